From an optimization exercise on the open Yosys and OpenROAD flow, aimed at small area; shortcuts taken in it are not production practice. RTL that was checked went through simulation tests only; none was proved equivalent to the original. Runs are listed by start time; runs that overlapped did not see each other's results, and the first one shown may already differ from the original design. Not every run is shown, and edits may drop behaviour that the tests do not exercise. For runs 1, 5 and 7 to 9, only the layout was checked, not whether the RTL still works. Power is estimated from default activity; no workload was simulated.

[config.mk]
export PLATFORM = sky130hd
export DESIGN_NAME = traffic
export DESIGN_NICKNAME = traffic
export VERILOG_FILES = /design/flow/design.v
export SDC_FILE = /design/flow/constraint.sdc
export NUM_CORES = 4
export LEC_CHECK = 0
export CAP_MARGIN = 20
export CORE_MARGIN = 2
export CORE_UTILIZATION = 40
export SLEW_MARGIN = 20
[constraint.sdc]
create_clock -name core_clock -period 10.0 [get_ports {clk}]
set_input_delay 2.0000 -clock core_clock [delete_from_list [all_inputs] [get_ports {clk}]]
set_output_delay 2.0000 -clock core_clock [all_outputs]
set_load 0.01 [all_outputs]
[design.v]
module oneshot(clk, rst, bt, bt_trig);
parameter WIDTH = 1;
input clk, rst;
input [WIDTH-1:0] bt;
reg [WIDTH-1:0] bt_reg;
output reg [WIDTH-1:0] bt_trig;
always @(negedge rst or posedge clk) begin
    if(!rst) begin
        bt_reg <= {WIDTH{1'b0}};
        bt_trig <= {WIDTH{1'b0}};
      end
      else begin
        bt_reg <= bt;
        bt_trig <= bt & ~ bt_reg;
      end
   end
   endmodule
module clockHz(clk, rst, dip, clk1, tick);   
	input	clk, rst;
	input[1:0] dip;
	output	clk1;
	output	tick;       
	reg [24:0] cnt_clk1;
	reg	clk1;
	reg [24:0] hz;
always @(posedge clk or negedge rst) begin
if(!rst) begin
    hz <= 25'd1000;      
    end
    else if(cnt_clk1 == 0) begin
    case(dip)
    2'b00 : hz <= 25'd1000;
    2'b01 : hz <= 25'd100;
    2'b10 : hz <= 25'd10;
    2'b11 : hz <= 25'd5;
    endcase
	end
	end
	always @ (posedge clk or negedge rst) begin
		if(!rst) begin
			cnt_clk1 <= 0;
			clk1		<= 0;
		end
		else if (cnt_clk1 == hz)	begin   
			cnt_clk1 <= 0;
			clk1		<= ~clk1;
		end
		else
			cnt_clk1 <= cnt_clk1 + 1'b1;
	end
	assign tick = (cnt_clk1 == hz) & ~clk1;
endmodule
module second(clk, en, rst, w_m, sec_10, sec1);
	input 	clk, en, rst;
	output 	[3:0] sec_10, sec1;
	output	w_m;        
	reg		[3:0] sec_10, sec1;
	always @(posedge clk or negedge rst)
		if(!rst) begin
			sec1 		<= 4'b0;
			sec_10	<= 4'd0;
		end
		else if(en) begin
		if(sec_10 == 4'd5 && sec1 == 4'd9) begin  
			sec1		<= 4'd0;
			sec_10	<= 4'd0;
		end
		else if(sec1 == 4'd9) begin
			sec1 		<= 4'd0;
			sec_10	    <= sec_10 + 4'd1;
		end
		else begin
			sec1 		<= sec1 + 4'd1;
			sec_10	<= sec_10;
		end
		end
	assign w_m = en && sec_10 == 4'd5 && sec1 == 4'd9;
endmodule
module minute	(
					  clk,
					  w_m,
					  rst,
					  w_h,
					  min_10,
					  min1 );
	input			clk;
	input			rst;
	input			w_m;        
	output		w_h;            
	output		[3:0] min_10, min1;
	reg			[3:0] min_10, min1;
	always @ ( posedge clk or negedge rst ) begin
		if(!rst) begin
			min1 	<= 4'd0;
			min_10	<= 4'd0;
		end
		else if (w_m) begin
		if (min_10 == 4'd5 && min1 == 4'd9) begin  
			min1	<= 4'd0;
			min_10	<= 4'd0;
		end
		else if (min1 == 4'd9) begin
			min1 	<= 4'd0;
			min_10	<= min_10 + 4'd1;
		end
		else begin
			min1 	<= min1 + 4'd1;
			min_10	<= min_10;
		end
		end
	end
	assign w_h = w_m && min_10 == 4'd5 && min1 == 4'd9;
endmodule
module	hour	(
						clk,
						w_h,
						rst,
						hplus,
						hour_10,
						hour1 );
	input				clk;
	input				rst;
	input				w_h;        
	input                  hplus;   
	output			[3:0] hour_10, hour1;
	reg				[3:0] hour_10,hour1;
	always @ (posedge clk or negedge rst) begin
		if(!rst) begin
			hour1 <= 4'd0;
			hour_10	<= 4'd0;
		end
		else if (w_h || hplus) begin
		if ( hour1 == 9 ) begin
			hour1 <= 4'd0;
			hour_10   <= hour_10 + 4'd1;
		end
		else if ( hour_10 == 2 && hour1 == 3 ) begin   
			hour1 	<= 4'd0;
			hour_10	<= 4'd0;
		end
				else if (hplus) begin
			hour1 <= hour1 + 4'd1;
			hour_10 <= hour_10;
		end
			else  begin
			hour1 <= hour1 + 2'd1;
			hour_10 <= hour_10;
		end
		end
	end
endmodule
module hourbt( clk, rst, bt, hplus);    
input clk, rst;
input bt;
output hplus;
wire bt_trig;
oneshot #(.WIDTH(1))  O1(clk, rst, bt, bt_trig);   
assign hplus = bt_trig;
     endmodule
module daynight(clk, rst, hour_10, hour1, daynight);  
input clk;
input rst;
input	[3:0] hour_10, hour1;
output daynight;             
reg daynight;        
always @(posedge clk or negedge rst)
    if(!rst)
    daynight <= 1'b1;
    else begin
    if( hour_10 == 0 && hour1 >= 8)
    daynight <= 1'b0;    
    else if ( hour_10 == 2 && hour1 >= 3)
    daynight <= 1'b1;   
    end
    endmodule
module	clock (                                   
					clk,rst,
					dip,                        
					bt,                         
					hour_10, hour1,
					min_10, min1,
					sec_10, sec1,
					daynight);                  
	input				clk, rst;
	input           [1:0] dip;
	input            bt;
	output			[3:0] hour_10, hour1, min_10, min1, sec_10, sec1;
	output daynight;
	wire				w_m, w_h;   
	wire				clk1;
	wire				tick;       
	wire[3:0]               hour_10, hour1;
	wire hplus;
	clockHz		U0 (
							  .clk		(clk),
							  .rst		(rst),
							  .dip       (dip),
							  .clk1		(clk1),
							  .tick		(tick) );
	second			U1 (
							  .clk		(clk),
							  .en		(tick),
							  .rst		(rst),
							  .w_m		(w_m),
							  .sec_10	(sec_10),
							  .sec1		(sec1) );
	minute			U2 (
							  .clk		(clk),
							  .w_m		(w_m),
							  .rst		(rst),
							  .w_h		(w_h),
							  .min_10	(min_10),
							  .min1		(min1) );
	hour				U3 (
							  .clk		(clk),
							  .w_h		(w_h),
							  .rst		(rst),
							 .hplus  (hplus),
							  .hour_10	(hour_10),
							  .hour1		(hour1) );
    hourbt             U4 ( .clk       (clk),
	                        .rst       (rst),
	                        .bt        (bt),
	                        .hplus     (hplus)   );
	daynight  U5 (
	                      .clk (clk),
	                      .rst (rst),
	                      .hour_10  (hour_10),
	                      .hour1    (hour1),
	                      .daynight (daynight) );
endmodule
module statework( rst, clk, 
                    daynight, st, bt_manual,
                led_red, led_yellow, led_green, led_left,
                led_walk_red, led_walk_green);
input clk;
input rst;
input daynight;              
input [7:0] bt_manual;       
wire [7:0] bt_trig;
oneshot #(.WIDTH(8)) O2(clk, rst, bt_manual, bt_trig);  
parameter stateA1 = 4'b0000;
parameter stateB = 4'b0001;
parameter stateC = 4'b0010;
parameter stateD = 4'b0011;
parameter stateE1 = 4'b0100;
parameter stateF = 4'b0101;
parameter stateG = 4'b0110;
parameter stateH = 4'b0111;
parameter stateA2 = 4'b1000;         
parameter stateE2 = 4'b1100;         
output [3:0] st;             
output [3:0] led_red;
output [3:0] led_yellow;
output [3:0] led_green;
output [3:0] led_left;
output [3:0] led_walk_red;
output [3:0] led_walk_green;               
reg [3:0] led_red;
reg [3:0] led_yellow;
reg [3:0] led_green;
reg [3:0] led_left;
reg [3:0] led_walk_red;
reg [3:0] led_walk_green;                
reg [31:0] cnt_1h;               
reg [31:0] cnt_circle;           
reg [31:0] daynight_circle;      
reg [3:0] st;            
reg [3:0] st2;
reg [7:0] bt_trig_t;     
wire clk_1h;
wire clk_flicker;
 always @ (negedge rst or posedge clk)
 begin
    if(!rst) begin
        cnt_1h <= 0;
        cnt_circle <= 0 ;
        daynight_circle <= 80;           
        bt_trig_t <= 1'b0;  
        end
           else if( bt_trig_t >= 8'b00000001 && cnt_circle == 4) begin       
    case(bt_trig_t)                                              
    8'b00000001 : begin
                    cnt_circle <= 0;
                    bt_trig_t <= 8'b00000000;
                    end
    8'b00000010 : begin
                  cnt_circle <= 0;
                  bt_trig_t <= 8'b00000000;
                  end
    8'b00000100 : begin
                  cnt_circle <= 0;
                  bt_trig_t <= 8'b00000000;
                  end
    8'b00001000 : begin
                  cnt_circle <= 0;
                  bt_trig_t <= 8'b00000000;
                  end
    8'b00010000 : begin
                  cnt_circle <= 0;
                  bt_trig_t <= 8'b00000000;
                  end
    8'b00100000 : begin 
                  cnt_circle <= 0;
                  bt_trig_t <= 8'b00000000;
                  end
    8'b01000000 : begin 
                  cnt_circle <= 0;
                  bt_trig_t <= 8'b00000000;
                  end
    8'b10000000 : begin 
                  cnt_circle <= 0;
                  bt_trig_t <= 8'b00000000;
    end
    endcase
end
    else 
        if(cnt_1h >= 250) begin   
           cnt_1h <= 0;
          cnt_circle <= cnt_circle + 1;     
           end
           else  if(bt_trig >= 8'b00000001)  begin
                   daynight_circle <= 120;           
                      cnt_1h <= 0;
                  cnt_circle <= 0;                   
                     bt_trig_t <= bt_trig;           
                   end
      else
        if(cnt_circle >= daynight_circle + 1) begin
            cnt_circle <= 0;
             if( daynight == 0)              
                    daynight_circle <= 40;
             else if (daynight == 1)         
                    daynight_circle <= 80;
            end
     else 
          cnt_1h <= cnt_1h + 1;      
    end
    assign clk_1h = (cnt_1h >= 250) ? 1 : 0;    
 assign clk_flicker = (cnt_1h <= 125) ? 0 : 1;  
always @(posedge clk or negedge rst) begin
    if(!rst)  begin 
  st <= stateB;          
  st2 <= stateB;
    end
         else if( bt_trig_t >= 8'b00000001 && cnt_circle == 4) begin     
    case(bt_trig_t)
    8'b00000001 : begin
                    st <= stateA1;
                    end
    8'b00000010 : begin
                    st <= stateB;
                  end
    8'b00000100 : begin
                    st <= stateC;
                  end
    8'b00001000 : begin
                    st <= stateD;
                  end
    8'b00010000 : begin
                    st <= stateE1;
                  end
    8'b00100000 : begin 
                     st <= stateF;
                  end
    8'b01000000 : begin 
                    st <= stateG;
                  end
    8'b10000000 : begin 
                    st <= stateH;
    end
    endcase
end
     else  if(bt_trig >= 8'b00000001)  begin
    st2 <= st;         
    end
     else if((clk_1h == 1'b1) && ( cnt_circle == daynight_circle)) begin     
    case(daynight)
    0 :   
        case(st2)                   
        stateA1  :st2 <= stateD;        
        stateD  : st2 <= stateF;
        stateF  : st2 <= stateE1;
        stateE1 : st2 <= stateG;
        stateG  : st2 <= stateE2;
        stateE2 : st2 <= stateA1;
        default : st2 <= stateA1;
    endcase
    1:  
        case(st2)
        stateB  : st2 <= stateA1;
        stateA1 : st2 <= stateC;
        stateC  : st2 <= stateA2;
        stateA2 : st2 <= stateE1;
        stateE1  : st2 <= stateH;       
       default : st2 <= stateB;
        endcase
    endcase 
  st <= st2;
end
end
 always @(negedge rst or posedge clk)
 begin
    if(!rst)
        begin
            led_red <= 4'b0000;
            led_green <= 4'b0000;
            led_yellow <= 4'b0000;
            led_walk_red <= 4'b0000;
            led_walk_green <= 4'b0000;
            led_left <= 4'b0000;
         end
        else
            case(st)         
                stateA1 : 
                    begin
                    if(cnt_circle <= ((daynight_circle)/2) )     
                        begin   
                        led_red <= 4'b0101;
                        led_green <= 4'b1010;
                        led_yellow <= 4'b0000;
                        led_left <= 4'b0000;
                        end
                    else
                        begin                                
                        led_red <= 4'b0101;
                        led_green <= 4'b0000;
                        led_yellow <= 4'b1010;
                        led_left <= 4'b0000;
                        end
                    if(cnt_circle <= ((daynight_circle)/2))  
                        begin
                        led_walk_red <= 4'b1010;
                        led_walk_green <= 4'b0101;
                        end
                    else if(cnt_circle <= (daynight_circle))         
                        begin
                        led_walk_red <= 4'b1010;
                        led_walk_green <= {1'b0, ~clk_flicker, 1'b0,~clk_flicker};
                        end
                     else
                        begin  
                        led_walk_red <= 4'b1111;
                        led_walk_green <= 4'b0000;
                        end
                  end
                   stateA2 : 
                    begin
                    if(cnt_circle <= ((daynight_circle)/2))
                        begin   
                        led_red <= 4'b0101;
                        led_green <= 4'b1010;
                        led_yellow <= 4'b0000;
                        led_left <= 4'b0000;
                        end
                    else
                        begin   
                        led_red <= 4'b0101;
                        led_green <= 4'b0000;
                        led_yellow <= 4'b1010;
                        led_left <= 4'b0000;
                        end
                    if(cnt_circle <= ((daynight_circle)/2))
                        begin
                        led_walk_red <= 4'b1010;
                        led_walk_green <= 4'b0101;
                        end
                    else if(cnt_circle <= daynight_circle)
                        begin
                        led_walk_red <= 4'b1010;
                        led_walk_green <= {1'b0, ~clk_flicker, 1'b0,~clk_flicker};
                        end
                     else
                        begin  
                        led_walk_red <= 4'b1111;
                        led_walk_green <= 4'b0000;
                        end
                  end
                   stateB : 
                    begin
                    if(cnt_circle <= ((daynight_circle)/2))
                        begin   
                        led_red <= 4'b0111;
                        led_green <= 4'b1000;
                        led_yellow <= 4'b0000;
                        led_left <= 4'b1000;
                        end
                    else
                        begin   
                        led_red <= 4'b0111;
                        led_green <= 4'b0000;
                        led_yellow <= 4'b1000;
                        led_left <= 4'b0000;
                        end
                    if(cnt_circle <= ((daynight_circle)/2))
                        begin
                        led_walk_red <= 4'b1110;
                        led_walk_green <= 4'b0001;
                        end
                    else if(cnt_circle <= daynight_circle)
                        begin
                        led_walk_red <= 4'b1110;
                        led_walk_green <= {3'b000, ~clk_flicker};
                        end
                     else
                        begin
                        led_walk_red <= 4'b1111;
                        led_walk_green <= 4'b0000;
                        end
                   end
                      stateC : 
                    begin
                    if(cnt_circle <= ((daynight_circle)/2))
                        begin   
                        led_red <= 4'b1101;
                        led_green <= 4'b0010;
                        led_yellow <= 4'b0000;
                        led_left <= 4'b0010;
                        end
                    else
                        begin   
                        led_red <= 4'b1101;
                        led_green <= 4'b0000;
                        led_yellow <= 4'b0010;
                        led_left <= 4'b0000;
                        end
                    if(cnt_circle <= ((daynight_circle)/2))
                        begin
                        led_walk_red <= 4'b1011;
                        led_walk_green <= 4'b0100;
                        end
                    else if(cnt_circle <= daynight_circle)
                        begin
                        led_walk_red <= 4'b1011;
                        led_walk_green <= {1'b0, ~clk_flicker, 2'b00};
                        end
                     else
                        begin
                        led_walk_red <= 4'b1111;
                        led_walk_green <= 4'b0000;
                        end
                  end
                     stateD : 
                    begin
                    if(cnt_circle <= ((daynight_circle)/2))
                        begin   
                        led_red <= 4'b0101;
                        led_green <= 4'b0000;
                        led_yellow <= 4'b0000;
                        led_left <= 4'b1010;
                        end
                    else
                        begin   
                        led_red <= 4'b0101;
                        led_green <= 4'b0000;
                        led_yellow <= 4'b1010;
                        led_left <= 4'b0000;
                        end
                    if(cnt_circle <= ((daynight_circle)/2))
                        begin
                        led_walk_red <= 4'b1111;
                        led_walk_green <= 4'b0000;
                        end
                    else if(cnt_circle <= daynight_circle)
                        begin
                        led_walk_red <= 4'b1111;
                        led_walk_green <= 4'b0000;
                        end
                     else
                        begin
                        led_walk_red <= 4'b1111;
                        led_walk_green <= 4'b0000;
                        end
               end
                     stateE1 : 
                    begin
                    if(cnt_circle <= ((daynight_circle)/2))
                        begin   
                        led_red <= 4'b1010;
                        led_green <= 4'b0101;
                        led_yellow <= 4'b0000;
                        led_left <= 4'b0000;
                        end
                    else
                        begin   
                        led_red <= 4'b1010;
                        led_green <= 4'b0000;
                        led_yellow <= 4'b0101;
                        led_left <= 4'b0000;
                        end
                    if(cnt_circle <= ((daynight_circle)/2))
                        begin
                        led_walk_red <= 4'b0101;
                        led_walk_green <= 4'b1010;
                        end
                    else if(cnt_circle <= daynight_circle)
                        begin
                        led_walk_red <= 4'b0101;
                        led_walk_green <= {~clk_flicker,1'b0,~clk_flicker, 1'b0};
                        end
                     else
                        begin
                        led_walk_red <= 4'b1111;
                        led_walk_green <= 4'b0000;
                        end
               end
                     stateE2 : 
                    begin
                    if(cnt_circle <= ((daynight_circle)/2))
                        begin   
                        led_red <= 4'b1010;
                        led_green <= 4'b0101;
                        led_yellow <= 4'b0000;
                        led_left <= 4'b0000;
                        end
                    else
                        begin   
                        led_red <= 4'b1010;
                        led_green <= 4'b0000;
                        led_yellow <= 4'b0101;
                        led_left <= 4'b0000;
                        end
                    if(cnt_circle <= ((daynight_circle)/2))
                        begin
                        led_walk_red <= 4'b0101;
                        led_walk_green <= 4'b1010;
                        end
                    else if(cnt_circle <= daynight_circle)
                        begin
                        led_walk_red <= 4'b0101;
                        led_walk_green <= {~clk_flicker,1'b0,~clk_flicker, 1'b0};
                        end
                     else
                        begin
                        led_walk_red <= 4'b1111;
                        led_walk_green <= 4'b0000;
                        end
               end
                     stateF : 
                    begin
                    if(cnt_circle <= ((daynight_circle)/2))
                        begin   
                        led_red <= 4'b1011;
                        led_green <= 4'b0100;
                        led_yellow <= 4'b0000;
                        led_left <= 4'b0100;
                        end
                    else
                        begin   
                        led_red <= 4'b1011;
                        led_green <= 4'b0000;
                        led_yellow <= 4'b0100;
                        led_left <= 4'b0100;
                        end
                    if(cnt_circle <= ((daynight_circle)/2))
                        begin
                        led_walk_red <= 4'b0111;
                        led_walk_green <= 4'b1000;
                        end
                    else if(cnt_circle <= daynight_circle)
                        begin
                        led_walk_red <= 4'b0111;
                        led_walk_green <= {~clk_flicker,3'b000};
                        end
                     else
                        begin
                        led_walk_red <= 4'b1111;
                        led_walk_green <= 4'b0000;
                        end
               end
                     stateG : 
                    begin
                    if(cnt_circle <= ((daynight_circle)/2))
                        begin   
                        led_red <= 4'b1110;
                        led_green <= 4'b0001;
                        led_yellow <= 4'b0000;
                        led_left <= 4'b0001;
                        end
                    else
                        begin   
                        led_red <= 4'b1110;
                        led_green <= 4'b0000;
                        led_yellow <= 4'b0001;
                        led_left <= 4'b0000;
                        end
                    if(cnt_circle <= ((daynight_circle)/2))
                        begin
                        led_walk_red <= 4'b1101;
                        led_walk_green <= 4'b0010;
                        end
                    else if(cnt_circle <= daynight_circle)
                        begin
                        led_walk_red <= 4'b1101;
                        led_walk_green <= {2'b00, ~clk_flicker, 1'b0};
                        end
                     else
                        begin
                        led_walk_red <= 4'b1111;
                        led_walk_green <= 4'b0000;
                        end
               end  
                     stateH : 
                    begin
                    if(cnt_circle <= ((daynight_circle)/2))
                        begin   
                        led_red <= 4'b1010;
                        led_green <= 4'b0000;
                        led_yellow <= 4'b0000;
                        led_left <= 4'b0101;
                        end
                    else
                        begin   
                        led_red <= 4'b1010;
                        led_green <= 4'b0000;
                        led_yellow <= 4'b0101;
                        led_left <= 4'b0000;
                        end
                    if(cnt_circle <= ((daynight_circle)/2))
                        begin
                        led_walk_red <= 4'b1111;
                        led_walk_green <= 4'b0000;
                        end
                    else if(cnt_circle <= daynight_circle)
                        begin
                        led_walk_red <= 4'b1111;
                        led_walk_green <= 4'b0000;
                        end
                     else
                        begin
                        led_walk_red <= 4'b1111;
                        led_walk_green <= 4'b0000;
                        end
               end
               default :
                    begin
                    led_red <= 4'b0000;
                    led_green <= 4'b0000;
                    led_yellow <= 4'b0000;
                    led_walk_red <= 4'b0000;
                    led_walk_green <= 4'b0000;                 
                    end
               endcase
 end
 endmodule
module lcdstate(clk, rst, st, state2);   
input clk, rst;
input [3:0] st;
output [3:0] state2;
parameter stateA1 = 4'b0000;
parameter stateB = 4'b0001;
parameter stateC = 4'b0010;
parameter stateD = 4'b0011;
parameter stateE1 = 4'b0100;
parameter stateF = 4'b0101;
parameter stateG = 4'b0110;
parameter stateH = 4'b0111;
parameter stateA2 = 4'b1000;
parameter stateE2 = 4'b1100;
reg [3:0] state2;
always @(posedge clk or negedge rst) begin
    if(!rst)
        state2 <= 4'b0010;
     else begin
        case(st)
            stateA1 : state2 <= 4'b0001;
            stateA2 : state2 <= 4'b0001;
            stateB  : state2 <= 4'b0010;
            stateC  : state2 <= 4'b0011;
            stateD  : state2 <= 4'b0100;
            stateE1 : state2 <= 4'b0101;
            stateE2 : state2 <= 4'b0101;
            stateF  : state2 <= 4'b0110;
            stateG  : state2 <= 4'b0111;
            stateH  : state2 <= 4'b1000;
        endcase
        end
   end 
 endmodule           
module LCD(clk, rst,
            hour_10, hour1, min_10, min1, sec_10, sec1,
            daynight, state2,
                LCD_RS, LCD_RW, LCD_DATA, LED_out);
input rst, clk;
input [3:0] hour_10, hour1, min_10, min1, sec_10, sec1;
input daynight;
input [3:0] state2;
output LCD_RS, LCD_RW;
output reg[7:0] LCD_DATA;
output reg[7:0] LED_out;
reg LCD_RS, LCD_RW;
reg [2:0] state;
parameter DELAY = 3'b000;
parameter FUNCTION_SET = 3'b001;
parameter ENTRY_MODE   = 3'b010;
parameter DISP_ONOFF   = 3'b011;
parameter LINE1        = 3'b100;
parameter LINE2        = 3'b101; 
parameter DELAY_T      = 3'b110; 
parameter CLEAR_DISP   = 3'b111;
reg[31:0] cnt;
parameter state2A = 4'b0001;
parameter state2B = 4'b0010;
parameter state2C = 4'b0011;
parameter state2D = 4'b0100;
parameter state2E = 4'b0101;
parameter state2F = 4'b0110;
parameter state2G = 4'b0111;
parameter state2H = 4'b1000;
always @(posedge clk or negedge rst)
begin
    if(!rst)
        begin
        {state, cnt} <= {DELAY, 32'd0};
        LED_out <= 8'b1000_0000;
        end
    else begin
        case(state)
            DELAY : begin
                LED_out <= 8'b1000_0000;
                if(cnt == 70) {state, cnt} <= {FUNCTION_SET, 32'd0};
                else cnt <= cnt + 1;
            end
            FUNCTION_SET : begin
                LED_out <= 8'b0100_0000;
                if(cnt == 30) {state, cnt} <= {DISP_ONOFF, 32'd0};
                else cnt <= cnt + 1;
            end
            DISP_ONOFF : begin
                LED_out <= 8'b0010_0000;
                if(cnt == 30) {state, cnt} <= {ENTRY_MODE, 32'd0};
                else cnt <= cnt + 1;
            end
            ENTRY_MODE : begin
                LED_out <= 8'b0001_0000;
                if(cnt == 30) {state, cnt} <= {LINE1, 32'd0};
                else cnt <= cnt + 1;
            end
            LINE1 : begin
                LED_out <= 8'b0000_1000;
                if(cnt == 20) {state, cnt} <= {LINE2, 32'd0};
                else cnt <= cnt + 1;
            end
            LINE2 : begin
                LED_out <= 8'b0000_0100;
                if(cnt == 20) {state, cnt} <= {DELAY_T, 32'd0};
                else cnt <= cnt + 1;
            end
            DELAY_T : begin
                LED_out <= 8'b0000_0010;
                if(cnt == 80) {state, cnt} <= {CLEAR_DISP, 32'd0};
                else cnt <= cnt + 1;
            end
            CLEAR_DISP : begin
                LED_out <= 8'b0000_0001;
                if(cnt == 5) {state, cnt} <= {LINE1, 32'd0};
                else cnt <= cnt + 1;
            end
            default : state <= DELAY;
         endcase
     end
  end
always @(posedge clk or negedge rst)
begin
    if(!rst)
        {LCD_RS, LCD_RW, LCD_DATA} <= 10'b1_1_00000000;
    else begin
        case(state)
            FUNCTION_SET : 
                {LCD_RS, LCD_RW, LCD_DATA} <= 10'b0_0_0011_1000;
            DISP_ONOFF :
                {LCD_RS, LCD_RW, LCD_DATA} <= 10'b0_0_0000_1100;
            ENTRY_MODE :
                {LCD_RS, LCD_RW, LCD_DATA} <= 10'b0_0_0000_0110;
            LINE1 :
                begin
                    case(cnt)
            00 : {LCD_RS, LCD_RW, LCD_DATA} <= 10'b0_0_1000_0000;           
            01 : {LCD_RS, LCD_RW, LCD_DATA} <= 10'b1_0_0101_0100;            
            02 : {LCD_RS, LCD_RW, LCD_DATA} <= 10'b1_0_0110_1001;            
            03 : {LCD_RS, LCD_RW, LCD_DATA} <= 10'b1_0_0110_1101;           
            04 : {LCD_RS, LCD_RW, LCD_DATA} <= 10'b1_0_0110_0101;           
            05 : {LCD_RS, LCD_RW, LCD_DATA} <= 10'b1_0_0010_0000;         
            06 : {LCD_RS, LCD_RW, LCD_DATA} <= 10'b1_0_0011_1010;           
            07 : {LCD_RS, LCD_RW, LCD_DATA} <= 10'b1_0_0010_0000;           
            08 : case(hour_10)                                       
            4'd0 :{LCD_RS, LCD_RW, LCD_DATA} <= 10'b1_0_0011_0000;
            4'd1 :{LCD_RS, LCD_RW, LCD_DATA} <= 10'b1_0_0011_0001;
            4'd2 :{LCD_RS, LCD_RW, LCD_DATA} <= 10'b1_0_0011_0010;
            4'd3 :{LCD_RS, LCD_RW, LCD_DATA} <= 10'b1_0_0011_0011;
            4'd4 :{LCD_RS, LCD_RW, LCD_DATA} <= 10'b1_0_0011_0100;
            4'd5 :{LCD_RS, LCD_RW, LCD_DATA} <= 10'b1_0_0011_0101;
            4'd6 :{LCD_RS, LCD_RW, LCD_DATA} <= 10'b1_0_0011_0110;
            4'd7 :{LCD_RS, LCD_RW, LCD_DATA} <= 10'b1_0_0011_0111;
            4'd8 :{LCD_RS, LCD_RW, LCD_DATA} <= 10'b1_0_0011_1000;
            4'd9 :{LCD_RS, LCD_RW, LCD_DATA} <= 10'b1_0_0011_1001;
            endcase
            09 :case(hour1) 
            4'd0 :{LCD_RS, LCD_RW, LCD_DATA} <= 10'b1_0_0011_0000;
            4'd1 :{LCD_RS, LCD_RW, LCD_DATA} <= 10'b1_0_0011_0001;
            4'd2 :{LCD_RS, LCD_RW, LCD_DATA} <= 10'b1_0_0011_0010;
            4'd3 :{LCD_RS, LCD_RW, LCD_DATA} <= 10'b1_0_0011_0011;
            4'd4 :{LCD_RS, LCD_RW, LCD_DATA} <= 10'b1_0_0011_0100;
            4'd5 :{LCD_RS, LCD_RW, LCD_DATA} <= 10'b1_0_0011_0101;
            4'd6 :{LCD_RS, LCD_RW, LCD_DATA} <= 10'b1_0_0011_0110;
            4'd7 :{LCD_RS, LCD_RW, LCD_DATA} <= 10'b1_0_0011_0111;
            4'd8 :{LCD_RS, LCD_RW, LCD_DATA} <= 10'b1_0_0011_1000;
            4'd9 :{LCD_RS, LCD_RW, LCD_DATA} <= 10'b1_0_0011_1001;
            endcase        
            10 : {LCD_RS, LCD_RW, LCD_DATA} <= 10'b1_0_0011_1010;          
            11 : {LCD_RS, LCD_RW, LCD_DATA} <= {6'b1_0_0011,min_10};       
            12 : {LCD_RS, LCD_RW, LCD_DATA} <= {6'b1_0_0011,min1};         
            13 : {LCD_RS, LCD_RW, LCD_DATA} <= 10'b1_0_0011_1010;          
            14 : {LCD_RS, LCD_RW, LCD_DATA} <= {6'b1_0_0011, sec_10};      
            15 : {LCD_RS, LCD_RW, LCD_DATA} <= {6'b1_0_0011, sec1};        
            16 : {LCD_RS, LCD_RW, LCD_DATA} <= 10'b1_0_0010_0000;
            default : {LCD_RS, LCD_RW, LCD_DATA} <= 10'b1_0_0010_0000;
         endcase
     end
            LINE2 :
            begin
            case(daynight)
            0:
                    case(cnt)
            00 : {LCD_RS, LCD_RW, LCD_DATA} <= 10'b0_0_1100_0000;
            01 : {LCD_RS, LCD_RW, LCD_DATA} <= 10'b1_0_0101_0011;  
            02 : {LCD_RS, LCD_RW, LCD_DATA} <= 10'b1_0_0111_0100;  
            03 : {LCD_RS, LCD_RW, LCD_DATA} <= 10'b1_0_0110_0001;  
            04 : {LCD_RS, LCD_RW, LCD_DATA} <= 10'b1_0_0101_0100;  
            05 : {LCD_RS, LCD_RW, LCD_DATA} <= 10'b1_0_0110_0101;  
            06 : {LCD_RS, LCD_RW, LCD_DATA} <= 10'b1_0_0010_0000; 
            07 : {LCD_RS, LCD_RW, LCD_DATA} <= 10'b1_0_0011_1010;  
            08 : {LCD_RS, LCD_RW, LCD_DATA} <= 10'b1_0_0010_0000; 
            09 : {LCD_RS, LCD_RW, LCD_DATA} <= {6'b1_0_0100, state2} ;  
            10 : {LCD_RS, LCD_RW, LCD_DATA} <= 10'b1_0_0010_0000;
            11 : {LCD_RS, LCD_RW, LCD_DATA} <= 10'b1_0_0010_1000; 
            12 : {LCD_RS, LCD_RW, LCD_DATA} <= 10'b1_0_0100_0100; 
            13 : {LCD_RS, LCD_RW, LCD_DATA} <= 10'b1_0_0110_0001; 
            14 : {LCD_RS, LCD_RW, LCD_DATA} <= 10'b1_0_0111_1001; 
            15 : {LCD_RS, LCD_RW, LCD_DATA} <= 10'b1_0_0010_1001; 
            16 : {LCD_RS, LCD_RW, LCD_DATA} <= 10'b1_0_0010_0000;
            default : {LCD_RS, LCD_RW, LCD_DATA} <= 10'b1_0_0010_0000;
         endcase
          1:
                    case(cnt)
            00 : {LCD_RS, LCD_RW, LCD_DATA} <= 10'b0_0_1100_0000;
            01 : {LCD_RS, LCD_RW, LCD_DATA} <= 10'b1_0_0101_0011;   
            02 : {LCD_RS, LCD_RW, LCD_DATA} <= 10'b1_0_0111_0100;   
            03 : {LCD_RS, LCD_RW, LCD_DATA} <= 10'b1_0_0110_0001;   
            04 : {LCD_RS, LCD_RW, LCD_DATA} <= 10'b1_0_0101_0100;   
            05 : {LCD_RS, LCD_RW, LCD_DATA} <= 10'b1_0_0110_0101;   
            06 : {LCD_RS, LCD_RW, LCD_DATA} <= 10'b1_0_0010_0000; 
            07 : {LCD_RS, LCD_RW, LCD_DATA} <= 10'b1_0_0011_1010;   
            08 : {LCD_RS, LCD_RW, LCD_DATA} <= 10'b1_0_0010_0000; 
            09 : {LCD_RS, LCD_RW, LCD_DATA} <= {6'b1_0_0100, state2} ;  
            10 : {LCD_RS, LCD_RW, LCD_DATA} <= 10'b1_0_0010_1000;   
            11 : {LCD_RS, LCD_RW, LCD_DATA} <= 10'b1_0_0100_1110;   
            12 : {LCD_RS, LCD_RW, LCD_DATA} <= 10'b1_0_0110_1001;   
            13 : {LCD_RS, LCD_RW, LCD_DATA} <= 10'b1_0_0110_0111;   
            14 : {LCD_RS, LCD_RW, LCD_DATA} <= 10'b1_0_0110_1000;   
            15 : {LCD_RS, LCD_RW, LCD_DATA} <= 10'b1_0_0111_0100;   
            16 : {LCD_RS, LCD_RW, LCD_DATA} <= 10'b1_0_0010_1001;   
            default : {LCD_RS, LCD_RW, LCD_DATA} <= 10'b1_0_0010_0000;
         endcase
         endcase
     end
            DELAY_T : 
                {LCD_RS, LCD_RW, LCD_DATA} <= 10'b0_0_0000_0010;
            CLEAR_DISP :
                {LCD_RS, LCD_RW, LCD_DATA} <= 10'b0_0_0000_0001;
            default :
                {LCD_RS, LCD_RW, LCD_DATA} <= 10'b1_1_0000_0000;
         endcase
      end
   end
  endmodule    
module traffic( rst, clk,
                    dip, bt,
                    bt_manual,
                led_red, led_yellow, led_green, led_left,
                led_walk_red, led_walk_green,
                LCD_RS, LCD_RW,
                LCD_DATA, LED_out);
input rst;
input clk;
input [1:0] dip;
input bt;
input [7:0] bt_manual;
output [3:0] led_red;
output [3:0] led_yellow;
output [3:0] led_green;
output [3:0] led_left;
output [3:0] led_walk_red;
output [3:0] led_walk_green;          
output LCD_RS, LCD_RW;
output [7:0] LCD_DATA;
output [7:0] LED_out;
wire rstn;
assign rstn = ~rst;
wire [3:0] hour_10, hour1, min_10, min1, sec_10, sec1;   
wire daynight;           
wire [3:0] st;           
wire [3:0] state2;       
	clock			TIME(
						.clk		(clk),
						.rst		(rstn),
						.dip        (dip),
						.bt         (bt),
						.sec_10	    (sec_10),
						.sec1		(sec1),
						.min_10	    (min_10),
						.min1		(min1),
						.hour_10	(hour_10),
						.hour1	    (hour1),
						.daynight   (daynight) );
   statework      SWK(
            .clk                    (clk),
            .rst                    (rstn),
            .daynight               (daynight),
            .st                     (st),
            .bt_manual              (bt_manual),
            .led_red                (led_red),
            .led_yellow             (led_yellow),
            .led_green              (led_green),
            .led_left               (led_left),
            .led_walk_red           (led_walk_red),
            .led_walk_green         (led_walk_green) );
  lcdstate       lcdstate(
                    .clk        (clk),
                    .rst        (rstn),
                    .st         (st),
                    .state2     (state2)    );          
    LCD             LCD(
                      .clk          (clk),
                      .rst          (rstn),
                      .hour_10      (hour_10),
                      .hour1        (hour1),
                      .min_10       (min_10),
                      .min1         (min1),
                      .sec_10       (sec_10),
                      .sec1         (sec1),
                      .daynight     (daynight),
                      .state2           (state2),
                                            .LCD_RS       (LCD_RS),
                      .LCD_RW       (LCD_RW),
                      .LCD_DATA     (LCD_DATA),
                      .LED_out      (LED_out)   );
 endmodule
[run.sh]
#!/bin/bash
# synth_recipe.tcl (not shown) runs the flow's synth.tcl, then flattens the netlist and writes it again
# the make line also repeats each setting of config.mk as NAME=value (left out here)
make -C /OpenROAD-flow-scripts/flow DESIGN_CONFIG=/design/flow/config.mk WORK_HOME=/design/flow/orfs CLKGATE_MAP_FILE= SYNTH_SCRIPT=/design/flow/synth_recipe.tcl finish
==> impl_metrics.py, run 1 <==
metrics = {
    "pwr": {
        "p_sw_uw": 629,
        "leakagePower_nw": 5.98,
        "ir_drop_mv": 0.120,
        "p_per_area_nw_per_um2": 168,
        "p_int_mw": 1.78,
        "power_frac_seq_pct": 46.1,
        "switching_share_pct": 26.2,
        "power_frac_comb_pct": 10.4,
        "clkPwrFrac_pct": 43.6,
    },
    "floorplanning": {
        "fp.dieW_um": 181,
        "die_area_sq_um": 32800,
        "die_y_um": 181,
        "start_util_pct": 40.8,
        "fp-row-count": 64,
        "boundaryPins": 55,
        "core_area_sq_um": 30700,
    },
    "sta": {
        "maxSlewHeadroom_pct": 32.5,
        "fmax_mhz": 241,
        "worst_slew_pin_slew_ns": 0.987,
        "finClkSkew_ns": 0.0105,
        "hold_slack_ns": 0.392,
        "rsz0062_at_grt": "no",
        "report.final.setup_viol": 0,
        "post-route-period-util_pct": 41.5,
        "period_minus_slack_ns": 4.15,
        "setup_tns_ns": 0,
        "drv_slew": 0,
        "hold_violations": 0,
    },
    "yosys": {
        "ys_top_cells_by_area": "dfrtp_1, nor2_1, xnor2_1",
        "synth_cell_types": 88,
        "synth_flop_cell": "dfrtp_1",
        "synth-seq-cells": 238,
        "yosysTopAreaCellShare_pct": 45.3,
        "synth-async-reset-ratio_pct": 100,
        "syn_avg_cell_area_sq_um": 9.36,
        "yosys.area.top_type": "dfrtp_1",
        "synth_warnings": 10,
        "synthCells": 1339,
        "synthesis.nets": 1386,
        "syn_area_sq_um": 12500,
        "synth_edf_count": 0,
        "yosysSeqAreaShare_pct": 47.6,
    },
    "critical_path": {
        "max_stage_delay_ns": 0.76,
        "critical-path-slowest-cell": "buf_4",
        "crit_fanout": 112,
        "cp.required_ns": 10.56,
        "cp_common_cell": "buf_4",
        "cp-end-kind": "asynchronous set/reset pin",
        "start_kind": "input pin",
        "critPathArrivalTime_ns": 4.71,
        "path_cells": "clkdlybuf4s50_1 -> inv_8 -> buf_4 -> buf_4",
        "critical_path_class": "in -> async",
    },
    "global_route": {
        "grt_remaining_overflow": 0,
        "grt_pass1_wl_um": 48400,
        "antenna_found_initial": 0,
        "grt_pass1_vias": 9582,
        "grtUsageTotal_pct": 17.5,
        "grt_max_degree": 113,
    },
    "cts": {
        "clock_sinks": 238,
        "cts_resized": 0,
        "cts_buffers": 28,
        "post_cts_buffers": 0,
        "cts_tree": "done",
        "clk_pin_slew_ns": 0.06,
        "holdBufCountCts": 0,
        "cts_root_buf": "clkbuf_16",
        "htreeDepth": 1,
        "insertion_delay_ns": 0.55,
        "clock_path_buffers": 3,
    },
    "layout": {
        "area_delta_synth_final_pct": 14.3,
        "postLayoutCoreUtil_pct": 46.6,
        "layout-drive-gt1-share_pct": 7.12,
        "top_regs": "LCD.cnt: 32 flops, SWK.cnt_1h: 32 flops, SWK.cnt_circle: 32 flops",
        "nets": 1415,
        "n_antenna_cell": 0,
    },
    "run": {
        "maxCapViolCount": 0,
    },
    "routing": {
        "via_per_inst": 5.50,
        "drcViolationCount": 0,
        "dr_total_vias": 9820,
        "drt_iter0_drc": 802,
        "drt.antenna.violating_nets": 0,
        "first_pass_iters": 5,
        "wl_per_cell_um": 16.0,
        "finalWirelength_um": 28500,
    },
    "hold_path": {
        "min_path_type": "reg -> reg",
    },
    "placed_design": {
        "dp_hpwl_um": 19600,
        "place_congestion": 0.884,
        "io_buffers": 54,
    },
    "run_status": {
        "status": "complete, no violations",
    },
}
[logic make-up (layout without fill, tap and decap cells)]
| family | Yosys count | after routing | synth area share, % |
|---|---|---|---|
| simple gates | 578 | 578 | 23.4 |
| compound gates | 259 | 259 | 13.6 |
| flops | 238 | 238 | 47.6 |
| buf+inv | 116 | 167 | 3.82 |
| xor+xnor | 100 | 100 | 6.99 |
| fa+ha+maj | 34 | 34 | 3.39 |
| mux | 14 | 14 | 1.18 |
[layout by cell type (no fill, tap or decap), types with 10 or more instances in the layout]
cell type        Yosys  routed
xor2_1              47      47
inv_1               53      52
nand3_1             52      52
dfstp_2             11      11
nand4_1             46      46
xnor2_1             53      53
nor2_1             161     161
o21ai_0             73      73
clkbuf_16            0      28
or3_1               11      11
o22ai_1             10      10
and3_1              24      24
nor2b_1             41      41
a31oi_1             18      18
nor3_1              21      21
nand2b_1            12      12
ha_1                34      34
o211ai_1            10      10
nor4_1              33      33
clkdlybuf4s50_1      0      54
dfrtp_1            227     227
a21oi_1             57      57
nand2_1            123     123
and2_1              13      13
[area by class of cell]
class	instances	area, sq um
Fill cell	2928	16400
Tap cell	396	495
Clock buffer	42	823
Inverter	54	210
Timing Repair Buffer	61	593
Sequential cell	238	5970
Clock inverter	10	139
Multi-Input combinational cell	985	6090
[layer usage]
metal / GRT usage [%] / part of all wire, % / vias to the layer above
met3: 2.62 / 4.5 / 47
met2: 27.5 / 44 / 213
met5: 0 / 0 / -
met4: 4.20 / 1.7 / 0
li1: - / - / 4801
met1: 25.6 / 49 / 4759
[worst max-delay path: cells and delay by family]
family / cells / cell delay [ns]
buffers and inverters: 4 / 2.56
[metrics by stage]
step                cells  cell area (sq um)  worst slack (ns)  total power [mW]
global route         1786              14300              5.41              2.52
detailed placement   1734              13400              5.15              1.38
CTS                  1786              14300              5.71              2.43
global placement     1734              13400              5.17              1.37
finish               1786              14300              5.85              2.40
floorplan            1339              12500              1.49              1.31
[cells in the mapped netlist, types with 5 or more instances]
library cell	n
dfrtp_1	227
nor2_1	161
nand2_1	123
o21ai_0	73
a21oi_1	57
inv_1	53
xnor2_1	53
nand3_1	52
xor2_1	47
nand4_1	46
clkbuf_1	44
nor2b_1	41
ha_1	34
nor4_1	33
and3_1	24
nor3_1	21
a31oi_1	18
and2_1	13
nand2b_1	12
dfstp_2	11
or3_1	11
o211ai_1	10
o22ai_1	10
a211oi_1	8
and4_1	8
mux2i_1	8
o31ai_1	8
buf_1	7
o21a_1	7
a221oi_1	6
a41oi_1	5
buf_2	5
o41ai_1	5
or2_2	5
or4_1	5
[final timing paths]
check                                                       to  slack (ns)  cells past startpoint                     startpoint
worst max-delay path                     LCD.cnt[10]$_DFF_PP0_        5.85                      4                            rst
worst min-delay path               SWK.O2.bt_trig[4]$_DFF_PP0_        0.39                      1     SWK.O2.bt_reg[4]$_DFF_PP0_
worst max register to register  SWK.cnt_circle[27]$_DFFE_PP0P_        6.49                      7  SWK.cnt_circle[8]$_DFFE_PP0P_
worst min register to register     SWK.O2.bt_trig[4]$_DFF_PP0_        0.39                      1     SWK.O2.bt_reg[4]$_DFF_PP0_
max in group core_clock                                 LCD_RS        6.40                      1         LCD.LCD_RS$_DFFE_PP1P_
min in group asynchronous           SWK.led_green[2]$_DFF_PP0_        2.03                      2                            rst
[power by group through the flow]
stage / clock network (mW) / logic (mW) / registers, mW
after global placement: 0 / 0.245 / 1.12
after detailed placement: 0 / 0.251 / 1.12
after global routing: 1.12 / 0.286 / 1.12
after floorplan: 0 / 0.233 / 1.08
after CTS: 1.07 / 0.253 / 1.11
final: 1.05 / 0.250 / 1.11
==> inputs of run 2 (changes only) <==
==> design.v (replaced) <==
module traffic( rst, clk,
                dip, bt,
                bt_manual,
                led_red, led_yellow, led_green, led_left,
                led_walk_red, led_walk_green,
                LCD_RS, LCD_RW,
                LCD_DATA, LED_out);
input rst;
input clk;
input [1:0] dip;
input bt;
input [7:0] bt_manual;
output reg [3:0] led_red;
output reg [3:0] led_yellow;
output reg [3:0] led_green;
output reg [3:0] led_left;
output reg [3:0] led_walk_red;
output reg [3:0] led_walk_green;
output reg LCD_RS, LCD_RW;
output reg [7:0] LCD_DATA;
output reg [7:0] LED_out;
reg [9:0] r;
reg clk1;
wire r_first = (r == 10'd0);
wire r_last  = (r == 10'd1);
wire tick = r_last & ~clk1;
always @(posedge clk or posedge rst)
    if (rst) begin
        r <= 10'd0;
        clk1 <= 1'b0;
    end else if (r_first) begin
        case (dip)
            2'b00: r <= 10'd1000;
            2'b01: r <= 10'd100;
            2'b10: r <= 10'd10;
            2'b11: r <= 10'd5;
        endcase
    end else begin
        r <= r - 10'd1;
        if (r_last) clk1 <= ~clk1;
    end
reg [3:0] s1, m1, h1;
reg [2:0] s10, m10;
reg [1:0] h10;
reg bt_d, hplus;
wire s1_9  = s1[3] & s1[0];
wire m1_9  = m1[3] & m1[0];
wire h1_9  = h1[3] & h1[0];
wire s59   = s1_9 & s10[2] & s10[0];
wire m59   = m1_9 & m10[2] & m10[0];
wire w_m   = tick & s59;
wire w_h   = w_m & m59;
wire h_inc = w_h | hplus;
always @(posedge clk or posedge rst)
    if (rst) begin
        bt_d <= 1'b0;
        hplus <= 1'b0;
    end else begin
        bt_d <= bt;
        hplus <= bt & ~bt_d;
    end
always @(posedge clk or posedge rst)
    if (rst) begin
        s1 <= 4'd0; s10 <= 3'd0;
    end else if (tick) begin
        if (s59) begin
            s1 <= 4'd0; s10 <= 3'd0;
        end else if (s1_9) begin
            s1 <= 4'd0; s10 <= s10 + 3'd1;
        end else
            s1 <= s1 + 4'd1;
    end
always @(posedge clk or posedge rst)
    if (rst) begin
        m1 <= 4'd0; m10 <= 3'd0;
    end else if (w_m) begin
        if (m59) begin
            m1 <= 4'd0; m10 <= 3'd0;
        end else if (m1_9) begin
            m1 <= 4'd0; m10 <= m10 + 3'd1;
        end else
            m1 <= m1 + 4'd1;
    end
always @(posedge clk or posedge rst)
    if (rst) begin
        h1 <= 4'd0; h10 <= 2'd0;
    end else if (h_inc) begin
        if (h1_9) begin
            h1 <= 4'd0; h10 <= h10 + 2'd1;
        end else if (h10[1] & h1[1] & h1[0]) begin    
            h1 <= 4'd0; h10 <= 2'd0;
        end else
            h1 <= h1 + 4'd1;
    end
reg daynight;
always @(posedge clk or posedge rst)
    if (rst)
        daynight <= 1'b1;
    else if (h10 == 2'd0 && h1[3])
        daynight <= 1'b0;
    else if (h10[1] & h1[1] & h1[0])
        daynight <= 1'b1;
reg [7:0] bm_d;
reg [3:0] trig;
wire [7:0] bm_e = bt_manual & ~bm_d;
wire [2:0] bm_idx = {bm_e[7] | bm_e[6] | bm_e[5] | bm_e[4],
                     bm_e[7] | bm_e[6] | bm_e[3] | bm_e[2],
                     bm_e[7] | bm_e[5] | bm_e[3] | bm_e[1]};
wire bm_lo_any = |bm_e[3:0];
wire bm_hi_any = |bm_e[7:4];
wire bm_lo_mul = (bm_e[0] & (bm_e[1] | bm_e[2] | bm_e[3])) |
                 (bm_e[1] & (bm_e[2] | bm_e[3])) | (bm_e[2] & bm_e[3]);
wire bm_hi_mul = (bm_e[4] & (bm_e[5] | bm_e[6] | bm_e[7])) |
                 (bm_e[5] & (bm_e[6] | bm_e[7])) | (bm_e[6] & bm_e[7]);
wire bm_mul = bm_lo_mul | bm_hi_mul | (bm_lo_any & bm_hi_any);
wire bm_any = bm_lo_any | bm_hi_any;
always @(posedge clk or posedge rst)
    if (rst) begin
        bm_d <= 8'd0;
        trig <= 4'd0;
    end else begin
        bm_d <= bt_manual;
        trig <= {bm_any & ~bm_mul, bm_idx};
    end
wire trig_any = |trig;
localparam [3:0] SA1 = 4'b0000, SB = 4'b0001, SC = 4'b0010, SD = 4'b0011,
                 SE1 = 4'b0100, SF = 4'b0101, SG = 4'b0110, SH = 4'b0111,
                 SA2 = 4'b1000, SE2 = 4'b1100, SMUL = 4'b1111;
localparam [1:0] M_NIGHT = 2'b00, M_DAY = 2'b01, M_MAN = 2'b10, M_PEND = 2'b11;
reg [7:0] c1;      
reg [6:0] cc;      
reg [1:0] md;
reg [3:0] st, st2;
wire step_end = c1[7] & c1[6] & c1[5] & c1[4] & c1[3] & c1[1];    
wire flick    = c1[7] | (&c1[6:1]);                                
wire pend     = md[1] & md[0];
wire jump     = pend & cc[2];                                      
wire at_lim   = md[1] ? (cc[6] & cc[5] & cc[4] & cc[3]) :
                md[0] ? (cc[5] & cc[3]) : (cc[6] & cc[4]);
wire beyond   = at_lim & cc[0];
wire half     = md[1] ? (cc <= 7'd60) : md[0] ? (cc <= 7'd20) : (cc <= 7'd40);
wire jmul     = (st2 == SMUL);
always @(posedge clk or posedge rst)
    if (rst) begin
        c1 <= 8'd0;
        cc <= 7'd0;
        md <= M_NIGHT;
    end else if (jump) begin
        if (!jmul) begin
            cc <= 7'd0;
            md <= M_MAN;
        end
    end else if (step_end) begin
        c1 <= 8'd0;
        cc <= cc + 7'd1;
    end else if (trig_any) begin
        md <= M_PEND;
        c1 <= 8'd0;
        cc <= 7'd0;
    end else if (beyond) begin
        cc <= 7'd0;
        md <= daynight ? M_NIGHT : M_DAY;
    end else
        c1 <= c1 + 8'd1;
reg [3:0] nxt;
always @(*)
    if (!daynight)
        case (st2)
            SA1: nxt = SD;
            SD:  nxt = SF;
            SF:  nxt = SE1;
            SE1: nxt = SG;
            SG:  nxt = SE2;
            default: nxt = SA1;
        endcase
    else
        case (st2)
            SB:  nxt = SA1;
            SA1: nxt = SC;
            SC:  nxt = SA2;
            SA2: nxt = SE1;
            SE1: nxt = SH;
            default: nxt = SB;
        endcase
always @(posedge clk or posedge rst)
    if (rst) begin
        st <= SB;
        st2 <= SB;
    end else if (jump) begin
        if (!jmul) begin
            st <= st2;
            st2 <= st;
        end
    end else if (trig_any) begin
        if (!step_end)
            st2 <= trig[3] ? {1'b0, trig[2:0]} : SMUL;
        else if (!pend)
            st2 <= st;
    end else if (step_end & at_lim) begin
        st2 <= nxt;
        st <= st2;
    end
reg [2:0] lcls;
reg lh, lle, lwg;
always @(posedge clk or posedge rst)
    if (rst) begin
        lcls <= 3'b001;
        lh <= 1'b1;
        lle <= 1'b0;
        lwg <= 1'b0;
    end else begin
        lcls <= st[2:0];
        lh <= half;
        lle <= ~beyond;
        lwg <= half | (~beyond & ~flick);
    end
wire lv = ~lh | lle;
reg [3:0] p_red, p_grn, p_yel, p_left, p_wr, p_wg;
always @(*) begin
    case (lcls)
        3'd0: begin p_red = 4'b0101; p_grn = 4'b1010; p_yel = 4'b1010; p_left = 4'b0000; p_wr = 4'b1010; p_wg = 4'b0101; end
        3'd1: begin p_red = 4'b0111; p_grn = 4'b1000; p_yel = 4'b1000; p_left = 4'b1000; p_wr = 4'b1110; p_wg = 4'b0001; end
        3'd2: begin p_red = 4'b1101; p_grn = 4'b0010; p_yel = 4'b0010; p_left = 4'b0010; p_wr = 4'b1011; p_wg = 4'b0100; end
        3'd3: begin p_red = 4'b0101; p_grn = 4'b0000; p_yel = 4'b1010; p_left = 4'b1010; p_wr = 4'b1111; p_wg = 4'b0000; end
        3'd4: begin p_red = 4'b1010; p_grn = 4'b0101; p_yel = 4'b0101; p_left = 4'b0000; p_wr = 4'b0101; p_wg = 4'b1010; end
        3'd5: begin p_red = 4'b1011; p_grn = 4'b0100; p_yel = 4'b0100; p_left = 4'b0100; p_wr = 4'b0111; p_wg = 4'b1000; end
        3'd6: begin p_red = 4'b1110; p_grn = 4'b0001; p_yel = 4'b0001; p_left = 4'b0001; p_wr = 4'b1101; p_wg = 4'b0010; end
        default: begin p_red = 4'b1010; p_grn = 4'b0000; p_yel = 4'b0101; p_left = 4'b0101; p_wr = 4'b1111; p_wg = 4'b0000; end
    endcase
    led_red        = lv ? p_red : 4'b0000;
    led_green      = (lv & lh) ? p_grn : 4'b0000;
    led_yellow     = (lv & ~lh) ? p_yel : 4'b0000;
    led_left       = (lv & (lh | (lcls == 3'd5))) ? p_left : 4'b0000;
    led_walk_red   = lv ? (lle ? p_wr : 4'b1111) : 4'b0000;
    led_walk_green = lwg ? p_wg : 4'b0000;
end
localparam [2:0] DELAY = 3'b000, FUNCTION_SET = 3'b001, ENTRY_MODE = 3'b010,
                 DISP_ONOFF = 3'b011, LINE1 = 3'b100, LINE2 = 3'b101,
                 DELAY_T = 3'b110, CLEAR_DISP = 3'b111;
reg [2:0] ls;
reg [6:0] lc;
reg [3:0] ld;      
reg lc_end;
always @(*)
    case (ls)
        DELAY:        lc_end = lc[6] & lc[2] & lc[1] & lc[0];             
        FUNCTION_SET, DISP_ONOFF, ENTRY_MODE:
                      lc_end = lc[4] & lc[3] & lc[2] & lc[1];             
        LINE1, LINE2: lc_end = lc[4] & lc[2];                             
        DELAY_T:      lc_end = lc[6] & lc[4];                             
        default:      lc_end = lc[2] & lc[0];                             
    endcase
reg [2:0] ls_nx;
always @(*)
    case (ls)
        DELAY:        ls_nx = FUNCTION_SET;
        FUNCTION_SET: ls_nx = DISP_ONOFF;
        DISP_ONOFF:   ls_nx = ENTRY_MODE;
        ENTRY_MODE:   ls_nx = LINE1;
        LINE1:        ls_nx = LINE2;
        LINE2:        ls_nx = DELAY_T;
        DELAY_T:      ls_nx = CLEAR_DISP;
        default:      ls_nx = LINE1;
    endcase
always @(posedge clk or posedge rst)
    if (rst) begin
        ls <= DELAY;
        lc <= 7'd0;
    end else if (lc_end) begin
        ls <= ls_nx;
        lc <= 7'd0;
    end else
        lc <= lc + 7'd1;
always @(posedge clk or posedge rst)
    if (rst)
        ld <= 4'd0;
    else if (!ls[0])
        case (lc[3:0])
            4'd7:  ld <= {2'b00, h10};
            4'd8:  ld <= h1;
            4'd10: ld <= {1'b0, m10};
            4'd11: ld <= m1;
            4'd13: ld <= {1'b0, s10};
            4'd14: ld <= s1;
            default: ;
        endcase
    else if (lc == 7'd8)
        ld <= {1'b0, lcls} + 4'd1;
    else
        ld <= {3'b000, daynight};
always @(*) begin
    case (ls)
        DELAY:        LED_out = 8'b1000_0000;
        FUNCTION_SET: LED_out = 8'b0100_0000;
        DISP_ONOFF:   LED_out = 8'b0010_0000;
        ENTRY_MODE:   LED_out = 8'b0001_0000;
        LINE1:        LED_out = 8'b0000_1000;
        LINE2:        LED_out = 8'b0000_0100;
        DELAY_T:      LED_out = 8'b0000_0010;
        default:      LED_out = 8'b0000_0001;
    endcase
    case (ls)
        FUNCTION_SET: {LCD_RS, LCD_RW, LCD_DATA} = 10'b0_0_0011_1000;
        DISP_ONOFF:   {LCD_RS, LCD_RW, LCD_DATA} = 10'b0_0_0000_1100;
        ENTRY_MODE:   {LCD_RS, LCD_RW, LCD_DATA} = 10'b0_0_0000_0110;
        LINE1:
            case (lc)
                7'd0:  {LCD_RS, LCD_RW, LCD_DATA} = 10'b0_0_1000_0000;
                7'd1:  {LCD_RS, LCD_RW, LCD_DATA} = 10'b1_0_0101_0100;
                7'd2:  {LCD_RS, LCD_RW, LCD_DATA} = 10'b1_0_0110_1001;
                7'd3:  {LCD_RS, LCD_RW, LCD_DATA} = 10'b1_0_0110_1101;
                7'd4:  {LCD_RS, LCD_RW, LCD_DATA} = 10'b1_0_0110_0101;
                7'd6:  {LCD_RS, LCD_RW, LCD_DATA} = 10'b1_0_0011_1010;
                7'd8, 7'd9, 7'd11, 7'd12, 7'd14, 7'd15:
                       {LCD_RS, LCD_RW, LCD_DATA} = {6'b1_0_0011, ld};
                7'd10, 7'd13:
                       {LCD_RS, LCD_RW, LCD_DATA} = 10'b1_0_0011_1010;
                default: {LCD_RS, LCD_RW, LCD_DATA} = 10'b1_0_0010_0000;
            endcase
        LINE2:
            case (lc)
                7'd0:  {LCD_RS, LCD_RW, LCD_DATA} = 10'b0_0_1100_0000;
                7'd1:  {LCD_RS, LCD_RW, LCD_DATA} = 10'b1_0_0101_0011;
                7'd2:  {LCD_RS, LCD_RW, LCD_DATA} = 10'b1_0_0111_0100;
                7'd3:  {LCD_RS, LCD_RW, LCD_DATA} = 10'b1_0_0110_0001;
                7'd4:  {LCD_RS, LCD_RW, LCD_DATA} = 10'b1_0_0101_0100;
                7'd5:  {LCD_RS, LCD_RW, LCD_DATA} = 10'b1_0_0110_0101;
                7'd7:  {LCD_RS, LCD_RW, LCD_DATA} = 10'b1_0_0011_1010;
                7'd9:  {LCD_RS, LCD_RW, LCD_DATA} = {6'b1_0_0100, ld};
                7'd10: {LCD_RS, LCD_RW, LCD_DATA} = ld[0] ? 10'b1_0_0010_1000 : 10'b1_0_0010_0000;
                7'd11: {LCD_RS, LCD_RW, LCD_DATA} = ld[0] ? 10'b1_0_0100_1110 : 10'b1_0_0010_1000;
                7'd12: {LCD_RS, LCD_RW, LCD_DATA} = ld[0] ? 10'b1_0_0110_1001 : 10'b1_0_0100_0100;
                7'd13: {LCD_RS, LCD_RW, LCD_DATA} = ld[0] ? 10'b1_0_0110_0111 : 10'b1_0_0110_0001;
                7'd14: {LCD_RS, LCD_RW, LCD_DATA} = ld[0] ? 10'b1_0_0110_1000 : 10'b1_0_0111_1001;
                7'd15: {LCD_RS, LCD_RW, LCD_DATA} = ld[0] ? 10'b1_0_0111_0100 : 10'b1_0_0010_1001;
                7'd16: {LCD_RS, LCD_RW, LCD_DATA} = ld[0] ? 10'b1_0_0010_1001 : 10'b1_0_0010_0000;
                default: {LCD_RS, LCD_RW, LCD_DATA} = 10'b1_0_0010_0000;
            endcase
        DELAY_T:      {LCD_RS, LCD_RW, LCD_DATA} = 10'b0_0_0000_0010;
        CLEAR_DISP:   {LCD_RS, LCD_RW, LCD_DATA} = 10'b0_0_0000_0001;
        default:      {LCD_RS, LCD_RW, LCD_DATA} = 10'b1_1_0000_0000;
    endcase
end
endmodule
==> impl_metrics.py, run 2 <==
metrics = {
    "cts": {
        "clock_sinks": 91,
        "cts_root_buf": "clkbuf_16",
        "insertion_delay_ns": 0.35,
        "cts_buffers": 9,
        "cts_resized": 0,
        "clk_pin_slew_ns": 0.07,
        "post_cts_buffers": 0,
        "cts_tree": "done",
        "clock_path_buffers": 2,
        "htreeDepth": 3,
        "holdBufCountCts": 0,
    },
    "critical_path": {
        "critical_path_class": "reg -> out",
        "cp-end-kind": "output pin",
        "cp.required_ns": 8.00,
        "critPathArrivalTime_ns": 3.18,
        "crit_fanout": 16,
        "start_kind": "flip-flop",
        "ff2ff_setup_slack_ns": 7.39,
        "worst-path-buf-inv": 3,
        "crit_family": "buffers and inverters",
        "max_stage_delay_ns": 0.56,
        "path_cells": "inv_1 -> ha_1 -> inv_1 -> o21ai_1 -> nand3_1 -> a311o_1 -> o211ai_1 -> clkdlybuf4s50_1",
        "critical-path-slowest-cell": "ha_1",
        "cp_common_cell": "inv_1",
    },
    "routing": {
        "via_per_inst": 5.85,
        "drt.antenna.violating_nets": 0,
        "drcViolationCount": 0,
        "finalWirelength_um": 14400,
        "first_pass_iters": 5,
        "dr_total_vias": 5326,
        "wl_per_cell_um": 15.8,
        "drt_iter0_drc": 497,
    },
    "yosys": {
        "synth_cell_types": 79,
        "synth_top_family_by_area": "simple AND/OR/NAND/NOR gates",
        "synth_warnings": 1,
        "synth-async-reset-ratio_pct": 100,
        "synth_xor_area_share_pct": 2.69,
        "synth_most_common_cell": "dfrtp_1",
        "muxShareOfSynthArea_pct": 3.40,
        "yosysTopAreaCellShare_pct": 36.8,
        "synth_flop_cell": "dfrtp_1",
        "yosysSeqAreaShare_pct": 39.0,
        "synth_compound_area_share_pct": 22.5,
        "yosys.area.top_type": "dfrtp_1",
        "yosys-top-cells-count": "dfrtp_1, nor2_1, o21ai_0",
        "synth-seq-cells": 91,
        "synth_edf_count": 0,
        "ys_top_cells_by_area": "dfrtp_1, o21ai_0, nor2_1",
        "synth_fa_ha_area_share_pct": 4.62,
        "synthesis.nets": 722,
        "synthCells": 689,
        "syn_area_sq_um": 5850,
        "synth-simple-area-share_pct": 22.7,
        "syn_avg_cell_area_sq_um": 8.49,
    },
    "global_route": {
        "grt_pass1_vias": 5193,
        "grtUsageTotal_pct": 18.7,
        "antenna_found_initial": 0,
        "grt_remaining_overflow": 0,
        "grt_pass1_wl_um": 24600,
        "grt_max_degree": 57,
    },
    "layout": {
        "area_delta_synth_final_pct": 16.4,
        "mostFrequentLayoutCells": "dfrtp_1, nor2_1, o21ai_0",
        "top_regs": "r: 10 flops, bm_d: 8 flops, c1: 8 flops",
        "postLayoutCellArea_sq_um": 6810,
        "top_register": "r",
        "final_common_cell": "dfrtp_1",
        "instances_no_fill": 910,
        "largest_reg_flops": 10,
        "nets": 754,
        "layout-drive-gt1-share_pct": 7.16,
        "n_antenna_cell": 0,
    },
    "pwr": {
        "power.total_uw": 935,
        "clkPwrFrac_pct": 40.6,
        "p_per_area_nw_per_um2": 137,
        "switching_share_pct": 26.8,
        "power_frac_seq_pct": 47.8,
        "p_int_uw": 684,
        "leakagePower_nw": 2.78,
        "p_sw_uw": 251,
        "ir_drop_mv": 0.0795,
        "power_frac_comb_pct": 11.6,
    },
    "sta": {
        "maxSlewHeadroom_pct": 27.7,
        "hold_violations": 0,
        "report.final.setup_viol": 0,
        "worst_slew_pin_slew_ns": 1.08,
        "setup_tns_ns": 0,
        "fmax_mhz": 193,
        "rsz0062_at_grt": "no",
        "drv_slew": 0,
        "period_minus_slack_ns": 5.18,
        "finClkSkew_ns": 0.0100,
        "post-route-period-util_pct": 51.8,
    },
    "floorplanning": {
        "fp-row-count": 44,
        "die_y_um": 125,
        "fp.dieW_um": 125,
        "start_util_pct": 40.6,
        "die_area_sq_um": 15600,
        "core_area_sq_um": 14400,
        "boundaryPins": 55,
    },
    "placed_design": {
        "place_congestion": 0.908,
        "postPlaceCellArea_sq_um": 6480,
        "placedCellCount": 894,
        "dp_hpwl_um": 10400,
        "io_buffers": 54,
    },
    "run": {
        "maxCapViolCount": 0,
    },
    "run_status": {
        "status": "complete, no violations",
    },
    "hold_path": {
        "min_path_type": "reg -> reg",
    },
}
==> run 2: cell count changes after synthesis, moves of 38 or more <==
cell / change
dfrtp_1: -141
nand2_1: -62
nand4_1: -38
nor2_1: -94
xnor2_1: -42
xor2_1: -40
==> run 2: kinds of logic (layout without fill, tap and decap cells) <==
logic type                 after synthesis  after routing
and+or+nand+nor                        266            266
AOI/OAI and AO/OA                      204            204
DFF                                     91             91
buffers and inverters                   71            108
adders and majority gates               22             22
xor gates and xnor gates                18             18
muxes                                   17             17
==> run 2: power by group through the flow <==
stage	Sequential, mW	Clock [mW]	Combinational [mW]
after detailed placement	0.453	0	0.110
after global routing	0.453	0.403	0.127
final	0.447	0.379	0.109
after global placement	0.451	0	0.105
after floorplan	0.436	0	0.0920
after CTS	0.446	0.390	0.110
==> run 2: metrics by stage <==
step	hold slack, ns	setup slack, ns	utilization, %
2_1_floorplan	0.357	5.64	-
3_3_place_gp	0.373	5.28	44.9
3_5_place_dp	0.372	5.22	44.9
4_1_cts	0.388	4.81	47.2
5_1_grt	0.399	4.57	47.2
6_report	0.384	4.82	47.2
==> run 2: cell type report <==
| class | count | area, sq um |
|---|---|---|
| tap | 184 | 230 |
| timing repair buffer | 56 | 556 |
| clock inverter | 6 | 95.1 |
| sequential | 91 | 2280 |
| clock buffer | 10 | 239 |
| multi-input combinational | 527 | 3270 |
| fill | 1447 | 7610 |
| inverter | 36 | 136 |
==> run 2: final timing paths <==
kind                                   start           endpoint  cells after the start
max                          lc[1]$_DFF_PP0_        LCD_DATA[3]                      8
min                        st[0]$_DFFE_PP1P_  lcls[0]$_DFF_PP1_                      0
max reg2reg                   r[1]$_DFF_PP0_  h1[3]$_DFFE_PP0P_                      7
min reg2reg                st[0]$_DFFE_PP1P_  lcls[0]$_DFF_PP1_                      0
max in group asynchronous                rst  ls[2]$_DFFE_PP0N_                      3
min in group asynchronous                rst  bm_d[6]$_DFF_PP0_                      2
==> run 2: layer usage <==
metal	up-vias	GRT usage, %	part of all wire [%]	wire [um]
met5	-	0	0	0
met4	0	6.54	1.9	272
met3	22	2.52	4.1	585
met2	128	33.4	51	7310
met1	2597	23.4	43	6200
li1	2579	-	-	-
==> inputs of run 3 (changes only) <==
--- a/config.mk
+++ b/config.mk
@@ -6,6 +6,8 @@
 export NUM_CORES = 4
 export LEC_CHECK = 0
+export ABC_AREA = 1
 export CAP_MARGIN = 20
 export CORE_MARGIN = 2
-export CORE_UTILIZATION = 40
+export CORE_UTILIZATION = 70
+export PLACE_DENSITY = 0.8
 export SLEW_MARGIN = 20
==> impl_metrics.py, run 3 <==
metrics = {
    "sta": {
        "report.final.setup_viol": 0,
        "setup_tns_ns": 0,
        "fmax_mhz": 211,
        "hold_violations": 0,
        "worst_slew_pin_slew_ns": 0.801,
        "rsz0062_at_grt": "no",
        "period_minus_slack_ns": 4.74,
        "post-route-period-util_pct": 47.4,
        "drv_slew": 0,
        "finClkSkew_ns": 0.0156,
        "maxSlewHeadroom_pct": 46.6,
    },
    "layout": {
        "final_common_cell": "nand2_1",
        "largest_reg_flops": 10,
        "layout-drive-gt1-share_pct": 8.90,
        "postLayoutCellArea_sq_um": 7030,
        "nets": 961,
        "n_antenna_cell": 0,
        "top_regs": "r: 10 flops, bm_d: 8 flops, c1: 8 flops",
        "instances_no_fill": 1041,
        "area_delta_synth_final_pct": 12.2,
        "regArea_sq_um": 2280,
        "multiInputGateArea_sq_um": 3350,
        "fillers": 587,
        "mostFrequentLayoutCells": "nand2_1, inv_1, nor2_1",
        "top_register": "r",
    },
    "critical_path": {
        "path_cells": "inv_1 -> nand3_1 -> nor2_1 -> nor2_2 -> nand2_1 -> nor2_1 -> nand2_1 -> nand2_1 -> nand2_1 -> nand2_1 -> clkdlybuf4s50_1",
        "critical_path_class": "reg -> out",
        "start_kind": "flip-flop",
        "critical-path-slowest-cell": "dfrtp_1",
        "critPathArrivalTime_ns": 2.74,
        "crit_fanout": 14,
        "cp-end-kind": "output pin",
        "cp_common_cell": "nand2_1",
        "worst-path-buf-inv": 2,
        "max_stage_delay_ns": 0.78,
        "crit_family": "simple AND/OR/NAND/NOR gates",
        "cp.required_ns": 8.00,
    },
    "cts": {
        "cts_buffers": 9,
        "holdBufCountCts": 0,
        "htreeDepth": 3,
        "cts_tree": "done",
        "cts_root_buf": "clkbuf_8",
        "insertion_delay_ns": 0.36,
        "cts_resized": 0,
        "clock_path_buffers": 2,
        "clk_pin_slew_ns": 0.10,
        "clock_sinks": 91,
        "post_cts_buffers": 0,
    },
    "yosys": {
        "synth_cell_types": 49,
        "synth_fa_ha_area_share_pct": 3.99,
        "synth_warnings": 1,
        "synth-seq-cells": 91,
        "ys_top_cells_by_area": "dfrtp_1, nand2_1, inv_1",
        "synth_compound_area_share_pct": 8.86,
        "syn_area_sq_um": 6270,
        "yosys-top-cells-count": "nand2_1, inv_1, nor2_1",
        "syn_avg_cell_area_sq_um": 7.17,
        "muxShareOfSynthArea_pct": 0.160,
        "yosysTopAreaCellShare_pct": 34.3,
        "synthesis.nets": 907,
        "yosysSeqAreaShare_pct": 36.4,
        "synthCells": 874,
        "yosys.area.top_type": "dfrtp_1",
        "synth-simple-area-share_pct": 36.5,
        "synth-async-reset-ratio_pct": 100,
        "synth_top_family_by_area": "simple AND/OR/NAND/NOR gates",
        "synth_edf_count": 0,
        "synth_most_common_cell": "nand2_1",
        "synth_flop_cell": "dfrtp_1",
        "synth_xor_area_share_pct": 3.91,
    },
    "floorplanning": {
        "die_area_sq_um": 9730,
        "fp-row-count": 34,
        "die_y_um": 98.6,
        "boundaryPins": 55,
        "fp.dieW_um": 98.6,
        "start_util_pct": 71.9,
        "core_area_sq_um": 8720,
    },
    "routing": {
        "via_per_inst": 5.76,
        "dr_total_vias": 5993,
        "drt_iter0_drc": 550,
        "first_pass_iters": 6,
        "drt.antenna.violating_nets": 0,
        "finalWirelength_um": 15100,
        "wl_per_cell_um": 14.5,
        "drcViolationCount": 0,
    },
    "pwr": {
        "p_per_area_nw_per_um2": 105,
        "leakagePower_nw": 3.46,
        "ir_drop_mv": 0.131,
    },
    "placed_design": {
        "placedCellCount": 1025,
        "place_congestion": 0.941,
        "io_buffers": 54,
        "dp_hpwl_um": 11400,
        "postPlaceCellArea_sq_um": 6830,
    },
    "run_status": {
        "status": "complete, no violations",
    },
    "run": {
        "maxCapViolCount": 0,
    },
    "global_route": {
        "grt_pass1_wl_um": 26200,
        "antenna_found_initial": 0,
        "grt_remaining_overflow": 0,
        "grtUsageTotal_pct": 32.3,
        "grt_max_degree": 92,
        "grt_pass1_vias": 5742,
    },
    "hold_path": {
        "min_path_type": "reg -> reg",
    },
}
## run 3: cell types whose count changed in the layout (fill, tap and decap cells not counted), sizes merged, moves of 27 or more
cell | before | now
nand3 | 37 | 90
nor2 | 67 | 118
inv | 36 | 137
o21ai | 68 | 41
nand2 | 61 | 234
## run 3: per-layer routing
metal,vias up,global-route usage (%),wire [um]
met1,2783,43.5,6450
met3,37,5.39,996
met2,265,54.2,7350
met4,0,9.38,276
li1,2908,-,-
met5,-,0,0
## run 3: cell families after synthesis
family / after synthesis
mux: 1
buf+inv: 149
simple gates: 487
fa+ha+maj: 20
xor+xnor: 28
compound gates: 98
flops: 91
## run 3: per-stage QoR
stage               setup slack [ns]  utilization [%]  hold WS [ns]  power (mW)
floorplan                       5.64                -         0.361       0.471
global route                    5.02             80.6         0.400       0.771
finish                          5.26             80.6         0.390       0.739
CTS                             5.26             80.5         0.390       0.739
detailed placement              5.67             78.4         0.374       0.501
global placement                5.69             78.4         0.369       0.494
## run 3: final timing paths
kind,cells after the start,startpoint,slack (ns),to
min in group asynchronous,3,rst,2.21,bm_d[0]$_DFF_PP0_
worst max register to register,8,c1[6]$_DFFE_PP0P_,7.94,st[2]$_DFFE_PP0P_
worst max-delay path,11,lc[3]$_DFF_PP0_,5.26,LCD_DATA[5]
worst min register to register,0,st[0]$_DFFE_PP1P_,0.39,lcls[0]$_DFF_PP1_
max in group asynchronous,3,rst,7.26,r[4]$_DFF_PP0_
worst min-delay path,0,st[0]$_DFFE_PP1P_,0.39,lcls[0]$_DFF_PP1_
## run 3: report_power, final
group          leakage [nW]  switching (mW)  internal, mW
logic                  2.24          0.0562        0.0336
registers              1.13          0.0203         0.388
clock network        0.0872           0.145        0.0959
total                  3.46           0.222         0.518
## run 3: layout make-up
type | instances | area share (%)
Timing Repair Buffer | 55 | 7.85
Multi-Input combinational cell | 634 | 47.7
Tap cell | 108 | 1.92
Inverter | 137 | 7.37
Clock inverter | 7 | 0.961
Clock buffer | 9 | 1.76
Sequential cell | 91 | 32.5
==> inputs of run 4 (changes only) <==
--- a/config.mk
+++ b/config.mk
@@ -6,8 +6,7 @@
 export NUM_CORES = 4
 export LEC_CHECK = 0
-export ABC_AREA = 1
 export CAP_MARGIN = 20
 export CORE_MARGIN = 2
-export CORE_UTILIZATION = 70
-export PLACE_DENSITY = 0.8
+export CORE_UTILIZATION = 40
+export CTS_BUF_LIST = sky130_fd_sc_hd__clkbuf_8
 export SLEW_MARGIN = 20
==> impl_metrics.py, run 4 <==
metrics = {
    "run_status": {
        "status": "complete, no violations",
    },
    "critical_path": {
        "ff2ff_setup_slack_ns": 7.39,
        "r2r_cells": 7,
        "cp.required_ns": 8.00,
        "critical_path_class": "reg -> out",
        "critPathArrivalTime_ns": 3.21,
        "crit_fanout": 16,
        "start_kind": "flip-flop",
        "cp-end-kind": "output pin",
        "worst_r2r_endpoint": "h1[3]$_DFFE_PP0P_",
        "r2r-start": "r[1]$_DFF_PP0_",
    },
    "layout": {
        "mostFrequentLayoutCells": "dfrtp_1, nor2_1, o21ai_0",
        "area_delta_synth_final_pct": 14.6,
        "top_regs": "r: 10 flops, bm_d: 8 flops, c1: 8 flops",
        "postLayoutCellArea_sq_um": 6710,
        "final_common_cell": "dfrtp_1",
        "postLayoutCoreUtil_pct": 46.5,
        "largest_reg_flops": 10,
        "top_register": "r",
        "n_antenna_cell": 0,
        "nets": 754,
        "instances_no_fill": 910,
        "layout-drive-gt1-share_pct": 7.16,
    },
    "yosys": {
        "synthCells": 689,
        "synth_cell_types": 79,
        "ys_top_cells_by_area": "dfrtp_1, o21ai_0, nor2_1",
        "synth_warnings": 1,
        "synth_most_common_cell": "dfrtp_1",
        "synth-seq-cells": 91,
        "synth_flop_cell": "dfrtp_1",
        "yosysSeqAreaShare_pct": 39.0,
        "syn_area_sq_um": 5850,
        "yosysTopAreaCellShare_pct": 36.8,
        "syn_avg_cell_area_sq_um": 8.49,
        "synthesis.nets": 722,
        "yosys.area.top_type": "dfrtp_1",
        "synth_edf_count": 0,
        "synth-async-reset-ratio_pct": 100,
        "yosys-top-cells-count": "dfrtp_1, nor2_1, o21ai_0",
    },
    "sta": {
        "finClkSkew_ns": 0.0128,
        "rsz0062_at_grt": "no",
        "hold_slack_ns": 0.393,
        "period_minus_slack_ns": 5.21,
        "post-route-period-util_pct": 52.1,
        "fmax_mhz": 192,
        "report.final.setup_viol": 0,
        "layout_setup_ws_ns": 4.79,
        "setup_tns_ns": 0,
        "worst_slew_pin_slew_ns": 1.02,
        "hold_violations": 0,
        "maxSlewHeadroom_pct": 31.3,
        "drv_slew": 0,
    },
    "cts": {
        "cts_root_buf": "clkbuf_8",
        "clock_path_buffers": 2,
        "insertion_delay_ns": 0.37,
        "cts_resized": 0,
        "cts_tree": "done",
        "clock_sinks": 91,
        "post_cts_buffers": 0,
        "cts_buffers": 9,
        "clk_pin_slew_ns": 0.09,
        "holdBufCountCts": 0,
        "htreeDepth": 3,
    },
    "hold_path": {
        "min_path_type": "reg -> reg",
        "hp-start": "st[0]$_DFFE_PP1P_",
        "holdPathEnd": "lcls[0]$_DFF_PP1_",
        "whs_path_depth": 0,
    },
    "floorplanning": {
        "die_y_um": 125,
        "fp.dieW_um": 125,
        "fp-row-count": 44,
        "core_area_sq_um": 14400,
        "die_area_sq_um": 15600,
        "boundaryPins": 55,
        "start_util_pct": 40.6,
    },
    "placed_design": {
        "dp_slack_ns": 5.22,
        "io_buffers": 54,
        "postPlaceCellArea_sq_um": 6480,
        "dp_hpwl_um": 10400,
        "place_congestion": 0.908,
        "placedCellCount": 894,
    },
    "pwr": {
        "leakagePower_nw": 2.73,
        "p_per_area_nw_per_um2": 126,
        "power.total_uw": 844,
        "ir_drop_mv": 0.0709,
    },
    "routing": {
        "drt.antenna.violating_nets": 0,
        "via_per_inst": 5.84,
        "drcViolationCount": 0,
        "dr_total_vias": 5317,
        "wl_per_cell_um": 15.7,
        "first_pass_iters": 5,
        "drt_iter0_drc": 417,
        "finalWirelength_um": 14300,
    },
    "global_route": {
        "top_usage_layer": "met2",
        "grt_use_met2_pct": 33.2,
        "grt_max_degree": 57,
        "grt_remaining_overflow": 0,
        "use_met1_pct": 23.2,
        "met3_usage_pct": 2.57,
        "grtUsageTotal_pct": 18.5,
        "antenna_found_initial": 0,
        "grt_pass1_wl_um": 24400,
        "grt_pass1_vias": 5174,
    },
    "run": {
        "maxCapViolCount": 0,
    },
}
==> run 4: changes by cell type after synthesis, moves of 11 or more <==
cell	before	now
nor2b_1	0	13
nand3_1	79	36
nor2_1	94	67
inv_1	126	33
clkbuf_1	0	24
nor2_2	14	0
nand2b_1	0	11
o21ai_0	35	65
nand2_1	228	61
xor2_1	21	7
==> run 4: logic make-up (layout without fill, tap and decap cells) <==
kind of cell	after synthesis	count (layout)	synth area share [%]
fa+ha+maj	22	22	4.62
compound gates	204	204	22.5
buf+inv	71	108	5.09
xor+xnor	18	18	2.69
mux	17	17	3.40
flops	91	91	39.0
simple gates	266	266	22.7
==> run 4: how the worst max path moves through the flow <==
stage                          startpoint                 to  slack, ns  cells after the start
after floorplan                       rst  bm_d[0]$_DFF_PP0_       5.64                      1
after global placement    lc[1]$_DFF_PP0_        LCD_DATA[3]       5.28                      8
after detailed placement  lc[1]$_DFF_PP0_        LCD_DATA[3]       5.22                      8
after CTS                 lc[1]$_DFF_PP0_        LCD_DATA[3]       4.77                      8
after global routing      lc[1]$_DFF_PP0_        LCD_DATA[3]       4.54                      8
final                     lc[1]$_DFF_PP0_        LCD_DATA[3]       4.79                      8
==> run 4: cell type report <==
| class | count | area, sq um |
|---|---|---|
| clock buffer | 10 | 138 |
| clock inverter | 6 | 95.1 |
| sequential | 91 | 2280 |
| multi-input combinational | 527 | 3270 |
| tap | 184 | 230 |
| timing repair buffer | 56 | 556 |
| fill | 1460 | 7710 |
| inverter | 36 | 136 |
==> run 4: power breakdown <==
| part | internal [mW] | total [mW] | switching [mW] |
|---|---|---|---|
| combinational | 0.0522 | 0.108 | 0.0562 |
| clock | 0.151 | 0.289 | 0.138 |
| sequential | 0.403 | 0.447 | 0.0439 |
| total | 0.605 | 0.844 | 0.238 |
==> run 4: critical path, stage by stage, from the launching register on <==
cell	delay, ns
dfrtp_1	0.43
inv_1	0.14
ha_1	0.55
inv_1	0.23
o21ai_1	0.33
nand3_1	0.12
a311o_1	0.39
o211ai_1	0.09
clkdlybuf4s50_1	0.56
==> run 4: routing by layer <==
metal	part of all wire, %	vias to the layer above
met5	0	-
met4	1.4	0
met3	3.3	15
met2	51	113
met1	44	2612
li1	-	2577
==> inputs of run 5 (changes only) <==
--- a/design.v
+++ b/design.v
@@ -21,27 +21,27 @@
 output reg [7:0] LED_out;
 reg [9:0] r;
-reg clk1;
+reg ph;
 wire r_first = (r == 10'd0);
-wire r_last  = (r == 10'd1);
-wire tick = r_last & ~clk1;
+wire tick_d = r_first & ~ph;
 always @(posedge clk or posedge rst)
     if (rst) begin
         r <= 10'd0;
-        clk1 <= 1'b0;
-    end else if (r_first) begin
-        case (dip)
-            2'b00: r <= 10'd1000;
-            2'b01: r <= 10'd100;
-            2'b10: r <= 10'd10;
-            2'b11: r <= 10'd5;
-        endcase
+        ph <= 1'b1;
     end else begin
-        r <= r - 10'd1;
-        if (r_last) clk1 <= ~clk1;
+        ph <= ph ^ r_first;
+        if (r_first)
+            case (dip)
+                2'b00: r <= 10'b1000000100;
+                2'b01: r <= 10'b1001110110;
+                2'b10: r <= 10'b0111000111;
+                2'b11: r <= 10'b0011100000;
+            endcase
+        else
+            r <= {r[8:0], ~(r[9] ^ r[6])};
     end
 reg [3:0] s1, m1, h1;
 reg [2:0] s10, m10;
 reg [1:0] h10;
-reg bt_d, hplus;
+reg bt_d, bt_d2, hplus_d;
 wire s1_9  = s1[3] & s1[0];
 wire m1_9  = m1[3] & m1[0];
@@ -49,19 +49,21 @@
 wire s59   = s1_9 & s10[2] & s10[0];
 wire m59   = m1_9 & m10[2] & m10[0];
-wire w_m   = tick & s59;
+wire w_m   = tick_d & s59;
 wire w_h   = w_m & m59;
-wire h_inc = w_h | hplus;
+wire h_inc = w_h | hplus_d;
 always @(posedge clk or posedge rst)
     if (rst) begin
         bt_d <= 1'b0;
-        hplus <= 1'b0;
+        bt_d2 <= 1'b0;
+        hplus_d <= 1'b0;
     end else begin
         bt_d <= bt;
-        hplus <= bt & ~bt_d;
+        bt_d2 <= bt_d;
+        hplus_d <= bt_d & ~bt_d2;
     end
 always @(posedge clk or posedge rst)
     if (rst) begin
         s1 <= 4'd0; s10 <= 3'd0;
-    end else if (tick) begin
+    end else if (tick_d) begin
         if (s59) begin
             s1 <= 4'd0; s10 <= 3'd0;
@@ -93,12 +95,5 @@
             h1 <= h1 + 4'd1;
     end
-reg daynight;
-always @(posedge clk or posedge rst)
-    if (rst)
-        daynight <= 1'b1;
-    else if (h10 == 2'd0 && h1[3])
-        daynight <= 1'b0;
-    else if (h10[1] & h1[1] & h1[0])
-        daynight <= 1'b1;
+wire daynight = ~((h10 == 2'd0 & h1[3]) | (h10 == 2'd1) | (h10[1] & ~(h1[1] & h1[0])));
 reg [7:0] bm_d;
 reg [3:0] trig;
@@ -275,15 +270,5 @@
     if (rst)
         ld <= 4'd0;
-    else if (!ls[0])
-        case (lc[3:0])
-            4'd7:  ld <= {2'b00, h10};
-            4'd8:  ld <= h1;
-            4'd10: ld <= {1'b0, m10};
-            4'd11: ld <= m1;
-            4'd13: ld <= {1'b0, s10};
-            4'd14: ld <= s1;
-            default: ;
-        endcase
-    else if (lc == 7'd8)
+    else if (lc[3:0] == 4'd8)
         ld <= {1'b0, lcls} + 4'd1;
     else
@@ -312,6 +297,10 @@
                 7'd4:  {LCD_RS, LCD_RW, LCD_DATA} = 10'b1_0_0110_0101;
                 7'd6:  {LCD_RS, LCD_RW, LCD_DATA} = 10'b1_0_0011_1010;
-                7'd8, 7'd9, 7'd11, 7'd12, 7'd14, 7'd15:
-                       {LCD_RS, LCD_RW, LCD_DATA} = {6'b1_0_0011, ld};
+                7'd8:  {LCD_RS, LCD_RW, LCD_DATA} = {8'b1_0_0011_00, h10};
+                7'd9:  {LCD_RS, LCD_RW, LCD_DATA} = {6'b1_0_0011, h1};
+                7'd11: {LCD_RS, LCD_RW, LCD_DATA} = {7'b1_0_0011_0, m10};
+                7'd12: {LCD_RS, LCD_RW, LCD_DATA} = {6'b1_0_0011, m1};
+                7'd14: {LCD_RS, LCD_RW, LCD_DATA} = {7'b1_0_0011_0, s10};
+                7'd15: {LCD_RS, LCD_RW, LCD_DATA} = {6'b1_0_0011, s1};
                 7'd10, 7'd13:
                        {LCD_RS, LCD_RW, LCD_DATA} = 10'b1_0_0011_1010;
==> flow/run.sh (new file) <==
#!/bin/bash
# Own layout flow: the standard flow (standard.sh), with
#  - the standard synthesis, except that ABC maps the logic with an area-oriented
#    script (flow/abc.script) instead of ORFS's speed script;
#  - port buffers of the smallest buffer cell;
#  - clock tree buffers from CTS_BUF_LIST without dummy loads.
# Each tool's output is in orfs/logs/; make's own output in own_flow_make.log.
set -euo pipefail
W=$(pwd)
F=$W/flow
sed -e "s|^  log_cmd abc {\*}\$abc_args|  set abc_args [lreplace \$abc_args 1 1 $F/abc.script]\n  log_cmd abc {*}\$abc_args|" \
    "$FLOW_HOME/scripts/synth.tcl" > "$W/own_synth_body.tcl"
grep -q "$F/abc.script" "$W/own_synth_body.tcl"
sed -e "s|source \$::env(SCRIPTS_DIR)/synth.tcl|source $W/own_synth_body.tcl|" "$W/synth_recipe.tcl" > "$W/own_synth.tcl"
grep -q own_synth_body "$W/own_synth.tcl"
CTS="-sink_clustering_enable -repair_clock_nets -dont_use_dummy_load -buf_list sky130_fd_sc_hd__clkbuf_8"
bash "$W/standard.sh" "SYNTH_SCRIPT=$W/own_synth.tcl" \
    "BUFFER_PORTS_ARGS=-buffer_cell sky130_fd_sc_hd__buf_1" \
    "CTS_ARGS=$CTS" finish > "$W/own_flow_make.log" 2>&1
==> flow/abc.script (new file) <==
strash
&get -n
&deepsyn -T 20
&put
dch -f
amap
topo
stime -c
==> standard.sh (new file) <==
#!/bin/bash
# synth_recipe.tcl (not shown) runs the flow's synth.tcl, then flattens the netlist and writes it again
# the make line also repeats each setting of config.mk as NAME=value (left out here)
make -C /OpenROAD-flow-scripts/flow DESIGN_CONFIG=/design/flow/config.mk WORK_HOME=/design/flow/orfs CLKGATE_MAP_FILE= SYNTH_SCRIPT=/design/flow/synth_recipe.tcl "${@:-finish}"
--- a/config.mk
+++ b/config.mk
@@ -9,4 +9,3 @@
 export CORE_MARGIN = 2
 export CORE_UTILIZATION = 40
-export CTS_BUF_LIST = sky130_fd_sc_hd__clkbuf_8
 export SLEW_MARGIN = 20
removed: run.sh
==> impl_metrics.py, run 5 <==
metrics = {
    "run_status": {
        "status": "complete, no violations",
    },
    "floorplanning": {
        "die_area_sq_um": 13400,
        "die_y_um": 116,
        "fp.dieW_um": 116,
        "fp-row-count": 40,
        "start_util_pct": 41.2,
        "core_area_sq_um": 12100,
        "boundaryPins": 55,
    },
    "sta": {
        "post-route-period-util_pct": 50.0,
        "maxSlewHeadroom_pct": 42.2,
        "hold_violations": 0,
        "setup_tns_ns": 0,
        "worst_slew_pin_slew_ns": 0.861,
        "fmax_mhz": 200,
        "finClkSkew_ns": 0.0380,
        "period_minus_slack_ns": 5.00,
        "rsz0062_at_grt": "no",
        "report.final.setup_viol": 0,
        "drv_slew": 0,
    },
    "cts": {
        "clock_sinks": 91,
        "holdBufCountCts": 0,
        "htreeDepth": 3,
        "cts_resized": 0,
        "cts_tree": "done",
        "insertion_delay_ns": 0.38,
        "post_cts_buffers": 0,
        "clk_pin_slew_ns": 0.08,
        "cts_buffers": 9,
        "cts_root_buf": "clkbuf_8",
        "clock_path_buffers": 2,
    },
    "yosys": {
        "synth_edf_count": 0,
        "synthCells": 614,
        "synth_warnings": 1,
        "synth_most_common_cell": "nor2_1",
        "synthesis.nets": 652,
        "synth-async-reset-ratio_pct": 100,
        "syn_area_sq_um": 4990,
        "synth_cell_types": 40,
        "synth-seq-cells": 91,
        "synth_flop_cell": "dfrtp_1",
        "yosysSeqAreaShare_pct": 45.8,
        "yosys.area.top_type": "dfrtp_1",
        "ys_top_cells_by_area": "dfrtp_1, nor2_1, clkinv_1",
        "yosysTopAreaCellShare_pct": 43.2,
        "yosys-top-cells-count": "nor2_1, clkinv_1, dfrtp_1",
        "syn_avg_cell_area_sq_um": 8.12,
    },
    "pwr": {
        "leakagePower_nw": 2.25,
        "ir_drop_mv": 0.0767,
        "p_per_area_nw_per_um2": 164,
    },
    "critical_path": {
        "cp.required_ns": 8.00,
        "start_kind": "flip-flop",
        "path_cells": "clkinv_1 -> nand2_1 -> nor2_1 -> or3_1 -> a2111o_1 -> a2111oi_0 -> a211oi_1 -> buf_1",
        "critPathArrivalTime_ns": 3.00,
        "critical-path-slowest-cell": "dfrtp_1",
        "cp-end-kind": "output pin",
        "critical_path_class": "reg -> out",
        "crit_fanout": 12,
        "worst-path-buf-inv": 2,
        "crit_family": "compound AO/OA/AOI/OAI gates",
        "max_stage_delay_ns": 0.50,
    },
    "placed_design": {
        "dp_hpwl_um": 8830,
        "io_buffers": 54,
        "place_congestion": 1.03,
    },
    "routing": {
        "finalWirelength_um": 11600,
        "drt.antenna.violating_nets": 0,
        "drcViolationCount": 0,
        "dr_total_vias": 4411,
        "drt_iter0_drc": 262,
        "wl_per_cell_um": 13.7,
        "via_per_inst": 5.23,
        "first_pass_iters": 7,
    },
    "global_route": {
        "grt_pass1_vias": 4118,
        "top_usage_layer": "met2",
        "antenna_found_initial": 0,
        "use_met1_pct": 23.5,
        "met3_usage_pct": 3.19,
        "grt_use_met2_pct": 29.6,
        "grt_max_degree": 53,
        "grt_pass1_wl_um": 19400,
        "grtUsageTotal_pct": 18.2,
        "grt_remaining_overflow": 0,
    },
    "layout": {
        "largest_reg_flops": 10,
        "n_antenna_cell": 0,
        "nets": 716,
        "top_register": "r",
        "top_regs": "r: 10 flops, bm_d: 8 flops, c1: 8 flops",
        "final_common_cell": "nor2_1",
        "mostFrequentLayoutCells": "nor2_1, clkinv_1, dfrtp_1",
        "layout-drive-gt1-share_pct": 2.37,
        "postLayoutCoreUtil_pct": 45.6,
        "area_delta_synth_final_pct": 10.8,
    },
    "run": {
        "maxCapViolCount": 0,
    },
    "hold_path": {
        "min_path_type": "reg -> reg",
    },
}
run 5: per-layer routing:
layer / vias up / wire length (um)
met5: - / 0
met4: 0 / 280
met3: 25 / 526
met2: 117 / 5550
met1: 2035 / 5220
li1: 2234 / -
run 5: worst paths after layout:
| check | cells past startpoint | endpoint | slack [ns] | from |
|---|---|---|---|---|
| hold / removal | 0 | bt_d2$_DFF_PP0_ | 0.38 | bt_d$_DFF_PP0_ |
| setup reg to reg | 15 | h10[0]$_DFFE_PP0P_ | 5.48 | r[1]$_DFF_PP0_ |
| hold reg to reg | 0 | bt_d2$_DFF_PP0_ | 0.38 | bt_d$_DFF_PP0_ |
| min in group asynchronous | 2 | bm_d[2]$_DFF_PP0_ | 1.69 | rst |
| setup / recovery | 8 | LCD_DATA[0] | 5.00 | lc[2]$_DFF_PP0_ |
| max in group asynchronous | 3 | lc[2]$_DFF_PP0_ | 7.20 | rst |
run 5: logic make-up (layout without fill, tap and decap cells):
kind of cell	count (synthesis)	in the layout	share of synthesized area, %
and+or+nand+nor	246	246	21.2
AOI/OAI and AO/OA	155	155	19.4
buffers and inverters	97	159	7.30
DFF	91	91	45.8
adders and majority gates	25	25	6.27
run 5: area by class of cell:
type	count	area (sq um)
clock buffer	9	124
fill	1231	6590
inverter	95	358
multi-input combinational	426	2340
sequential	91	2280
tap	168	210
timing repair buffer	55	210
run 5: where the power goes:
group	total [mW]	switching [mW]	internal, mW
Clock	0.195	0.114	0.0806
Combinational	0.240	0.150	0.0893
Sequential	0.470	0.0479	0.422
run 5: stage by stage:
| step | cells | hold slack, ns | setup WS (ns) | power, mW | cell area, sq um |
|---|---|---|---|---|---|
| 2_1_floorplan | 614 | 0.347 | 5.91 | 0.638 | 4990 |
| 3_3_place_gp | 835 | 0.355 | 5.53 | 0.717 | 5400 |
| 3_5_place_dp | 835 | 0.363 | 5.49 | 0.718 | 5400 |
| 4_1_cts | 844 | 0.384 | 5.09 | 0.919 | 5520 |
| 5_1_grt | 844 | 0.395 | 4.81 | 0.973 | 5520 |
| 6_report | 844 | 0.382 | 5.00 | 0.905 | 5520 |
run 5: worst reg2reg max path: stages (launching register included):
cell	delay [ns]
dfrtp_1	0.39
nor4_1	0.30
nand3_1	0.15
nor2_1	0.31
ha_1	0.34
clkinv_1	0.14
nor3_1	0.73
nand2_1	0.16
nor2_1	0.44
nand3_1	0.27
nor3_1	0.31
nor2_1	0.12
nor2_1	0.22
o21ai_0	0.16
nor2_1	0.25
o22ai_1	0.12
==> inputs of run 6 (changes only) <==
--- a/design.v
+++ b/design.v
@@ -20,11 +20,12 @@
 output reg [7:0] LCD_DATA;
 output reg [7:0] LED_out;
+localparam [9:0] R_FIRST = 10'b0000110011;
 reg [9:0] r;
 reg ph;
-wire r_first = (r == 10'd0);
+wire r_first = (r == R_FIRST);
 wire tick_d = r_first & ~ph;
 always @(posedge clk or posedge rst)
     if (rst) begin
-        r <= 10'd0;
+        r <= R_FIRST;
         ph <= 1'b1;
     end else begin
@@ -32,11 +33,11 @@
         if (r_first)
             case (dip)
-                2'b00: r <= 10'b1000000100;
-                2'b01: r <= 10'b1001110110;
-                2'b10: r <= 10'b0111000111;
-                2'b11: r <= 10'b0011100000;
+                2'b00: r <= 10'b1101001111;
+                2'b01: r <= 10'b0101100111;
+                2'b10: r <= 10'b1101101011;
+                2'b11: r <= 10'b0101100001;
             endcase
         else
-            r <= {r[8:0], ~(r[9] ^ r[6])};
+            r <= {r[8:0], r[9] ^ r[6]};
     end
 reg [3:0] s1, m1, h1;
@@ -123,10 +124,12 @@
                  SA2 = 4'b1000, SE2 = 4'b1100, SMUL = 4'b1111;
 localparam [1:0] M_NIGHT = 2'b00, M_DAY = 2'b01, M_MAN = 2'b10, M_PEND = 2'b11;
-reg [7:0] c1;      
+localparam [6:0] C1_START = 7'b0000001, C1_E0 = 7'b1100000, C1_E1 = 7'b1111000;
+reg c1p;
+reg [6:0] c1q;
 reg [6:0] cc;      
 reg [1:0] md;
 reg [3:0] st, st2;
-wire step_end = c1[7] & c1[6] & c1[5] & c1[4] & c1[3] & c1[1];    
-wire flick    = c1[7] | (&c1[6:1]);                                
+wire step_end = c1p & (c1q == C1_E1);                               
+wire flick    = c1p;                                               
 wire pend     = md[1] & md[0];
 wire jump     = pend & cc[2];                                      
@@ -136,7 +139,18 @@
 wire half     = md[1] ? (cc <= 7'd60) : md[0] ? (cc <= 7'd20) : (cc <= 7'd40);
 wire jmul     = (st2 == SMUL);
+wire c1_run = ~jump & ~step_end & ~trig_any & ~beyond;
+always @(posedge clk or posedge rst)
+    if (rst) begin
+        c1p <= 1'b0;
+        c1q <= C1_START;
+    end else if (c1_run) begin
+        c1p <= c1p | (c1q == C1_E0);
+        c1q <= {c1q[5:0], c1q[6] ^ c1q[5]};
+    end else begin
+        c1p <= 1'b0;
+        c1q <= C1_START;
+    end
 always @(posedge clk or posedge rst)
     if (rst) begin
-        c1 <= 8'd0;
         cc <= 7'd0;
         md <= M_NIGHT;
@@ -147,15 +161,12 @@
         end
     end else if (step_end) begin
-        c1 <= 8'd0;
         cc <= cc + 7'd1;
     end else if (trig_any) begin
         md <= M_PEND;
-        c1 <= 8'd0;
         cc <= 7'd0;
     end else if (beyond) begin
         cc <= 7'd0;
         md <= daynight ? M_NIGHT : M_DAY;
-    end else
-        c1 <= c1 + 8'd1;
+    end
 reg [3:0] nxt;
 always @(*)
==> impl_metrics.py, run 6 <==
metrics = {
    "critical_path": {
        "critPathArrivalTime_ns": 2.93,
        "path_cells": "clkinv_1 -> nand2_1 -> nor2_1 -> clkinv_1 -> nor2_1 -> clkinv_1 -> o21ai_0 -> o211ai_1 -> o21ai_0 -> o2111ai_1 -> a21o_1 -> buf_1",
        "crit_fanout": 7,
        "max_stage_delay_ns": 0.40,
        "critical-path-slowest-cell": "dfrtp_1",
        "critical_path_class": "reg -> out",
        "cp_common_cell": "clkinv_1",
        "worst-path-buf-inv": 4,
        "start_kind": "flip-flop",
        "cp.required_ns": 8.00,
        "crit_family": "simple AND/OR/NAND/NOR gates",
        "cp-end-kind": "output pin",
    },
    "placed_design": {
        "io_buffers": 54,
        "dp_slack_ns": 5.53,
        "dp_hpwl_um": 8790,
        "place_congestion": 0.922,
    },
    "yosys": {
        "yosysSeqAreaShare_pct": 47.4,
        "muxShareOfSynthArea_pct": 0,
        "synth-seq-cells": 91,
        "synth_compound_area_share_pct": 19.2,
        "yosysTopAreaCellShare_pct": 42.0,
        "syn_area_sq_um": 4830,
        "ys_top_cells_by_area": "dfrtp_1, nor2_1, clkinv_1",
        "synth-async-reset-ratio_pct": 100,
        "synth_flop_cell": "dfrtp_1",
        "synth_xor_area_share_pct": 0.181,
        "yosys-top-cells-count": "nor2_1, clkinv_1, dfrtp_1",
        "synth_most_common_cell": "nor2_1",
        "synthesis.nets": 605,
        "synth_edf_count": 0,
        "synth_fa_ha_area_share_pct": 4.92,
        "synth-simple-area-share_pct": 20.7,
        "synth_cell_types": 48,
        "synth_warnings": 1,
        "synthCells": 573,
        "synth_top_family_by_area": "simple AND/OR/NAND/NOR gates",
        "syn_avg_cell_area_sq_um": 8.43,
        "yosys.area.top_type": "dfrtp_1",
    },
    "sta": {
        "layout_setup_ws_ns": 5.07,
        "report.final.setup_viol": 0,
        "hold_violations": 0,
        "finClkSkew_ns": 0.0286,
        "worst_slew_pin_slew_ns": 0.677,
        "drv_slew": 0,
        "setup_tns_ns": 0,
        "period_minus_slack_ns": 4.93,
        "rsz0062_at_grt": "no",
        "maxSlewHeadroom_pct": 54.9,
        "fmax_mhz": 203,
        "post-route-period-util_pct": 49.3,
    },
    "layout": {
        "nets": 667,
        "multiInputGateArea_sq_um": 2170,
        "area_delta_synth_final_pct": 10.4,
        "layout-drive-gt1-share_pct": 3.32,
        "fillers": 1187,
        "mostFrequentLayoutCells": "nor2_1, clkinv_1, dfrtp_1",
        "top_regs": "r: 10 flops, bm_d: 8 flops",
        "postLayoutCoreUtil_pct": 44.8,
        "largest_reg_flops": 10,
        "final_common_cell": "nor2_1",
        "regArea_sq_um": 2290,
        "top_register": "r",
        "n_antenna_cell": 0,
    },
    "routing": {
        "dr_total_vias": 4238,
        "via_per_inst": 5.43,
        "drt.antenna.violating_nets": 0,
        "first_pass_iters": 4,
        "wl_per_cell_um": 14.3,
        "drcViolationCount": 0,
        "drt_iter0_drc": 181,
        "finalWirelength_um": 11100,
    },
    "floorplanning": {
        "boundaryPins": 55,
        "start_util_pct": 40.5,
        "fp-row-count": 40,
        "core_area_sq_um": 11900,
        "die_y_um": 114,
        "die_area_sq_um": 13000,
        "fp.dieW_um": 114,
    },
    "global_route": {
        "antenna_found_initial": 0,
        "grt_max_degree": 57,
        "grt_remaining_overflow": 0,
        "grt_pass1_wl_um": 19100,
        "grt_pass1_vias": 4026,
        "grtUsageTotal_pct": 18.2,
    },
    "cts": {
        "clock_sinks": 91,
        "cts_buffers": 9,
        "clk_pin_slew_ns": 0.08,
        "cts_tree": "done",
        "cts_resized": 0,
        "insertion_delay_ns": 0.36,
        "clock_path_buffers": 2,
        "post_cts_buffers": 0,
        "cts_root_buf": "clkbuf_8",
        "holdBufCountCts": 0,
        "htreeDepth": 3,
    },
    "pwr": {
        "p_per_area_nw_per_um2": 165,
        "leakagePower_nw": 2.14,
        "ir_drop_mv": 0.114,
    },
    "hold_path": {
        "min_path_type": "reg -> reg",
    },
    "run": {
        "maxCapViolCount": 0,
    },
    "run_status": {
        "status": "complete, no violations",
    },
}
-- run 6: cell types whose count changed after synthesis, moves of 6 or more --
cell and change:
nor2_1 -14, o21ai_0 -12, ha_1 -6, a21oi_1 -13
nor3_1 -8, nor2b_1 +8
-- run 6: cells by family (layout without fill, tap and decap cells) --
logic type,after synthesis,after routing
compound gates,138,138
xor+xnor,1,1
fa+ha+maj,19,19
buf+inv,97,157
flops,91,91
simple gates,227,227
-- run 6: report_power, final --
| part | leakage, nW | total, mW | internal [mW] | switching (mW) |
|---|---|---|---|---|
| combinational | 0.972 | 0.230 | 0.0822 | 0.148 |
| clock | 0.0647 | 0.190 | 0.0807 | 0.109 |
| sequential | 1.11 | 0.462 | 0.421 | 0.0412 |
-- run 6: metal layers --
layer	routed length, um	global-route usage (%)	vias up
li1	-	-	2119
met3	504	4.46	16
met2	5570	31.9	107
met1	4870	22.4	1996
met4	195	5.20	0
met5	0	0	-
-- run 6: layout make-up --
cell class | count | area share (%)
Inverter | 93 | 6.57
Sequential cell | 91 | 42.9
Clock buffer | 9 | 2.32
Timing Repair Buffer | 55 | 3.94
Multi-Input combinational cell | 385 | 40.8
Tap cell | 147 | 3.45
-- run 6: path summary, 6_finish.rpt --
path                            startpoint                 end  slack, ns  cells past startpoint
setup / recovery           lc[6]$_DFF_PP0_         LCD_DATA[5]       5.07                     12
hold / removal              bt_d$_DFF_PP0_     bt_d2$_DFF_PP0_       0.38                      0
setup reg to reg            r[0]$_DFF_PP1_  h10[1]$_DFFE_PP0P_       5.68                     18
hold reg to reg             bt_d$_DFF_PP0_     bt_d2$_DFF_PP0_       0.38                      0
max in group asynchronous              rst     lc[6]$_DFF_PP0_       7.24                      3
min in group asynchronous              rst      r[2]$_DFF_PP0_       1.64                      2
-- run 6: per-stage QoR --
stage | hold WS, ns | std cells | area, sq um | power, mW
3_3_place_gp | 0.358 | 771 | 5210 | 0.695
5_1_grt | 0.399 | 780 | 5330 | 0.947
2_1_floorplan | 0.347 | 573 | 4830 | 0.623
6_report | 0.380 | 780 | 5330 | 0.882
4_1_cts | 0.385 | 780 | 5330 | 0.894
3_5_place_dp | 0.362 | 771 | 5210 | 0.700
==> inputs of run 7 (changes only) <==
--- a/design.v
+++ b/design.v
@@ -127,5 +127,6 @@
 reg c1p;
 reg [6:0] c1q;
-reg [6:0] cc;      
+reg hf;
+reg [5:0] d;
 reg [1:0] md;
 reg [3:0] st, st2;
@@ -133,9 +134,10 @@
 wire flick    = c1p;                                               
 wire pend     = md[1] & md[0];
-wire jump     = pend & cc[2];                                      
-wire at_lim   = md[1] ? (cc[6] & cc[5] & cc[4] & cc[3]) :
-                md[0] ? (cc[5] & cc[3]) : (cc[6] & cc[4]);
-wire beyond   = at_lim & cc[0];
-wire half     = md[1] ? (cc <= 7'd60) : md[0] ? (cc <= 7'd20) : (cc <= 7'd40);
+wire jump     = pend & ~d[2] & ~d[1] & ~d[0];                      
+wire d_zero   = (d == 6'd0);
+wire at_lim   = ~hf & (d == 6'd1);                                 
+wire beyond   = ~hf & d_zero;                                      
+wire half     = hf;
+wire [5:0] d_half = md[1] ? 6'd60 : md[0] ? 6'd20 : 6'd40;
 wire jmul     = (st2 == SMUL);
 wire c1_run = ~jump & ~step_end & ~trig_any & ~beyond;
@@ -153,18 +155,26 @@
 always @(posedge clk or posedge rst)
     if (rst) begin
-        cc <= 7'd0;
+        hf <= 1'b1;
+        d <= 6'd40;
         md <= M_NIGHT;
     end else if (jump) begin
         if (!jmul) begin
-            cc <= 7'd0;
+            hf <= 1'b1;
+            d <= 6'd60;
             md <= M_MAN;
         end
     end else if (step_end) begin
-        cc <= cc + 7'd1;
+        if (hf & d_zero) begin
+            hf <= 1'b0;
+            d <= d_half;
+        end else
+            d <= d - 6'd1;
     end else if (trig_any) begin
         md <= M_PEND;
-        cc <= 7'd0;
+        hf <= 1'b1;
+        d <= 6'd60;
     end else if (beyond) begin
-        cc <= 7'd0;
+        hf <= 1'b1;
+        d <= daynight ? 6'd40 : 6'd20;
         md <= daynight ? M_NIGHT : M_DAY;
     end
@@ -222,22 +232,18 @@
     end
 wire lv = ~lh | lle;
-reg [3:0] p_red, p_grn, p_yel, p_left, p_wr, p_wg;
+wire [2:0] c = lcls;
+wire [3:0] y  = {~c[2] & ~(c[1] & ~c[0]), c[2] & ~(c[1] & ~c[0]),
+                 ~c[2] & ~(~c[1] & c[0]), c[2] & ~(~c[1] & c[0])};
+wire [3:0] wg = {c[2] & ~c[1], ~c[2] & ~c[0], c[2] & ~c[0], ~c[2] & ~c[1]};
+wire no_grn   = c[1] & c[0];
+wire has_left = c[1] | c[0];
+wire left_2nd = c[2] & ~c[1] & c[0];
 always @(*) begin
-    case (lcls)
-        3'd0: begin p_red = 4'b0101; p_grn = 4'b1010; p_yel = 4'b1010; p_left = 4'b0000; p_wr = 4'b1010; p_wg = 4'b0101; end
-        3'd1: begin p_red = 4'b0111; p_grn = 4'b1000; p_yel = 4'b1000; p_left = 4'b1000; p_wr = 4'b1110; p_wg = 4'b0001; end
-        3'd2: begin p_red = 4'b1101; p_grn = 4'b0010; p_yel = 4'b0010; p_left = 4'b0010; p_wr = 4'b1011; p_wg = 4'b0100; end
-        3'd3: begin p_red = 4'b0101; p_grn = 4'b0000; p_yel = 4'b1010; p_left = 4'b1010; p_wr = 4'b1111; p_wg = 4'b0000; end
-        3'd4: begin p_red = 4'b1010; p_grn = 4'b0101; p_yel = 4'b0101; p_left = 4'b0000; p_wr = 4'b0101; p_wg = 4'b1010; end
-        3'd5: begin p_red = 4'b1011; p_grn = 4'b0100; p_yel = 4'b0100; p_left = 4'b0100; p_wr = 4'b0111; p_wg = 4'b1000; end
-        3'd6: begin p_red = 4'b1110; p_grn = 4'b0001; p_yel = 4'b0001; p_left = 4'b0001; p_wr = 4'b1101; p_wg = 4'b0010; end
-        default: begin p_red = 4'b1010; p_grn = 4'b0000; p_yel = 4'b0101; p_left = 4'b0101; p_wr = 4'b1111; p_wg = 4'b0000; end
-    endcase
-    led_red        = lv ? p_red : 4'b0000;
-    led_green      = (lv & lh) ? p_grn : 4'b0000;
-    led_yellow     = (lv & ~lh) ? p_yel : 4'b0000;
-    led_left       = (lv & (lh | (lcls == 3'd5))) ? p_left : 4'b0000;
-    led_walk_red   = lv ? (lle ? p_wr : 4'b1111) : 4'b0000;
-    led_walk_green = lwg ? p_wg : 4'b0000;
+    led_red        = {4{lv}} & ~y;
+    led_yellow     = {4{lv & ~lh}} & y;
+    led_green      = {4{lv & lh & ~no_grn}} & y;
+    led_left       = {4{lv & has_left}} & y & {lh, lh | left_2nd, lh, lh};
+    led_walk_red   = {4{lv}} & ({4{~lle}} | ~wg);
+    led_walk_green = {4{lwg}} & wg;
 end
 localparam [2:0] DELAY = 3'b000, FUNCTION_SET = 3'b001, ENTRY_MODE = 3'b010,
@@ -246,5 +252,5 @@
 reg [2:0] ls;
 reg [6:0] lc;
-reg [3:0] ld;      
+reg [2:0] ld;      
 reg lc_end;
 always @(*)
@@ -280,9 +286,9 @@
 always @(posedge clk or posedge rst)
     if (rst)
-        ld <= 4'd0;
+        ld <= 3'd0;
     else if (lc[3:0] == 4'd8)
-        ld <= {1'b0, lcls} + 4'd1;
+        ld <= lcls;
     else
-        ld <= {3'b000, daynight};
+        ld <= {2'b00, daynight};
 always @(*) begin
     case (ls)
@@ -301,38 +307,39 @@
         ENTRY_MODE:   {LCD_RS, LCD_RW, LCD_DATA} = 10'b0_0_0000_0110;
         LINE1:
-            case (lc)
-                7'd0:  {LCD_RS, LCD_RW, LCD_DATA} = 10'b0_0_1000_0000;
-                7'd1:  {LCD_RS, LCD_RW, LCD_DATA} = 10'b1_0_0101_0100;
-                7'd2:  {LCD_RS, LCD_RW, LCD_DATA} = 10'b1_0_0110_1001;
-                7'd3:  {LCD_RS, LCD_RW, LCD_DATA} = 10'b1_0_0110_1101;
-                7'd4:  {LCD_RS, LCD_RW, LCD_DATA} = 10'b1_0_0110_0101;
-                7'd6:  {LCD_RS, LCD_RW, LCD_DATA} = 10'b1_0_0011_1010;
-                7'd8:  {LCD_RS, LCD_RW, LCD_DATA} = {8'b1_0_0011_00, h10};
-                7'd9:  {LCD_RS, LCD_RW, LCD_DATA} = {6'b1_0_0011, h1};
-                7'd11: {LCD_RS, LCD_RW, LCD_DATA} = {7'b1_0_0011_0, m10};
-                7'd12: {LCD_RS, LCD_RW, LCD_DATA} = {6'b1_0_0011, m1};
-                7'd14: {LCD_RS, LCD_RW, LCD_DATA} = {7'b1_0_0011_0, s10};
-                7'd15: {LCD_RS, LCD_RW, LCD_DATA} = {6'b1_0_0011, s1};
-                7'd10, 7'd13:
+            if (lc[4]) {LCD_RS, LCD_RW, LCD_DATA} = 10'b1_0_0010_0000; else
+            case (lc[3:0])
+                4'd0:  {LCD_RS, LCD_RW, LCD_DATA} = 10'b0_0_1000_0000;
+                4'd1:  {LCD_RS, LCD_RW, LCD_DATA} = 10'b1_0_0101_0100;
+                4'd2:  {LCD_RS, LCD_RW, LCD_DATA} = 10'b1_0_0110_1001;
+                4'd3:  {LCD_RS, LCD_RW, LCD_DATA} = 10'b1_0_0110_1101;
+                4'd4:  {LCD_RS, LCD_RW, LCD_DATA} = 10'b1_0_0110_0101;
+                4'd6:  {LCD_RS, LCD_RW, LCD_DATA} = 10'b1_0_0011_1010;
+                4'd8:  {LCD_RS, LCD_RW, LCD_DATA} = {8'b1_0_0011_00, h10};
+                4'd9:  {LCD_RS, LCD_RW, LCD_DATA} = {6'b1_0_0011, h1};
+                4'd11: {LCD_RS, LCD_RW, LCD_DATA} = {7'b1_0_0011_0, m10};
+                4'd12: {LCD_RS, LCD_RW, LCD_DATA} = {6'b1_0_0011, m1};
+                4'd14: {LCD_RS, LCD_RW, LCD_DATA} = {7'b1_0_0011_0, s10};
+                4'd15: {LCD_RS, LCD_RW, LCD_DATA} = {6'b1_0_0011, s1};
+                4'd10, 4'd13:
                        {LCD_RS, LCD_RW, LCD_DATA} = 10'b1_0_0011_1010;
                 default: {LCD_RS, LCD_RW, LCD_DATA} = 10'b1_0_0010_0000;
             endcase
         LINE2:
-            case (lc)
-                7'd0:  {LCD_RS, LCD_RW, LCD_DATA} = 10'b0_0_1100_0000;
-                7'd1:  {LCD_RS, LCD_RW, LCD_DATA} = 10'b1_0_0101_0011;
-                7'd2:  {LCD_RS, LCD_RW, LCD_DATA} = 10'b1_0_0111_0100;
-                7'd3:  {LCD_RS, LCD_RW, LCD_DATA} = 10'b1_0_0110_0001;
-                7'd4:  {LCD_RS, LCD_RW, LCD_DATA} = 10'b1_0_0101_0100;
-                7'd5:  {LCD_RS, LCD_RW, LCD_DATA} = 10'b1_0_0110_0101;
-                7'd7:  {LCD_RS, LCD_RW, LCD_DATA} = 10'b1_0_0011_1010;
-                7'd9:  {LCD_RS, LCD_RW, LCD_DATA} = {6'b1_0_0100, ld};
-                7'd10: {LCD_RS, LCD_RW, LCD_DATA} = ld[0] ? 10'b1_0_0010_1000 : 10'b1_0_0010_0000;
-                7'd11: {LCD_RS, LCD_RW, LCD_DATA} = ld[0] ? 10'b1_0_0100_1110 : 10'b1_0_0010_1000;
-                7'd12: {LCD_RS, LCD_RW, LCD_DATA} = ld[0] ? 10'b1_0_0110_1001 : 10'b1_0_0100_0100;
-                7'd13: {LCD_RS, LCD_RW, LCD_DATA} = ld[0] ? 10'b1_0_0110_0111 : 10'b1_0_0110_0001;
-                7'd14: {LCD_RS, LCD_RW, LCD_DATA} = ld[0] ? 10'b1_0_0110_1000 : 10'b1_0_0111_1001;
-                7'd15: {LCD_RS, LCD_RW, LCD_DATA} = ld[0] ? 10'b1_0_0111_0100 : 10'b1_0_0010_1001;
-                7'd16: {LCD_RS, LCD_RW, LCD_DATA} = ld[0] ? 10'b1_0_0010_1001 : 10'b1_0_0010_0000;
+            if (lc[4]) {LCD_RS, LCD_RW, LCD_DATA} = (ld[0] & ~lc[3] & ~lc[2] & ~lc[1] & ~lc[0]) ? 10'b1_0_0010_1001 : 10'b1_0_0010_0000; else
+            case (lc[3:0])
+                4'd0:  {LCD_RS, LCD_RW, LCD_DATA} = 10'b0_0_1100_0000;
+                4'd1:  {LCD_RS, LCD_RW, LCD_DATA} = 10'b1_0_0101_0011;
+                4'd2:  {LCD_RS, LCD_RW, LCD_DATA} = 10'b1_0_0111_0100;
+                4'd3:  {LCD_RS, LCD_RW, LCD_DATA} = 10'b1_0_0110_0001;
+                4'd4:  {LCD_RS, LCD_RW, LCD_DATA} = 10'b1_0_0101_0100;
+                4'd5:  {LCD_RS, LCD_RW, LCD_DATA} = 10'b1_0_0110_0101;
+                4'd7:  {LCD_RS, LCD_RW, LCD_DATA} = 10'b1_0_0011_1010;
+                4'd9:  {LCD_RS, LCD_RW, LCD_DATA} = {6'b1_0_0100, {1'b0, ld} + 4'd1};
+                4'd10: {LCD_RS, LCD_RW, LCD_DATA} = ld[0] ? 10'b1_0_0010_1000 : 10'b1_0_0010_0000;
+                4'd11: {LCD_RS, LCD_RW, LCD_DATA} = ld[0] ? 10'b1_0_0100_1110 : 10'b1_0_0010_1000;
+                4'd12: {LCD_RS, LCD_RW, LCD_DATA} = ld[0] ? 10'b1_0_0110_1001 : 10'b1_0_0100_0100;
+                4'd13: {LCD_RS, LCD_RW, LCD_DATA} = ld[0] ? 10'b1_0_0110_0111 : 10'b1_0_0110_0001;
+                4'd14: {LCD_RS, LCD_RW, LCD_DATA} = ld[0] ? 10'b1_0_0110_1000 : 10'b1_0_0111_1001;
+                4'd15: {LCD_RS, LCD_RW, LCD_DATA} = ld[0] ? 10'b1_0_0111_0100 : 10'b1_0_0010_1001;
                 default: {LCD_RS, LCD_RW, LCD_DATA} = 10'b1_0_0010_0000;
             endcase
==> flow/abc.script (replaced) <==
strash
&get -n
&deepsyn -T 60
&put
dch -f
amap
topo
stime -c
==> impl_metrics.py, run 7 <==
metrics = {
    "run_status": {
        "status": "complete, no violations",
    },
    "critical_path": {
        "r2r_cells": 17,
        "cp-end-kind": "output pin",
        "cp.required_ns": 8.00,
        "crit_fanout": 13,
        "max_stage_delay_ns": 0.60,
        "start_kind": "flip-flop",
        "critical_path_class": "reg -> out",
        "critPathArrivalTime_ns": 2.92,
        "ff2ff_setup_slack_ns": 5.15,
        "worst_r2r_endpoint": "h10[0]$_DFFE_PP0P_",
        "path_cells": "clkinv_1 -> nor2_1 -> clkinv_1 -> nor2_1 -> nand2_1 -> a2111o_1 -> o32a_1 -> buf_1",
        "crit_start": "lc[3]$_DFF_PP0_",
        "r2r-start": "r[1]$_DFF_PP1_",
        "critical-path-slowest-cell": "dfrtp_1",
    },
    "floorplanning": {
        "boundaryPins": 55,
        "fp.dieW_um": 112,
        "start_util_pct": 40.9,
        "core_area_sq_um": 11400,
        "fp-row-count": 39,
        "die_y_um": 112,
        "die_area_sq_um": 12500,
    },
    "global_route": {
        "grt_pass1_wl_um": 18200,
        "antenna_found_initial": 0,
        "grt_remaining_overflow": 0,
        "grt_max_degree": 91,
        "grt_pass1_vias": 3944,
        "grtUsageTotal_pct": 17.9,
    },
    "routing": {
        "finalWirelength_um": 10500,
        "drt_iter0_drc": 313,
        "via_per_inst": 5.45,
        "wl_per_cell_um": 14.0,
        "drt.antenna.violating_nets": 0,
        "dr_total_vias": 4092,
        "drcViolationCount": 0,
        "first_pass_iters": 5,
    },
    "cts": {
        "cts_resized": 0,
        "cts_buffers": 9,
        "holdBufCountCts": 0,
        "cts_root_buf": "clkbuf_8",
        "post_cts_buffers": 0,
        "clk_pin_slew_ns": 0.08,
        "htreeDepth": 3,
        "clock_path_buffers": 2,
        "insertion_delay_ns": 0.36,
        "clock_sinks": 90,
        "cts_tree": "done",
    },
    "sta": {
        "post-route-period-util_pct": 49.2,
        "drv_slew": 0,
        "rsz0062_at_grt": "no",
        "setup_tns_ns": 0,
        "period_minus_slack_ns": 4.92,
        "hold_violations": 0,
        "fmax_mhz": 203,
        "finClkSkew_ns": 0.0250,
        "maxSlewHeadroom_pct": 45.3,
        "report.final.setup_viol": 0,
        "hold_slack_ns": 0.371,
        "worst_slew_pin_slew_ns": 0.815,
    },
    "pwr": {
        "p_sw_uw": 176,
        "leakagePower_nw": 2.02,
        "switching_share_pct": 26.4,
        "ir_drop_mv": 0.0986,
        "p_per_area_nw_per_um2": 129,
        "power_frac_seq_pct": 60.1,
        "p_int_uw": 490,
        "power_frac_comb_pct": 11.6,
        "clkPwrFrac_pct": 28.3,
    },
    "layout": {
        "area_delta_synth_final_pct": 10.8,
        "postLayoutCellArea_sq_um": 5160,
        "layout-drive-gt1-share_pct": 3.95,
        "final_common_cell": "nor2_1",
        "regArea_sq_um": 2270,
        "multiInputGateArea_sq_um": 2080,
        "nets": 638,
        "top_register": "r",
        "largest_reg_flops": 10,
        "mostFrequentLayoutCells": "nor2_1, clkinv_1, dfrtp_1",
        "n_antenna_cell": 0,
        "top_regs": "r: 10 flops, bm_d: 8 flops",
        "fillers": 1134,
    },
    "yosys": {
        "synth-async-reset-ratio_pct": 100,
        "synthCells": 548,
        "synth_most_common_cell": "nor2_1",
        "yosysTopAreaCellShare_pct": 41.4,
        "yosys-top-cells-count": "nor2_1, clkinv_1, dfrtp_1",
        "synthesis.nets": 576,
        "syn_area_sq_um": 4650,
        "synth-seq-cells": 90,
        "synth_edf_count": 0,
        "yosysSeqAreaShare_pct": 48.7,
        "synth_warnings": 1,
        "ys_top_cells_by_area": "dfrtp_1, nor2_1, dfstp_2",
        "synth_cell_types": 44,
        "synth_flop_cell": "dfrtp_1",
        "yosys.area.top_type": "dfrtp_1",
        "syn_avg_cell_area_sq_um": 8.49,
    },
    "hold_path": {
        "min_path_type": "reg -> reg",
        "holdPathEnd": "lcls[0]$_DFF_PP1_",
        "whs_path_depth": 0,
        "hp-start": "st[0]$_DFFE_PP1P_",
    },
    "placed_design": {
        "place_congestion": 0.929,
        "postPlaceCellArea_sq_um": 5030,
        "dp_hpwl_um": 7950,
        "io_buffers": 54,
    },
    "run": {
        "maxCapViolCount": 0,
    },
}
run 7: changes by cell type in the layout (fill, tap and decap cells not counted), moves of 3 or more:
cell / previous run / this run
clkinv_1: 92 / 77
nor2_1: 125 / 116
o21a_1: 4 / 10
o21ai_0: 19 / 25
nand2_1: 30 / 35
a211oi_1: 10 / 6
dfrtp_1: 81 / 77
ha_1: 19 / 15
dfstp_2: 10 / 13
o221ai_1: 4 / 1
run 7: power groups by stage:
stage	clock (mW)	combinational [mW]	sequential [mW]
4_1_cts	0.200	0.0780	0.401
6_report	0.189	0.0772	0.401
3_3_place_gp	0	0.0768	0.407
2_1_floorplan	0	0.0582	0.402
5_1_grt	0.216	0.0903	0.403
3_5_place_dp	0	0.0775	0.408
run 7: worst max path at each step:
stage / slack (ns) / endpoint / depth (start not counted)
6_report: 5.08 / LCD_DATA[5] / 8
3_3_place_gp: 5.47 / h10[0]$_DFFE_PP0P_ / 17
4_1_cts: 5.09 / LCD_DATA[5] / 8
5_1_grt: 4.51 / h10[0]$_DFFE_PP0P_ / 17
2_1_floorplan: 5.92 / LCD_DATA[5] / 7
3_5_place_dp: 5.19 / h10[1]$_DFFE_PP0P_ / 17
run 7: final cells by class:
type	count	area share [%]
inverter	78	5.70
sequential	90	44.0
tap	143	3.47
timing repair buffer	55	4.15
multi-input combinational	376	40.3
clock buffer	9	2.40
run 7: through the flow:
| step | util, % | power, mW | setup slack [ns] | instances |
|---|---|---|---|---|
| floorplan | - | 0.460 | 5.92 | 548 |
| global placement | 44.2 | 0.484 | 5.47 | 742 |
| detailed placement | 44.2 | 0.485 | 5.19 | 742 |
| CTS | 45.3 | 0.680 | 5.09 | 751 |
| global route | 45.4 | 0.710 | 4.51 | 751 |
| finish | 45.4 | 0.667 | 5.08 | 751 |
run 7: worst max-delay path: cells and delay by family, from the launching register on:
family	cells	cell delay, ns
AO/OA/AOI/OAI	2	0.76
buffers and inverters	3	0.63
flip-flops	1	0.60
AND/OR/NAND/NOR	3	0.58
run 7: cell families after synthesis:
logic type,synth area share (%)
compound gates,19.0
xor+xnor,0.188
fa+ha+maj,4.03
buf+inv,6.61
flops,48.7
simple gates,21.4
run 7: routing by layer:
layer	GRT usage, %	share of wire (%)
met5	0	0
met4	7.33	2.4
met3	4.74	5.5
met2	29.2	48
met1	22.7	44
==> inputs of run 8 (changes only) <==
--- a/design.v
+++ b/design.v
@@ -127,6 +127,5 @@
 reg c1p;
 reg [6:0] c1q;
-reg hf;
-reg [5:0] d;
+reg [6:0] cc;      
 reg [1:0] md;
 reg [3:0] st, st2;
@@ -134,10 +133,9 @@
 wire flick    = c1p;                                               
 wire pend     = md[1] & md[0];
-wire jump     = pend & ~d[2] & ~d[1] & ~d[0];                      
-wire d_zero   = (d == 6'd0);
-wire at_lim   = ~hf & (d == 6'd1);                                 
-wire beyond   = ~hf & d_zero;                                      
-wire half     = hf;
-wire [5:0] d_half = md[1] ? 6'd60 : md[0] ? 6'd20 : 6'd40;
+wire jump     = pend & cc[2];                                      
+wire at_lim   = md[1] ? (cc[6] & cc[5] & cc[4] & cc[3]) :
+                md[0] ? (cc[5] & cc[3]) : (cc[6] & cc[4]);
+wire beyond   = at_lim & cc[0];
+wire half     = md[1] ? (cc <= 7'd60) : md[0] ? (cc <= 7'd20) : (cc <= 7'd40);
 wire jmul     = (st2 == SMUL);
 wire c1_run = ~jump & ~step_end & ~trig_any & ~beyond;
@@ -155,26 +153,18 @@
 always @(posedge clk or posedge rst)
     if (rst) begin
-        hf <= 1'b1;
-        d <= 6'd40;
+        cc <= 7'd0;
         md <= M_NIGHT;
     end else if (jump) begin
         if (!jmul) begin
-            hf <= 1'b1;
-            d <= 6'd60;
+            cc <= 7'd0;
             md <= M_MAN;
         end
     end else if (step_end) begin
-        if (hf & d_zero) begin
-            hf <= 1'b0;
-            d <= d_half;
-        end else
-            d <= d - 6'd1;
+        cc <= cc + 7'd1;
     end else if (trig_any) begin
         md <= M_PEND;
-        hf <= 1'b1;
-        d <= 6'd60;
+        cc <= 7'd0;
     end else if (beyond) begin
-        hf <= 1'b1;
-        d <= daynight ? 6'd40 : 6'd20;
+        cc <= 7'd0;
         md <= daynight ? M_NIGHT : M_DAY;
     end
==> impl_metrics.py, run 8 <==
metrics = {
    "cts": {
        "clock_sinks": 90,
        "cts_buffers": 9,
        "clk_pin_slew_ns": 0.09,
        "holdBufCountCts": 0,
        "cts_tree": "done",
        "post_cts_buffers": 0,
        "cts_root_buf": "clkbuf_8",
        "insertion_delay_ns": 0.37,
        "clock_path_buffers": 2,
        "htreeDepth": 3,
        "cts_resized": 0,
    },
    "layout": {
        "nets": 637,
        "area_delta_synth_final_pct": 10.8,
        "mostFrequentLayoutCells": "nor2_1, clkinv_1, dfrtp_1",
        "layout-drive-gt1-share_pct": 3.46,
        "n_antenna_cell": 0,
        "top_register": "r",
        "fillers": 1140,
        "postLayoutCellArea_sq_um": 5140,
        "top_regs": "r: 10 flops, bm_d: 8 flops",
        "final_common_cell": "nor2_1",
        "largest_reg_flops": 10,
    },
    "critical_path": {
        "crit_fanout": 7,
        "critical_path_class": "reg -> out",
        "max_stage_delay_ns": 0.45,
        "cp-end-kind": "output pin",
        "path_cells": "clkinv_1 -> ha_1 -> nor2_1 -> clkinv_1 -> a22oi_1 -> o21ai_0 -> a21oi_1 -> nor2_1 -> o32a_1 -> buf_1",
        "ff2ff_setup_slack_ns": 5.80,
        "critical-path-slowest-cell": "dfrtp_1",
        "r2r-start": "r[6]$_DFF_PP0_",
        "cp.required_ns": 8.00,
        "start_kind": "flip-flop",
        "critPathArrivalTime_ns": 2.82,
        "crit_start": "lc[0]$_DFF_PP0_",
    },
    "hold_path": {
        "min_path_type": "reg -> reg",
        "hp-start": "bt_d$_DFF_PP0_",
    },
    "yosys": {
        "yosys-top-cells-count": "nor2_1, clkinv_1, dfrtp_1",
        "synth_warnings": 1,
        "synth_edf_count": 0,
        "yosysSeqAreaShare_pct": 48.8,
        "synth_most_common_cell": "nor2_1",
        "synthCells": 547,
        "syn_area_sq_um": 4640,
        "synthesis.nets": 575,
        "yosysTopAreaCellShare_pct": 43.1,
        "synth-async-reset-ratio_pct": 100,
        "synth_cell_types": 39,
        "synth_flop_cell": "dfrtp_1",
        "ys_top_cells_by_area": "dfrtp_1, nor2_1, clkinv_1",
        "syn_avg_cell_area_sq_um": 8.49,
        "synth-seq-cells": 90,
        "yosys.area.top_type": "dfrtp_1",
    },
    "sta": {
        "fmax_mhz": 207,
        "post-route-period-util_pct": 48.2,
        "rsz0062_at_grt": "no",
        "finClkSkew_ns": 0.0316,
        "period_minus_slack_ns": 4.82,
        "report.final.setup_viol": 0,
        "setup_tns_ns": 0,
        "hold_violations": 0,
        "drv_slew": 0,
        "worst_slew_pin_slew_ns": 0.835,
        "maxSlewHeadroom_pct": 43.8,
    },
    "floorplanning": {
        "boundaryPins": 55,
        "die_area_sq_um": 12500,
        "die_y_um": 112,
        "start_util_pct": 40.8,
        "fp.dieW_um": 112,
        "core_area_sq_um": 11400,
        "fp-row-count": 39,
    },
    "pwr": {
        "power_frac_comb_pct": 14.5,
        "power_frac_seq_pct": 58.6,
        "p_int_uw": 512,
        "ir_drop_mv": 0.0873,
        "p_per_area_nw_per_um2": 138,
        "clkPwrFrac_pct": 26.9,
        "switching_share_pct": 27.9,
        "power.total_uw": 710,
        "leakagePower_nw": 2.05,
        "p_sw_uw": 198,
    },
    "placed_design": {
        "postPlaceCellArea_sq_um": 5020,
        "io_buffers": 54,
        "dp_hpwl_um": 8150,
        "place_congestion": 0.937,
    },
    "routing": {
        "via_per_inst": 5.44,
        "drt_iter0_drc": 277,
        "dr_total_vias": 4077,
        "wl_per_cell_um": 14.2,
        "drt.antenna.violating_nets": 0,
        "first_pass_iters": 7,
        "drcViolationCount": 0,
        "finalWirelength_um": 10600,
    },
    "global_route": {
        "grt_pass1_wl_um": 18100,
        "grt_remaining_overflow": 0,
        "grt_pass1_vias": 3894,
        "grt_max_degree": 70,
        "antenna_found_initial": 0,
        "grtUsageTotal_pct": 17.7,
    },
    "run_status": {
        "status": "complete, no violations",
    },
    "run": {
        "maxCapViolCount": 0,
    },
}
run 8: layer usage:
layer	up-vias	GRT usage (%)	routed length (um)
met4	0	9.55	338
li1	2032	-	-
met2	107	28.5	5090
met1	1912	22.6	4760
met5	-	0	0
met3	26	3.65	436
run 8: logic make-up after synthesis:
kind of cell             synth area share, %
flip-flops                              48.8
adder cells (fa/ha/maj)                 4.04
AO/OA/AOI/OAI                           19.2
buffers and inverters                   7.28
AND/OR/NAND/NOR                         20.7
run 8: critical path: cells and delay by family (launching register included):
| family | cells | cell delay [ns] |
|---|---|---|
| compound gates | 4 | 0.83 |
| simple gates | 2 | 0.46 |
| flops | 1 | 0.45 |
| buf+inv | 3 | 0.40 |
| fa+ha+maj | 1 | 0.31 |
run 8: power by group through the flow:
stage / clock network (mW) / registers (mW) / logic [mW]
finish: 0.191 / 0.416 / 0.103
CTS: 0.201 / 0.416 / 0.104
floorplan: 0 / 0.417 / 0.0787
global placement: 0 / 0.422 / 0.101
detailed placement: 0 / 0.423 / 0.104
global route: 0.218 / 0.420 / 0.119
run 8: stage by stage:
stage | worst slack [ns] | utilization [%] | hold WS [ns] | std cells
detailed placement | 5.64 | 44.1 | 0.354 | 741
global route | 4.92 | 45.2 | 0.392 | 750
global placement | 5.70 | 44.1 | 0.351 | 741
CTS | 5.24 | 45.2 | 0.376 | 750
finish | 5.18 | 45.2 | 0.375 | 750
floorplan | 6.03 | - | 0.347 | 547
run 8: path summary, 6_finish.rpt:
path	to	depth (start not counted)
setup / recovery	LCD_DATA[5]	10
hold / removal	bt_d2$_DFF_PP0_	0
setup reg to reg	h10[0]$_DFFE_PP0P_	13
hold reg to reg	bt_d2$_DFF_PP0_	0
max in group asynchronous	ls[2]$_DFFE_PP0N_	3
min in group asynchronous	bt_d$_DFF_PP0_	2
run 8: final cells by class:
type | instances | area, sq um | area share [%]
Tap cell | 143 | 179 | 3.48
Multi-Input combinational cell | 367 | 2040 | 39.7
Clock buffer | 9 | 124 | 2.41
Inverter | 86 | 324 | 6.30
Sequential cell | 90 | 2260 | 44.0
Timing Repair Buffer | 55 | 210 | 4.09
==> inputs of run 9 (changes only) <==
--- a/design.v
+++ b/design.v
@@ -63,36 +63,35 @@
         hplus_d <= bt_d & ~bt_d2;
     end
+wire e_s1  = tick_d;
+wire e_s10 = tick_d & s1_9;
+wire e_m1  = w_m;
+wire e_m10 = w_m & m1_9;
+wire wrap23 = h10[1] & h1[1] & h1[0];
 always @(posedge clk or posedge rst)
     if (rst) begin
         s1 <= 4'd0; s10 <= 3'd0;
-    end else if (tick_d) begin
-        if (s59) begin
-            s1 <= 4'd0; s10 <= 3'd0;
-        end else if (s1_9) begin
-            s1 <= 4'd0; s10 <= s10 + 3'd1;
-        end else
-            s1 <= s1 + 4'd1;
-    end
-always @(posedge clk or posedge rst)
-    if (rst) begin
         m1 <= 4'd0; m10 <= 3'd0;
-    end else if (w_m) begin
-        if (m59) begin
-            m1 <= 4'd0; m10 <= 3'd0;
-        end else if (m1_9) begin
-            m1 <= 4'd0; m10 <= m10 + 3'd1;
-        end else
-            m1 <= m1 + 4'd1;
-    end
-always @(posedge clk or posedge rst)
-    if (rst) begin
         h1 <= 4'd0; h10 <= 2'd0;
-    end else if (h_inc) begin
-        if (h1_9) begin
-            h1 <= 4'd0; h10 <= h10 + 2'd1;
-        end else if (h10[1] & h1[1] & h1[0]) begin    
-            h1 <= 4'd0; h10 <= 2'd0;
-        end else
-            h1 <= h1 + 4'd1;
+    end else begin
+        s1  <= s1 ^ {e_s1 & s1[0] & (s1[3] | (s1[1] & s1[2])),
+                     e_s1 & s1[0] & s1[1],
+                     e_s1 & s1[0] & ~s1[3],
+                     e_s1};
+        s10 <= s10 ^ {e_s10 & s10[0] & (s10[1] | s10[2]),
+                      e_s10 & s10[0] & ~s10[2],
+                      e_s10};
+        m1  <= m1 ^ {e_m1 & m1[0] & (m1[3] | (m1[1] & m1[2])),
+                     e_m1 & m1[0] & m1[1],
+                     e_m1 & m1[0] & ~m1[3],
+                     e_m1};
+        m10 <= m10 ^ {e_m10 & m10[0] & (m10[1] | m10[2]),
+                      e_m10 & m10[0] & ~m10[2],
+                      e_m10};
+        h1  <= h1 ^ {h_inc & h1[0] & (h1[3] | (h1[1] & h1[2])),
+                     h_inc & h1[0] & h1[1] & ~h10[1],
+                     h_inc & h1[0] & ~h1[3],
+                     h_inc};
+        h10 <= h10 ^ {h_inc & ((h1_9 & h10[0]) | wrap23),
+                      h_inc & h1_9};
     end
 wire daynight = ~((h10 == 2'd0 & h1[3]) | (h10 == 2'd1) | (h10[1] & ~(h1[1] & h1[0])));
@@ -127,5 +126,6 @@
 reg c1p;
 reg [6:0] c1q;
-reg [6:0] cc;      
+reg hf;
+reg [5:0] d;
 reg [1:0] md;
 reg [3:0] st, st2;
@@ -133,9 +133,10 @@
 wire flick    = c1p;                                               
 wire pend     = md[1] & md[0];
-wire jump     = pend & cc[2];                                      
-wire at_lim   = md[1] ? (cc[6] & cc[5] & cc[4] & cc[3]) :
-                md[0] ? (cc[5] & cc[3]) : (cc[6] & cc[4]);
-wire beyond   = at_lim & cc[0];
-wire half     = md[1] ? (cc <= 7'd60) : md[0] ? (cc <= 7'd20) : (cc <= 7'd40);
+wire jump     = pend & ~d[2] & ~d[1] & ~d[0];                      
+wire d_zero   = (d == 6'd0);
+wire at_lim   = ~hf & (d == 6'd1);                                 
+wire beyond   = ~hf & d_zero;                                      
+wire half     = hf;
+wire [5:0] d_half = md[1] ? 6'd60 : md[0] ? 6'd20 : 6'd40;
 wire jmul     = (st2 == SMUL);
 wire c1_run = ~jump & ~step_end & ~trig_any & ~beyond;
@@ -153,18 +154,26 @@
 always @(posedge clk or posedge rst)
     if (rst) begin
-        cc <= 7'd0;
+        hf <= 1'b1;
+        d <= 6'd40;
         md <= M_NIGHT;
     end else if (jump) begin
         if (!jmul) begin
-            cc <= 7'd0;
+            hf <= 1'b1;
+            d <= 6'd60;
             md <= M_MAN;
         end
     end else if (step_end) begin
-        cc <= cc + 7'd1;
+        if (hf & d_zero) begin
+            hf <= 1'b0;
+            d <= d_half;
+        end else
+            d <= d - 6'd1;
     end else if (trig_any) begin
         md <= M_PEND;
-        cc <= 7'd0;
+        hf <= 1'b1;
+        d <= 6'd60;
     end else if (beyond) begin
-        cc <= 7'd0;
+        hf <= 1'b1;
+        d <= daynight ? 6'd40 : 6'd20;
         md <= daynight ? M_NIGHT : M_DAY;
     end
==> impl_metrics.py, run 9 <==
metrics = {
    "layout": {
        "largest_reg_flops": 10,
        "layout-drive-gt1-share_pct": 4.43,
        "n_antenna_cell": 0,
        "nets": 615,
        "area_delta_synth_final_pct": 11.7,
        "top_regs": "r: 10 flops, bm_d: 8 flops",
        "top_register": "r",
        "fillers": 1080,
        "mostFrequentLayoutCells": "nor2_1, dfrtp_1, clkinv_1",
        "final_common_cell": "nor2_1",
        "postLayoutCellArea_sq_um": 5050,
    },
    "floorplanning": {
        "fp.dieW_um": 110,
        "boundaryPins": 55,
        "die_y_um": 110,
        "fp-row-count": 38,
        "core_area_sq_um": 10900,
        "start_util_pct": 41.3,
        "die_area_sq_um": 12200,
    },
    "cts": {
        "insertion_delay_ns": 0.36,
        "cts_buffers": 9,
        "cts_tree": "done",
        "cts_root_buf": "clkbuf_8",
        "clk_pin_slew_ns": 0.09,
        "htreeDepth": 3,
        "clock_path_buffers": 2,
        "cts_resized": 0,
        "holdBufCountCts": 0,
        "clock_sinks": 90,
        "post_cts_buffers": 0,
    },
    "sta": {
        "maxSlewHeadroom_pct": 45.8,
        "report.final.setup_viol": 0,
        "post-route-period-util_pct": 49.3,
        "finClkSkew_ns": 0.0335,
        "drv_slew": 0,
        "rsz0062_at_grt": "no",
        "period_minus_slack_ns": 4.93,
        "setup_tns_ns": 0,
        "worst_slew_pin_slew_ns": 0.810,
        "fmax_mhz": 203,
        "hold_violations": 0,
    },
    "yosys": {
        "synthesis.nets": 551,
        "yosys.area.top_type": "dfrtp_1",
        "syn_area_sq_um": 4520,
        "ys_top_cells_by_area": "dfrtp_1, nor2_1, dfstp_2",
        "synth-seq-cells": 90,
        "synth_top_family_by_area": "simple AND/OR/NAND/NOR gates",
        "synth_cell_types": 40,
        "muxShareOfSynthArea_pct": 0,
        "synth-simple-area-share_pct": 21.2,
        "synth_edf_count": 0,
        "synth_fa_ha_area_share_pct": 3.60,
        "syn_avg_cell_area_sq_um": 8.61,
        "synthCells": 525,
        "yosysSeqAreaShare_pct": 50.2,
        "synth_compound_area_share_pct": 18.6,
        "synth_xor_area_share_pct": 0,
        "yosys-top-cells-count": "nor2_1, dfrtp_1, clkinv_1",
        "synth_warnings": 1,
        "yosysTopAreaCellShare_pct": 42.6,
        "synth_flop_cell": "dfrtp_1",
        "synth-async-reset-ratio_pct": 100,
        "synth_most_common_cell": "nor2_1",
    },
    "critical_path": {
        "cp-end-kind": "output pin",
        "cp.required_ns": 8.00,
        "start_kind": "flip-flop",
        "critPathArrivalTime_ns": 2.93,
        "critical_path_class": "reg -> out",
        "crit_fanout": 6,
    },
    "routing": {
        "wl_per_cell_um": 14.5,
        "dr_total_vias": 3888,
        "drcViolationCount": 0,
        "via_per_inst": 5.35,
        "first_pass_iters": 5,
        "drt.antenna.violating_nets": 0,
        "drt_iter0_drc": 248,
        "finalWirelength_um": 10500,
    },
    "global_route": {
        "grt_pass1_wl_um": 17600,
        "grtUsageTotal_pct": 18.6,
        "grt_max_degree": 49,
        "antenna_found_initial": 0,
        "grt_pass1_vias": 3735,
        "grt_remaining_overflow": 0,
    },
    "run_status": {
        "status": "complete, no violations",
    },
    "pwr": {
        "p_per_area_nw_per_um2": 166,
        "power_frac_seq_pct": 54.2,
        "ir_drop_mv": 0.0916,
        "power_frac_comb_pct": 23.1,
        "p_int_uw": 567,
        "power.total_uw": 839,
        "leakagePower_nw": 1.99,
        "clkPwrFrac_pct": 22.7,
        "switching_share_pct": 32.5,
        "p_sw_uw": 272,
    },
    "hold_path": {
        "min_path_type": "reg -> reg",
    },
    "placed_design": {
        "dp_hpwl_um": 8170,
        "io_buffers": 54,
        "postPlaceCellArea_sq_um": 4930,
        "place_congestion": 0.918,
    },
    "run": {
        "maxCapViolCount": 0,
    },
}
run 9: cell count changes after synthesis, moves of 5 or more:
cell and delta:
a22oi_1 -6, clkinv_1 -13, nand2_1 +7, nor2_1 -11
nor3_1 -17, o21a_1 +5, o21ai_0 +9
run 9: critical path, stage by stage, from the launching register on:
cell and delay, ns:
dfrtp_1 0.41, clkinv_1 0.16, ha_1 0.23, clkinv_1 0.12, nor2_1 0.11, o21ai_0 0.44
o221ai_1 0.25, nor4_1 0.28, a211oi_1 0.08, o21a_1 0.19, o21ai_0 0.16, buf_1 0.17
run 9: power groups by stage:
| stage | Sequential (mW) | Combinational [mW] | Clock [mW] |
|---|---|---|---|
| final | 0.454 | 0.194 | 0.191 |
| after global routing | 0.463 | 0.220 | 0.214 |
| after CTS | 0.455 | 0.196 | 0.199 |
| after detailed placement | 0.462 | 0.196 | 0 |
| after global placement | 0.462 | 0.194 | 0 |
| after floorplan | 0.449 | 0.139 | 0 |
run 9: worst paths after layout:
check,startpoint,to,slack (ns),cells past startpoint
min in group asynchronous,rst,bm_d[4]$_DFF_PP0_,1.75,3
worst max register to register,d[3]$_DFFE_PP1P_,d[4]$_DFFE_PP0P_,7.10,12
max in group asynchronous,rst,d[3]$_DFFE_PP1P_,7.54,4
worst max-delay path,lc[0]$_DFF_PP0_,LCD_DATA[5],5.07,11
worst min register to register,bt_d$_DFF_PP0_,bt_d2$_DFF_PP0_,0.38,0
worst min-delay path,bt_d$_DFF_PP0_,bt_d2$_DFF_PP0_,0.38,0
run 9: final cells by class:
cell class                 count  area (sq um)  area share, %
multi-input combinational    358          1960           38.9
sequential                    90          2270           44.9
inverter                      73           275           5.45
timing repair buffer          57           245           4.86
clock buffer                   9           124           2.45
tap                          140           175           3.47
run 9: metrics by stage:
| stage | utilization [%] | setup WS, ns | cells | hold slack [ns] |
|---|---|---|---|---|
| floorplan | - | 5.90 | 525 | 0.347 |
| finish | 46.2 | 5.07 | 727 | 0.379 |
| CTS | 46.2 | 5.10 | 727 | 0.382 |
| detailed placement | 45.0 | 5.51 | 718 | 0.365 |
| global placement | 44.8 | 5.48 | 717 | 0.355 |
| global route | 46.2 | 4.81 | 727 | 0.389 |
run 9: logic make-up (layout without fill, tap and decap cells):
kind of cell / after synthesis / in the layout
and+or+nand+nor: 214 / 214
buffers and inverters: 77 / 139
AOI/OAI and AO/OA: 131 / 131
DFF: 90 / 90
adders and majority gates: 13 / 13
run 9: metal layers:
layer / track usage, % / wire (um) / vias to the layer above
li1: - / - / 1940
met1: 23.9 / 4700 / 1834
met2: 31.3 / 5080 / 94
met3: 3.35 / 483 / 20
met4: 7.41 / 253 / 0
met5: 0 / 0 / -
==> inputs of run 10 (changes only) <==
--- a/design.v
+++ b/design.v
@@ -99,15 +99,13 @@
 reg [3:0] trig;
 wire [7:0] bm_e = bt_manual & ~bm_d;
-wire [2:0] bm_idx = {bm_e[7] | bm_e[6] | bm_e[5] | bm_e[4],
-                     bm_e[7] | bm_e[6] | bm_e[3] | bm_e[2],
-                     bm_e[7] | bm_e[5] | bm_e[3] | bm_e[1]};
-wire bm_lo_any = |bm_e[3:0];
-wire bm_hi_any = |bm_e[7:4];
-wire bm_lo_mul = (bm_e[0] & (bm_e[1] | bm_e[2] | bm_e[3])) |
-                 (bm_e[1] & (bm_e[2] | bm_e[3])) | (bm_e[2] & bm_e[3]);
-wire bm_hi_mul = (bm_e[4] & (bm_e[5] | bm_e[6] | bm_e[7])) |
-                 (bm_e[5] & (bm_e[6] | bm_e[7])) | (bm_e[6] & bm_e[7]);
-wire bm_mul = bm_lo_mul | bm_hi_mul | (bm_lo_any & bm_hi_any);
+wire a01 = bm_e[0] | bm_e[1], m01 = bm_e[0] & bm_e[1];
+wire a23 = bm_e[2] | bm_e[3], m23 = bm_e[2] & bm_e[3];
+wire a45 = bm_e[4] | bm_e[5], m45 = bm_e[4] & bm_e[5];
+wire a67 = bm_e[6] | bm_e[7], m67 = bm_e[6] & bm_e[7];
+wire bm_lo_any = a01 | a23, bm_lo_mul = m01 | m23 | (a01 & a23);
+wire bm_hi_any = a45 | a67, bm_hi_mul = m45 | m67 | (a45 & a67);
 wire bm_any = bm_lo_any | bm_hi_any;
+wire bm_mul = bm_lo_mul | bm_hi_mul | (bm_lo_any & bm_hi_any);
+wire [2:0] bm_idx = {bm_hi_any, a23 | a67, bm_e[1] | bm_e[3] | bm_e[5] | bm_e[7]};
 always @(posedge clk or posedge rst)
     if (rst) begin
==> impl_metrics.py, run 10 <==
metrics = {
    "yosys": {
        "synth_cell_types": 41,
        "yosys.area.top_type": "dfrtp_1",
        "syn_avg_cell_area_sq_um": 8.56,
        "synthesis.nets": 555,
        "synth-async-reset-ratio_pct": 100,
        "yosysTopAreaCellShare_pct": 42.5,
        "syn_area_sq_um": 4530,
        "synth_most_common_cell": "nor2_1",
        "synth_warnings": 1,
        "yosys-top-cells-count": "nor2_1, clkinv_1, dfrtp_1",
        "synth-seq-cells": 90,
        "ys_top_cells_by_area": "dfrtp_1, nor2_1, dfstp_2",
        "synth_edf_count": 0,
        "yosysSeqAreaShare_pct": 50.1,
        "synthCells": 529,
        "synth_flop_cell": "dfrtp_1",
    },
    "cts": {
        "insertion_delay_ns": 0.35,
        "cts_root_buf": "clkbuf_8",
        "htreeDepth": 3,
        "holdBufCountCts": 0,
        "clk_pin_slew_ns": 0.09,
        "cts_resized": 0,
        "clock_path_buffers": 2,
        "cts_buffers": 9,
        "cts_tree": "done",
        "post_cts_buffers": 0,
        "clock_sinks": 90,
    },
    "pwr": {
        "ir_drop_mv": 0.109,
        "leakagePower_nw": 1.99,
        "p_int_uw": 513,
        "switching_share_pct": 26.9,
        "p_sw_uw": 189,
        "power.total_uw": 702,
        "power_frac_seq_pct": 61.9,
        "clkPwrFrac_pct": 27.2,
        "p_per_area_nw_per_um2": 139,
        "power_frac_comb_pct": 10.9,
    },
    "sta": {
        "rsz0062_at_grt": "no",
        "drv_slew": 0,
        "period_minus_slack_ns": 4.82,
        "maxSlewHeadroom_pct": 47.0,
        "setup_tns_ns": 0,
        "post-route-period-util_pct": 48.2,
        "worst_slew_pin_slew_ns": 0.796,
        "finClkSkew_ns": 0.0340,
        "report.final.setup_viol": 0,
        "fmax_mhz": 208,
        "hold_violations": 0,
    },
    "routing": {
        "dr_total_vias": 3992,
        "drt_iter0_drc": 223,
        "wl_per_cell_um": 14.9,
        "finalWirelength_um": 10900,
        "via_per_inst": 5.48,
        "drcViolationCount": 0,
        "drt.antenna.violating_nets": 0,
        "first_pass_iters": 4,
    },
    "layout": {
        "top_regs": "r: 10 flops, bm_d: 8 flops",
        "mostFrequentLayoutCells": "nor2_1, clkinv_1, dfrtp_1",
        "final_common_cell": "nor2_1",
        "multiInputGateArea_sq_um": 1930,
        "layout-drive-gt1-share_pct": 4.07,
        "nets": 617,
        "largest_reg_flops": 10,
        "n_antenna_cell": 0,
        "area_delta_synth_final_pct": 11.0,
        "fillers": 1108,
        "regArea_sq_um": 2270,
        "top_register": "r",
    },
    "floorplanning": {
        "die_area_sq_um": 12200,
        "boundaryPins": 55,
        "core_area_sq_um": 10900,
        "die_y_um": 110,
        "fp-row-count": 38,
        "start_util_pct": 41.4,
        "fp.dieW_um": 110,
    },
    "critical_path": {
        "cp-end-kind": "output pin",
        "cp.required_ns": 8.00,
        "max_stage_delay_ns": 0.52,
        "path_cells": "clkinv_1 -> nor2_1 -> clkinv_1 -> nor2_1 -> nor3_1 -> o32ai_1 -> o21ai_0 -> nor2_1 -> o22ai_1 -> buf_1",
        "start_kind": "flip-flop",
        "critical-path-slowest-cell": "dfrtp_1",
        "critical_path_class": "reg -> out",
        "cp_common_cell": "nor2_1",
        "critPathArrivalTime_ns": 2.82,
        "crit_fanout": 11,
    },
    "placed_design": {
        "place_congestion": 0.966,
        "dp_hpwl_um": 8330,
        "io_buffers": 54,
    },
    "run": {
        "maxCapViolCount": 0,
    },
    "run_status": {
        "status": "complete, no violations",
    },
    "global_route": {
        "grt_pass1_wl_um": 18500,
        "grtUsageTotal_pct": 18.5,
        "antenna_found_initial": 0,
        "grt_pass1_vias": 3822,
        "grt_max_degree": 91,
        "grt_remaining_overflow": 0,
    },
    "hold_path": {
        "min_path_type": "reg -> reg",
    },
}
-- run 10: cell type report --
class,count,area share [%]
Sequential cell,90,45.1
Multi-Input combinational cell,351,38.4
Clock buffer,9,2.46
Tap cell,140,3.48
Inverter,84,6.29
Timing Repair Buffer,55,4.25
-- run 10: cell families (layout without fill, tap and decap cells) --
logic type	Yosys count	count (layout)	synth area share, %
buffers and inverters	88	148	7.29
adder cells (fa/ha/maj)	13	13	3.59
AO/OA/AOI/OAI	129	129	19.0
AND/OR/NAND/NOR	209	209	20.0
flip-flops	90	90	50.1
-- run 10: stage by stage --
stage / hold slack, ns / utilization [%] / cells / setup WS (ns) / cell area, sq um
2_1_floorplan: 0.347 / - / 529 / 6.13 / 4530
3_3_place_gp: 0.361 / 44.8 / 720 / 5.71 / 4900
3_5_place_dp: 0.364 / 44.8 / 720 / 5.60 / 4900
4_1_cts: 0.378 / 46.0 / 729 / 5.21 / 5030
5_1_grt: 0.392 / 46.0 / 729 / 4.85 / 5030
6_report: 0.374 / 46.0 / 729 / 5.18 / 5030
-- run 10: final timing paths --
| path | slack (ns) | endpoint | start | cells after the start |
|---|---|---|---|---|
| max | 5.18 | LCD_DATA[4] | lc[2]$_DFF_PP0_ | 10 |
| min | 0.37 | r[4]$_DFF_PP1_ | r[3]$_DFF_PP0_ | 0 |
| max reg2reg | 6.77 | h1[2]$_DFF_PP0_ | r[0]$_DFF_PP1_ | 13 |
| min reg2reg | 0.37 | r[4]$_DFF_PP1_ | r[3]$_DFF_PP0_ | 0 |
| max in group asynchronous | 7.60 | ld[0]$_DFF_PP0_ | rst | 3 |
| min in group asynchronous | 1.83 | bm_d[7]$_DFF_PP0_ | rst | 3 |
-- run 10: per-layer routing --
layer | up-vias | part of all wire, % | GRT usage [%]
met3 | 26 | 4.2 | 4.72
met2 | 127 | 49 | 31.4
li1 | 1951 | - | -
met4 | 0 | 3.3 | 7.92
met1 | 1888 | 43 | 22.4
met5 | - | 0 | 0
-- run 10: worst max-delay path, delay by kind of cell, from the launching register on --
family          cells  cell delay [ns]
compound gates      3             0.50
flops               1             0.52
buf+inv             3             0.73
simple gates        4             0.75
-- run 10: power by group through the flow --
stage	logic, mW	registers, mW	clock network (mW)
final	0.0767	0.434	0.191
after global routing	0.0922	0.440	0.216
after CTS	0.0785	0.434	0.201
after detailed placement	0.0787	0.441	0
after global placement	0.0772	0.440	0
after floorplan	0.0604	0.431	0
==> inputs of run 11 (changes only) <==
--- a/design.v
+++ b/design.v
@@ -176,24 +176,10 @@
         md <= daynight ? M_NIGHT : M_DAY;
     end
-reg [3:0] nxt;
-always @(*)
-    if (!daynight)
-        case (st2)
-            SA1: nxt = SD;
-            SD:  nxt = SF;
-            SF:  nxt = SE1;
-            SE1: nxt = SG;
-            SG:  nxt = SE2;
-            default: nxt = SA1;
-        endcase
-    else
-        case (st2)
-            SB:  nxt = SA1;
-            SA1: nxt = SC;
-            SC:  nxt = SA2;
-            SA2: nxt = SE1;
-            SE1: nxt = SH;
-            default: nxt = SB;
-        endcase
+wire s0 = st2[0], s1x = st2[1], s2 = st2[2], s3 = st2[3], dn = daynight;
+wire [3:0] nxt = {(~s0 & s1x & ~s2 & dn) | (~s0 & s1x & s2 & ~dn),
+                  (s0 & s1x & ~s2 & ~dn) | (~s0 & ~s1x & s2 & ~s3) | (~s2 & s3 & dn) |
+                  (~s0 & s2 & ~s3 & ~dn) | (s0 & ~s1x & s2 & ~dn),
+                  ~s0 & ~s1x & ~s3,
+                  (~s0 & ~s1x & ~s2 & ~s3 & ~dn) | (s0 & s1x & ~s2) | (s2 & dn)};
 always @(posedge clk or posedge rst)
     if (rst) begin
--- a/flow/run.sh
+++ b/flow/run.sh
@@ -14,5 +14,5 @@
 sed -e "s|source \$::env(SCRIPTS_DIR)/synth.tcl|source $W/own_synth_body.tcl|" "$W/synth_recipe.tcl" > "$W/own_synth.tcl"
 grep -q own_synth_body "$W/own_synth.tcl"
-CTS="-sink_clustering_enable -repair_clock_nets -dont_use_dummy_load -buf_list sky130_fd_sc_hd__clkbuf_8"
+CTS="-sink_clustering_enable -repair_clock_nets -dont_use_dummy_load -buf_list {sky130_fd_sc_hd__clkbuf_2 sky130_fd_sc_hd__clkbuf_4 sky130_fd_sc_hd__clkbuf_8}"
 bash "$W/standard.sh" "SYNTH_SCRIPT=$W/own_synth.tcl" \
     "BUFFER_PORTS_ARGS=-buffer_cell sky130_fd_sc_hd__buf_1" \
==> impl_metrics.py, run 11 <==
metrics = {
    "hold_path": {
        "min_path_type": "reg -> reg",
        "whs_path_depth": 0,
        "hp-start": "bt_d$_DFF_PP0_",
        "holdPathEnd": "bt_d2$_DFF_PP0_",
    },
    "critical_path": {
        "ff2ff_setup_slack_ns": 7.08,
        "cp.required_ns": 8.00,
        "cp-end-kind": "output pin",
        "critical-path-slowest-cell": "dfrtp_1",
        "r2r-start": "c1q[0]$_DFF_PP1_",
        "max_stage_delay_ns": 0.51,
        "worst_r2r_endpoint": "st2[2]$_DFFE_PP0P_",
        "path_cells": "clkinv_1 -> nor2_1 -> clkinv_1 -> a2111oi_0 -> o22a_1 -> nor2_1 -> nor2_1 -> o21ai_0 -> buf_1",
        "crit_fanout": 9,
        "start_kind": "flip-flop",
        "r2r_cells": 10,
        "critPathArrivalTime_ns": 2.85,
        "cp_common_cell": "nor2_1",
        "critical_path_class": "reg -> out",
    },
    "yosys": {
        "ys_top_cells_by_area": "dfrtp_1, nor2_1, dfstp_2",
        "synth-async-reset-ratio_pct": 100,
        "synthesis.nets": 562,
        "synthCells": 536,
        "yosysSeqAreaShare_pct": 49.8,
        "synth_most_common_cell": "nor2_1",
        "syn_area_sq_um": 4560,
        "synth_cell_types": 44,
        "synth_edf_count": 0,
        "synth_warnings": 1,
        "yosys.area.top_type": "dfrtp_1",
        "synth-seq-cells": 90,
        "syn_avg_cell_area_sq_um": 8.50,
        "yosys-top-cells-count": "nor2_1, clkinv_1, dfrtp_1",
        "yosysTopAreaCellShare_pct": 42.3,
        "synth_flop_cell": "dfrtp_1",
    },
    "layout": {
        "instances_no_fill": 737,
        "top_register": "r",
        "mostFrequentLayoutCells": "nor2_1, clkinv_1, dfrtp_1",
        "layout-drive-gt1-share_pct": 4.19,
        "area_delta_synth_final_pct": 11.1,
        "n_antenna_cell": 0,
        "final_common_cell": "nor2_1",
        "largest_reg_flops": 10,
        "postLayoutCoreUtil_pct": 46.1,
        "nets": 625,
        "top_regs": "r: 10 flops, bm_d: 8 flops",
        "fillers": 1121,
    },
    "floorplanning": {
        "boundaryPins": 55,
        "die_y_um": 111,
        "start_util_pct": 41.5,
        "fp-row-count": 38,
        "core_area_sq_um": 11000,
        "fp.dieW_um": 111,
        "die_area_sq_um": 12300,
    },
    "routing": {
        "wl_per_cell_um": 14.5,
        "drt_iter0_drc": 219,
        "first_pass_iters": 5,
        "dr_total_vias": 3941,
        "drt.antenna.violating_nets": 0,
        "via_per_inst": 5.35,
        "finalWirelength_um": 10700,
        "drcViolationCount": 0,
    },
    "pwr": {
        "power.total_uw": 822,
        "leakagePower_nw": 2.02,
        "p_per_area_nw_per_um2": 162,
        "ir_drop_mv": 0.111,
    },
    "run_status": {
        "status": "complete, no violations",
    },
    "sta": {
        "worst_slew_pin_slew_ns": 0.699,
        "report.final.setup_viol": 0,
        "setup_tns_ns": 0,
        "layout_setup_ws_ns": 5.15,
        "rsz0062_at_grt": "no",
        "hold_violations": 0,
        "post-route-period-util_pct": 48.5,
        "drv_slew": 0,
        "fmax_mhz": 206,
        "period_minus_slack_ns": 4.85,
        "finClkSkew_ns": 0.0278,
        "maxSlewHeadroom_pct": 53.4,
    },
    "cts": {
        "cts_resized": 0,
        "cts_root_buf": "clkbuf_8",
        "holdBufCountCts": 0,
        "htreeDepth": 3,
        "cts_tree": "done",
        "post_cts_buffers": 0,
        "clock_sinks": 90,
        "insertion_delay_ns": 0.36,
        "clk_pin_slew_ns": 0.09,
        "clock_path_buffers": 2,
        "cts_buffers": 9,
    },
    "global_route": {
        "grt_pass1_vias": 3736,
        "antenna_found_initial": 0,
        "grt_remaining_overflow": 0,
        "grt_max_degree": 82,
        "grt_pass1_wl_um": 18100,
        "grtUsageTotal_pct": 18.1,
    },
    "placed_design": {
        "dp_slack_ns": 5.56,
        "place_congestion": 0.939,
        "io_buffers": 54,
        "placedCellCount": 728,
        "dp_hpwl_um": 8200,
    },
    "run": {
        "maxCapViolCount": 0,
    },
}
run 11: area by class of cell:
type	count	area [sq um]	area share, %
repair buffers	56	221	4.37
clock buffers	9	124	2.45
inverters	86	324	6.40
multi-input cells	356	1950	38.5
well taps	140	175	3.46
flip-flops and latches	90	2270	44.8
run 11: metal layers:
layer  global-route usage, %  part of all wire (%)
met1                    26.1                    49
met2                    26.8                    44
met3                    3.55                   5.2
met4                    7.08                   1.8
met5                       0                     0
run 11: how the worst max path moves through the flow:
stage | startpoint | depth (start not counted) | slack, ns | to
2_1_floorplan | lc[2]$_DFF_PP0_ | 8 | 6.12 | LCD_DATA[3]
3_3_place_gp | lc[3]$_DFF_PP0_ | 9 | 5.65 | LCD_DATA[3]
3_5_place_dp | lc[3]$_DFF_PP0_ | 9 | 5.56 | LCD_DATA[3]
4_1_cts | lc[3]$_DFF_PP0_ | 9 | 5.15 | LCD_DATA[3]
5_1_grt | lc[3]$_DFF_PP0_ | 9 | 4.79 | LCD_DATA[3]
6_report | lc[3]$_DFF_PP0_ | 9 | 5.15 | LCD_DATA[3]
run 11: logic make-up (layout without fill, tap and decap cells):
family / after synthesis / after routing / synth area share, %
and+or+nand+nor: 212 / 212 / 20.9
AOI/OAI and AO/OA: 131 / 131 / 18.4
adders and majority gates: 13 / 13 / 3.57
DFF: 90 / 90 / 49.8
buffers and inverters: 90 / 151 / 7.41
run 11: report_power, final:
part           internal (mW)  leakage (nW)  switching, mW
combinational         0.0628         0.874          0.123
clock                 0.0808        0.0647          0.112
sequential             0.412          1.08         0.0318
run 11: critical path, delay by kind of cell, from the launching register on:
family | cells | cell delay [ns]
compound gates | 3 | 0.71
buf+inv | 3 | 0.69
flops | 1 | 0.51
simple gates | 3 | 0.59
run 11: per-stage QoR:
stage	hold WS (ns)	area, sq um
3_3_place_gp	0.355	4940
4_1_cts	0.373	5060
3_5_place_dp	0.358	4940
2_1_floorplan	0.347	4560
5_1_grt	0.383	5060
6_report	0.375	5060
==> inputs of run 12 (changes only) <==
--- a/flow/run.sh
+++ b/flow/run.sh
@@ -14,5 +14,5 @@
 sed -e "s|source \$::env(SCRIPTS_DIR)/synth.tcl|source $W/own_synth_body.tcl|" "$W/synth_recipe.tcl" > "$W/own_synth.tcl"
 grep -q own_synth_body "$W/own_synth.tcl"
-CTS="-sink_clustering_enable -repair_clock_nets -dont_use_dummy_load -buf_list {sky130_fd_sc_hd__clkbuf_2 sky130_fd_sc_hd__clkbuf_4 sky130_fd_sc_hd__clkbuf_8}"
+CTS="-sink_clustering_enable -repair_clock_nets -dont_use_dummy_load -buf_list sky130_fd_sc_hd__clkbuf_8"
 bash "$W/standard.sh" "SYNTH_SCRIPT=$W/own_synth.tcl" \
     "BUFFER_PORTS_ARGS=-buffer_cell sky130_fd_sc_hd__buf_1" \
==> flow/abc.script (replaced) <==
strash
&get -n
&deepsyn -T 60
&put
dch -f
amap -Q 0
topo
stime -c
==> impl_metrics.py, run 12 <==
metrics = {
    "run_status": {
        "status": "complete, no violations",
    },
    "critical_path": {
        "r2r_cells": 10,
        "crit_fanout": 9,
        "start_kind": "flip-flop",
        "ff2ff_setup_slack_ns": 7.08,
        "critPathArrivalTime_ns": 2.85,
        "critical_path_class": "reg -> out",
        "cp.required_ns": 8.00,
        "r2r-start": "c1q[0]$_DFF_PP1_",
        "crit_start": "lc[3]$_DFF_PP0_",
        "cp-end-kind": "output pin",
        "worst_r2r_endpoint": "st2[2]$_DFFE_PP0P_",
        "endpoint": "LCD_DATA[3]",
    },
    "sta": {
        "post-route-period-util_pct": 48.5,
        "drv_slew": 0,
        "setup_tns_ns": 0,
        "rsz0062_at_grt": "no",
        "maxSlewHeadroom_pct": 53.4,
        "fmax_mhz": 206,
        "period_minus_slack_ns": 4.85,
        "finClkSkew_ns": 0.0278,
        "layout_setup_ws_ns": 5.15,
        "worst_slew_pin_slew_ns": 0.699,
        "hold_violations": 0,
        "report.final.setup_viol": 0,
    },
    "pwr": {
        "power_frac_seq_pct": 54.0,
        "p_int_uw": 556,
        "ir_drop_mv": 0.111,
        "clkPwrFrac_pct": 23.4,
        "p_sw_uw": 266,
        "power.total_uw": 822,
        "p_per_area_nw_per_um2": 162,
        "switching_share_pct": 32.4,
        "leakagePower_nw": 2.02,
        "power_frac_comb_pct": 22.6,
    },
    "yosys": {
        "yosys.area.top_type": "dfrtp_1",
        "synth_edf_count": 0,
        "syn_avg_cell_area_sq_um": 8.50,
        "syn_area_sq_um": 4560,
        "ys_top_cells_by_area": "dfrtp_1, nor2_1, dfstp_2",
        "yosysTopAreaCellShare_pct": 42.3,
        "synthesis.nets": 562,
        "synthCells": 536,
        "synth_most_common_cell": "nor2_1",
        "synth-async-reset-ratio_pct": 100,
        "yosysSeqAreaShare_pct": 49.8,
        "synth_cell_types": 44,
        "synth_warnings": 1,
        "yosys-top-cells-count": "nor2_1, clkinv_1, dfrtp_1",
        "synth-seq-cells": 90,
        "synth_flop_cell": "dfrtp_1",
    },
    "placed_design": {
        "place_congestion": 0.939,
        "dp_hpwl_um": 8200,
        "io_buffers": 54,
        "dp_slack_ns": 5.56,
    },
    "floorplanning": {
        "core_area_sq_um": 11000,
        "die_y_um": 111,
        "boundaryPins": 55,
        "die_area_sq_um": 12300,
        "fp-row-count": 38,
        "start_util_pct": 41.5,
        "fp.dieW_um": 111,
    },
    "routing": {
        "via_per_inst": 5.35,
        "dr_total_vias": 3941,
        "finalWirelength_um": 10700,
        "drt_iter0_drc": 219,
        "first_pass_iters": 5,
        "drt.antenna.violating_nets": 0,
        "drcViolationCount": 0,
        "wl_per_cell_um": 14.5,
    },
    "cts": {
        "cts_root_buf": "clkbuf_8",
        "clock_sinks": 90,
        "post_cts_buffers": 0,
        "clk_pin_slew_ns": 0.09,
        "holdBufCountCts": 0,
        "cts_tree": "done",
        "cts_buffers": 9,
        "cts_resized": 0,
        "insertion_delay_ns": 0.36,
        "clock_path_buffers": 2,
        "htreeDepth": 3,
    },
    "layout": {
        "largest_reg_flops": 10,
        "final_common_cell": "nor2_1",
        "n_antenna_cell": 0,
        "top_regs": "r: 10 flops, bm_d: 8 flops",
        "area_delta_synth_final_pct": 11.1,
        "mostFrequentLayoutCells": "nor2_1, clkinv_1, dfrtp_1",
        "nets": 625,
        "layout-drive-gt1-share_pct": 4.19,
        "top_register": "r",
    },
    "global_route": {
        "grt_remaining_overflow": 0,
        "antenna_found_initial": 0,
        "grt_pass1_wl_um": 18100,
        "grtUsageTotal_pct": 18.1,
        "grt_pass1_vias": 3736,
        "grt_max_degree": 82,
    },
    "hold_path": {
        "min_path_type": "reg -> reg",
        "hp-start": "bt_d$_DFF_PP0_",
    },
    "run": {
        "maxCapViolCount": 0,
    },
}
-- run 12: cell counts after synthesis --
No cell type changed its count.
-- run 12: power groups by stage --
stage                     Sequential (mW)  Clock, mW  Combinational (mW)
after floorplan                     0.441          0               0.131
after global placement              0.449          0               0.186
after detailed placement            0.451          0               0.187
after CTS                           0.445      0.203               0.188
after global routing                0.450      0.215               0.211
final                               0.444      0.192               0.186
-- run 12: area by class of cell --
class | instances | area (sq um)
Fill cell | 1121 | 5920
Sequential cell | 90 | 2270
Tap cell | 140 | 175
Clock buffer | 9 | 124
Multi-Input combinational cell | 356 | 1950
Timing Repair Buffer | 56 | 221
Inverter | 86 | 324
-- run 12: per-layer routing --
metal  part of all wire, %  track usage, %
met3                   5.2            3.55
met2                    44            26.8
met4                   1.8            7.08
met1                    49            26.1
met5                     0               0
-- run 12: worst min-delay path by stage --
| stage | end | depth (start not counted) |
|---|---|---|
| after floorplan | bt_d2$_DFF_PP0_ | 0 |
| after global placement | bt_d2$_DFF_PP0_ | 0 |
| after detailed placement | bt_d2$_DFF_PP0_ | 0 |
| after global routing | lcls[0]$_DFF_PP1_ | 0 |
| after CTS | lcls[0]$_DFF_PP1_ | 0 |
| final | bt_d2$_DFF_PP0_ | 0 |
-- run 12: kinds of logic after synthesis --
family | Yosys count | share of synthesized area [%]
adder cells (fa/ha/maj) | 13 | 3.57
AND/OR/NAND/NOR | 212 | 20.9
AO/OA/AOI/OAI | 131 | 18.4
flip-flops | 90 | 49.8
buffers and inverters | 90 | 7.41
-- run 12: through the flow --
step / utilization (%) / cell area, sq um / instances / hold WS, ns
2_1_floorplan: - / 4560 / 536 / 0.347
3_3_place_gp: 44.9 / 4940 / 728 / 0.355
3_5_place_dp: 44.9 / 4940 / 728 / 0.358
4_1_cts: 46.1 / 5060 / 737 / 0.373
5_1_grt: 46.1 / 5060 / 737 / 0.383
6_report: 46.1 / 5060 / 737 / 0.375
-- run 12: worst max-delay path: stages, from the launching register on --
cell	delay, ns
dfrtp_1	0.51
clkinv_1	0.29
nor2_1	0.48
clkinv_1	0.26
a2111oi_0	0.42
o22a_1	0.21
nor2_1	0.04
nor2_1	0.07
o21ai_0	0.08
buf_1	0.14

-- re-timing with driven ports --
No port has a modelled driver above. Below, the same layouts with a new extraction and two added sets of constraints.
Step 1 (the two cells are an assumption about what drives the block):
set clk [get_ports {clk}]
set_driving_cell -lib_cell sky130_fd_sc_hd__clkbuf_16 $clk
set_driving_cell -lib_cell sky130_fd_sc_hd__buf_2 [delete_from_list [all_inputs] $clk]
Step 2 also shifts input and output timing later by t, the mid clock arrival at the registers, as if the neighbouring blocks saw the same clock.
Three values: ideal, step 1, step 2; two values: the first two.
run	shift t [ns]	setup WS [ns]	pins driven straight from the clock port
run 1	0.594	5.851 / 5.879 / 5.285	1
run 2	0.387	4.819 / 4.779 / 5.166	1
run 3	0.390	5.256 / 5.220 / 5.610	1
run 4	0.404	4.790 / 4.752 / 5.156	1
run 5	0.390	5.004 / 4.972 / 5.362	1
run 6	0.384	5.065 / 5.033 / 5.416	1
run 7	0.385	5.078 / 5.043 / 5.154	1
run 8	0.388	5.180 / 5.149 / 5.537	1
run 9	0.371	5.068 / 5.038 / 5.409	1
run 10	0.373	5.182 / 5.147 / 5.520	1
run 11	0.373	5.148 / 5.117 / 5.491	1
run 12	0.373	5.148 / 5.117 / 5.491	1
After both steps every run listed still meets setup and hold. For run 1, which loses most, drivers alone change the setup slack by +0.028 ns; drivers and shift together by -0.566 ns. The worst setup slack also covers recovery checks on asynchronous resets.
